From an optimization exercise on the open Yosys and OpenROAD flow, aimed at a short achievable clock period and few clock cycles; shortcuts taken in it are not production practice.
Where RTL was checked, it was by simulation tests only, not by an equivalence proof against the original.
Runs are listed by start time; runs that overlapped did not see each other's results, and the first one shown may already differ from the original design.
Some runs may be left out. An edit can pass the tests and still lose a function that they never use.
For runs 1 and 2, only the layout was checked, not whether the RTL still works.
Power is estimated from default activity; no workload was simulated.

`run.sh`:
```
#!/bin/bash
# synth_recipe.tcl (not shown) runs the flow's synth.tcl, then flattens the netlist and writes it again
# the make line also repeats each setting of config.mk as NAME=value (left out here)
make -C /OpenROAD-flow-scripts/flow DESIGN_CONFIG=/design/flow/config.mk WORK_HOME=/design/flow/orfs CLKGATE_MAP_FILE= SYNTH_SCRIPT=/design/flow/synth_recipe.tcl finish
```
`config.mk`:
```
export PLATFORM = sky130hd
export DESIGN_NAME = RV32nexpo
export DESIGN_NICKNAME = RV32nexpo
export VERILOG_FILES = /design/flow/design.v
export SDC_FILE = /design/flow/constraint.sdc
export NUM_CORES = 4
export LEC_CHECK = 0
export ABC_CLOCK_PERIOD_IN_PS = 2500
export CAP_MARGIN = 20
export CORE_MARGIN = 2
export CORE_UTILIZATION = 40
export SETUP_SLACK_MARGIN = 5
export SLEW_MARGIN = 20
```
`constraint.sdc`:
```
create_clock -name core_clock -period 10.0 [get_ports {clk}]
set_input_delay 2.0000 -clock core_clock [delete_from_list [all_inputs] [get_ports {clk}]]
set_output_delay 2.0000 -clock core_clock [all_outputs]
set_load 0.01 [all_outputs]
```
`design.v`:
```
module ALU (
  input  [10:0] op,     
  input         sra,    
  input  [31:0] in1,
  input  [31:0] in2,
  input  [2:0]  funct3,  
  output [31:0] sum,     
  output [31:0] ALUout,
  output        branch
);
  assign sum = in1 + in2;
  wire [32:0] minus = {1'b0, in1} - {1'b0, in2};
  wire LTU = minus[32];
  wire LT  = (in1[31] ^ in2[31]) ? in1[31] : minus[32];
  wire EQ  = (in1 == in2);
  wire [31:0] sll = in1 << in2[4:0];
  wire [31:0] sr  = $signed({sra & in1[31], in1}) >>> in2[4:0];
  assign ALUout = ({32{op[0]}} & sum)
                | ({32{op[1]}} & minus[31:0])
                | ({32{op[2]}} & sll)
                | ({32{op[3]}} & {31'b0, LT})
                | ({32{op[4]}} & {31'b0, LTU})
                | ({32{op[5]}} & (in1 ^ in2))
                | ({32{op[6]}} & sr)
                | ({32{op[7]}} & (in1 | in2))
                | ({32{op[8]}} & (in1 & in2));
  reg br;
  always @(*) case (funct3)
    3'b000:  br = EQ;
    3'b001:  br = !EQ;
    3'b100:  br = LT;
    3'b101:  br = !LT;
    3'b110:  br = LTU;
    3'b111:  br = !LTU;
    default: br = 1'b0;
  endcase
  assign branch = br;
endmodule
module registros (
  input         clk,
  input  [4:0]  readReg1,
  input  [4:0]  readReg2,
  output [31:0] reg1,
  output [31:0] reg2,
  input  [4:0]  wr_reg,    
  input  [31:0] wr_data
);
  reg [31:0] WORKREG [1:31];
  assign reg1 = (readReg1 == 5'd0) ? 32'b0 : WORKREG[readReg1];
  assign reg2 = (readReg2 == 5'd0) ? 32'b0 : WORKREG[readReg2];
  always @(posedge clk)
    if (wr_reg != 5'd0)
      WORKREG[wr_reg] <= wr_data;
endmodule
module LoadfromMEM (
  input  [1:0]  addr_LSB,
  input  [31:0] data_mem,
  input  [1:0]  data_width,  
  input         sin_signo,   
  output [31:0] data_readed
);
  wire [15:0] data_half = addr_LSB[1] ? data_mem[31:16] : data_mem[15:0];
  wire  [7:0] data_byte = addr_LSB[0] ? data_half[15:8] : data_half[7:0];
  wire signo_byte = !sin_signo & data_byte[7];
  wire signo_half = !sin_signo & data_half[15];
  assign data_readed = data_width[1] ? data_mem
                     : data_width[0] ? {{16{signo_half}}, data_half}
                     :                 {{24{signo_byte}}, data_byte};
endmodule
module RV32nexpo (
  input rst,
  input clk,
  output error,
  output end_prog,
  input  [31:0] InstrData,
  output [31:0] InstrAddr,
  input  [31:0] mem_in,
  output [31:0] mem_out,
  output [31:0] mem_address,
  output [3:0]  mem_mask,
  output mem_read,
  output mem_write
);
  reg [31:2] f_pc;       
  reg        i_v;        
  reg [31:2] i_pc;       
  reg        d_v;
  reg [31:0] d_ir;
  reg [31:2] d_pc;
  reg        halt_end, halt_err;
  assign InstrAddr = {f_pc, 2'b00};
  assign end_prog  = halt_end;
  assign error     = halt_err;
  wire halted = halt_end | halt_err;
  wire [6:0] D_opcode = d_ir[6:0];
  wire [4:0] D_rd     = d_ir[11:7];
  wire [2:0] D_funct3 = d_ir[14:12];
  wire [4:0] D_rs1    = d_ir[19:15];
  wire [4:0] D_rs2    = d_ir[24:20];
  wire D_isLOAD   = (D_opcode == 7'b0000011);
  wire D_isFENCE  = (D_opcode == 7'b0001111);
  wire D_isALUimm = (D_opcode == 7'b0010011);
  wire D_isAUIPC  = (D_opcode == 7'b0010111);
  wire D_isSTORE  = (D_opcode == 7'b0100011);
  wire D_isALUreg = (D_opcode == 7'b0110011);
  wire D_isLUI    = (D_opcode == 7'b0110111);
  wire D_isBRANCH = (D_opcode == 7'b1100011);
  wire D_isJALR   = (D_opcode == 7'b1100111);
  wire D_isJAL    = (D_opcode == 7'b1101111);
  wire D_isSYSTEM = (D_opcode == 7'b1110011);
  wire D_f3zero   = (D_funct3 == 3'b000);
  wire D_isEBREAK = D_isSYSTEM & D_f3zero & d_ir[20];
  wire D_isCSR    = D_isSYSTEM & !D_f3zero;
  wire D_isILL    = !(D_isLOAD | D_isFENCE | D_isALUimm | D_isAUIPC | D_isSTORE |
                      D_isALUreg | D_isLUI | D_isBRANCH | D_isJALR | D_isJAL |
                      D_isSYSTEM) | (D_isSYSTEM & D_f3zero & !d_ir[20]);
  wire D_use1 = D_isLOAD | D_isALUimm | D_isSTORE | D_isALUreg | D_isBRANCH |
                D_isJALR | (D_isCSR & !D_funct3[2]);
  wire D_use2 = D_isSTORE | D_isALUreg | D_isBRANCH;
  wire D_wr   = D_isLOAD | D_isALUimm | D_isAUIPC | D_isALUreg | D_isLUI |
                D_isJAL | D_isJALR | D_isCSR;
  wire [4:0] D_rdw = D_wr ? D_rd : 5'd0;
  wire [4:0] D_rs1u = D_use1 ? D_rs1 : 5'd0;
  wire [4:0] D_rs2u = D_use2 ? D_rs2 : 5'd0;
  wire [31:0] D_Iimm = {{21{d_ir[31]}}, d_ir[30:20]};
  wire [31:0] D_Simm = {{21{d_ir[31]}}, d_ir[30:25], d_ir[11:7]};
  wire [31:0] D_Bimm = {{20{d_ir[31]}}, d_ir[7], d_ir[30:25], d_ir[11:8], 1'b0};
  wire [31:0] D_Jimm = {{12{d_ir[31]}}, d_ir[19:12], d_ir[20], d_ir[30:21], 1'b0};
  wire [31:0] D_Uimm = {d_ir[31:12], 12'b0};
  wire [31:0] D_aimm = D_isSTORE ? D_Simm : D_Iimm;      
  wire [31:0] D_pimm = D_isJAL ? D_Jimm : D_isBRANCH ? D_Bimm : D_Uimm;
  wire [31:2] D_tgt  = d_pc + D_pimm[31:2];   
  wire [31:2] D_link = d_pc + 30'd1;          
  wire D_predT = D_isJAL | (D_isBRANCH & d_ir[31]);
  wire [31:0] rf1, rf2;
  reg  [31:0] r_res;
  reg  [4:0]  r_rdw;
  registros reg32 (
    .clk(clk),
    .readReg1(D_rs1), .readReg2(D_rs2),
    .reg1(rf1), .reg2(rf2),
    .wr_reg(r_rdw), .wr_data(r_res));
  reg [4:0] e_rdw, m_rdw, w_rdw;
  reg       e_ld, m_ld;
  wire h1E = (D_rs1u != 5'd0) & (D_rs1u == e_rdw);
  wire h1M = (D_rs1u != 5'd0) & (D_rs1u == m_rdw);
  wire h1W = (D_rs1u != 5'd0) & (D_rs1u == w_rdw);
  wire h1R = (D_rs1  != 5'd0) & (D_rs1  == r_rdw);
  wire h2E = (D_rs2u != 5'd0) & (D_rs2u == e_rdw);
  wire h2M = (D_rs2u != 5'd0) & (D_rs2u == m_rdw);
  wire h2W = (D_rs2u != 5'd0) & (D_rs2u == w_rdw);
  wire h2R = (D_rs2  != 5'd0) & (D_rs2  == r_rdw);
  wire D_stall = d_v & (((h1E | h2E) & e_ld) | ((h1M | h2M) & m_ld));
  wire [31:0] D_rs1v = h1R ? r_res : rf1;
  wire [31:0] D_rs2v = h2R ? r_res : rf2;
  wire        D_bimm = !(D_isALUreg | D_isBRANCH);   
  wire D_aluop = D_isALUreg | D_isALUimm;
  wire D_alt   = D_isALUreg ? d_ir[30] : (d_ir[30] & D_funct3 == 3'b101);
  wire [8:0] D_op;
  assign D_op[0] = (D_aluop & D_funct3 == 3'b000 & !(D_isALUreg & d_ir[30])) | D_isLOAD | D_isSTORE;
  assign D_op[1] = D_aluop & D_funct3 == 3'b000 & D_isALUreg & d_ir[30];
  assign D_op[2] = D_aluop & D_funct3 == 3'b001;
  assign D_op[3] = D_aluop & D_funct3 == 3'b010;
  assign D_op[4] = D_aluop & D_funct3 == 3'b011;
  assign D_op[5] = D_aluop & D_funct3 == 3'b100;
  assign D_op[6] = D_aluop & D_funct3 == 3'b101;
  assign D_op[7] = D_aluop & D_funct3 == 3'b110;
  assign D_op[8] = D_aluop & D_funct3 == 3'b111;
  wire D_usePres = D_isLUI | D_isAUIPC | D_isJAL | D_isJALR;
  wire [31:0] D_pres = D_isLUI ? D_Uimm : D_isAUIPC ? {D_tgt, 2'b00} : {D_link, 2'b00};
  wire [11:0] D_csr = d_ir[31:20];
  wire [4:0] D_csrsel;
  assign D_csrsel[0] = D_csr == 12'h800;
  assign D_csrsel[1] = D_csr == 12'hC00 || D_csr == 12'hC01;
  assign D_csrsel[2] = D_csr == 12'hC80 || D_csr == 12'hC81;
  assign D_csrsel[3] = D_csr == 12'hC02;
  assign D_csrsel[4] = D_csr == 12'hC82;
  reg        e_v, e_isBr, e_isJALR, e_isStore, e_pred, e_isCSR, e_usePres, e_sra;
  reg [8:0]  e_op;
  reg [4:0]  e_csrsel;
  reg [2:0]  e_f3;
  reg [4:0]  e_zimm;
  reg [31:0] e_a, e_b, e_s, e_pres;
  reg [31:2] e_alt;
  reg [2:0]  e_fa, e_fb, e_fs;    
  reg [31:0] m_res, w_res;
  wire [31:0] E_a = e_fa[0] ? m_res : e_fa[1] ? w_res : e_fa[2] ? r_res : e_a;
  wire [31:0] E_b = e_fb[0] ? m_res : e_fb[1] ? w_res : e_fb[2] ? r_res : e_b;
  wire [31:0] E_s = e_fs[0] ? m_res : e_fs[1] ? w_res : e_fs[2] ? r_res : e_s;
  wire [31:0] E_sum, E_alu;
  wire        E_take;
  ALU alu (
    .op({2'b00, e_op}), .sra(e_sra), .in1(E_a), .in2(E_b), .funct3(e_f3),
    .sum(E_sum), .ALUout(E_alu), .branch(E_take));
  wire E_redirect = (e_isBr & (E_take ^ e_pred)) | e_isJALR;
  wire [31:2] E_target = e_isJALR ? E_sum[31:2] : e_alt;
  reg [63:0] cycle, instret;
  reg [31:0] PWM_;
  wire [31:0] E_csrv = ({32{e_csrsel[0]}} & PWM_)
                     | ({32{e_csrsel[1]}} & cycle[31:0])
                     | ({32{e_csrsel[2]}} & cycle[63:32])
                     | ({32{e_csrsel[3]}} & instret[31:0])
                     | ({32{e_csrsel[4]}} & instret[63:32]);
  wire [31:0] E_csrsrc = e_f3[2] ? {27'b0, e_zimm} : E_a;
  wire [31:0] E_csrnew = (e_f3[1:0] == 2'b01) ? E_csrsrc
                       : (e_f3[1:0] == 2'b10) ? (PWM_ | E_csrsrc)
                       :                        (PWM_ & ~E_csrsrc);
  wire [31:0] E_res = E_alu
                    | ({32{e_usePres}} & e_pres)
                    | ({32{e_isCSR}} & E_csrv);
  wire [31:0] E_sdata = e_f3[1] ? E_s : e_f3[0] ? {2{E_s[15:0]}} : {4{E_s[7:0]}};
  wire [3:0]  E_smask = e_f3[1] ? 4'b1111
                      : e_f3[0] ? (E_sum[1] ? 4'b1100 : 4'b0011)
                      : (4'b0001 << E_sum[1:0]);
  reg [31:2] m_addr;
  reg [31:0] m_sdata;
  reg [3:0]  m_mask;
  reg        m_rd, m_wr;
  reg [2:0]  m_f3;
  reg [1:0]  m_lo;
  assign mem_address = {m_addr, 2'b00};
  assign mem_out     = m_sdata;
  assign mem_mask    = m_mask;
  assign mem_read    = m_rd;
  assign mem_write   = m_wr;
  reg        w_ld;
  reg [2:0]  w_f3;
  reg [1:0]  w_lo;
  wire [31:0] W_ldata;
  LoadfromMEM load (
    .addr_LSB(w_lo), .data_mem(mem_in), .data_width(w_f3[1:0]),
    .sin_signo(w_f3[2]), .data_readed(W_ldata));
  wire D_go   = d_v & !D_stall & !E_redirect & !halted;   
  wire D_halt = D_go & (D_isEBREAK | D_isILL);
  wire D_pass = D_go & !(D_isEBREAK | D_isILL);
  always @(posedge clk) begin
    if (rst) begin
      f_pc <= 30'd0;
      i_v  <= 1'b0;
      d_v  <= 1'b0;
    end else if (E_redirect) begin
      f_pc <= E_target;
      i_v  <= 1'b0;
      d_v  <= 1'b0;
    end else if (D_stall) begin
      if (i_v) begin            
        f_pc <= i_pc;
        i_v  <= 1'b0;
      end else begin
        f_pc <= f_pc + 30'd1;
        i_v  <= 1'b1;
      end
    end else if (d_v & D_predT) begin
      f_pc <= D_tgt;
      i_v  <= 1'b0;
      d_v  <= 1'b0;
    end else begin
      f_pc <= f_pc + 30'd1;
      i_v  <= 1'b1;
      d_v  <= i_v & !halted;
    end
    i_pc <= f_pc;
    if (!D_stall) begin
      d_ir <= InstrData;
      d_pc <= i_pc;
    end
    e_a     <= D_rs1v;
    e_b     <= D_bimm ? D_aimm : D_rs2v;
    e_s     <= D_rs2v;
    e_pres  <= D_pres;
    e_alt   <= D_predT ? D_link : D_tgt;
    e_pred  <= D_predT;
    e_op    <= D_op;
    e_sra   <= D_alt;
    e_f3    <= D_funct3;
    e_zimm  <= D_rs1;
    e_csrsel <= D_csrsel;
    e_usePres <= D_usePres;
    e_isCSR <= D_isCSR;
    e_fa    <= {h1W & !h1M & !h1E, h1M & !h1E, h1E};
    e_fb    <= D_bimm ? 3'b000 : {h2W & !h2M & !h2E, h2M & !h2E, h2E};
    e_fs    <= {h2W & !h2M & !h2E, h2M & !h2E, h2E};
    if (rst | !D_pass) begin
      e_v       <= 1'b0;
      e_isBr    <= 1'b0;
      e_isJALR  <= 1'b0;
      e_isStore <= 1'b0;
      e_ld      <= 1'b0;
      e_rdw     <= 5'd0;
    end else begin
      e_v       <= 1'b1;
      e_isBr    <= D_isBRANCH;
      e_isJALR  <= D_isJALR;
      e_isStore <= D_isSTORE;
      e_ld      <= D_isLOAD;
      e_rdw     <= D_rdw;
    end
    if (rst) begin
      halt_end <= 1'b0;
      halt_err <= 1'b0;
    end else if (D_halt) begin
      halt_end <= D_isEBREAK;
      halt_err <= D_isILL;
    end
    m_res   <= E_res;
    m_addr  <= E_sum[31:2];
    m_lo    <= E_sum[1:0];
    m_sdata <= E_sdata;
    m_mask  <= E_smask;
    m_f3    <= e_f3;
    if (rst) begin
      m_rd  <= 1'b0;
      m_wr  <= 1'b0;
      m_ld  <= 1'b0;
      m_rdw <= 5'd0;
    end else begin
      m_rd  <= e_ld;
      m_wr  <= e_isStore;
      m_ld  <= e_ld;
      m_rdw <= e_rdw;
    end
    w_res <= m_res;
    w_f3  <= m_f3;
    w_lo  <= m_lo;
    w_ld  <= m_ld;
    w_rdw <= rst ? 5'd0 : m_rdw;
    r_res <= w_ld ? W_ldata : w_res;
    r_rdw <= rst ? 5'd0 : w_rdw;
    if (rst) begin
      PWM_    <= 32'b0;
      cycle   <= 64'b0;
      instret <= 64'b0;
    end else begin
      cycle <= cycle + 64'd1;
      if (e_v) instret <= instret + 64'd1;
      if (e_v & e_isCSR & e_csrsel[0] & (e_f3[1] | (e_zimm != 5'd0))) PWM_ <= E_csrnew;
    end
  end
endmodule
```
==> summary.txt, run 1 <==
pwr/cell area -> 177 nW/µm²
global-route wire length before repair -> 455000 µm
H-tree levels -> 4
drt wl/cell -> 32.4 µm
Synth top area share -> 37.1%
crit-path leading delay family -> simple AND/OR/NAND/NOR gates
via count of the first global-routing pass -> 60900
pre-CTS WS -> 2940 ps
EDFF count, synth -> 1054
clk root buf -> clkbuf_16
post-route cell area -> 98200 µm²
Worst Path Buf+Inv -> 3
critical path type -> reg2reg
Final Slew Violations -> 0
crit path DAT -> 5710 ps
launching element type of the critical path -> flip-flop
die width -> 466 µm
YS warnings -> 3
Sum Neg Setup Slack -> 0 ps
CTS clk-pin slew, worst paths -> 60 ps
clock tree buffer depth -> 3
largest net degree at the start of global routing -> 120
Total GRT Usage -> 29.2%
gpl congestion -> 1.04
final setup fails -> 0
Tcrit/Tclk final -> 49.4%
number of top-level pins -> 170
Fmax -> 202 MHz
Clock Latency Late Sink -> 870 ps
Worst setup EP type -> flip-flop
die area -> 217000 µm²
crit-path cells -> buf_12 > nor2b_2 > buf_12 > a221o_1 > ha_4 > or3_4 > or3_4 > or4b_4 > or2_4 > a2111oi_4 > buf_4 > o221a_4 > nand2_8 > or4_4 > a31oi_1
Slowest cell on crit path -> or4b_4
hold path cells -> 0
total routed wirelength -> 326000 µm
hpwl dp -> 213000 µm
vias -> 63500
Inserted Clock Buffers -> 181
row cnt -> 169
DR pass1 iterations -> 7
Avg Cell Area, Syn -> 12.2 µm²
Initial Util -> 40.2%
Remaining DRCs -> 0
Most used DFF post-synth -> edfxtp_1
endpoints failing hold -> 0
layout cell share with drive strength beyond 1 -> 18.3%
worst path required time -> 10770 ps
IR drop worst, VDD -> 0.175 mV
post-synthesis instance total -> 7005
outcome -> complete, no violations
Yosys cell types -> 89
Post-DRT Antenna Nets -> 0
asr flop ratio synth -> 0%
commonest cells after routing, fill and taps aside -> edfxtp_1, nor2_1, dfxtp_1
Tightest Pin Transition -> 1300 ps
worst hold path class -> reg2reg
slack of the critical path -> 5060 ps
PortBufs -> 165
reg2reg start -> e_fa[0]
DR iter-0 viols -> 8372
antenna violations before repair -> 16
RSZ-0062 raised after global routing -> false
Core Footprint -> 212000 µm²
CTS tree -> built
sequential fraction of the synthesis area -> 51.8%
via/cell ratio -> 6.30
Slew Limit Headroom -> 13.0%
max incr delay on CP -> 570 ps
MaxCap Viol Count -> 0
R2R depth -> 15
Lkg Pwr -> 0.0340 µW
Synth area leader -> edfxtp_1
fillers -> 18900
Syn Std Cell Area -> 85200 µm²
CTS sink count -> 1679
commonest non-fill, non-tap cell in the layout -> edfxtp_1
dpl cell area -> 90200 µm²
final-stage net count -> 7292
gr ovfl total -> 0
Crit Path Max Fanout -> 23
Synth area leaders -> edfxtp_1, mux4_2, dfxtp_1, mux2i_1, nor2_1
#FFs+latches synth -> 1679
Power Total -> 17400 µW
min cycle time layout -> 4940 ps
WHS Endpoint -> w_f3[0]
R2R Setup Slk -> 5060 ps
Die Ht -> 466 µm
RR Endpoint -> f_pc[24]
P&R area growth vs syn -> 15.2%
Final Skew -> 84.9 ps
HP Start -> m_f3[0]
## repair_timing
item / CTS / global route
cloned: 4 / 4
resized for setup: 127 / 69
endpoints found under the setup margin: 170 / 66
pin swaps: 27 / 30
buffers inserted: 35 / 40
hold buffers: 0 / 0
## layer usage
metal	up-vias	track usage, %	part of all wire (%)	routed length (µm)
li1	26900	-	-	-
met1	32000	37.7	38	124000
met4	12	16.2	6.6	21600
met3	822	6.24	9.7	31500
met5	-	0	0.019	63
met2	3721	45.9	46	149000
## per-stage QoR
| stage | hold slack [ps] | utilization (%) | std cells |
|---|---|---|---|
| finish | 337 | 46.3 | 10100 |
| global route | 342 | 46.3 | 10100 |
| global placement | 310 | 42.6 | 9648 |
| CTS | 335 | 46.0 | 10000 |
| floorplan | 310 | - | 7008 |
| detailed placement | 315 | 42.6 | 9648 |
## sequential cells by signal (all words and copies together), names as in the netlist, 9 cells and up, named ones only
| name | count |
|---|---|
| e_pres | 30 |
| i_pc | 30 |
| d_pc | 30 |
| e_b | 32 |
| f_pc | 30 |
| d_ir | 32 |
| w_res | 32 |
| m_addr | 30 |
| r_res | 32 |
| e_op | 9 |
| e_s | 32 |
| cycle | 64 |
| m_res | 32 |
| m_sdata | 32 |
| reg32.WORKREG | 992 |
| instret | 64 |
| e_alt | 30 |
| e_a | 32 |
## cell families after synthesis
group	count (synthesis)	share of synthesized area, %
other cells	1	0.00440
compound gates	1469	11.4
flops	1679	51.8
simple gates	1829	9.83
xor+xnor	258	2.65
mux	938	19.3
fa+ha+maj	133	1.98
buf+inv	698	3.10
## Yosys cell counts, drive strengths merged (40+ instances only)
cell	count
inv	177
a221o	42
clkbuf	414
nor2b	143
nor2	669
nand3	119
mux2i	362
nand2	520
a22oi	64
dfxtp	625
ha	130
nor3	71
o21ai	343
nand2b	40
nand4	46
a21o	55
a211oi	164
a222oi	41
a21oi	389
mux4	559
or3	42
o211ai	59
xor2	140
edfxtp	1054
xnor2	118
and3	46
buf	106
## how the worst max path moves through the flow
stage / from / to / cells past startpoint
finish: e_fa[0] / f_pc[24] / 15
global placement: e_fa[2] / f_pc[24] / 13
global route: d_ir[3] / f_pc[30] / 18
detailed placement: e_fa[2] / e_rdw[4] / 13
CTS: e_fb[0] / m_res[24] / 18
floorplan: e_fa[2] / f_pc[24] / 16
## power breakdown
group	internal [µW]	switching, µW	total, µW
sequential	7610	245	7850
combinational	946	1610	2550
clock	4020	2940	6960
total	12600	4790	17400
## final cells by class
cell class              instances  area [µm²]  share of cell area (%)
diodes                          2        5.00                 0.00510
clock buffers                 239        5050                    5.14
clock inverters                99        1160                    1.18
inverters                     178         677                   0.689
multi-input cells            4633       39500                    40.2
flip-flops and latches       1679       44300                    45.1
well taps                    2821        3530                    3.59
repair buffers                420        4040                    4.11
==> run 2, diff against run 1 <==
--- a/design.v
+++ b/design.v
@@ -88,6 +88,11 @@
   reg [31:0] d_ir;
   reg [31:2] d_pc;
   reg        halt_end, halt_err;
+  reg        i_fp, d_fp;   
+  reg        lb_v;
+  reg [31:2] lb_pc, lb_tgt;
+  wire       F_hit = lb_v & (f_pc == lb_pc);
+  wire [31:2] F_next = F_hit ? lb_tgt : f_pc + 30'd1;
   assign InstrAddr = {f_pc, 2'b00};
   assign end_prog  = halt_end;
   assign error     = halt_err;
@@ -131,7 +136,13 @@
   wire [31:0] D_pimm = D_isJAL ? D_Jimm : D_isBRANCH ? D_Bimm : D_Uimm;
   wire [31:2] D_tgt  = d_pc + D_pimm[31:2];   
   wire [31:2] D_link = d_pc + 30'd1;          
-  wire D_predT = D_isJAL | (D_isBRANCH & d_ir[31]);
+  wire D_brShort  = D_isBRANCH & !d_ir[31] & (d_ir[30:25] == 6'd0) & !d_ir[7] &
+                    !d_ir[8] & (d_ir[11:9] != 3'd0) & (d_ir[11:9] <= 3'd4);
+  wire [1:0] D_brK = d_ir[10:9] - 2'd1;    
+  wire D_jalShort = D_isJAL & !d_ir[31] & (d_ir[30:24] == 7'd0) & (d_ir[19:12] == 8'd0) &
+                    !d_ir[20] & !d_ir[21] & (d_ir[23:22] != 2'd0);
+  wire [1:0] D_jalK = d_ir[23:22] - 2'd1;  
+  wire D_predT = (D_isJAL & !D_jalShort) | (D_isBRANCH & d_ir[31]);
   wire [31:0] rf1, rf2;
   reg  [31:0] r_res;
   reg  [4:0]  r_rdw;
@@ -141,7 +152,8 @@
     .reg1(rf1), .reg2(rf2),
     .wr_reg(r_rdw), .wr_data(r_res));
   reg [4:0] e_rdw, m_rdw, w_rdw;
-  reg       e_ld, m_ld;
+  reg       e_ld, m_ld, w_ld;
+  reg [31:0] m_res, w_res;
   wire h1E = (D_rs1u != 5'd0) & (D_rs1u == e_rdw);
   wire h1M = (D_rs1u != 5'd0) & (D_rs1u == m_rdw);
   wire h1W = (D_rs1u != 5'd0) & (D_rs1u == w_rdw);
@@ -150,9 +162,12 @@
   wire h2M = (D_rs2u != 5'd0) & (D_rs2u == m_rdw);
   wire h2W = (D_rs2u != 5'd0) & (D_rs2u == w_rdw);
   wire h2R = (D_rs2  != 5'd0) & (D_rs2  == r_rdw);
-  wire D_stall = d_v & (((h1E | h2E) & e_ld) | ((h1M | h2M) & m_ld));
-  wire [31:0] D_rs1v = h1R ? r_res : rf1;
-  wire [31:0] D_rs2v = h2R ? r_res : rf2;
+  reg  [1:0] kill_cnt;    
+  wire D_stall = d_v & (kill_cnt == 2'd0) & (((h1E | h2E) & e_ld) | ((h1M | h2M) & m_ld));
+  wire [31:0] D_rs1v = h1M ? m_res : h1W ? w_res : h1R ? r_res : rf1;
+  wire [31:0] D_rs2v = h2M ? m_res : h2W ? w_res : h2R ? r_res : rf2;
+  wire [1:0]  D_f1 = {h1W & w_ld & !h1M & !h1E, h1E};
+  wire [1:0]  D_f2 = {h2W & w_ld & !h2M & !h2E, h2E};
   wire        D_bimm = !(D_isALUreg | D_isBRANCH);   
   wire D_aluop = D_isALUreg | D_isALUimm;
   wire D_alt   = D_isALUreg ? d_ir[30] : (d_ir[30] & D_funct3 == 3'b101);
@@ -175,6 +190,8 @@
   assign D_csrsel[2] = D_csr == 12'hC80 || D_csr == 12'hC81;
   assign D_csrsel[3] = D_csr == 12'hC02;
   assign D_csrsel[4] = D_csr == 12'hC82;
+  reg        e_brShort;
+  reg [1:0]  e_brK;
   reg        e_v, e_isBr, e_isJALR, e_isStore, e_pred, e_isCSR, e_usePres, e_sra;
   reg [8:0]  e_op;
   reg [4:0]  e_csrsel;
@@ -182,17 +199,17 @@
   reg [4:0]  e_zimm;
   reg [31:0] e_a, e_b, e_s, e_pres;
   reg [31:2] e_alt;
-  reg [2:0]  e_fa, e_fb, e_fs;    
-  reg [31:0] m_res, w_res;
-  wire [31:0] E_a = e_fa[0] ? m_res : e_fa[1] ? w_res : e_fa[2] ? r_res : e_a;
-  wire [31:0] E_b = e_fb[0] ? m_res : e_fb[1] ? w_res : e_fb[2] ? r_res : e_b;
-  wire [31:0] E_s = e_fs[0] ? m_res : e_fs[1] ? w_res : e_fs[2] ? r_res : e_s;
+  reg [1:0]  e_fa, e_fb, e_fs;    
+  wire [31:0] E_a = e_fa[0] ? m_res : e_fa[1] ? r_res : e_a;
+  wire [31:0] E_b = e_fb[0] ? m_res : e_fb[1] ? r_res : e_b;
+  wire [31:0] E_s = e_fs[0] ? m_res : e_fs[1] ? r_res : e_s;
   wire [31:0] E_sum, E_alu;
   wire        E_take;
   ALU alu (
     .op({2'b00, e_op}), .sra(e_sra), .in1(E_a), .in2(E_b), .funct3(e_f3),
     .sum(E_sum), .ALUout(E_alu), .branch(E_take));
-  wire E_redirect = (e_isBr & (E_take ^ e_pred)) | e_isJALR;
+  wire E_redirect = (e_isBr & !e_brShort & (E_take ^ e_pred)) | e_isJALR;
+  wire E_skip     = e_isBr & e_brShort & E_take & (e_brK != 2'd0);   
   wire [31:2] E_target = e_isJALR ? E_sum[31:2] : e_alt;
   reg [63:0] cycle, instret;
   reg [31:0] PWM_;
@@ -223,7 +240,6 @@
   assign mem_mask    = m_mask;
   assign mem_read    = m_rd;
   assign mem_write   = m_wr;
-  reg        w_ld;
   reg [2:0]  w_f3;
   reg [1:0]  w_lo;
   wire [31:0] W_ldata;
@@ -231,8 +247,12 @@
     .addr_LSB(w_lo), .data_mem(mem_in), .data_width(w_f3[1:0]),
     .sin_signo(w_f3[2]), .data_readed(W_ldata));
   wire D_go   = d_v & !D_stall & !E_redirect & !halted;   
-  wire D_halt = D_go & (D_isEBREAK | D_isILL);
-  wire D_pass = D_go & !(D_isEBREAK | D_isILL);
+  wire D_kill = (kill_cnt != 2'd0) | E_skip;
+  wire D_halt = D_go & !D_kill & (D_isEBREAK | D_isILL);
+  wire D_pass = D_go & !D_kill & !(D_isEBREAK | D_isILL);
+  wire D_fpbad = d_fp & (D_kill | !(D_isBRANCH & d_ir[31]));
+  wire D_redir = d_v & (D_fpbad | (D_predT & !d_fp & !D_kill));
+  wire [31:2] D_rtgt = d_fp ? D_link : D_tgt;
   always @(posedge clk) begin
     if (rst) begin
       f_pc <= 30'd0;
@@ -247,22 +267,31 @@
         f_pc <= i_pc;
         i_v  <= 1'b0;
       end else begin
-        f_pc <= f_pc + 30'd1;
+        f_pc <= F_next;
         i_v  <= 1'b1;
       end
-    end else if (d_v & D_predT) begin
-      f_pc <= D_tgt;
+    end else if (D_redir) begin
+      f_pc <= D_rtgt;
       i_v  <= 1'b0;
       d_v  <= 1'b0;
     end else begin
-      f_pc <= f_pc + 30'd1;
+      f_pc <= F_next;
       i_v  <= 1'b1;
       d_v  <= i_v & !halted;
     end
     i_pc <= f_pc;
+    i_fp <= F_hit;
     if (!D_stall) begin
       d_ir <= InstrData;
       d_pc <= i_pc;
+      d_fp <= i_fp;
+    end
+    if (rst)
+      lb_v <= 1'b0;
+    else if (!E_redirect & !D_stall & D_redir & D_predT & !d_fp & D_isBRANCH) begin
+      lb_v   <= 1'b1;
+      lb_pc  <= d_pc;
+      lb_tgt <= D_tgt;
     end
     e_a     <= D_rs1v;
     e_b     <= D_bimm ? D_aimm : D_rs2v;
@@ -277,9 +306,9 @@
     e_csrsel <= D_csrsel;
     e_usePres <= D_usePres;
     e_isCSR <= D_isCSR;
-    e_fa    <= {h1W & !h1M & !h1E, h1M & !h1E, h1E};
-    e_fb    <= D_bimm ? 3'b000 : {h2W & !h2M & !h2E, h2M & !h2E, h2E};
-    e_fs    <= {h2W & !h2M & !h2E, h2M & !h2E, h2E};
+    e_fa    <= D_f1;
+    e_fb    <= D_bimm ? 2'b00 : D_f2;
+    e_fs    <= D_f2;
     if (rst | !D_pass) begin
       e_v       <= 1'b0;
       e_isBr    <= 1'b0;
@@ -295,6 +324,16 @@
       e_ld      <= D_isLOAD;
       e_rdw     <= D_rdw;
     end
+    if (rst | E_redirect)
+      kill_cnt <= 2'd0;
+    else if (E_skip)
+      kill_cnt <= e_brK - {1'b0, d_v & !D_stall};
+    else if (kill_cnt != 2'd0)
+      kill_cnt <= kill_cnt - {1'b0, d_v & !halted};
+    else if (D_pass & D_jalShort)
+      kill_cnt <= D_jalK;
+    e_brShort <= D_brShort;
+    e_brK     <= D_brK;
     if (rst) begin
       halt_end <= 1'b0;
       halt_err <= 1'b0;
==> flow/run.sh (new file) <==
#!/bin/bash
# The standard layout (standard.sh: ORFS synthesis to final), with only
# the setup repair target raised: repair_timing works until the worst setup
# slack is SETUP_SLACK_MARGIN ns (or it can do no better). The clock, its
# period and the I/O constraints are the standard flow's, unchanged.
set -euo pipefail
bash standard.sh SETUP_SLACK_MARGIN=6.5 finish > orfs_make.log 2>&1
==> standard.sh (new file) <==
#!/bin/bash
# synth_recipe.tcl (not shown) runs the flow's synth.tcl, then flattens the netlist and writes it again
# the make line also repeats each setting of config.mk as NAME=value (left out here)
make -C /OpenROAD-flow-scripts/flow DESIGN_CONFIG=/design/flow/config.mk WORK_HOME=/design/flow/orfs CLKGATE_MAP_FILE= SYNTH_SCRIPT=/design/flow/synth_recipe.tcl "${@:-finish}"
--- a/config.mk
+++ b/config.mk
@@ -9,5 +9,4 @@
 export CAP_MARGIN = 20
 export CORE_MARGIN = 2
 export CORE_UTILIZATION = 40
-export SETUP_SLACK_MARGIN = 5
 export SLEW_MARGIN = 20
removed: run.sh
==> summary.txt, run 2 <==
critical path type -> reg2reg
post-synthesis instance total -> 7227
WHS -> 330 ps
YS warnings -> 3
Clock Latency Late Sink -> 890 ps
die width -> 474 µm
gr ovfl total -> 0
Inserted Clock Buffers -> 187
max reg flops -> 992
sequential fraction of the synthesis area -> 52.1%
Clock power frac -> 39.8%
MaxCap Viol Count -> 0
Lkg Pwr -> 0.0382 µW
Crit Path Max Fanout -> 15
Tcrit/Tclk final -> 45.9%
row cnt -> 172
R2R depth -> 17
HP Start -> m_f3[0]
Sum Neg Setup Slack -> 0 ps
CTS sink count -> 1744
largest net degree at the start of global routing -> 85
RSZ-0062 raised after global routing -> true
synth cell count leaders -> edfxtp_1, nor2_1, dfxtp_1
Post-DRT Antenna Nets -> 0
Fmax -> 218 MHz
#FFs+latches synth -> 1744
total routed wirelength -> 374000 µm
final-stage net count -> 7858
Remaining DRCs -> 0
P&R area growth vs syn -> 23.3%
hpwl dp -> 232000 µm
Synth top area share -> 37.8%
Most flops, register -> reg32.WORKREG
antenna violations before repair -> 24
IR drop worst, VDD -> 0.180 mV
pwr/cell area -> 168 nW/µm²
min cycle time layout -> 4590 ps
Total GRT Usage -> 32.2%
commonest cells after routing, fill and taps aside -> edfxtp_1, nor2_1, mux4_2
final setup fails -> 0
pre-CTS WS -> 3620 ps
commonest non-fill, non-tap cell in the layout -> edfxtp_1
via/cell ratio -> 6.45
via count of the first global-routing pass -> 66100
Initial Util -> 40.3%
asr flop ratio synth -> 0%
EDFF count, synth -> 1115
Synth area leaders -> edfxtp_1, mux4_2, dfxtp_1, mux2i_1, nor2_1
Crit. Startpoint -> e_fb[1]
DR pass1 iterations -> 8
Final Slew Violations -> 0
top-count cell post-synth -> edfxtp_1
Core Footprint -> 220000 µm²
endpoints failing hold -> 0
switching share of total power -> 28.1%
global-route wire length before repair -> 512000 µm
crit path DAT -> 5370 ps
hold_buf cts -> 0
hold path cells -> 0
launching element type of the critical path -> flip-flop
reg2reg start -> e_fb[1]
Syn Std Cell Area -> 88500 µm²
worst path required time -> 10780 ps
Slew Limit Headroom -> 17.5%
outcome -> complete, no violations
number of top-level pins -> 170
Most used DFF post-synth -> edfxtp_1
DR iter-0 viols -> 9801
clk root buf -> clkbuf_16
Synth area leader -> edfxtp_1
worst hold path class -> reg2reg
CTS clk-pin slew, worst paths -> 60 ps
Final Skew -> 81.7 ps
Avg Cell Area, Syn -> 12.2 µm²
Net Sw Power -> 5150 µW
vias -> 69500
slack of the critical path -> 5410 ps
Sequential Power Share -> 44.1%
gpl congestion -> 1.02
Comb power frac -> 16.1%
Yosys cell types -> 94
Die Ht -> 474 µm
Worst setup EP type -> flip-flop
die area -> 225000 µm²
H-tree levels -> 4
Int Pwr -> 13200 µW
CTS tree -> built
PortBufs -> 165
drt wl/cell -> 34.8 µm
Tightest Pin Transition -> 1230 ps
clock tree buffer depth -> 3
layout cell share with drive strength beyond 1 -> 28.2%
run 2: cell types whose count changed after synthesis, moves of 50 or more:
cell | before | now
nor2b_1 | 143 | 72
nand2_1 | 519 | 573
mux2i_1 | 362 | 412
edfxtp_1 | 1054 | 1115
clkbuf_1 | 413 | 360
a21oi_1 | 389 | 468
run 2: timing repair:
action | 4_1_cts | 5_1_grt
endpoints found under the hold margin | 0 | 0
cloned | 36 | 9
endpoints found under the setup margin | 594 | 369
setup buffers | 282 | 91
resized for setup | 1001 | 301
pin swaps | 148 | 141
run 2: power by group through the flow:
stage                     registers (µW)  clock network, µW  logic (µW)
after floorplan                     8150                  0        1360
after global placement              8270                  0        2350
after detailed placement            8260                  0        2350
after CTS                           8080               7350        2710
after global routing                8090               7630        3040
final                               8090               7310        2960
run 2: path summary, 6_finish.rpt:
path	to	slack [ps]
setup / recovery	f_pc[31]	5410
hold / removal	w_f3[0]	330
setup reg to reg	f_pc[31]	5410
hold reg to reg	w_f3[0]	330
run 2: layout make-up:
class,count,area [µm²]
antenna,5,12.5
clock buffer,267,5500
clock inverter,80,1020
fill,18900,111000
inverter,197,795
multi-input combinational,4772,43700
sequential,1744,46400
tap,2958,3700
timing repair buffer,751,8010
timing repair inverter,2,17.5
run 2: stage by stage:
step | cell area (µm²) | utilization, % | total power [µW] | std cells
2_1_floorplan | 89200 | - | 9510 | 7230
3_3_place_gp | 94000 | 42.8 | 10600 | 10000
3_5_place_dp | 94000 | 42.8 | 10600 | 10000
4_1_cts | 107000 | 48.6 | 18100 | 10700
5_1_grt | 109000 | 49.6 | 18800 | 10800
6_report | 109000 | 49.6 | 18400 | 10800
run 2: per-layer routing:
layer / wire length (µm) / GRT usage (%) / part of all wire (%)
met5: 80 / 0 / 0.021
met3: 40200 / 6.68 / 11
met4: 29700 / 21.2 / 7.9
met1: 141000 / 42.4 / 38
met2: 164000 / 48.1 / 44
run 2: cells by family after synthesis:
kind of cell	share of synthesized area, %
compound gates	11.2
xor+xnor	2.93
fa+ha+maj	1.96
buf+inv	3.14
flops	52.1
mux	19.6
other cells	0.00424
simple gates	9.08
run 2: worst max-delay path, stage by stage (launching register included):
cell      delay (ps)
dfxtp_4          410
buf_8            220
mux2i_1          200
o21a_1           340
ha_2             440
nor4_4           370
nand4_1          300
o21a_1           280
a211o_1          280
buf_4            160
nor4_4           280
buf_6            170
nor4_4            40
buf_4            190
buf_6            110
nand3b_1         220
nor2_1           100
a2111o_1         340
==> run 3, diff against run 2 <==
--- a/design.v
+++ b/design.v
@@ -81,6 +81,8 @@
   output mem_read,
   output mem_write
 );
+  reg rst_r;
+  always @(posedge clk) rst_r <= rst;
   reg [31:2] f_pc;       
   reg        i_v;        
   reg [31:2] i_pc;       
@@ -133,9 +135,11 @@
   wire [31:0] D_Jimm = {{12{d_ir[31]}}, d_ir[19:12], d_ir[20], d_ir[30:21], 1'b0};
   wire [31:0] D_Uimm = {d_ir[31:12], 12'b0};
   wire [31:0] D_aimm = D_isSTORE ? D_Simm : D_Iimm;      
-  wire [31:0] D_pimm = D_isJAL ? D_Jimm : D_isBRANCH ? D_Bimm : D_Uimm;
-  wire [31:2] D_tgt  = d_pc + D_pimm[31:2];   
-  wire [31:2] D_link = d_pc + 30'd1;          
+  wire [31:2]  D_jtgt  = d_pc + D_Jimm[31:2];            
+  wire [31:2]  D_btgt  = d_pc + D_Bimm[31:2];            
+  wire [31:12] D_auhi  = d_pc[31:12] + d_ir[31:12];      
+  wire [31:2]  D_tgt   = D_isJAL ? D_jtgt : D_btgt;
+  wire [31:2]  D_link  = d_pc + 30'd1;                   
   wire D_brShort  = D_isBRANCH & !d_ir[31] & (d_ir[30:25] == 6'd0) & !d_ir[7] &
                     !d_ir[8] & (d_ir[11:9] != 3'd0) & (d_ir[11:9] <= 3'd4);
   wire [1:0] D_brK = d_ir[10:9] - 2'd1;    
@@ -153,22 +157,35 @@
     .wr_reg(r_rdw), .wr_data(r_res));
   reg [4:0] e_rdw, m_rdw, w_rdw;
   reg       e_ld, m_ld, w_ld;
+  reg       e_sq;    
+  wire [4:0] e_rdwv = e_sq ? 5'd0 : e_rdw;
+  wire       e_ldv  = e_ld & !e_sq;
   reg [31:0] m_res, w_res;
-  wire h1E = (D_rs1u != 5'd0) & (D_rs1u == e_rdw);
+  wire h1E = (D_rs1u != 5'd0) & (D_rs1u == e_rdwv);
   wire h1M = (D_rs1u != 5'd0) & (D_rs1u == m_rdw);
   wire h1W = (D_rs1u != 5'd0) & (D_rs1u == w_rdw);
   wire h1R = (D_rs1  != 5'd0) & (D_rs1  == r_rdw);
-  wire h2E = (D_rs2u != 5'd0) & (D_rs2u == e_rdw);
+  wire h2E = (D_rs2u != 5'd0) & (D_rs2u == e_rdwv);
   wire h2M = (D_rs2u != 5'd0) & (D_rs2u == m_rdw);
   wire h2W = (D_rs2u != 5'd0) & (D_rs2u == w_rdw);
   wire h2R = (D_rs2  != 5'd0) & (D_rs2  == r_rdw);
   reg  [1:0] kill_cnt;    
-  wire D_stall = d_v & (kill_cnt == 2'd0) & (((h1E | h2E) & e_ld) | ((h1M | h2M) & m_ld));
-  wire [31:0] D_rs1v = h1M ? m_res : h1W ? w_res : h1R ? r_res : rf1;
-  wire [31:0] D_rs2v = h2M ? m_res : h2W ? w_res : h2R ? r_res : rf2;
-  wire [1:0]  D_f1 = {h1W & w_ld & !h1M & !h1E, h1E};
-  wire [1:0]  D_f2 = {h2W & w_ld & !h2M & !h2E, h2E};
+  wire D_stall = d_v & (kill_cnt == 2'd0) & (((h1E | h2E) & e_ldv) | ((h1M | h2M) & m_ld));
+  reg [2:0]  w_f3;
+  reg [1:0]  w_lo;
+  wire [31:0] W_ldata;
+  LoadfromMEM load (
+    .addr_LSB(w_lo), .data_mem(mem_in), .data_width(w_f3[1:0]),
+    .sin_signo(w_f3[2]), .data_readed(W_ldata));
+  wire [31:0] W_val = w_ld ? W_ldata : w_res;    
+  wire [31:0] E_res;
+  wire [31:0] D_rs1m = h1M ? m_res : h1R ? r_res : rf1;
+  wire [31:0] D_rs2m = h2M ? m_res : h2R ? r_res : rf2;
   wire        D_bimm = !(D_isALUreg | D_isBRANCH);   
+  wire [31:0] D_bm   = D_bimm ? D_aimm : D_rs2m;
+  wire [31:0] D_rs1v = h1E ? E_res : (h1W & !h1M) ? W_val : D_rs1m;
+  wire [31:0] D_rs2v = h2E ? E_res : (h2W & !h2M) ? W_val : D_rs2m;
+  wire [31:0] D_bv   = (h2E & !D_bimm) ? E_res : (h2W & !h2M & !D_bimm) ? W_val : D_bm;
   wire D_aluop = D_isALUreg | D_isALUimm;
   wire D_alt   = D_isALUreg ? d_ir[30] : (d_ir[30] & D_funct3 == 3'b101);
   wire [8:0] D_op;
@@ -182,7 +199,7 @@
   assign D_op[7] = D_aluop & D_funct3 == 3'b110;
   assign D_op[8] = D_aluop & D_funct3 == 3'b111;
   wire D_usePres = D_isLUI | D_isAUIPC | D_isJAL | D_isJALR;
-  wire [31:0] D_pres = D_isLUI ? D_Uimm : D_isAUIPC ? {D_tgt, 2'b00} : {D_link, 2'b00};
+  wire [31:0] D_pres = D_isLUI ? D_Uimm : D_isAUIPC ? {D_auhi, d_pc[11:2], 2'b00} : {D_link, 2'b00};
   wire [11:0] D_csr = d_ir[31:20];
   wire [4:0] D_csrsel;
   assign D_csrsel[0] = D_csr == 12'h800;
@@ -199,17 +216,16 @@
   reg [4:0]  e_zimm;
   reg [31:0] e_a, e_b, e_s, e_pres;
   reg [31:2] e_alt;
-  reg [1:0]  e_fa, e_fb, e_fs;    
-  wire [31:0] E_a = e_fa[0] ? m_res : e_fa[1] ? r_res : e_a;
-  wire [31:0] E_b = e_fb[0] ? m_res : e_fb[1] ? r_res : e_b;
-  wire [31:0] E_s = e_fs[0] ? m_res : e_fs[1] ? r_res : e_s;
+  wire [31:0] E_a = e_a;
+  wire [31:0] E_b = e_b;
+  wire [31:0] E_s = e_s;
   wire [31:0] E_sum, E_alu;
   wire        E_take;
   ALU alu (
     .op({2'b00, e_op}), .sra(e_sra), .in1(E_a), .in2(E_b), .funct3(e_f3),
     .sum(E_sum), .ALUout(E_alu), .branch(E_take));
-  wire E_redirect = (e_isBr & !e_brShort & (E_take ^ e_pred)) | e_isJALR;
-  wire E_skip     = e_isBr & e_brShort & E_take & (e_brK != 2'd0);   
+  wire E_redirect = !e_sq & ((e_isBr & !e_brShort & (E_take ^ e_pred)) | e_isJALR);
+  wire E_skip     = !e_sq & e_isBr & e_brShort & E_take & (e_brK != 2'd0);   
   wire [31:2] E_target = e_isJALR ? E_sum[31:2] : e_alt;
   reg [63:0] cycle, instret;
   reg [31:0] PWM_;
@@ -222,7 +238,7 @@
   wire [31:0] E_csrnew = (e_f3[1:0] == 2'b01) ? E_csrsrc
                        : (e_f3[1:0] == 2'b10) ? (PWM_ | E_csrsrc)
                        :                        (PWM_ & ~E_csrsrc);
-  wire [31:0] E_res = E_alu
+  assign E_res = E_alu
                     | ({32{e_usePres}} & e_pres)
                     | ({32{e_isCSR}} & E_csrv);
   wire [31:0] E_sdata = e_f3[1] ? E_s : e_f3[0] ? {2{E_s[15:0]}} : {4{E_s[7:0]}};
@@ -240,21 +256,15 @@
   assign mem_mask    = m_mask;
   assign mem_read    = m_rd;
   assign mem_write   = m_wr;
-  reg [2:0]  w_f3;
-  reg [1:0]  w_lo;
-  wire [31:0] W_ldata;
-  LoadfromMEM load (
-    .addr_LSB(w_lo), .data_mem(mem_in), .data_width(w_f3[1:0]),
-    .sin_signo(w_f3[2]), .data_readed(W_ldata));
-  wire D_go   = d_v & !D_stall & !E_redirect & !halted;   
+  wire D_go   = d_v & !D_stall & !halted & (kill_cnt == 2'd0);
   wire D_kill = (kill_cnt != 2'd0) | E_skip;
-  wire D_halt = D_go & !D_kill & (D_isEBREAK | D_isILL);
-  wire D_pass = D_go & !D_kill & !(D_isEBREAK | D_isILL);
+  wire D_halt = D_go & !E_redirect & !E_skip & (D_isEBREAK | D_isILL);
+  wire D_pass = D_go & !(D_isEBREAK | D_isILL);
   wire D_fpbad = d_fp & (D_kill | !(D_isBRANCH & d_ir[31]));
   wire D_redir = d_v & (D_fpbad | (D_predT & !d_fp & !D_kill));
   wire [31:2] D_rtgt = d_fp ? D_link : D_tgt;
   always @(posedge clk) begin
-    if (rst) begin
+    if (rst_r) begin
       f_pc <= 30'd0;
       i_v  <= 1'b0;
       d_v  <= 1'b0;
@@ -286,18 +296,18 @@
       d_pc <= i_pc;
       d_fp <= i_fp;
     end
-    if (rst)
+    if (rst_r)
       lb_v <= 1'b0;
-    else if (!E_redirect & !D_stall & D_redir & D_predT & !d_fp & D_isBRANCH) begin
+    else if (d_v & D_isBRANCH & d_ir[31] & !d_fp) begin
       lb_v   <= 1'b1;
       lb_pc  <= d_pc;
-      lb_tgt <= D_tgt;
+      lb_tgt <= D_btgt;
     end
     e_a     <= D_rs1v;
-    e_b     <= D_bimm ? D_aimm : D_rs2v;
+    e_b     <= D_bv;
     e_s     <= D_rs2v;
     e_pres  <= D_pres;
-    e_alt   <= D_predT ? D_link : D_tgt;
+    e_alt   <= D_predT ? D_link : D_btgt;
     e_pred  <= D_predT;
     e_op    <= D_op;
     e_sra   <= D_alt;
@@ -306,10 +316,7 @@
     e_csrsel <= D_csrsel;
     e_usePres <= D_usePres;
     e_isCSR <= D_isCSR;
-    e_fa    <= D_f1;
-    e_fb    <= D_bimm ? 2'b00 : D_f2;
-    e_fs    <= D_f2;
-    if (rst | !D_pass) begin
+    if (rst_r | !D_pass) begin
       e_v       <= 1'b0;
       e_isBr    <= 1'b0;
       e_isJALR  <= 1'b0;
@@ -324,7 +331,8 @@
       e_ld      <= D_isLOAD;
       e_rdw     <= D_rdw;
     end
-    if (rst | E_redirect)
+    e_sq <= !rst_r & (E_redirect | E_skip);
+    if (rst_r | E_redirect)
       kill_cnt <= 2'd0;
     else if (E_skip)
       kill_cnt <= e_brK - {1'b0, d_v & !D_stall};
@@ -334,7 +342,7 @@
       kill_cnt <= D_jalK;
     e_brShort <= D_brShort;
     e_brK     <= D_brK;
-    if (rst) begin
+    if (rst_r) begin
       halt_end <= 1'b0;
       halt_err <= 1'b0;
     end else if (D_halt) begin
@@ -347,32 +355,32 @@
     m_sdata <= E_sdata;
     m_mask  <= E_smask;
     m_f3    <= e_f3;
-    if (rst) begin
+    if (rst_r) begin
       m_rd  <= 1'b0;
       m_wr  <= 1'b0;
       m_ld  <= 1'b0;
       m_rdw <= 5'd0;
     end else begin
-      m_rd  <= e_ld;
-      m_wr  <= e_isStore;
-      m_ld  <= e_ld;
-      m_rdw <= e_rdw;
+      m_rd  <= e_ldv;
+      m_wr  <= e_isStore & !e_sq;
+      m_ld  <= e_ldv;
+      m_rdw <= e_rdwv;
     end
     w_res <= m_res;
     w_f3  <= m_f3;
     w_lo  <= m_lo;
     w_ld  <= m_ld;
-    w_rdw <= rst ? 5'd0 : m_rdw;
-    r_res <= w_ld ? W_ldata : w_res;
-    r_rdw <= rst ? 5'd0 : w_rdw;
-    if (rst) begin
+    w_rdw <= rst_r ? 5'd0 : m_rdw;
+    r_res <= W_val;
+    r_rdw <= rst_r ? 5'd0 : w_rdw;
+    if (rst_r) begin
       PWM_    <= 32'b0;
       cycle   <= 64'b0;
       instret <= 64'b0;
     end else begin
       cycle <= cycle + 64'd1;
-      if (e_v) instret <= instret + 64'd1;
-      if (e_v & e_isCSR & e_csrsel[0] & (e_f3[1] | (e_zimm != 5'd0))) PWM_ <= E_csrnew;
+      if (e_v & !e_sq) instret <= instret + 64'd1;
+      if (e_v & !e_sq & e_isCSR & e_csrsel[0] & (e_f3[1] | (e_zimm != 5'd0))) PWM_ <= E_csrnew;
     end
   end
 endmodule
==> summary.txt, run 3 <==
H-tree levels -> 4
Avg Cell Area, Syn -> 12.4 µm²
global-route wire length before repair -> 488000 µm
PortBufs -> 165
reg2reg start -> e_a[31]
CTS clk-pin slew, worst paths -> 60 ps
die area -> 227000 µm²
Initial Util -> 40.2%
commonest cells after routing, fill and taps aside -> edfxtp_1, nor2_1, mux4_2
Sum Neg Setup Slack -> 0 ps
EDFF count, synth -> 1115
Int Pwr -> 13400 µW
Tightest Pin Transition -> 1220 ps
R2R depth -> 18
via/cell ratio -> 6.31
MaxCap Viol Count -> 0
Worst setup EP type -> flip-flop
Final Slew Violations -> 0
Post-DRT Antenna Nets -> 0
crit path DAT -> 4700 ps
max incr delay on CP -> 380 ps
DP Cell Count -> 9988
Core Footprint -> 222000 µm²
R2R Setup Slk -> 6070 ps
final setup fails -> 0
HP Start -> m_f3[1]
worst hold path class -> reg2reg
Slowest cell on crit path -> a211o_1
final-stage net count -> 7823
P&R area growth vs syn -> 22.2%
RR Endpoint -> f_pc[15]
Final Skew -> 69.7 ps
Slew Limit Headroom -> 18.0%
largest net degree at the start of global routing -> 90
RSZ-0062 raised after global routing -> true
crit-path cells -> buf_8 > clkinvlp_4 > ha_4 > buf_4 > a21oi_1 > a211o_1 > a22o_1 > a211oi_4 > buf_6 > buf_4 > nand3_4 > a311oi_4 > buf_6 > buf_12 > buf_12 > buf_16 > o221ai_4 > o22ai_2
layout cell share with drive strength beyond 1 -> 28.1%
CTS tree -> built
clock tree buffer depth -> 3
Total GRT Usage -> 30.0%
CTS sink count -> 1740
gr ovfl total -> 0
post-synthesis instance total -> 7190
Inserted Clock Buffers -> 187
drt wl/cell -> 32.6 µm
Lkg Pwr -> 0.0385 µW
pwr/cell area -> 170 nW/µm²
WHS Endpoint -> w_f3[1]
max reg flops -> 992
DR iter-0 viols -> 8972
Comb power frac -> 16.6%
Synth area leaders -> edfxtp_1, mux4_2, dfxtp_1, mux2i_1, nor2_1
YS warnings -> 3
asr flop ratio synth -> 0%
Crit Path Max Fanout -> 14
Most flops, register -> reg32.WORKREG
post-route insts no fill -> 10700
Remaining DRCs -> 0
#FFs+latches synth -> 1740
outcome -> complete, no violations
IR drop worst, VDD -> 0.160 mV
commonest non-fill, non-tap cell in the layout -> edfxtp_1
DR pass1 iterations -> 9
sequential fraction of the synthesis area -> 51.6%
synth cell count leaders -> edfxtp_1, nor2_1, dfxtp_1
Die Ht -> 476 µm
endpoints failing hold -> 0
switching share of total power -> 28.0%
via count of the first global-routing pass -> 65500
row cnt -> 173
Yosys cell types -> 103
Sequential Power Share -> 44.3%
antenna violations before repair -> 11
launching element type of the critical path -> flip-flop
number of top-level pins -> 170
clk root buf -> clkbuf_16
Net Sw Power -> 5190 µW
Synth top area share -> 37.6%
Synth area leader -> edfxtp_1
worst path required time -> 10760 ps
Clock Latency Late Sink -> 870 ps
crit-path leading delay family -> compound AO/OA/AOI/OAI gates
min cycle time layout -> 3930 ps
top-count cell post-synth -> edfxtp_1
hold path cells -> 0
die width -> 476 µm
Clock power frac -> 39.1%
total routed wirelength -> 350000 µm
vias -> 67700
Tcrit/Tclk final -> 39.3%
gpl congestion -> 0.982
critical path type -> reg2reg
hpwl dp -> 219000 µm
Most used DFF post-synth -> edfxtp_1
Syn Std Cell Area -> 89100 µm²
Fmax -> 254 MHz
Worst Path Buf+Inv -> 9
==> run 3: cell count changes after synthesis, sizes merged, moves of 27 or more <==
cell | previous run | this run
o21ai | 317 | 284
nor2 | 649 | 752
a221oi | 27 | 54
mux4 | 566 | 614
mux2i | 412 | 293
o21a | 61 | 19
nand2 | 573 | 473
xor2 | 132 | 162
o311ai | 54 | 14
a211oi | 121 | 178
==> run 3: layout make-up <==
class	instances	area (µm²)
Antenna cell	8	20.0
Clock inverter	103	1320
Tap cell	2975	3720
Clock buffer	242	5070
Inverter	193	825
Multi-Input combinational cell	4751	44000
Timing Repair Buffer	722	7740
Fill cell	19000	113000
Sequential cell	1740	46300
==> run 3: cells by family (layout without fill, tap and decap cells) <==
family                   count (synthesis)  in the layout  synth area share (%)
flip-flops                            1740           1740                  51.6
other                                    1             12               0.00421
XOR/XNOR                               319            319                  3.14
AND/OR/NAND/NOR                       1798           1801                  9.14
multiplexers                           954            954                  19.4
adder cells (fa/ha/maj)                162            162                  2.32
AO/OA/AOI/OAI                         1509           1511                  11.2
buffers and inverters                  707           1260                  3.18
==> run 3: how the worst max path moves through the flow <==
| stage | slack, ps | start | end | cells past startpoint |
|---|---|---|---|---|
| after global routing | 6010 | e_a[20] | f_pc[15] | 18 |
| after CTS | 6220 | e_b[0] | f_pc[24] | 20 |
| final | 6070 | e_a[31] | f_pc[15] | 18 |
| after global placement | 4370 | e_b[0] | f_pc[17] | 14 |
| after detailed placement | 4360 | e_b[0] | f_pc[31] | 15 |
| after floorplan | 6310 | mem_in[31] | e_b[9] | 10 |
==> run 3: repair_timing <==
item,4_1_cts,5_1_grt
endpoints found under the setup margin,394,198
gates cloned,31,9
endpoints found under the hold margin,0,0
hold buffers,0,0
gates resized for setup,832,295
pin swaps,110,132
setup buffers,245,108
==> run 3: per-layer routing <==
metal	track usage [%]	part of all wire, %
met1	38.8	38
met3	5.79	9.4
met2	47.1	46
met4	17.6	7.1
met5	0	0.014
==> run 3: power by group through the flow <==
stage	logic [µW]	registers [µW]	clock network, µW
global placement	2360	8380	0
floorplan	1410	8240	0
global route	3180	8240	7610
detailed placement	2370	8400	0
CTS	2780	8200	7330
finish	3070	8220	7260
==> run 3: metrics by stage <==
step	total power (µW)	setup WS, ps	util [%]	hold slack (ps)	instance area [µm²]
2_1_floorplan	9650	6310	-	310	89500
3_3_place_gp	10700	4370	42.5	317	94400
3_5_place_dp	10800	4360	42.5	316	94400
4_1_cts	18300	6220	48.0	331	107000
5_1_grt	19000	6010	49.1	343	109000
6_report	18600	6070	49.1	328	109000
Testbench counts for the RTL of run 3, summed over its fixed seeds: cycles 29,468.
==> run 4, diff against run 3 <==
--- a/design.v
+++ b/design.v
@@ -53,19 +53,31 @@
       WORKREG[wr_reg] <= wr_data;
 endmodule
 module LoadfromMEM (
-  input  [1:0]  addr_LSB,
-  input  [31:0] data_mem,
-  input  [1:0]  data_width,  
-  input         sin_signo,   
+  input  [31:0] data_mem,    
+  input  [31:0] other,       
+  input         use_other,
+  input  [3:0]  b0sel,       
+  input         b1m1,        
+  input         b1m3,        
+  input         b1s,         
+  input         b23m,        
+  input         b23s,        
+  input  [3:0]  sgsel,       
   output [31:0] data_readed
 );
-  wire [15:0] data_half = addr_LSB[1] ? data_mem[31:16] : data_mem[15:0];
-  wire  [7:0] data_byte = addr_LSB[0] ? data_half[15:8] : data_half[7:0];
-  wire signo_byte = !sin_signo & data_byte[7];
-  wire signo_half = !sin_signo & data_half[15];
-  assign data_readed = data_width[1] ? data_mem
-                     : data_width[0] ? {{16{signo_half}}, data_half}
-                     :                 {{24{signo_byte}}, data_byte};
+  wire sign = |(sgsel & {data_mem[31], data_mem[23], data_mem[15], data_mem[7]});
+  assign data_readed[7:0]   = ({8{b0sel[0]}} & data_mem[7:0])
+                            | ({8{b0sel[1]}} & data_mem[15:8])
+                            | ({8{b0sel[2]}} & data_mem[23:16])
+                            | ({8{b0sel[3]}} & data_mem[31:24])
+                            | ({8{use_other}} & other[7:0]);
+  assign data_readed[15:8]  = ({8{b1m1}} & data_mem[15:8])
+                            | ({8{b1m3}} & data_mem[31:24])
+                            | ({8{b1s & sign}})
+                            | ({8{use_other}} & other[15:8]);
+  assign data_readed[31:16] = ({16{b23m}} & data_mem[31:16])
+                            | ({16{b23s & sign}})
+                            | ({16{use_other}} & other[31:16]);
 endmodule
 module RV32nexpo (
   input rst,
@@ -171,13 +183,13 @@
   wire h2R = (D_rs2  != 5'd0) & (D_rs2  == r_rdw);
   reg  [1:0] kill_cnt;    
   wire D_stall = d_v & (kill_cnt == 2'd0) & (((h1E | h2E) & e_ldv) | ((h1M | h2M) & m_ld));
-  reg [2:0]  w_f3;
-  reg [1:0]  w_lo;
-  wire [31:0] W_ldata;
+  reg [3:0]  w_b0sel, w_sgsel;
+  reg        w_b1m1, w_b1m3, w_b1s, w_b23m, w_b23s;
+  wire [31:0] W_val;    
   LoadfromMEM load (
-    .addr_LSB(w_lo), .data_mem(mem_in), .data_width(w_f3[1:0]),
-    .sin_signo(w_f3[2]), .data_readed(W_ldata));
-  wire [31:0] W_val = w_ld ? W_ldata : w_res;    
+    .data_mem(mem_in), .other(w_res), .use_other(!w_ld),
+    .b0sel(w_b0sel), .b1m1(w_b1m1), .b1m3(w_b1m3), .b1s(w_b1s),
+    .b23m(w_b23m), .b23s(w_b23s), .sgsel(w_sgsel), .data_readed(W_val));
   wire [31:0] E_res;
   wire [31:0] D_rs1m = h1M ? m_res : h1R ? r_res : rf1;
   wire [31:0] D_rs2m = h2M ? m_res : h2R ? r_res : rf2;
@@ -256,20 +268,23 @@
   assign mem_mask    = m_mask;
   assign mem_read    = m_rd;
   assign mem_write   = m_wr;
-  wire D_go   = d_v & !D_stall & !halted & (kill_cnt == 2'd0);
-  wire D_kill = (kill_cnt != 2'd0) | E_skip;
+  reg         r_redir;
+  reg  [31:2] r_tgt;
+  wire D_go   = d_v & !D_stall & !halted & !r_redir & (kill_cnt == 2'd0);
+  wire D_kill = kill_cnt != 2'd0;
   wire D_halt = D_go & !E_redirect & !E_skip & (D_isEBREAK | D_isILL);
   wire D_pass = D_go & !(D_isEBREAK | D_isILL);
   wire D_fpbad = d_fp & (D_kill | !(D_isBRANCH & d_ir[31]));
   wire D_redir = d_v & (D_fpbad | (D_predT & !d_fp & !D_kill));
   wire [31:2] D_rtgt = d_fp ? D_link : D_tgt;
+  wire E_recover = E_skip & d_v & !D_stall & (D_redir | d_fp);
   always @(posedge clk) begin
     if (rst_r) begin
       f_pc <= 30'd0;
       i_v  <= 1'b0;
       d_v  <= 1'b0;
-    end else if (E_redirect) begin
-      f_pc <= E_target;
+    end else if (r_redir) begin
+      f_pc <= r_tgt;
       i_v  <= 1'b0;
       d_v  <= 1'b0;
     end else if (D_stall) begin
@@ -291,6 +306,8 @@
     end
     i_pc <= f_pc;
     i_fp <= F_hit;
+    r_redir <= !rst_r & (E_redirect | E_recover);
+    r_tgt   <= E_redirect ? E_target : D_link;
     if (!D_stall) begin
       d_ir <= InstrData;
       d_pc <= i_pc;
@@ -337,7 +354,7 @@
     else if (E_skip)
       kill_cnt <= e_brK - {1'b0, d_v & !D_stall};
     else if (kill_cnt != 2'd0)
-      kill_cnt <= kill_cnt - {1'b0, d_v & !halted};
+      kill_cnt <= kill_cnt - {1'b0, d_v & !halted & !r_redir};
     else if (D_pass & D_jalShort)
       kill_cnt <= D_jalK;
     e_brShort <= D_brShort;
@@ -367,8 +384,16 @@
       m_rdw <= e_rdwv;
     end
     w_res <= m_res;
-    w_f3  <= m_f3;
-    w_lo  <= m_lo;
+    w_b0sel <= !m_ld ? 4'b0000 : m_f3[1] ? 4'b0001 : m_f3[0] ? (m_lo[1] ? 4'b0100 : 4'b0001)
+                                                             : (4'b0001 << m_lo);
+    w_b1m1  <= m_ld & (m_f3[1] | (m_f3[0] & !m_lo[1]));
+    w_b1m3  <= m_ld & !m_f3[1] & m_f3[0] & m_lo[1];
+    w_b1s   <= m_ld & !m_f3[1] & !m_f3[0];
+    w_b23m  <= m_ld & m_f3[1];
+    w_b23s  <= m_ld & !m_f3[1];
+    w_sgsel <= (!m_ld | m_f3[1] | m_f3[2]) ? 4'b0000
+             : m_f3[0] ? (m_lo[1] ? 4'b1000 : 4'b0010)
+             :           (4'b0001 << m_lo);
     w_ld  <= m_ld;
     w_rdw <= rst_r ? 5'd0 : m_rdw;
     r_res <= W_val;
==> summary.txt, run 4 <==
outcome -> complete, no violations
Core Footprint -> 222000 µm²
max incr delay on CP -> 480 ps
drt wl/cell -> 33.5 µm
vias -> 67300
top-count cell post-synth -> edfxtp_1
Worst Path Buf+Inv -> 3
hpwl dp -> 225000 µm
Multi-input gate area -> 42900 µm²
endpoints failing hold -> 0
Crit Path Max Fanout -> 6
Avg Cell Area, Syn -> 12.6 µm²
Remaining DRCs -> 0
die width -> 477 µm
largest net degree at the start of global routing -> 93
GR Util met1 -> 38.9%
sequential fraction of the synthesis area -> 52.2%
Tcrit/Tclk final -> 36.9%
commonest cells after routing, fill and taps aside -> edfxtp_1, mux4_2, nor2_1
number of top-level pins -> 170
EDFF count, synth -> 1115
critical path type -> reg2reg
GRT busiest layer -> met2
layout cell share with drive strength beyond 1 -> 27.3%
row cnt -> 173
Fmax -> 271 MHz
crit path DAT -> 4430 ps
PortBufs -> 165
Total GRT Usage -> 30.3%
IR drop worst, VDD -> 0.130 mV
final setup fails -> 0
MaxCap Viol Count -> 0
clk root buf -> clkbuf_16
Post-DRT Antenna Nets -> 0
Lkg Pwr -> 0.0381 µW
worst hold path class -> reg2reg
commonest non-fill, non-tap cell in the layout -> edfxtp_1
Yosys cell types -> 90
CTS sink count -> 1779
total routed wirelength -> 356000 µm
Synth area leaders -> edfxtp_1, mux4_2, dfxtp_1, mux2i_1, nor2_1
Final Slew Violations -> 0
Tightest Pin Transition -> 1230 ps
gpl congestion -> 0.998
launching element type of the critical path -> flip-flop
clock tree buffer depth -> 3
CTS clk-pin slew, worst paths -> 60 ps
dpl cell area -> 94700 µm²
via count of the first global-routing pass -> 65000
register area -> 47100 µm²
CTS tree -> built
post-route cell area -> 108000 µm²
Most flops, register -> reg32.WORKREG
asr flop ratio synth -> 0%
crit-path leading delay family -> compound AO/OA/AOI/OAI gates
post-synthesis instance total -> 7102
#FFs+latches synth -> 1779
M3 GR Usage -> 5.88%
hold_buf cts -> 0
Slew Limit Headroom -> 17.3%
Sum Neg Setup Slack -> 0 ps
Inserted Clock Buffers -> 192
H-tree levels -> 4
antenna violations before repair -> 27
Synth area leader -> edfxtp_1
P&R area growth vs syn -> 20.6%
min cycle time layout -> 3690 ps
crit-path cells -> buf_12 > clkinv_16 > ha_4 > or4_4 > a211oi_4 > o311ai_4 > nand4_1 > buf_4 > nand2_4 > o211ai_1 > a31oi_2 > a221o_1 > a21o_1 > o21a_1
Clock Latency Late Sink -> 880 ps
via/cell ratio -> 6.33
Synth top area share -> 37.4%
DR iter-0 viols -> 9178
Final Skew -> 44.2 ps
pwr/cell area -> 171 nW/µm²
gr ovfl total -> 0
worst path required time -> 10740 ps
die area -> 228000 µm²
final-stage net count -> 7733
fillers -> 19400
max reg flops -> 992
YS warnings -> 3
Syn Std Cell Area -> 89500 µm²
Slowest cell on crit path -> o211ai_1
synth cell count leaders -> edfxtp_1, dfxtp_1, mux4_2
Most used DFF post-synth -> edfxtp_1
Die Ht -> 477 µm
RSZ-0062 raised after global routing -> true
Initial Util -> 40.3%
global-route wire length before repair -> 495000 µm
GR met2 Demand/Resource -> 47.9%
Worst setup EP type -> flip-flop
DR pass1 iterations -> 8
==> run 4: changes by cell type in the layout (fill, tap and decap cells not counted), sizes merged, moves of 34 or more <==
cell | previous run | this run
a211oi | 178 | 91
o211ai | 62 | 97
a21oi | 463 | 416
nand2 | 473 | 507
dfxtp | 625 | 664
nor2 | 752 | 640
==> run 4: logic make-up (layout without fill, tap and decap cells) <==
kind of cell,Yosys count,in the layout,share of synthesized area (%)
AOI/OAI and AO/OA,1428,1428,10.6
other,1,13,0.00419
DFF,1779,1779,52.2
buffers and inverters,704,1255,3.04
muxes,981,981,20.0
adders and majority gates,162,162,2.31
xor gates and xnor gates,319,319,3.12
and+or+nand+nor,1728,1729,8.68
==> run 4: repair_timing <==
item,4_1_cts,5_1_grt
setup endpoints to repair,440,208
pin swaps,72,104
buffers inserted,232,114
resized for setup,718,237
cloned,24,8
==> run 4: metal layers <==
| metal | vias to the layer above | routed length, µm |
|---|---|---|
| li1 | 28200 | - |
| met3 | 866 | 31900 |
| met2 | 3862 | 165000 |
| met5 | - | 41 |
| met4 | 6 | 23700 |
| met1 | 34400 | 135000 |
==> run 4: final timing paths <==
kind	from	to	slack [ps]	cells after the start
worst max-delay path	e_b[4]	e_s[24]	6310	14
worst min register to register	m_res[24]	w_res[24]	360	0
worst min-delay path	m_res[24]	w_res[24]	360	0
worst max register to register	e_b[4]	e_s[24]	6310	14
==> run 4: per-stage QoR <==
stage | setup WS, ps | std cells | power [µW] | hold WS, ps | utilization [%]
2_1_floorplan | 6450 | 7105 | 9780 | 329 | -
3_3_place_gp | 4320 | 9905 | 10900 | 359 | 42.6
3_5_place_dp | 4660 | 9908 | 10900 | 358 | 42.6
4_1_cts | 6410 | 10500 | 18300 | 348 | 47.6
5_1_grt | 6280 | 10600 | 18900 | 355 | 48.6
6_report | 6310 | 10600 | 18500 | 355 | 48.6
==> run 4: cell type report <==
cell class / count / share of cell area, %
Tap cell: 2975 / 3.45
Clock inverter: 84 / 0.899
Antenna cell: 9 / 0.0209
Timing Repair Buffer: 695 / 6.55
Clock buffer: 262 / 4.89
Timing Repair inverter: 2 / 0.0232
Multi-Input combinational cell: 4623 / 39.7
Sequential cell: 1779 / 43.7
Inverter: 212 / 0.815
==> run 4: report_power, final <==
part           internal, µW  total [µW]  switching (µW)  leakage, µW
combinational          1190        2910            1730       0.0191
clock                  4090        7150            3070      0.00303
sequential             8060        8390             334       0.0159
total                 13300       18500            5130       0.0381
==> run 4: worst register-to-register path, stage by stage (launching register included) <==
cell       delay (ps)
dfxtp_4           360
buf_12            140
clkinv_16          80
ha_4              240
or4_4             450
a211oi_4          300
o311ai_4          180
nand4_1           190
buf_4             150
nand2_4            50
o211ai_1          480
a31oi_2           210
a221o_1           340
a21o_1            220
o21a_1            190
Testbench counts for the RTL of run 4, summed over its fixed seeds: cycles 29,886.
==> run 5, diff against run 4 <==
--- a/design.v
+++ b/design.v
@@ -36,6 +36,18 @@
   endcase
   assign branch = br;
 endmodule
+module SumEq (
+  input  [31:0] a,
+  input  [31:0] b,
+  input  [31:2] c,
+  output        eq
+);
+  wire [1:0]  lo = a[1:0] + b[1:0];
+  wire [31:0] nc = ~{c, lo};
+  wire [31:0] x  = a ^ b ^ nc;
+  wire [31:0] y  = {(a[30:0] & b[30:0]) | (a[30:0] & nc[30:0]) | (b[30:0] & nc[30:0]), 1'b0};
+  assign eq = &(x ^ y);
+endmodule
 module registros (
   input         clk,
   input  [4:0]  readReg1,
@@ -103,10 +115,15 @@
   reg [31:2] d_pc;
   reg        halt_end, halt_err;
   reg        i_fp, d_fp;   
-  reg        lb_v;
-  reg [31:2] lb_pc, lb_tgt;
-  wire       F_hit = lb_v & (f_pc == lb_pc);
-  wire [31:2] F_next = F_hit ? lb_tgt : f_pc + 30'd1;
+  reg [31:2] i_ptgt, d_ptgt, e_ptgt;   
+  reg [15:0] bt_v;
+  reg        be_en, be_val, bd_en;
+  reg [31:2] be_pc, be_tgt, bd_pc, bd_tgt;
+  reg [11:6] bt_tag [0:15];
+  reg [31:2] bt_tgt [0:15];
+  wire [3:0] F_idx = f_pc[5:2];
+  wire       F_hit = bt_v[F_idx] & (bt_tag[F_idx] == f_pc[11:6]);
+  wire [31:2] F_next = F_hit ? bt_tgt[F_idx] : f_pc + 30'd1;
   assign InstrAddr = {f_pc, 2'b00};
   assign end_prog  = halt_end;
   assign error     = halt_err;
@@ -159,6 +176,7 @@
                     !d_ir[20] & !d_ir[21] & (d_ir[23:22] != 2'd0);
   wire [1:0] D_jalK = d_ir[23:22] - 2'd1;  
   wire D_predT = (D_isJAL & !D_jalShort) | (D_isBRANCH & d_ir[31]);
+  wire D_pred  = d_fp | D_predT;    
   wire [31:0] rf1, rf2;
   reg  [31:0] r_res;
   reg  [4:0]  r_rdw;
@@ -227,7 +245,8 @@
   reg [2:0]  e_f3;
   reg [4:0]  e_zimm;
   reg [31:0] e_a, e_b, e_s, e_pres;
-  reg [31:2] e_alt;
+  reg [31:2] e_alt, e_pc, e_tgt;
+  reg        e_fp, e_isJAL;
   wire [31:0] E_a = e_a;
   wire [31:0] E_b = e_b;
   wire [31:0] E_s = e_s;
@@ -236,9 +255,15 @@
   ALU alu (
     .op({2'b00, e_op}), .sra(e_sra), .in1(E_a), .in2(E_b), .funct3(e_f3),
     .sum(E_sum), .ALUout(E_alu), .branch(E_take));
-  wire E_redirect = !e_sq & ((e_isBr & !e_brShort & (E_take ^ e_pred)) | e_isJALR);
+  wire E_jalrEq;
+  SumEq jalrcheck (.a(E_a), .b(E_b), .c(e_ptgt), .eq(E_jalrEq));
+  wire E_jalrOk   = e_pred & E_jalrEq;
+  wire E_fpMis    = !e_sq & e_fp & ((e_isBr & E_take) | e_isJAL) & (e_ptgt != e_tgt);
+  wire E_redirect = (!e_sq & ((e_isBr & !e_brShort & (E_take ^ e_pred)) | (e_isJALR & !E_jalrOk))) | E_fpMis;
   wire E_skip     = !e_sq & e_isBr & e_brShort & E_take & (e_brK != 2'd0);   
   wire [31:2] E_target = e_isJALR ? E_sum[31:2] : e_alt;
+  wire E_btIns = !e_sq & ((e_isBr & !e_pred & E_take) | (e_isJALR & !E_jalrOk));
+  wire E_btDel = (!e_sq & e_isBr & e_pred & !E_take) | E_fpMis;
   reg [63:0] cycle, instret;
   reg [31:0] PWM_;
   wire [31:0] E_csrv = ({32{e_csrsel[0]}} & PWM_)
@@ -268,64 +293,73 @@
   assign mem_mask    = m_mask;
   assign mem_read    = m_rd;
   assign mem_write   = m_wr;
-  reg         r_redir;
-  reg  [31:2] r_tgt;
-  wire D_go   = d_v & !D_stall & !halted & !r_redir & (kill_cnt == 2'd0);
+  reg         r_redir, rd_redir;
+  reg  [31:2] r_tgt, rd_tgt, r_tgtB;
+  reg         r_useB;
+  wire D_go   = d_v & !D_stall & !halted & !r_redir & !rd_redir & (kill_cnt == 2'd0);
   wire D_kill = kill_cnt != 2'd0;
   wire D_halt = D_go & !E_redirect & !E_skip & (D_isEBREAK | D_isILL);
   wire D_pass = D_go & !(D_isEBREAK | D_isILL);
-  wire D_fpbad = d_fp & (D_kill | !(D_isBRANCH & d_ir[31]));
+  wire D_fpbad = d_fp & (D_kill | !(D_isBRANCH | D_isJAL | D_isJALR));
   wire D_redir = d_v & (D_fpbad | (D_predT & !d_fp & !D_kill));
   wire [31:2] D_rtgt = d_fp ? D_link : D_tgt;
   wire E_recover = E_skip & d_v & !D_stall & (D_redir | d_fp);
+  wire        F_alt   = rst_r | r_redir | rd_redir | (D_stall & i_v);
+  wire [31:2] F_altpc = rst_r ? 30'd0 : r_redir ? (r_useB ? r_tgtB : r_tgt) : rd_redir ? rd_tgt : i_pc;
   always @(posedge clk) begin
-    if (rst_r) begin
-      f_pc <= 30'd0;
-      i_v  <= 1'b0;
-      d_v  <= 1'b0;
-    end else if (r_redir) begin
-      f_pc <= r_tgt;
+    f_pc <= F_alt ? F_altpc : F_next;
+    if (rst_r | r_redir | rd_redir) begin
       i_v  <= 1'b0;
       d_v  <= 1'b0;
     end else if (D_stall) begin
-      if (i_v) begin            
-        f_pc <= i_pc;
-        i_v  <= 1'b0;
-      end else begin
-        f_pc <= F_next;
-        i_v  <= 1'b1;
-      end
-    end else if (D_redir) begin
-      f_pc <= D_rtgt;
-      i_v  <= 1'b0;
-      d_v  <= 1'b0;
+      i_v  <= !i_v;             
     end else begin
-      f_pc <= F_next;
       i_v  <= 1'b1;
       d_v  <= i_v & !halted;
     end
     i_pc <= f_pc;
     i_fp <= F_hit;
+    i_ptgt <= bt_tgt[F_idx];
     r_redir <= !rst_r & (E_redirect | E_recover);
-    r_tgt   <= E_redirect ? E_target : D_link;
+    rd_redir <= !rst_r & d_v & !r_redir & !rd_redir & !D_stall & D_redir;
+    rd_tgt   <= D_rtgt;
+    r_tgt   <= (e_isBr & e_brShort) ? D_link : E_target;   
+    r_tgtB  <= e_tgt;
+    r_useB  <= E_fpMis;
     if (!D_stall) begin
       d_ir <= InstrData;
       d_pc <= i_pc;
       d_fp <= i_fp;
+      d_ptgt <= i_ptgt;
     end
+    be_en  <= !rst_r & (E_btIns | E_btDel);
+    be_val <= E_btIns;
+    be_pc  <= e_pc;
+    be_tgt <= E_target;
+    bd_en  <= !rst_r & d_v & !d_fp & (D_isJAL | (D_isBRANCH & d_ir[31]));
+    bd_pc  <= d_pc;
+    bd_tgt <= D_tgt;
     if (rst_r)
-      lb_v <= 1'b0;
-    else if (d_v & D_isBRANCH & d_ir[31] & !d_fp) begin
-      lb_v   <= 1'b1;
-      lb_pc  <= d_pc;
-      lb_tgt <= D_btgt;
+      bt_v <= 16'd0;
+    else if (be_en) begin
+      bt_v[be_pc[5:2]]   <= be_val;
+      bt_tag[be_pc[5:2]] <= be_pc[11:6];
+      bt_tgt[be_pc[5:2]] <= be_tgt;
+    end else if (bd_en) begin
+      bt_v[bd_pc[5:2]]   <= 1'b1;
+      bt_tag[bd_pc[5:2]] <= bd_pc[11:6];
+      bt_tgt[bd_pc[5:2]] <= bd_tgt;
     end
     e_a     <= D_rs1v;
     e_b     <= D_bv;
     e_s     <= D_rs2v;
     e_pres  <= D_pres;
-    e_alt   <= D_predT ? D_link : D_btgt;
-    e_pred  <= D_predT;
+    e_alt   <= D_pred ? D_link : D_btgt;
+    e_pred  <= D_pred;
+    e_pc    <= d_pc;
+    e_tgt   <= D_tgt;
+    e_fp    <= d_fp;
+    e_ptgt  <= d_ptgt;
     e_op    <= D_op;
     e_sra   <= D_alt;
     e_f3    <= D_funct3;
@@ -337,6 +371,7 @@
       e_v       <= 1'b0;
       e_isBr    <= 1'b0;
       e_isJALR  <= 1'b0;
+      e_isJAL   <= 1'b0;
       e_isStore <= 1'b0;
       e_ld      <= 1'b0;
       e_rdw     <= 5'd0;
@@ -344,6 +379,7 @@
       e_v       <= 1'b1;
       e_isBr    <= D_isBRANCH;
       e_isJALR  <= D_isJALR;
+      e_isJAL   <= D_isJAL;
       e_isStore <= D_isSTORE;
       e_ld      <= D_isLOAD;
       e_rdw     <= D_rdw;
@@ -354,10 +390,10 @@
     else if (E_skip)
       kill_cnt <= e_brK - {1'b0, d_v & !D_stall};
     else if (kill_cnt != 2'd0)
-      kill_cnt <= kill_cnt - {1'b0, d_v & !halted & !r_redir};
-    else if (D_pass & D_jalShort)
+      kill_cnt <= kill_cnt - {1'b0, d_v & !halted & !r_redir & !rd_redir};
+    else if (D_pass & D_jalShort & !d_fp)
       kill_cnt <= D_jalK;
-    e_brShort <= D_brShort;
+    e_brShort <= D_brShort & !d_fp;
     e_brK     <= D_brK;
     if (rst_r) begin
       halt_end <= 1'b0;
==> summary.txt, run 5 <==
Die Ht -> 548 µm
global-route wire length before repair -> 635000 µm
MaxCap Viol Count -> 0
Total GRT Usage -> 29.9%
Core Footprint -> 294000 µm²
RSZ-0062 raised after global routing -> true
Inserted Clock Buffers -> 280
die area -> 300000 µm²
Tightest Pin Transition -> 1190 ps
final-stage net count -> 9329
number of top-level pins -> 170
critical path type -> reg2reg
vias -> 84000
launching element type of the critical path -> flip-flop
commonest non-fill, non-tap cell in the layout -> edfxtp_1
DR pass1 iterations -> 9
Post-DRT Antenna Nets -> 0
GR met2 Demand/Resource -> 44.2%
#FFs+latches synth -> 2547
asr flop ratio synth -> 0%
final setup fails -> 0
synth cell count leaders -> edfxtp_1, dfxtp_1, mux4_2
Worst setup EP type -> flip-flop
Clock Latency Late Sink -> 870 ps
commonest cells after routing, fill and taps aside -> edfxtp_1, mux4_2, dfxtp_1
R2R Setup Slk -> 6260 ps
slack of the critical path -> 6260 ps
Final Slew Violations -> 0
clock tree buffer depth -> 4
layout cell share with drive strength beyond 1 -> 29.3%
via/cell ratio -> 6.36
total routed wirelength -> 464000 µm
endpoints failing hold -> 0
EDFF count, synth -> 1661
hold_buf cts -> 0
crit-path cells -> buf_12 > inv_6 > ha_4 > a211o_1 > buf_4 > a221o_1 > xnor2_2 > a221oi_4 > buf_4 > nand2_1 > nor2_1 > a21oi_1 > mux2_2
die width -> 548 µm
largest net degree at the start of global routing -> 72
Remaining DRCs -> 0
Synth area leader -> edfxtp_1
Crit Path Max Fanout -> 6
fillers -> 25000
gr ovfl total -> 0
max reg flops -> 992
CTS tree -> built
CTS sink count -> 2547
drt wl/cell -> 35.1 µm
M3 GR Usage -> 7.06%
GRT busiest layer -> met2
WHS -> 338 ps
Most flops, register -> reg32.WORKREG
Synth area leaders -> edfxtp_1, mux4_2, dfxtp_1, mux2i_1, nor2_1
Synth top area share -> 42.2%
Syn Std Cell Area -> 118000 µm²
hpwl dp -> 291000 µm
Avg Cell Area, Syn -> 13.9 µm²
Initial Util -> 40.2%
worst hold path class -> reg2reg
antenna violations before repair -> 42
row cnt -> 199
DP Cell Count -> 12200
Tcrit/Tclk final -> 37.4%
PortBufs -> 165
sequential fraction of the synthesis area -> 57.2%
clk root buf -> clkbuf_16
outcome -> complete, no violations
gpl congestion -> 1.02
H-tree levels -> 5
pwr/cell area -> 191 nW/µm²
P&R area growth vs syn -> 21.2%
Lkg Pwr -> 0.0496 µW
post-route insts no fill -> 13200
YS warnings -> 3
Final Skew -> 57.0 ps
post-synthesis instance total -> 8508
Slowest cell on crit path -> xnor2_2
R2R depth -> 13
min cycle time layout -> 3740 ps
crit path DAT -> 4530 ps
max incr delay on CP -> 920 ps
CTS clk-pin slew, worst paths -> 60 ps
top-count cell post-synth -> edfxtp_1
worst path required time -> 10790 ps
pre-CTS WS -> 4630 ps
IR drop worst, VDD -> 0.146 mV
Slew Limit Headroom -> 20.4%
DR iter-0 viols -> 12600
via count of the first global-routing pass -> 80400
GR Util met1 -> 41.2%
Finished Core Util -> 48.8%
Fmax -> 267 MHz
Most used DFF post-synth -> edfxtp_1
Yosys cell types -> 104
hold path cells -> 0
Sum Neg Setup Slack -> 0 ps
most used cell, CP -> buf_4
## run 5: cell types whose count changed after synthesis, sizes merged, moves of 24 or more
cell / change
a211oi: +82
xnor2: +24
mux4: +170
mux2: +113
buf: +40
clkbuf: +44
nand4: +24
nand2: +27
fa: +29
edfxtp: +546
dfxtp: +222
mux2i: -32
## run 5: worst paths after layout
path | start | end
setup reg to reg | e_b[1] | e_b[5]
hold / removal | d_ptgt[7] | e_ptgt[7]
setup / recovery | e_b[1] | e_b[5]
hold reg to reg | d_ptgt[7] | e_ptgt[7]
## run 5: worst max-delay path, delay by kind of cell (launching register included)
family | cells | cell delay [ps]
XOR/XNOR | 1 | 920
buffers and inverters | 4 | 580
flip-flops | 1 | 410
AND/OR/NAND/NOR | 2 | 200
AO/OA/AOI/OAI | 4 | 1130
adder cells (fa/ha/maj) | 1 | 270
multiplexers | 1 | 180
## run 5: layout make-up
cell class,count,area (µm²),area share [%]
well taps,3919,4900,3.42
diodes,19,47.5,0.0332
clock inverters,123,1200,0.839
inverters,228,947,0.661
clock buffers,373,7800,5.45
flip-flops and latches,2547,67800,47.4
repair buffers,844,9080,6.34
repair inverters,2,17.5,0.0122
multi-input cells,5161,51400,35.9
## run 5: where the power goes
| group | leakage [µW] | internal, µW | switching [µW] |
|---|---|---|---|
| Clock | 0.00441 | 6020 | 4330 |
| Sequential | 0.0224 | 11700 | 483 |
| Combinational | 0.0228 | 1940 | 2810 |
| Total | 0.0496 | 19700 | 7620 |
## run 5: cell families (layout without fill, tap and decap cells)
group           after synthesis  count (layout)  share of synthesized area [%]
fa+ha+maj                   199             199                           2.32
buf+inv                     804            1570                           2.72
flops                      2547            2547                           57.2
other cells                   1              23                        0.00317
mux                        1232            1232                           19.2
xor+xnor                    359             359                           2.66
simple gates               1821            1822                           7.05
compound gates             1545            1545                           8.82
## run 5: through the flow
| stage | area (µm²) | power (µW) |
|---|---|---|
| 2_1_floorplan | 118000 | 14300 |
| 3_3_place_gp | 125000 | 16100 |
| 3_5_place_dp | 125000 | 16100 |
| 4_1_cts | 140000 | 26900 |
| 5_1_grt | 143000 | 28000 |
| 6_report | 143000 | 27300 |
## run 5: timing repair
| action | in CTS | in global routing |
|---|---|---|
| gates cloned | 28 | 13 |
| pin swaps | 96 | 155 |
| setup buffers | 250 | 183 |
| endpoints found under the setup margin | 560 | 253 |
| resized for setup | 893 | 336 |
## run 5: layer usage
metal | vias up | part of all wire, %
met5 | - | 0.017
met2 | 5338 | 44
li1 | 34300 | -
met3 | 1036 | 11
met4 | 12 | 6.0
met1 | 43400 | 39
Testbench counts for the RTL of run 5, summed over its fixed seeds: cycles 28,893.
==> run 6, diff against run 5 <==
--- a/design.v
+++ b/design.v
@@ -117,6 +117,7 @@
   reg        i_fp, d_fp;   
   reg [31:2] i_ptgt, d_ptgt, e_ptgt;   
   reg [15:0] bt_v;
+  integer    bj;
   reg        be_en, be_val, bd_en;
   reg [31:2] be_pc, be_tgt, bd_pc, bd_tgt;
   reg [11:6] bt_tag [0:15];
@@ -175,8 +176,6 @@
   wire D_jalShort = D_isJAL & !d_ir[31] & (d_ir[30:24] == 7'd0) & (d_ir[19:12] == 8'd0) &
                     !d_ir[20] & !d_ir[21] & (d_ir[23:22] != 2'd0);
   wire [1:0] D_jalK = d_ir[23:22] - 2'd1;  
-  wire D_predT = (D_isJAL & !D_jalShort) | (D_isBRANCH & d_ir[31]);
-  wire D_pred  = d_fp | D_predT;    
   wire [31:0] rf1, rf2;
   reg  [31:0] r_res;
   reg  [4:0]  r_rdw;
@@ -190,6 +189,15 @@
   reg       e_sq;    
   wire [4:0] e_rdwv = e_sq ? 5'd0 : e_rdw;
   wire       e_ldv  = e_ld & !e_sq;
+  reg        e_isAUIPC, e_auz;
+  reg [31:0] e_pres;
+  wire        D_jrKnown = D_isJALR & e_isAUIPC & !e_sq & (D_rs1 != 5'd0) & (D_rs1 == e_rdw);
+  wire [31:2] D_jrTgt   = e_pres[31:2] + D_Iimm[31:2];
+  wire        D_jrShort = D_jrKnown & e_auz & !d_ir[31] & (d_ir[30:25] == 6'd0) &
+                          (d_ir[21:20] == 2'd0) & (d_ir[24:22] >= 3'd2) & (d_ir[24:22] <= 3'd4);
+  wire [1:0]  D_jrK = d_ir[23:22] - 2'd2;    
+  wire D_predT = (D_isJAL & !D_jalShort) | (D_isBRANCH & d_ir[31]) | (D_jrKnown & !D_jrShort);
+  wire D_pred  = d_fp | D_predT | D_jrShort;    
   reg [31:0] m_res, w_res;
   wire h1E = (D_rs1u != 5'd0) & (D_rs1u == e_rdwv);
   wire h1M = (D_rs1u != 5'd0) & (D_rs1u == m_rdw);
@@ -244,7 +252,7 @@
   reg [4:0]  e_csrsel;
   reg [2:0]  e_f3;
   reg [4:0]  e_zimm;
-  reg [31:0] e_a, e_b, e_s, e_pres;
+  reg [31:0] e_a, e_b, e_s;
   reg [31:2] e_alt, e_pc, e_tgt;
   reg        e_fp, e_isJAL;
   wire [31:0] E_a = e_a;
@@ -302,7 +310,7 @@
   wire D_pass = D_go & !(D_isEBREAK | D_isILL);
   wire D_fpbad = d_fp & (D_kill | !(D_isBRANCH | D_isJAL | D_isJALR));
   wire D_redir = d_v & (D_fpbad | (D_predT & !d_fp & !D_kill));
-  wire [31:2] D_rtgt = d_fp ? D_link : D_tgt;
+  wire [31:2] D_rtgt = d_fp ? D_link : D_isJALR ? D_jrTgt : D_tgt;
   wire E_recover = E_skip & d_v & !D_stall & (D_redir | d_fp);
   wire        F_alt   = rst_r | r_redir | rd_redir | (D_stall & i_v);
   wire [31:2] F_altpc = rst_r ? 30'd0 : r_redir ? (r_useB ? r_tgtB : r_tgt) : rd_redir ? rd_tgt : i_pc;
@@ -336,20 +344,21 @@
     be_val <= E_btIns;
     be_pc  <= e_pc;
     be_tgt <= E_target;
-    bd_en  <= !rst_r & d_v & !d_fp & (D_isJAL | (D_isBRANCH & d_ir[31]));
+    bd_en  <= !rst_r & d_v & !d_fp & (D_isJAL | (D_isBRANCH & d_ir[31]) | D_jrKnown);
     bd_pc  <= d_pc;
-    bd_tgt <= D_tgt;
-    if (rst_r)
-      bt_v <= 16'd0;
-    else if (be_en) begin
-      bt_v[be_pc[5:2]]   <= be_val;
+    bd_tgt <= D_isJALR ? D_jrTgt : D_tgt;
+    if (be_en) begin
       bt_tag[be_pc[5:2]] <= be_pc[11:6];
       bt_tgt[be_pc[5:2]] <= be_tgt;
     end else if (bd_en) begin
-      bt_v[bd_pc[5:2]]   <= 1'b1;
       bt_tag[bd_pc[5:2]] <= bd_pc[11:6];
       bt_tgt[bd_pc[5:2]] <= bd_tgt;
     end
+    for (bj = 0; bj < 16; bj = bj + 1)
+      if (rst_r)
+        bt_v[bj] <= 1'b0;
+      else if (be_en ? (be_pc[5:2] == bj) : (bd_en & (bd_pc[5:2] == bj)))
+        bt_v[bj] <= be_en ? be_val : 1'b1;
     e_a     <= D_rs1v;
     e_b     <= D_bv;
     e_s     <= D_rs2v;
@@ -359,7 +368,7 @@
     e_pc    <= d_pc;
     e_tgt   <= D_tgt;
     e_fp    <= d_fp;
-    e_ptgt  <= d_ptgt;
+    e_ptgt  <= d_fp ? d_ptgt : D_jrShort ? d_pc + {28'd0, D_jrK} + 30'd1 : D_jrTgt;
     e_op    <= D_op;
     e_sra   <= D_alt;
     e_f3    <= D_funct3;
@@ -372,6 +381,8 @@
       e_isBr    <= 1'b0;
       e_isJALR  <= 1'b0;
       e_isJAL   <= 1'b0;
+      e_isAUIPC <= 1'b0;
+      e_auz     <= 1'b0;
       e_isStore <= 1'b0;
       e_ld      <= 1'b0;
       e_rdw     <= 5'd0;
@@ -380,6 +391,8 @@
       e_isBr    <= D_isBRANCH;
       e_isJALR  <= D_isJALR;
       e_isJAL   <= D_isJAL;
+      e_isAUIPC <= D_isAUIPC;
+      e_auz     <= D_isAUIPC & (d_ir[31:12] == 20'd0);
       e_isStore <= D_isSTORE;
       e_ld      <= D_isLOAD;
       e_rdw     <= D_rdw;
@@ -391,8 +404,8 @@
       kill_cnt <= e_brK - {1'b0, d_v & !D_stall};
     else if (kill_cnt != 2'd0)
       kill_cnt <= kill_cnt - {1'b0, d_v & !halted & !r_redir & !rd_redir};
-    else if (D_pass & D_jalShort & !d_fp)
-      kill_cnt <= D_jalK;
+    else if (D_pass & !d_fp & (D_jalShort | D_jrShort))
+      kill_cnt <= D_jalShort ? D_jalK : D_jrK;
     e_brShort <= D_brShort & !d_fp;
     e_brK     <= D_brK;
     if (rst_r) begin
==> flow/run.sh (replaced) <==
#!/bin/bash
# The standard layout (standard.sh: ORFS synthesis to final) with two
# layout settings changed; the clock, its period and the I/O constraints are
# the standard flow's, unchanged:
# - SETUP_SLACK_MARGIN: repair_timing works until the worst setup slack is
#   this many ns (or it can do no better);
# - BUFFER_PORTS_ARGS: every input and output port still gets a buffer, a
#   buf_4 instead of the default delay buffer.
# ORFS writes each step's full log under orfs/logs/; make's own output goes
# to orfs_make.log here.
set -euo pipefail
bash standard.sh SETUP_SLACK_MARGIN=6.5 "BUFFER_PORTS_ARGS=-buffer_cell sky130_fd_sc_hd__buf_4" finish > orfs_make.log 2>&1
==> summary.txt, run 6 <==
Syn Std Cell Area -> 121000 µm²
vias -> 85600
crit path DAT -> 4530 ps
Final Slew Violations -> 0
min cycle time layout -> 3740 ps
global-route wire length before repair -> 643000 µm
PortBufs -> 165
commonest cells after routing, fill and taps aside -> edfxtp_1, mux4_2, dfxtp_1
row cnt -> 201
Most used DFF post-synth -> edfxtp_1
reg2reg start -> e_op[7]
Avg Cell Area, Syn -> 13.6 µm²
die width -> 554 µm
P&R area growth vs syn -> 19.3%
IR drop worst, VDD -> 0.143 mV
Final Skew -> 81.1 ps
endpoints failing hold -> 0
Slowest cell on crit path -> a31oi_1
Remaining DRCs -> 0
Most flops, register -> reg32.WORKREG
post-synthesis compound-gate area fraction -> 9.09%
hold path cells -> 0
gpl congestion -> 1.01
synth cell count leaders -> edfxtp_1, dfxtp_1, mux4_2
layout cell share with drive strength beyond 1 -> 29.0%
Synth area leaders -> edfxtp_1, mux4_2, dfxtp_1, nor2_1, a21oi_1
CTS sink count -> 2579
via/cell ratio -> 6.34
WHS Endpoint -> be_pc[9]
Sum Neg Setup Slack -> 0 ps
number of top-level pins -> 170
R2R depth -> 11
Inserted Clock Buffers -> 285
largest family of logic cells by synthesized area -> multiplexers
largest net degree at the start of global routing -> 90
Synth area leader -> edfxtp_1
commonest non-fill, non-tap cell in the layout -> edfxtp_1
RSZ-0062 raised after global routing -> true
clk root buf -> clkbuf_16
Tcrit/Tclk final -> 37.4%
pre-CTS WS -> 4560 ps
Tightest Pin Transition -> 1370 ps
crit-path cells -> inv_1 > buf_4 > o21ai_0 > a31oi_1 > o211ai_1 > a21oi_1 > o211a_1 > a21oi_1 > nand2_1 > o21ai_0 > buf_4
Crit Path Max Fanout -> 32
hpwl dp -> 299000 µm
drt wl/cell -> 34.6 µm
Post-Synth XOR/XNOR Area -> 2.95%
R2R Setup Slk -> 6260 ps
asr flop ratio synth -> 0%
max incr delay on CP -> 690 ps
EDFF count, synth -> 1661
Synth top area share -> 41.2%
Finished Core Util -> 48.0%
critical path type -> reg2reg
CTS tree -> built
total routed wirelength -> 467000 µm
worst path required time -> 10790 ps
max reg flops -> 992
CTS clk-pin slew, worst paths -> 60 ps
pwr/cell area -> 188 nW/µm²
Total GRT Usage -> 29.5%
Power Total -> 27100 µW
via count of the first global-routing pass -> 82700
Synth Area in Adders -> 2.55%
final setup fails -> 0
gr ovfl total -> 0
Worst setup EP type -> flip-flop
DR iter-0 viols -> 12400
die area -> 307000 µm²
Core Footprint -> 301000 µm²
post-synthesis instance total -> 8882
Clock Latency Late Sink -> 920 ps
outcome -> complete, no violations
launching element type of the critical path -> flip-flop
slack of the critical path -> 6260 ps
top-count cell post-synth -> edfxtp_1
proportion of synthesized area in mux cells -> 18.7%
RR Endpoint -> e_b[0]
#FFs+latches synth -> 2579
clock tree buffer depth -> 4
Slew Limit Headroom -> 7.68%
Yosys cell types -> 99
Lkg Pwr -> 0.0503 µW
Die Ht -> 554 µm
HP Start -> bd_pc[9]
DR pass1 iterations -> 9
Initial Util -> 40.3%
worst hold path class -> reg2reg
H-tree levels -> 5
fillers -> 25900
Synth Area in Simple Gates -> 7.52%
Post-DRT Antenna Nets -> 0
antenna violations before repair -> 27
Fmax -> 268 MHz
final-stage net count -> 9590
YS warnings -> 3
sequential fraction of the synthesis area -> 56.4%
MaxCap Viol Count -> 0
## run 6: cells by family after synthesis
kind of cell / count (synthesis)
xor+xnor: 408
fa+ha+maj: 225
flops: 2579
compound gates: 1626
mux: 1210
other cells: 1
simple gates: 1996
buf+inv: 837
## run 6: how the worst max path moves through the flow
stage	start	end	slack, ps
global route	e_a[26]	kill_cnt[0]	6320
detailed placement	e_b[1]	e_b[29]	4560
CTS	e_b[0]	e_b[9]	6360
finish	e_op[7]	e_b[0]	6260
global placement	e_b[0]	e_b[12]	4460
floorplan	d_ir[31]	bd_tgt[27]	6430
## run 6: repair_timing
action	CTS	global route
hold buffers	0	0
pin swaps	78	105
cloned	37	14
setup buffers	194	94
resized for setup	629	248
endpoints found under the setup margin	548	240
## run 6: layout make-up
class / instances / area (µm²) / area share (%)
clock buffer: 384 / 7930 / 5.49
multi-input combinational: 5470 / 53000 / 36.7
timing repair buffer: 715 / 7560 / 5.24
timing repair inverter: 2 / 17.5 / 0.0121
tap: 3958 / 4950 / 3.43
clock inverter: 137 / 1360 / 0.943
antenna: 14 / 35.0 / 0.0243
sequential: 2579 / 68500 / 47.5
inverter: 246 / 983 / 0.681
## run 6: per-layer routing
layer,up-vias,part of all wire [%],track usage (%),wire length (µm)
met5,-,0.039,0.328,181
met4,8,6.2,15.5,28900
met3,983,10,5.58,47800
met2,5349,44,44.1,205000
met1,44000,40,40.7,186000
li1,35200,-,-,-
## run 6: worst max-delay path, delay by kind of cell (launching register included)
kind / cells / cell delay [ps]
AND/OR/NAND/NOR: 1 / 100
AO/OA/AOI/OAI: 7 / 2460
flip-flops: 1 / 290
buffers and inverters: 3 / 690
## run 6: report_power, final
group          internal (µW)  switching, µW  total (µW)
Clock                   5990           4550       10500
Combinational           1740           2530        4270
Sequential             11900            466       12300
Total                  19600           7550       27100
## run 6: metrics by stage
step                hold slack (ps)  instances  area [µm²]
floorplan                       326       8885      121000
global placement                336      12600      127000
detailed placement              341      12600      127000
CTS                             354      13400      142000
global route                    363      13500      144000
finish                          352      13500      144000
Testbench counts for the RTL of run 6, summed over its fixed seeds: cycles 28,519.
==> run 7, diff against run 6 <==
--- a/config.mk
+++ b/config.mk
@@ -8,5 +8,5 @@
 export ABC_CLOCK_PERIOD_IN_PS = 2500
 export CAP_MARGIN = 20
 export CORE_MARGIN = 2
-export CORE_UTILIZATION = 40
+export CORE_UTILIZATION = 55
 export SLEW_MARGIN = 20
==> summary.txt, run 7 <==
P&R area growth vs syn -> 17.2%
top-count cell post-synth -> edfxtp_1
clock tree buffer depth -> 4
layout cell share with drive strength beyond 1 -> 28.2%
largest net degree at the start of global routing -> 88
Crit Path Max Fanout -> 5
Yosys cell types -> 99
Worst setup EP type -> flip-flop
hpwl dp -> 276000 µm
dpl cell area -> 126000 µm²
min cycle time layout -> 3670 ps
synth cell count leaders -> edfxtp_1, dfxtp_1, mux4_2
Initial Util -> 55.2%
EDFF count, synth -> 1661
vias -> 85700
Most used DFF post-synth -> edfxtp_1
total routed wirelength -> 446000 µm
worst path required time -> 10680 ps
YS warnings -> 3
launching element type of the critical path -> flip-flop
clk root buf -> clkbuf_16
PortBufs -> 165
pwr/cell area -> 188 nW/µm²
outcome -> complete, no violations
commonest cells after routing, fill and taps aside -> edfxtp_1, mux4_2, dfxtp_1
crit path DAT -> 4350 ps
Inserted Clock Buffers -> 287
Synth area leaders -> edfxtp_1, mux4_2, dfxtp_1, nor2_1, a21oi_1
global-route wire length before repair -> 615000 µm
crit-path leading delay family -> compound AO/OA/AOI/OAI gates
Most flops, register -> reg32.WORKREG
CTS tree -> built
gpl congestion -> 1.00
post-synthesis instance total -> 8882
Syn Std Cell Area -> 121000 µm²
WHS -> 321 ps
Power Total -> 26600 µW
Final Skew -> 83.3 ps
Slowest cell on crit path -> a221oi_2
antenna violations before repair -> 31
Tcrit/Tclk final -> 36.7%
MaxCap Viol Count -> 0
Fmax -> 272 MHz
Core Footprint -> 219000 µm²
Synth area leader -> edfxtp_1
IR drop worst, VDD -> 0.212 mV
final setup fails -> 0
Sum Neg Setup Slack -> 0 ps
Tightest Pin Transition -> 1330 ps
most used cell, CP -> buf_4
drt wl/cell -> 36.0 µm
max incr delay on CP -> 660 ps
endpoints failing hold -> 0
Avg Cell Area, Syn -> 13.6 µm²
crit-path cells -> buf_4 > ha_4 > fa_2 > a21o_1 > a21oi_4 > o21bai_4 > a31oi_4 > buf_4 > o22ai_1 > o21a_1 > nor2_1 > xnor2_1 > a221oi_2 > a221oi_1
Remaining DRCs -> 0
Lkg Pwr -> 0.0500 µW
asr flop ratio synth -> 0%
worst hold path class -> reg2reg
Total GRT Usage -> 38.8%
#FFs+latches synth -> 2579
final-stage net count -> 9602
CTS clk-pin slew, worst paths -> 70 ps
number of top-level pins -> 170
Die Ht -> 473 µm
slack of the critical path -> 6330 ps
commonest non-fill, non-tap cell in the layout -> edfxtp_1
post-route cell area -> 142000 µm²
Slew Limit Headroom -> 10.5%
Worst Path Buf+Inv -> 2
Final Slew Violations -> 0
via/cell ratio -> 6.92
max reg flops -> 992
gr ovfl total -> 0
CTS sink count -> 2579
Clock Latency Late Sink -> 950 ps
critical path type -> reg2reg
fillers -> 16000
RSZ-0062 raised after global routing -> true
Post-DRT Antenna Nets -> 0
via count of the first global-routing pass -> 81900
DR pass1 iterations -> 8
die area -> 224000 µm²
Synth top area share -> 41.2%
pre-CTS WS -> 4890 ps
die width -> 473 µm
sequential fraction of the synthesis area -> 56.4%
H-tree levels -> 5
row cnt -> 172
DR iter-0 viols -> 12900
==> run 7: cell counts after synthesis <==
Identical to the previous run, type by type.
==> run 7: where the power goes <==
| group | internal [µW] | leakage [µW] | switching (µW) |
|---|---|---|---|
| logic | 1760 | 0.0230 | 2530 |
| clock network | 5800 | 0.00429 | 4280 |
| registers | 11900 | 0.0227 | 402 |
==> run 7: cells by family (layout without fill, tap and decap cells) <==
kind of cell / Yosys count / count (layout) / share of synthesized area (%)
buffers and inverters: 837 / 1459 / 2.76
AO/OA/AOI/OAI: 1626 / 1626 / 9.09
adder cells (fa/ha/maj): 225 / 225 / 2.55
multiplexers: 1210 / 1210 / 18.7
other: 1 / 11 / 0.00310
AND/OR/NAND/NOR: 1996 / 1999 / 7.52
XOR/XNOR: 408 / 408 / 2.95
flip-flops: 2579 / 2579 / 56.4
==> run 7: layout make-up <==
| cell class | instances | area (µm²) | area share (%) |
|---|---|---|---|
| Timing Repair Buffer | 722 | 7570 | 5.33 |
| Sequential cell | 2579 | 68500 | 48.3 |
| Timing Repair inverter | 3 | 27.5 | 0.0194 |
| Multi-Input combinational cell | 5472 | 52400 | 36.9 |
| Clock buffer | 387 | 7950 | 5.60 |
| Clock inverter | 101 | 797 | 0.562 |
| Inverter | 246 | 1010 | 0.710 |
| Antenna cell | 7 | 17.5 | 0.0123 |
| Tap cell | 2871 | 3590 | 2.53 |
==> run 7: worst paths after layout <==
kind / from / to / slack [ps] / depth (start not counted)
worst min-delay path: m_res[11] / w_res[11] / 320 / 0
worst max register to register: e_b[0] / e_b[16] / 6330 / 14
worst min register to register: m_res[11] / w_res[11] / 320 / 0
worst max-delay path: e_b[0] / e_b[16] / 6330 / 14
==> run 7: worst reg2reg max path, cell delays in order (launching register included) <==
cell and delay (ps):
dfxtp_4 380, buf_4 150, ha_4 180, fa_2 410, a21o_1 230, a21oi_4 190
o21bai_4 90, a31oi_4 260, buf_4 170, o22ai_1 90, o21a_1 190, nor2_1 110
xnor2_1 150, a221oi_2 660, a221oi_1 200
==> run 7: repair_timing <==
action / CTS / global route
pin swaps: 58 / 90
hold endpoints to repair: 0 / 0
cloned: 33 / 18
resized for setup: 544 / 273
endpoints found under the setup margin: 505 / 280
hold buffers: 0 / 0
buffers inserted: 179 / 121
==> run 7: per-stage QoR <==
stage                     cells  utilization (%)
after global placement    11500             57.3
after global routing      12400             64.7
after floorplan            8885                -
after detailed placement  11500             57.3
after CTS                 12200             63.5
final                     12400             64.7
==> run 7: routing by layer <==
metal  vias to the layer above  global-route usage [%]  part of all wire, %
li1                      35300                       -                    -
met1                     43700                    54.9                   39
met2                      5578                    56.0                   43
met3                      1136                    10.3                   12
met4                         6                    18.4                  6.0
met5                         -                       0                0.010
==> run 8, diff against run 7 <==
--- a/design.v
+++ b/design.v
@@ -165,8 +165,14 @@
   wire [31:0] D_Jimm = {{12{d_ir[31]}}, d_ir[19:12], d_ir[20], d_ir[30:21], 1'b0};
   wire [31:0] D_Uimm = {d_ir[31:12], 12'b0};
   wire [31:0] D_aimm = D_isSTORE ? D_Simm : D_Iimm;      
-  wire [31:2]  D_jtgt  = d_pc + D_Jimm[31:2];            
-  wire [31:2]  D_btgt  = d_pc + D_Bimm[31:2];            
+  wire [31:0]  I_Bimm = {{20{InstrData[31]}}, InstrData[7], InstrData[30:25], InstrData[11:8], 1'b0};
+  wire [31:0]  I_Jimm = {{12{InstrData[31]}}, InstrData[19:12], InstrData[20], InstrData[30:21], 1'b0};
+  reg  [11:0]  d_blo, d_jlo;                             
+  wire [31:13] D_bhi = d_ir[31] ? (d_blo[11] ? d_pc[31:13] : d_pc[31:13] - 19'd1)
+                                : (d_blo[11] ? d_pc[31:13] + 19'd1 : d_pc[31:13]);
+  wire [31:13] D_jhi = d_pc[31:13] + {{12{d_ir[31]}}, d_ir[19:13]} + {18'd0, d_jlo[11]};
+  wire [31:2]  D_jtgt  = {D_jhi, d_jlo[10:0]};           
+  wire [31:2]  D_btgt  = {D_bhi, d_blo[10:0]};           
   wire [31:12] D_auhi  = d_pc[31:12] + d_ir[31:12];      
   wire [31:2]  D_tgt   = D_isJAL ? D_jtgt : D_btgt;
   wire [31:2]  D_link  = d_pc + 30'd1;                   
@@ -309,14 +315,17 @@
   wire D_halt = D_go & !E_redirect & !E_skip & (D_isEBREAK | D_isILL);
   wire D_pass = D_go & !(D_isEBREAK | D_isILL);
   wire D_fpbad = d_fp & (D_kill | !(D_isBRANCH | D_isJAL | D_isJALR));
-  wire D_redir = d_v & (D_fpbad | (D_predT & !d_fp & !D_kill));
-  wire [31:2] D_rtgt = d_fp ? D_link : D_isJALR ? D_jrTgt : D_tgt;
-  wire E_recover = E_skip & d_v & !D_stall & (D_redir | d_fp);
-  wire        F_alt   = rst_r | r_redir | rd_redir | (D_stall & i_v);
-  wire [31:2] F_altpc = rst_r ? 30'd0 : r_redir ? (r_useB ? r_tgtB : r_tgt) : rd_redir ? rd_tgt : i_pc;
+  wire D_fastC = d_v & !D_kill & !d_fp & ((D_isJAL & !D_jalShort) | (D_isBRANCH & d_ir[31]));
+  wire D_fast  = D_fastC & !r_redir & !rd_redir & !D_stall;
+  wire D_redir = d_v & (D_fpbad | (D_jrKnown & !D_jrShort & !d_fp & !D_kill));
+  wire [31:2] D_rtgt = d_fp ? D_link : D_jrTgt;
+  wire E_recover = E_skip & d_v & !D_stall & (D_redir | D_fastC | d_fp);
+  wire        F_alt   = rst_r | r_redir | rd_redir | (D_stall & i_v) | D_fast;
+  wire [31:2] F_altpc = rst_r ? 30'd0 : r_redir ? (r_useB ? r_tgtB : r_tgt) : rd_redir ? rd_tgt :
+                        D_fast ? D_tgt : i_pc;
   always @(posedge clk) begin
     f_pc <= F_alt ? F_altpc : F_next;
-    if (rst_r | r_redir | rd_redir) begin
+    if (rst_r | r_redir | rd_redir | D_fast) begin
       i_v  <= 1'b0;
       d_v  <= 1'b0;
     end else if (D_stall) begin
@@ -338,6 +347,8 @@
       d_ir <= InstrData;
       d_pc <= i_pc;
       d_fp <= i_fp;
+      d_blo <= {1'b0, i_pc[12:2]} + {1'b0, I_Bimm[12:2]};
+      d_jlo <= {1'b0, i_pc[12:2]} + {1'b0, I_Jimm[12:2]};
       d_ptgt <= i_ptgt;
     end
     be_en  <= !rst_r & (E_btIns | E_btDel);
==> summary.txt, run 8 <==
outcome -> complete, no violations
register area -> 69200 µm²
post-synthesis compound-gate area fraction -> 9.31%
RSZ-0062 raised after global routing -> true
max reg flops -> 992
clock tree buffer depth -> 4
Synth area leaders -> edfxtp_1, dfxtp_1, mux4_2, mux2i_1, nor2_1
Inserted Clock Buffers -> 290
number of top-level pins -> 170
Fmax -> 270 MHz
Lkg Pwr -> 0.0505 µW
DR iter-0 viols -> 14100
MaxCap Viol Count -> 0
Crit Path Max Fanout -> 7
Avg Cell Area, Syn -> 13.5 µm²
YS warnings -> 3
Clock Latency Late Sink -> 960 ps
CTS tree -> built
proportion of synthesized area in mux cells -> 18.4%
post-route insts no fill -> 12700
Core Footprint -> 222000 µm²
critical path type -> reg2reg
Synth area leader -> edfxtp_1
global-route wire length before repair -> 626000 µm
drt wl/cell -> 35.8 µm
Die Ht -> 476 µm
CTS clk-pin slew, worst paths -> 60 ps
H-tree levels -> 5
clk root buf -> clkbuf_16
Syn Std Cell Area -> 122000 µm²
Final Skew -> 97.0 ps
Comb power frac -> 14.1%
endpoints failing hold -> 0
#FFs+latches synth -> 2603
DP Cell Count -> 11800
commonest non-fill, non-tap cell in the layout -> edfxtp_1
Worst setup EP type -> flip-flop
PortBufs -> 165
final-stage net count -> 9767
Sum Neg Setup Slack -> 0 ps
worst hold path class -> reg2reg
Synth top area share -> 41.4%
asr flop ratio synth -> 0%
synth cell count leaders -> edfxtp_1, dfxtp_1, mux4_2
post-synthesis instance total -> 9069
switching share of total power -> 26.2%
top-count cell post-synth -> edfxtp_1
Total GRT Usage -> 39.3%
Remaining DRCs -> 0
CTS sink count -> 2603
total routed wirelength -> 454000 µm
sequential fraction of the synthesis area -> 56.4%
Post-DRT Antenna Nets -> 0
die width -> 476 µm
Synth Area in Simple Gates -> 7.47%
largest family of logic cells by synthesized area -> multiplexers
row cnt -> 173
fillers -> 16500
gr ovfl total -> 0
DR pass1 iterations -> 10
hpwl dp -> 286000 µm
Tcrit/Tclk final -> 37.1%
min cycle time layout -> 3710 ps
commonest cells after routing, fill and taps aside -> edfxtp_1, dfxtp_1, mux4_2
Multi-input gate area -> 52700 µm²
final setup fails -> 0
Most used DFF post-synth -> edfxtp_1
Int Pwr -> 19400 µW
Tightest Pin Transition -> 1200 ps
Post-Synth XOR/XNOR Area -> 3.03%
antenna violations before repair -> 43
EDFF count, synth -> 1685
Clock power frac -> 39.6%
Synth Area in Adders -> 2.51%
Initial Util -> 55.2%
Yosys cell types -> 110
pwr/cell area -> 183 nW/µm²
P&R area growth vs syn -> 17.2%
Final Slew Violations -> 0
vias -> 87400
IR drop worst, VDD -> 0.178 mV
worst path required time -> 10820 ps
via/cell ratio -> 6.89
die area -> 226000 µm²
launching element type of the critical path -> flip-flop
Sequential Power Share -> 46.3%
Net Sw Power -> 6870 µW
crit path DAT -> 4520 ps
via count of the first global-routing pass -> 82600
Most flops, register -> reg32.WORKREG
Slew Limit Headroom -> 19.6%
largest net degree at the start of global routing -> 164
layout cell share with drive strength beyond 1 -> 27.3%
gpl congestion -> 1.02
==> run 8: cell types whose count changed in the layout (fill, tap and decap cells not counted), sizes merged, moves of 29 or more <==
cell    before  now
o21ai      261  327
a221oi     115   69
mux4       824  794
nor2       793  758
mux2i      203  300
clkinv      80  109
a211oi     139  215
a21o        99   63
mux2       183  139
a21oi      479  513
==> run 8: cell families after synthesis <==
family / Yosys count
buffers and inverters: 883
adders and majority gates: 223
AOI/OAI and AO/OA: 1720
xor gates and xnor gates: 423
and+or+nand+nor: 1983
other: 1
DFF: 2603
muxes: 1233
==> run 8: cell type report <==
| type | instances | share of cell area [%] |
|---|---|---|
| antenna | 17 | 0.0297 |
| clock buffer | 365 | 5.50 |
| clock inverter | 140 | 0.848 |
| inverter | 252 | 0.704 |
| multi-input combinational | 5588 | 36.7 |
| sequential | 2603 | 48.3 |
| tap | 2975 | 2.60 |
| timing repair buffer | 740 | 5.29 |
| timing repair inverter | 3 | 0.0157 |
==> run 8: worst max-delay path: stages, from the launching register on <==
cell and delay (ps):
dfxtp_4 390, inv_6 40, buf_12 120, ha_4 310, o211ai_1 190, o21ai_2 300, a32oi_4 200, buf_4 180
a21o_1 220, xnor2_1 820, nor2_1 300, nor2_1 330, nand2_1 110, o21ai_0 120
==> run 8: per-stage QoR <==
stage / area (µm²) / total power [µW] / hold WS, ps / setup slack (ps) / utilization [%]
after floorplan: 123000 / 14000 / 326 / 5990 / -
after CTS: 141000 / 26000 / 332 / 6400 / 63.7
after global placement: 127000 / 15400 / 332 / 5040 / 57.4
final: 143000 / 26200 / 332 / 6290 / 64.7
after global routing: 143000 / 26900 / 342 / 6300 / 64.7
after detailed placement: 127000 / 15400 / 335 / 5030 / 57.4
==> run 8: final timing paths <==
path | from | endpoint | slack, ps | depth (start not counted)
max | e_b[3] | r_tgt[15] | 6290 | 13
min reg2reg | m_res[22] | w_res[22] | 330 | 0
min | m_res[22] | w_res[22] | 330 | 0
max reg2reg | e_b[3] | r_tgt[15] | 6290 | 13
==> run 8: power by group through the flow <==
stage / clock network, µW / logic (µW) / registers (µW)
6_report: 10400 / 3710 / 12100
5_1_grt: 10900 / 3830 / 12200
4_1_cts: 10500 / 3430 / 12100
3_5_place_dp: 0 / 2970 / 12400
3_3_place_gp: 0 / 2950 / 12400
2_1_floorplan: 0 / 1780 / 12300
==> run 8: repair_timing <==
item / 4_1_cts / 5_1_grt
setup buffers: 228 / 102
setup endpoints to repair: 521 / 342
hold buffers: 0 / 0
gates resized for setup: 538 / 206
gates cloned: 22 / 14
pin swaps: 80 / 91
==> run 8: layer usage <==
layer	share of wire [%]	routed length, µm	track usage (%)	vias to the layer above
met3	13	58300	10.7	1182
met2	42	191000	54.9	6031
met1	39	176000	56.1	44300
li1	-	-	-	35900
met4	6.2	28200	20.7	20
met5	0.030	138	0	-
Testbench counts for the RTL of run 8, summed over its fixed seeds: cycles 28,327.
==> run 9, diff against run 8 <==
--- a/design.v
+++ b/design.v
@@ -195,7 +195,8 @@
   reg       e_sq;    
   wire [4:0] e_rdwv = e_sq ? 5'd0 : e_rdw;
   wire       e_ldv  = e_ld & !e_sq;
-  reg        e_isAUIPC, e_auz;
+  reg        e_isAUIPC, e_auz, e_isAdd;
+  reg [31:0] e_a, e_b;
   reg [31:0] e_pres;
   wire        D_jrKnown = D_isJALR & e_isAUIPC & !e_sq & (D_rs1 != 5'd0) & (D_rs1 == e_rdw);
   wire [31:2] D_jrTgt   = e_pres[31:2] + D_Iimm[31:2];
@@ -203,7 +204,11 @@
                           (d_ir[21:20] == 2'd0) & (d_ir[24:22] >= 3'd2) & (d_ir[24:22] <= 3'd4);
   wire [1:0]  D_jrK = d_ir[23:22] - 2'd2;    
   wire D_predT = (D_isJAL & !D_jalShort) | (D_isBRANCH & d_ir[31]) | (D_jrKnown & !D_jrShort);
-  wire D_pred  = d_fp | D_predT | D_jrShort;    
+  wire        D_early = D_isBRANCH & d_ir[31] & (D_funct3[2:1] == 2'b00) & (D_rs2 == 5'd0) &
+                        e_isAdd & !e_sq & (D_rs1 != 5'd0) & (D_rs1 == e_rdw);
+  wire        E_zero  = ((e_a ^ e_b) == {e_a[30:0] | e_b[30:0], 1'b0});
+  wire        D_earlyNT = D_early & !(D_funct3[0] ^ E_zero);   
+  wire D_pred  = D_earlyNT ? 1'b0 : (d_fp | D_predT | D_jrShort);    
   reg [31:0] m_res, w_res;
   wire h1E = (D_rs1u != 5'd0) & (D_rs1u == e_rdwv);
   wire h1M = (D_rs1u != 5'd0) & (D_rs1u == m_rdw);
@@ -258,7 +263,7 @@
   reg [4:0]  e_csrsel;
   reg [2:0]  e_f3;
   reg [4:0]  e_zimm;
-  reg [31:0] e_a, e_b, e_s;
+  reg [31:0] e_s;
   reg [31:2] e_alt, e_pc, e_tgt;
   reg        e_fp, e_isJAL;
   wire [31:0] E_a = e_a;
@@ -315,14 +320,15 @@
   wire D_halt = D_go & !E_redirect & !E_skip & (D_isEBREAK | D_isILL);
   wire D_pass = D_go & !(D_isEBREAK | D_isILL);
   wire D_fpbad = d_fp & (D_kill | !(D_isBRANCH | D_isJAL | D_isJALR));
-  wire D_fastC = d_v & !D_kill & !d_fp & ((D_isJAL & !D_jalShort) | (D_isBRANCH & d_ir[31]));
+  wire D_fastC = d_v & !D_kill & ((!d_fp & ((D_isJAL & !D_jalShort) | (D_isBRANCH & d_ir[31] & !D_earlyNT))) |
+                                  (d_fp & D_earlyNT));
   wire D_fast  = D_fastC & !r_redir & !rd_redir & !D_stall;
   wire D_redir = d_v & (D_fpbad | (D_jrKnown & !D_jrShort & !d_fp & !D_kill));
   wire [31:2] D_rtgt = d_fp ? D_link : D_jrTgt;
   wire E_recover = E_skip & d_v & !D_stall & (D_redir | D_fastC | d_fp);
   wire        F_alt   = rst_r | r_redir | rd_redir | (D_stall & i_v) | D_fast;
   wire [31:2] F_altpc = rst_r ? 30'd0 : r_redir ? (r_useB ? r_tgtB : r_tgt) : rd_redir ? rd_tgt :
-                        D_fast ? D_tgt : i_pc;
+                        D_fast ? (D_earlyNT ? D_link : D_tgt) : i_pc;
   always @(posedge clk) begin
     f_pc <= F_alt ? F_altpc : F_next;
     if (rst_r | r_redir | rd_redir | D_fast) begin
@@ -355,7 +361,7 @@
     be_val <= E_btIns;
     be_pc  <= e_pc;
     be_tgt <= E_target;
-    bd_en  <= !rst_r & d_v & !d_fp & (D_isJAL | (D_isBRANCH & d_ir[31]) | D_jrKnown);
+    bd_en  <= !rst_r & d_v & !d_fp & (D_isJAL | (D_isBRANCH & d_ir[31] & !D_earlyNT) | D_jrKnown);
     bd_pc  <= d_pc;
     bd_tgt <= D_isJALR ? D_jrTgt : D_tgt;
     if (be_en) begin
@@ -394,6 +400,7 @@
       e_isJAL   <= 1'b0;
       e_isAUIPC <= 1'b0;
       e_auz     <= 1'b0;
+      e_isAdd   <= 1'b0;
       e_isStore <= 1'b0;
       e_ld      <= 1'b0;
       e_rdw     <= 5'd0;
@@ -404,6 +411,7 @@
       e_isJAL   <= D_isJAL;
       e_isAUIPC <= D_isAUIPC;
       e_auz     <= D_isAUIPC & (d_ir[31:12] == 20'd0);
+      e_isAdd   <= D_aluop & D_op[0];
       e_isStore <= D_isSTORE;
       e_ld      <= D_isLOAD;
       e_rdw     <= D_rdw;
==> summary.txt, run 9 <==
outcome -> complete, no violations
Crit Path Max Fanout -> 3
Synth area leaders -> edfxtp_1, dfxtp_1, mux4_2, nor2_1, mux2i_1
die area -> 228000 µm²
max incr delay on CP -> 570 ps
hold_buf cts -> 0
Die Ht -> 477 µm
largest net degree at the start of global routing -> 183
final-stage net count -> 9957
sequential fraction of the synthesis area -> 56.1%
YS warnings -> 3
Finished Core Util -> 66.0%
DR pass1 iterations -> 8
Sum Neg Setup Slack -> 0 ps
row cnt -> 173
Tcrit/Tclk final -> 39.7%
R2R Setup Slk -> 6030 ps
Initial Util -> 55.4%
Post-DRT Antenna Nets -> 0
Slew Limit Headroom -> 10.7%
drt wl/cell -> 37.4 µm
MaxCap Viol Count -> 0
min cycle time layout -> 3970 ps
max reg flops -> 992
final setup fails -> 0
crit path DAT -> 4700 ps
clock tree buffer depth -> 4
global-route wire length before repair -> 658000 µm
post-synthesis instance total -> 9185
register area -> 69300 µm²
Synth area leader -> edfxtp_1
layout cell share with drive strength beyond 1 -> 29.5%
Yosys cell types -> 100
commonest cells after routing, fill and taps aside -> edfxtp_1, mux4_2, dfxtp_1
fillers -> 16000
IR drop worst, VDD -> 0.151 mV
Total GRT Usage -> 41.3%
Avg Cell Area, Syn -> 13.4 µm²
Inserted Clock Buffers -> 292
DR iter-0 viols -> 14400
via count of the first global-routing pass -> 84800
CTS tree -> built
R2R depth -> 17
Final Slew Violations -> 0
EDFF count, synth -> 1685
via/cell ratio -> 6.95
Most flops, register -> reg32.WORKREG
endpoints failing hold -> 0
hpwl dp -> 300000 µm
Core Footprint -> 222000 µm²
antenna violations before repair -> 54
worst hold path class -> reg2reg
Fmax -> 252 MHz
total routed wirelength -> 482000 µm
clk root buf -> clkbuf_16
die width -> 477 µm
Final Skew -> 120 ps
Multi-input gate area -> 54900 µm²
slack of the critical path -> 6030 ps
Synth top area share -> 41.1%
commonest non-fill, non-tap cell in the layout -> edfxtp_1
H-tree levels -> 5
critical path type -> reg2reg
Lkg Pwr -> 0.0516 µW
PortBufs -> 165
RSZ-0062 raised after global routing -> true
Most used DFF post-synth -> edfxtp_1
vias -> 89500
CTS sink count -> 2604
#FFs+latches synth -> 2604
top-count cell post-synth -> edfxtp_1
Slowest cell on crit path -> or4_4
hold path cells -> 0
Worst setup EP type -> flip-flop
launching element type of the critical path -> flip-flop
asr flop ratio synth -> 0%
Syn Std Cell Area -> 123000 µm²
Tightest Pin Transition -> 1340 ps
pre-CTS WS -> 3410 ps
pwr/cell area -> 185 nW/µm²
gpl congestion -> 1.05
post-route cell area -> 147000 µm²
P&R area growth vs syn -> 19.1%
CTS clk-pin slew, worst paths -> 60 ps
Power Total -> 27100 µW
dpl cell area -> 128000 µm²
worst path required time -> 10730 ps
synth cell count leaders -> edfxtp_1, dfxtp_1, mux4_2
gr ovfl total -> 0
Remaining DRCs -> 0
number of top-level pins -> 170
crit-path cells -> inv_2 > ha_4 > or4_4 > a211oi_4 > o31ai_4 > a2111oi_4 > buf_4 > buf_6 > buf_12 > o211ai_1 > buf_4 > a21oi_4 > mux2i_1 > o21ai_1 > buf_6 > nor2_4 > o31ai_4
Clock Latency Late Sink -> 960 ps
run 9: changes by cell type after synthesis, sizes merged, moves of 17 or more:
cell / previous run / this run
a211oi: 215 / 112
nand2: 518 / 595
nor2: 758 / 803
xor2: 189 / 232
o211ai: 44 / 73
a21oi: 513 / 485
nor4: 37 / 59
or3: 64 / 43
o31ai: 21 / 41
a21o: 63 / 46
and3: 45 / 62
buf: 218 / 201
mux4: 794 / 811
run 9: power by group:
| part | leakage, µW | switching (µW) | internal (µW) |
|---|---|---|---|
| sequential | 0.0230 | 390 | 11900 |
| combinational | 0.0241 | 2640 | 1680 |
| clock | 0.00447 | 4380 | 6080 |
run 9: routing by layer:
layer,global-route usage (%),vias up,share of wire (%),wire length (µm)
li1,-,36300,-,-
met1,55.9,45300,37,178000
met2,59.4,6403,43,208000
met3,10.2,1498,12,56800
met4,27.0,12,8.0,38500
met5,0,-,0.017,80
run 9: final timing paths:
path	startpoint	end
worst max-delay path	e_b[9]	e_b[30]
worst min-delay path	bd_pc[8]	be_pc[8]
worst max register to register	e_b[9]	e_b[30]
worst min register to register	bd_pc[8]	be_pc[8]
run 9: final cells by class:
cell class | instances | share of cell area [%]
Antenna cell | 32 | 0.0546
Clock buffer | 388 | 5.48
Clock inverter | 119 | 0.733
Inverter | 253 | 0.707
Multi-Input combinational cell | 5707 | 37.4
Sequential cell | 2604 | 47.3
Tap cell | 2975 | 2.54
Timing Repair Buffer | 806 | 5.74
Timing Repair inverter | 4 | 0.0307
run 9: per-stage QoR:
| step | cells | hold slack [ps] |
|---|---|---|
| CTS | 12700 | 298 |
| finish | 12900 | 298 |
| floorplan | 9188 | 326 |
| global placement | 11900 | 334 |
| global route | 12900 | 300 |
| detailed placement | 11900 | 339 |
run 9: repair_timing:
item | 4_1_cts | 5_1_grt
gates resized for setup | 710 | 305
setup buffers | 308 | 99
cloned | 37 | 17
setup endpoints to repair | 549 | 320
pin swaps | 137 | 130
run 9: cells by family after synthesis:
family	Yosys count	share of synthesized area, %
muxes	1262	18.7
xor gates and xnor gates	473	3.37
adders and majority gates	223	2.50
DFF	2604	56.1
buffers and inverters	878	2.79
other	1	0.00305
and+or+nand+nor	2132	7.92
AOI/OAI and AO/OA	1612	8.68
run 9: worst max-delay path: cells and delay by family, from the launching register on:
family                   cells  cell delay [ps]
buffers and inverters        6              790
AO/OA/AOI/OAI                7             1740
AND/OR/NAND/NOR              2              620
multiplexers                 1               80
flip-flops                   1              340
adder cells (fa/ha/maj)      1              240
Testbench counts for the RTL of run 9, summed over its fixed seeds: cycles 27,945.
==> run 10, diff against run 9 <==
--- a/design.v
+++ b/design.v
@@ -8,10 +8,12 @@
   output [31:0] ALUout,
   output        branch
 );
-  assign sum = in1 + in2;
-  wire [32:0] minus = {1'b0, in1} - {1'b0, in2};
-  wire LTU = minus[32];
-  wire LT  = (in1[31] ^ in2[31]) ? in1[31] : minus[32];
+  wire        sum_co, minus_co;
+  wire [31:0] minus;
+  KSAdd #(.W(32)) add_u (.a(in1), .b(in2),  .cin(1'b0), .sum(sum),   .cout(sum_co));
+  KSAdd #(.W(32)) sub_u (.a(in1), .b(~in2), .cin(1'b1), .sum(minus), .cout(minus_co));
+  wire LTU = !minus_co;
+  wire LT  = (in1[31] ^ in2[31]) ? in1[31] : LTU;
   wire EQ  = (in1 == in2);
   wire [31:0] sll = in1 << in2[4:0];
   wire [31:0] sr  = $signed({sra & in1[31], in1}) >>> in2[4:0];
@@ -48,6 +50,37 @@
   wire [31:0] y  = {(a[30:0] & b[30:0]) | (a[30:0] & nc[30:0]) | (b[30:0] & nc[30:0]), 1'b0};
   assign eq = &(x ^ y);
 endmodule
+module KSAdd #(parameter W = 32) (
+  input  [W-1:0] a,
+  input  [W-1:0] b,
+  input          cin,
+  output [W-1:0] sum,
+  output         cout
+);
+  localparam L = (W > 16) ? 5 : (W > 8) ? 4 : (W > 4) ? 3 : (W > 2) ? 2 : 1;   
+  wire [W-1:0] p = a ^ b;
+  wire [W-1:0] g = a & b;
+  wire [W-1:0] G [0:L];
+  wire [W-1:0] P [0:L];
+  assign G[0] = {g[W-1:1], g[0] | (p[0] & cin)};
+  assign P[0] = p;
+  genvar l, i;
+  generate
+    for (l = 0; l < L; l = l + 1) begin : lvl
+      for (i = 0; i < W; i = i + 1) begin : bit_
+        if (i >= (1 << l)) begin : comb
+          assign G[l+1][i] = G[l][i] | (P[l][i] & G[l][i - (1 << l)]);
+          assign P[l+1][i] = P[l][i] & P[l][i - (1 << l)];
+        end else begin : pass
+          assign G[l+1][i] = G[l][i];
+          assign P[l+1][i] = P[l][i];
+        end
+      end
+    end
+  endgenerate
+  assign sum  = p ^ {G[L][W-2:0], cin};
+  assign cout = G[L][W-1];
+endmodule
 module registros (
   input         clk,
   input  [4:0]  readReg1,
@@ -170,7 +203,13 @@
   reg  [11:0]  d_blo, d_jlo;                             
   wire [31:13] D_bhi = d_ir[31] ? (d_blo[11] ? d_pc[31:13] : d_pc[31:13] - 19'd1)
                                 : (d_blo[11] ? d_pc[31:13] + 19'd1 : d_pc[31:13]);
-  wire [31:13] D_jhi = d_pc[31:13] + {{12{d_ir[31]}}, d_ir[19:13]} + {18'd0, d_jlo[11]};
+  wire [31:13] D_jhi;
+  wire        D_jhi_co, I_blo_co, I_jlo_co;
+  KSAdd #(.W(19)) jhi_u (.a(d_pc[31:13]), .b({{12{d_ir[31]}}, d_ir[19:13]}), .cin(d_jlo[11]),
+                         .sum(D_jhi), .cout(D_jhi_co));
+  wire [10:0] I_blo, I_jlo;
+  KSAdd #(.W(11)) blo_u (.a(i_pc[12:2]), .b(I_Bimm[12:2]), .cin(1'b0), .sum(I_blo), .cout(I_blo_co));
+  KSAdd #(.W(11)) jlo_u (.a(i_pc[12:2]), .b(I_Jimm[12:2]), .cin(1'b0), .sum(I_jlo), .cout(I_jlo_co));
   wire [31:2]  D_jtgt  = {D_jhi, d_jlo[10:0]};           
   wire [31:2]  D_btgt  = {D_bhi, d_blo[10:0]};           
   wire [31:12] D_auhi  = d_pc[31:12] + d_ir[31:12];      
@@ -353,8 +392,8 @@
       d_ir <= InstrData;
       d_pc <= i_pc;
       d_fp <= i_fp;
-      d_blo <= {1'b0, i_pc[12:2]} + {1'b0, I_Bimm[12:2]};
-      d_jlo <= {1'b0, i_pc[12:2]} + {1'b0, I_Jimm[12:2]};
+      d_blo <= {I_blo_co, I_blo};
+      d_jlo <= {I_jlo_co, I_jlo};
       d_ptgt <= i_ptgt;
     end
     be_en  <= !rst_r & (E_btIns | E_btDel);
==> summary.txt, run 10 <==
Crit Path Max Fanout -> 5
outcome -> complete, no violations
die width -> 478 µm
post-synthesis instance total -> 9229
Synth area leader -> edfxtp_1
Final Slew Violations -> 0
Remaining DRCs -> 0
critical path type -> reg2reg
layout cell share with drive strength beyond 1 -> 29.9%
endpoints failing hold -> 0
Core Footprint -> 223000 µm²
total routed wirelength -> 470000 µm
synth cell count leaders -> edfxtp_1, dfxtp_1, mux4_2
DR iter-0 viols -> 14000
pwr/cell area -> 186 nW/µm²
final setup fails -> 0
global-route wire length before repair -> 651000 µm
H-tree levels -> 5
Inserted Clock Buffers -> 292
Synth area leaders -> edfxtp_1, mux4_2, dfxtp_1, nor2_1, a21oi_1
CTS clk-pin slew, worst paths -> 70 ps
Net Sw Power -> 7350 µW
P&R area growth vs syn -> 18.8%
Tcrit/Tclk final -> 37.0%
DR pass1 iterations -> 8
Yosys cell types -> 109
RSZ-0062 raised after global routing -> true
asr flop ratio synth -> 0%
worst hold path class -> reg2reg
switching share of total power -> 27.0%
drt wl/cell -> 36.4 µm
Slew Limit Headroom -> 16.1%
clk root buf -> clkbuf_16
Synth top area share -> 41.0%
number of top-level pins -> 170
min cycle time layout -> 3700 ps
clock tree buffer depth -> 4
Lkg Pwr -> 0.0517 µW
largest net degree at the start of global routing -> 115
vias -> 89600
#FFs+latches synth -> 2604
launching element type of the critical path -> flip-flop
MaxCap Viol Count -> 0
sequential fraction of the synthesis area -> 55.9%
Most flops, register -> reg32.WORKREG
post-route cell area -> 147000 µm²
hpwl dp -> 298000 µm
row cnt -> 173
Sequential Power Share -> 45.1%
top-count cell post-synth -> edfxtp_1
PortBufs -> 165
dpl cell area -> 128000 µm²
YS warnings -> 6
die area -> 228000 µm²
commonest cells after routing, fill and taps aside -> edfxtp_1, mux4_2, dfxtp_1
worst path required time -> 10850 ps
Final Skew -> 89.5 ps
Tightest Pin Transition -> 1250 ps
CTS tree -> built
Most used DFF post-synth -> edfxtp_1
hold_buf cts -> 0
Total GRT Usage -> 40.4%
Worst setup EP type -> flip-flop
Int Pwr -> 19900 µW
Die Ht -> 478 µm
Clock power frac -> 39.2%
crit path DAT -> 4550 ps
IR drop worst, VDD -> 0.225 mV
CTS sink count -> 2604
gr ovfl total -> 0
via/cell ratio -> 6.93
Clock Latency Late Sink -> 970 ps
max reg flops -> 992
gpl congestion -> 1.06
WHS -> 345 ps
Avg Cell Area, Syn -> 13.4 µm²
Comb power frac -> 15.7%
EDFF count, synth -> 1685
commonest non-fill, non-tap cell in the layout -> edfxtp_1
antenna violations before repair -> 27
fillers -> 16300
final-stage net count -> 10000
Sum Neg Setup Slack -> 0 ps
Fmax -> 270 MHz
Syn Std Cell Area -> 123000 µm²
via count of the first global-routing pass -> 85200
Initial Util -> 55.4%
Post-DRT Antenna Nets -> 0
## run 10: cell types whose count changed in the layout (fill, tap and decap cells not counted), moves of 20 or more
cell      change
dfxtp_2      -21
a21oi_2      +22
nand2b_1     -22
or3_1        +20
mux2_2       +43
mux2i_1      -49
xor2_1       -22
nor3_1       +33
o21ai_1      +30
## run 10: repair_timing
item                                    CTS  global route
endpoints found under the setup margin  542           310
cloned                                   42            10
buffers inserted                        250           138
pin swaps                               150           186
gates resized for setup                 672           333
## run 10: final timing paths
path / to / slack, ps / from / depth (start not counted)
setup reg to reg: f_pc[30] / 6300 / e_b[19] / 15
setup / recovery: f_pc[30] / 6300 / e_b[19] / 15
hold / removal: be_pc[8] / 350 / bd_pc[8] / 0
hold reg to reg: be_pc[8] / 350 / bd_pc[8] / 0
## run 10: routing by layer
metal,vias to the layer above,track usage (%),wire [µm]
li1,36500,-,-
met1,45400,56.5,180000
met2,6371,57.4,200000
met3,1315,10.6,59100
met4,14,22.6,31900
met5,-,0,106
## run 10: cell type report
cell class	instances	area [µm²]	area share, %
Timing Repair inverter	5	60.1	0.0410
Tap cell	2975	3720	2.54
Sequential cell	2604	69400	47.3
Clock buffer	385	8080	5.51
Antenna cell	13	32.5	0.0222
Inverter	256	1070	0.728
Clock inverter	119	1270	0.870
Multi-Input combinational cell	5757	54700	37.3
Timing Repair Buffer	818	8300	5.66
## run 10: through the flow
stage          std cells  setup WS (ps)  utilization, %  power [µW]
3_3_place_gp       12000           4460            57.6       15900
2_1_floorplan       9232           5920               -       14400
6_report           12900           6300            65.9       27300
3_5_place_dp       12000           4510            57.7       15900
4_1_cts            12800           6250            64.7       26900
5_1_grt            12900           6190            65.9       27900
## run 10: power by group through the flow
stage	clock (µW)	sequential [µW]	combinational, µW
floorplan	0	12400	1980
global placement	0	12600	3330
detailed placement	0	12600	3330
CTS	10700	12300	3910
global route	11200	12300	4400
finish	10700	12300	4290
## run 10: worst max-delay path, stage by stage, from the launching register on
cell and delay, ps:
dfxtp_4 410, inv_4 50, ha_4 320, xor2_4 190
nand4_1 160, nor4_4 330, nand4_1 150, buf_6 170
or4_4 410, a31o_4 280, or2_4 250, buf_12 150
buf_12 120, a31oi_1 330, o211ai_1 170, o22ai_1 150
## run 10: logic make-up (layout without fill, tap and decap cells)
| family | Yosys count | after routing | synth area share (%) |
|---|---|---|---|
| buffers and inverters | 875 | 1583 | 2.83 |
| adder cells (fa/ha/maj) | 222 | 222 | 2.48 |
| XOR/XNOR | 451 | 451 | 3.20 |
| other | 1 | 17 | 0.00304 |
| AO/OA/AOI/OAI | 1671 | 1671 | 8.79 |
| multiplexers | 1241 | 1241 | 18.6 |
| AND/OR/NAND/NOR | 2164 | 2168 | 8.13 |
| flip-flops | 2604 | 2604 | 55.9 |
Testbench counts for the RTL of run 10, summed over its fixed seeds: cycles 27,945.
==> run 11, diff against run 10 <==
--- a/design.v
+++ b/design.v
@@ -365,12 +365,12 @@
   wire D_redir = d_v & (D_fpbad | (D_jrKnown & !D_jrShort & !d_fp & !D_kill));
   wire [31:2] D_rtgt = d_fp ? D_link : D_jrTgt;
   wire E_recover = E_skip & d_v & !D_stall & (D_redir | D_fastC | d_fp);
-  wire        F_alt   = rst_r | r_redir | rd_redir | (D_stall & i_v) | D_fast;
-  wire [31:2] F_altpc = rst_r ? 30'd0 : r_redir ? (r_useB ? r_tgtB : r_tgt) : rd_redir ? rd_tgt :
+  wire        F_alt   = rst | r_redir | rd_redir | (D_stall & i_v) | D_fast;
+  wire [31:2] F_altpc = rst ? 30'd0 : r_redir ? (r_useB ? r_tgtB : r_tgt) : rd_redir ? rd_tgt :
                         D_fast ? (D_earlyNT ? D_link : D_tgt) : i_pc;
   always @(posedge clk) begin
     f_pc <= F_alt ? F_altpc : F_next;
-    if (rst_r | r_redir | rd_redir | D_fast) begin
+    if (rst | r_redir | rd_redir | D_fast) begin
       i_v  <= 1'b0;
       d_v  <= 1'b0;
     end else if (D_stall) begin
==> summary.txt, run 11 <==
H-tree levels -> 5
Remaining DRCs -> 0
Crit Path Max Fanout -> 4
hold_buf cts -> 0
max incr delay on CP -> 500 ps
hold path cells -> 0
clock tree buffer depth -> 4
worst hold path class -> reg2reg
EDFF count, synth -> 1685
IR drop worst, VDD -> 0.210 mV
final-stage net count -> 10100
Sum Neg Setup Slack -> 0 ps
DP Cell Count -> 12000
asr flop ratio synth -> 0%
hpwl dp -> 307000 µm
Most used DFF post-synth -> edfxtp_1
Post-DRT Antenna Nets -> 0
die area -> 229000 µm²
YS warnings -> 6
final setup fails -> 0
DR pass1 iterations -> 10
Final Slew Violations -> 0
R2R depth -> 15
HP Start -> m_res[19]
via/cell ratio -> 6.96
Fmax -> 264 MHz
commonest non-fill, non-tap cell in the layout -> edfxtp_1
Most flops, register -> reg32.WORKREG
top-count cell post-synth -> edfxtp_1
Initial Util -> 55.3%
Core Footprint -> 224000 µm²
Yosys cell types -> 105
largest net degree at the start of global routing -> 138
Slew Limit Headroom -> 15.9%
endpoints failing hold -> 0
synth cell count leaders -> edfxtp_1, dfxtp_1, mux4_2
Slowest cell on crit path -> a221o_2
reg2reg start -> e_b[1]
Die Ht -> 479 µm
global-route wire length before repair -> 669000 µm
max reg flops -> 992
Syn Std Cell Area -> 124000 µm²
CTS clk-pin slew, worst paths -> 70 ps
Avg Cell Area, Syn -> 13.4 µm²
min cycle time layout -> 3790 ps
outcome -> complete, no violations
via count of the first global-routing pass -> 86200
MaxCap Viol Count -> 0
total routed wirelength -> 486000 µm
Worst setup EP type -> flip-flop
RR Endpoint -> e_b[0]
crit-path cells -> buf_12 > clkinvlp_4 > buf_6 > fa_2 > nor2b_4 > o211ai_1 > a211o_2 > o211ai_1 > buf_4 > and3_4 > buf_4 > nor2_2 > a221o_2 > o21a_4 > a21o_1
Clock Latency Late Sink -> 980 ps
RSZ-0062 raised after global routing -> true
commonest cells after routing, fill and taps aside -> edfxtp_1, mux4_2, dfxtp_1
die width -> 479 µm
#FFs+latches synth -> 2604
Final Skew -> 125 ps
PortBufs -> 165
gpl congestion -> 1.04
P&R area growth vs syn -> 19.4%
gr ovfl total -> 0
post-synthesis instance total -> 9257
fillers -> 16000
pwr/cell area -> 189 nW/µm²
Tcrit/Tclk final -> 37.9%
post-route insts no fill -> 13000
number of top-level pins -> 170
Synth area leaders -> edfxtp_1, dfxtp_1, mux4_2, mux2i_1, nor2_1
Synth top area share -> 40.8%
Tightest Pin Transition -> 1260 ps
Inserted Clock Buffers -> 289
dpl cell area -> 129000 µm²
Synth area leader -> edfxtp_1
post-route cell area -> 148000 µm²
clk root buf -> clkbuf_16
critical path type -> reg2reg
layout cell share with drive strength beyond 1 -> 29.8%
CTS tree -> built
Lkg Pwr -> 0.0524 µW
Total GRT Usage -> 41.5%
CTS sink count -> 2604
row cnt -> 174
worst path required time -> 10770 ps
launching element type of the critical path -> flip-flop
DR iter-0 viols -> 14500
vias -> 90500
crit path DAT -> 4560 ps
R2R Setup Slk -> 6210 ps
drt wl/cell -> 37.4 µm
WHS Endpoint -> w_res[19]
sequential fraction of the synthesis area -> 55.6%
antenna violations before repair -> 43
==> run 11: cell count changes in the layout (fill, tap and decap cells not counted), sizes merged, moves of 35 or more <==
cell,previous run,this run
mux2i,227,352
mux2,190,144
a221oi,60,25
nand2,587,546
nand2b,24,62
a21oi,505,443
nor2,795,705
==> run 11: cell type report <==
cell class	instances	area, µm²	share of cell area, %
well taps	2992	3740	2.53
diodes	24	60.1	0.0405
inverters	273	1090	0.735
flip-flops and latches	2604	69300	46.8
repair inverters	1	11.3	0.00760
repair buffers	841	8610	5.81
clock inverters	130	1450	0.981
multi-input cells	5760	56000	37.8
clock buffers	368	7890	5.32
==> run 11: per-stage QoR <==
stage	hold slack [ps]	setup WS, ps	power (µW)	utilization, %
3_5_place_dp	354	4340	16400	57.5
3_3_place_gp	353	4250	16400	57.5
2_1_floorplan	326	5290	14700	-
5_1_grt	322	6200	28500	66.0
6_report	319	6210	27900	66.0
4_1_cts	303	6220	27500	64.6
==> run 11: cell families after synthesis <==
group	Yosys count	share of synthesized area, %
xor gates and xnor gates	458	3.23
DFF	2604	55.6
muxes	1311	18.9
buffers and inverters	897	2.85
AOI/OAI and AO/OA	1711	9.15
adders and majority gates	222	2.47
other	1	0.00302
and+or+nand+nor	2053	7.76
==> run 11: worst max-delay path, delay by kind of cell, from the launching register on <==
family | cells | cell delay (ps)
simple gates | 3 | 440
buf+inv | 5 | 690
flops | 1 | 350
fa+ha+maj | 1 | 220
compound gates | 6 | 1960
==> run 11: where the power goes <==
part | total [µW] | internal [µW] | switching [µW]
logic | 4790 | 1920 | 2870
registers | 12500 | 12000 | 464
clock network | 10700 | 6320 | 4370
==> run 11: metal layers <==
metal  global-route usage (%)  up-vias  wire, µm
met4                     25.2       18     37500
met2                     60.5     6258    210000
met5                        0        -       128
met1                     56.3    46000    182000
li1                         -    36800         -
met3                     10.3     1416     56500
==> run 11: worst max path at each step <==
stage / from / endpoint / slack (ps) / depth (start not counted)
floorplan: d_ir[2] / kill_cnt[0] / 5290 / 12
global route: d_ir[19] / f_pc[18] / 6200 / 17
global placement: e_b[0] / e_b[22] / 4250 / 12
detailed placement: e_a[23] / f_pc[22] / 4340 / 13
finish: e_b[1] / e_b[0] / 6210 / 15
CTS: f_pc[2] / f_pc[21] / 6220 / 11
==> run 11: repair_timing <==
| item | CTS | global route |
|---|---|---|
| pin swaps | 145 | 160 |
| cloned | 35 | 8 |
| endpoints found under the setup margin | 519 | 319 |
| gates resized for setup | 735 | 327 |
| buffers inserted | 243 | 181 |
Testbench counts for the RTL of run 11, summed over its fixed seeds: cycles 27,897.
==> run 12, diff against run 11 <==
--- a/design.v
+++ b/design.v
@@ -167,31 +167,53 @@
   wire [2:0] D_funct3 = d_ir[14:12];
   wire [4:0] D_rs1    = d_ir[19:15];
   wire [4:0] D_rs2    = d_ir[24:20];
-  wire D_isLOAD   = (D_opcode == 7'b0000011);
-  wire D_isFENCE  = (D_opcode == 7'b0001111);
-  wire D_isALUimm = (D_opcode == 7'b0010011);
-  wire D_isAUIPC  = (D_opcode == 7'b0010111);
-  wire D_isSTORE  = (D_opcode == 7'b0100011);
-  wire D_isALUreg = (D_opcode == 7'b0110011);
-  wire D_isLUI    = (D_opcode == 7'b0110111);
-  wire D_isBRANCH = (D_opcode == 7'b1100011);
-  wire D_isJALR   = (D_opcode == 7'b1100111);
-  wire D_isJAL    = (D_opcode == 7'b1101111);
-  wire D_isSYSTEM = (D_opcode == 7'b1110011);
-  wire D_f3zero   = (D_funct3 == 3'b000);
-  wire D_isEBREAK = D_isSYSTEM & D_f3zero & d_ir[20];
-  wire D_isCSR    = D_isSYSTEM & !D_f3zero;
-  wire D_isILL    = !(D_isLOAD | D_isFENCE | D_isALUimm | D_isAUIPC | D_isSTORE |
-                      D_isALUreg | D_isLUI | D_isBRANCH | D_isJALR | D_isJAL |
-                      D_isSYSTEM) | (D_isSYSTEM & D_f3zero & !d_ir[20]);
-  wire D_use1 = D_isLOAD | D_isALUimm | D_isSTORE | D_isALUreg | D_isBRANCH |
-                D_isJALR | (D_isCSR & !D_funct3[2]);
-  wire D_use2 = D_isSTORE | D_isALUreg | D_isBRANCH;
-  wire D_wr   = D_isLOAD | D_isALUimm | D_isAUIPC | D_isALUreg | D_isLUI |
-                D_isJAL | D_isJALR | D_isCSR;
-  wire [4:0] D_rdw = D_wr ? D_rd : 5'd0;
-  wire [4:0] D_rs1u = D_use1 ? D_rs1 : 5'd0;
-  wire [4:0] D_rs2u = D_use2 ? D_rs2 : 5'd0;
+  wire I_isLOAD   = (InstrData[6:0] == 7'b0000011);
+  wire I_isFENCE  = (InstrData[6:0] == 7'b0001111);
+  wire I_isALUimm = (InstrData[6:0] == 7'b0010011);
+  wire I_isAUIPC  = (InstrData[6:0] == 7'b0010111);
+  wire I_isSTORE  = (InstrData[6:0] == 7'b0100011);
+  wire I_isALUreg = (InstrData[6:0] == 7'b0110011);
+  wire I_isLUI    = (InstrData[6:0] == 7'b0110111);
+  wire I_isBRANCH = (InstrData[6:0] == 7'b1100011);
+  wire I_isJALR   = (InstrData[6:0] == 7'b1100111);
+  wire I_isJAL    = (InstrData[6:0] == 7'b1101111);
+  wire I_isSYSTEM = (InstrData[6:0] == 7'b1110011);
+  wire I_f3zero   = (InstrData[14:12] == 3'b000);
+  wire I_isEBREAK = I_isSYSTEM & I_f3zero & InstrData[20];
+  wire I_isCSR    = I_isSYSTEM & !I_f3zero;
+  wire I_isILL    = !(I_isLOAD | I_isFENCE | I_isALUimm | I_isAUIPC | I_isSTORE |
+                      I_isALUreg | I_isLUI | I_isBRANCH | I_isJALR | I_isJAL |
+                      I_isSYSTEM) | (I_isSYSTEM & I_f3zero & !InstrData[20]);
+  wire I_use1 = I_isLOAD | I_isALUimm | I_isSTORE | I_isALUreg | I_isBRANCH |
+                I_isJALR | (I_isCSR & !InstrData[14]);
+  wire I_use2 = I_isSTORE | I_isALUreg | I_isBRANCH;
+  wire I_wr   = I_isLOAD | I_isALUimm | I_isAUIPC | I_isALUreg | I_isLUI |
+                I_isJAL | I_isJALR | I_isCSR;
+  wire [4:0] I_rdw = I_wr ? InstrData[11:7] : 5'd0;
+  wire [4:0] I_rs1u = I_use1 ? InstrData[19:15] : 5'd0;
+  wire [4:0] I_rs2u = I_use2 ? InstrData[24:20] : 5'd0;
+  reg  d_isLOAD, d_isFENCE, d_isALUimm, d_isAUIPC, d_isSTORE, d_isALUreg, d_isLUI, d_isBRANCH, d_isJALR, d_isJAL, d_isSYSTEM, d_isEBREAK, d_isCSR, d_isILL, d_use1, d_use2, d_wr;
+  reg  [4:0] d_rdw, d_rs1u, d_rs2u;
+  wire D_isLOAD = d_isLOAD;
+  wire D_isFENCE = d_isFENCE;
+  wire D_isALUimm = d_isALUimm;
+  wire D_isAUIPC = d_isAUIPC;
+  wire D_isSTORE = d_isSTORE;
+  wire D_isALUreg = d_isALUreg;
+  wire D_isLUI = d_isLUI;
+  wire D_isBRANCH = d_isBRANCH;
+  wire D_isJALR = d_isJALR;
+  wire D_isJAL = d_isJAL;
+  wire D_isSYSTEM = d_isSYSTEM;
+  wire D_isEBREAK = d_isEBREAK;
+  wire D_isCSR = d_isCSR;
+  wire D_isILL = d_isILL;
+  wire D_use1 = d_use1;
+  wire D_use2 = d_use2;
+  wire D_wr = d_wr;
+  wire [4:0] D_rdw = d_rdw;
+  wire [4:0] D_rs1u = d_rs1u;
+  wire [4:0] D_rs2u = d_rs2u;
   wire [31:0] D_Iimm = {{21{d_ir[31]}}, d_ir[30:20]};
   wire [31:0] D_Simm = {{21{d_ir[31]}}, d_ir[30:25], d_ir[11:7]};
   wire [31:0] D_Bimm = {{20{d_ir[31]}}, d_ir[7], d_ir[30:25], d_ir[11:8], 1'b0};
@@ -390,6 +412,26 @@
     r_useB  <= E_fpMis;
     if (!D_stall) begin
       d_ir <= InstrData;
+      d_isLOAD <= I_isLOAD;
+      d_isFENCE <= I_isFENCE;
+      d_isALUimm <= I_isALUimm;
+      d_isAUIPC <= I_isAUIPC;
+      d_isSTORE <= I_isSTORE;
+      d_isALUreg <= I_isALUreg;
+      d_isLUI <= I_isLUI;
+      d_isBRANCH <= I_isBRANCH;
+      d_isJALR <= I_isJALR;
+      d_isJAL <= I_isJAL;
+      d_isSYSTEM <= I_isSYSTEM;
+      d_isEBREAK <= I_isEBREAK;
+      d_isCSR <= I_isCSR;
+      d_isILL <= I_isILL;
+      d_use1 <= I_use1;
+      d_use2 <= I_use2;
+      d_wr <= I_wr;
+      d_rdw <= I_rdw;
+      d_rs1u <= I_rs1u;
+      d_rs2u <= I_rs2u;
       d_pc <= i_pc;
       d_fp <= i_fp;
       d_blo <= {I_blo_co, I_blo};
==> summary.txt, run 12 <==
DR pass1 iterations -> 6
drt wl/cell -> 36.3 µm
Slew Limit Headroom -> 12.1%
layout cell share with drive strength beyond 1 -> 29.4%
worst path required time -> 10710 ps
Initial Util -> 55.3%
critical path type -> reg2reg
Inserted Clock Buffers -> 293
launching element type of the critical path -> flip-flop
Avg Cell Area, Syn -> 13.5 µm²
Synth area leader -> edfxtp_1
Most used DFF post-synth -> edfxtp_1
Synth top area share -> 41.3%
clock tree buffer depth -> 4
Slowest cell on crit path -> buf_4
hold_buf cts -> 0
Final Skew -> 76.5 ps
asr flop ratio synth -> 0%
clk root buf -> clkbuf_16
Clock Latency Late Sink -> 960 ps
Syn Std Cell Area -> 124000 µm²
row cnt -> 174
Tightest Pin Transition -> 1310 ps
global-route wire length before repair -> 647000 µm
H-tree levels -> 5
endpoints failing hold -> 0
sequential fraction of the synthesis area -> 56.1%
P&R area growth vs syn -> 18.6%
outcome -> complete, no violations
top-count cell post-synth -> edfxtp_1
total routed wirelength -> 469000 µm
Fmax -> 272 MHz
fillers -> 16200
largest net degree at the start of global routing -> 86
DR iter-0 viols -> 13700
DP Cell Count -> 11900
die width -> 479 µm
YS warnings -> 6
Yosys cell types -> 90
Post-DRT Antenna Nets -> 0
Final Slew Violations -> 0
Worst setup EP type -> flip-flop
WHS -> 336 ps
number of top-level pins -> 170
synth cell count leaders -> edfxtp_1, dfxtp_1, mux4_2
final setup fails -> 0
EDFF count, synth -> 1705
max incr delay on CP -> 530 ps
Core Footprint -> 224000 µm²
crit path DAT -> 4390 ps
Die Ht -> 479 µm
Sum Neg Setup Slack -> 0 ps
post-route insts no fill -> 12900
CTS sink count -> 2624
final-stage net count -> 9982
Crit. Startpoint -> d_rs2u[2]
post-synthesis instance total -> 9210
Finished Core Util -> 65.5%
HP Start -> m_res[17]
RSZ-0062 raised after global routing -> true
vias -> 89400
commonest non-fill, non-tap cell in the layout -> edfxtp_1
most used cell, CP -> buf_4
Lkg Pwr -> 0.0525 µW
Synth area leaders -> edfxtp_1, dfxtp_1, mux4_2, mux2i_1, nor2_1
Total GRT Usage -> 39.9%
IR drop worst, VDD -> 0.232 mV
Tcrit/Tclk final -> 36.8%
gpl congestion -> 1.01
pwr/cell area -> 193 nW/µm²
MaxCap Viol Count -> 0
crit-path cells -> buf_4 > buf_4 > nor4bb_1 > a31oi_1 > o22ai_1 > and3_1 > buf_4 > nand2_2 > o22ai_1 > a41oi_1
Remaining DRCs -> 0
hpwl dp -> 295000 µm
commonest cells after routing, fill and taps aside -> edfxtp_1, mux4_2, dfxtp_1
CTS clk-pin slew, worst paths -> 60 ps
worst hold path class -> reg2reg
min cycle time layout -> 3680 ps
max reg flops -> 992
reg2reg start -> d_rs2u[2]
via/cell ratio -> 6.92
antenna violations before repair -> 46
die area -> 229000 µm²
Crit Path Max Fanout -> 34
PortBufs -> 165
CTS tree -> built
gr ovfl total -> 0
Most flops, register -> reg32.WORKREG
via count of the first global-routing pass -> 84900
#FFs+latches synth -> 2624
-- run 12: cell types whose count changed after synthesis, sizes merged, moves of 34 or more --
cell | before | now
o211ai | 110 | 35
mux2i | 352 | 281
nand3 | 154 | 94
a221oi | 25 | 83
mux2 | 144 | 184
nand2 | 545 | 584
clkbuf | 415 | 452
a211oi | 126 | 160
-- run 12: layer usage --
| metal | share of wire, % | GRT usage (%) |
|---|---|---|
| met1 | 38 | 55.9 |
| met2 | 44 | 58.5 |
| met5 | 0.016 | 0 |
| met4 | 6.4 | 21.0 |
| met3 | 12 | 9.11 |
-- run 12: layout make-up --
type | instances | area (µm²) | share of cell area (%)
well taps | 2992 | 3740 | 2.54
clock buffers | 386 | 8050 | 5.47
repair inverters | 3 | 26.3 | 0.0179
inverters | 258 | 1050 | 0.711
multi-input cells | 5691 | 54600 | 37.1
repair buffers | 823 | 8440 | 5.74
flip-flops and latches | 2624 | 70000 | 47.6
clock inverters | 117 | 1150 | 0.781
diodes | 19 | 47.5 | 0.0323
-- run 12: kinds of logic (layout without fill, tap and decap cells) --
group | after synthesis | in the layout | synth area share, %
other cells | 1 | 23 | 0.00302
mux | 1264 | 1264 | 18.4
fa+ha+maj | 222 | 222 | 2.47
buf+inv | 903 | 1587 | 2.90
compound gates | 1729 | 1732 | 9.29
xor+xnor | 460 | 460 | 3.25
simple gates | 2007 | 2009 | 7.54
flops | 2624 | 2624 | 56.1
-- run 12: worst paths after layout --
kind	endpoint	slack, ps	depth (start not counted)
setup / recovery	e_b[2]	6320	10
setup reg to reg	e_b[2]	6320	10
hold reg to reg	w_res[17]	340	0
hold / removal	w_res[17]	340	0
-- run 12: metrics by stage --
stage          instance area, µm²  power [µW]  setup slack [ps]
6_report                   147000       28400              6320
3_3_place_gp               129000       16800              4120
2_1_floorplan              124000       15000              6100
5_1_grt                    147000       29000              6290
4_1_cts                    144000       27900              6400
3_5_place_dp               129000       16900              4150
-- run 12: what timing repair did --
| item | 4_1_cts | 5_1_grt |
|---|---|---|
| gates cloned | 35 | 16 |
| gates resized for setup | 647 | 282 |
| pin swaps | 88 | 98 |
| buffers inserted | 263 | 151 |
| setup endpoints to repair | 559 | 243 |
-- run 12: critical path, delay by kind of cell (launching register included) --
family / cells / cell delay [ps]
and+or+nand+nor: 3 / 1210
AOI/OAI and AO/OA: 4 / 950
buffers and inverters: 3 / 830
DFF: 1 / 430
-- run 12: report_power, final --
part	internal [µW]	leakage [µW]	total (µW)	switching, µW
sequential	12100	0.0237	12600	494
clock	6130	0.00452	10500	4400
combinational	2080	0.0242	5250	3170
total	20300	0.0525	28400	8060
Testbench counts for the RTL of run 12, summed over its fixed seeds: cycles 27,897.
==> run 13, diff against run 12 <==
--- a/config.mk
+++ b/config.mk
@@ -9,4 +9,5 @@
 export CAP_MARGIN = 20
 export CORE_MARGIN = 2
 export CORE_UTILIZATION = 55
+export PLACE_DENSITY = 0.7
 export SLEW_MARGIN = 20
==> summary.txt, run 13 <==
outcome -> complete, no violations
endpoints failing hold -> 0
Final Slew Violations -> 0
die area -> 229000 µm²
worst path required time -> 10620 ps
die width -> 479 µm
sequential fraction of the synthesis area -> 56.1%
commonest non-fill, non-tap cell in the layout -> edfxtp_1
Remaining DRCs -> 0
commonest cells after routing, fill and taps aside -> edfxtp_1, dfxtp_1, mux4_2
row cnt -> 174
CTS sink count -> 2624
pre-CTS WS -> 4320 ps
antenna violations before repair -> 34
H-tree levels -> 5
post-synthesis instance total -> 9210
#FFs+latches synth -> 2624
drt wl/cell -> 36.1 µm
max incr delay on CP -> 450 ps
Avg Cell Area, Syn -> 13.5 µm²
Yosys cell types -> 90
RSZ-0062 raised after global routing -> true
Worst setup EP type -> flip-flop
Core Footprint -> 224000 µm²
hold_buf cts -> 0
gpl congestion -> 1.03
Most flops, register -> reg32.WORKREG
number of top-level pins -> 170
Post-DRT Antenna Nets -> 0
Die Ht -> 479 µm
layout cell share with drive strength beyond 1 -> 28.5%
Final Skew -> 113 ps
worst hold path class -> reg2reg
DR pass1 iterations -> 8
WHS -> 337 ps
Worst Path Buf+Inv -> 6
slack of the critical path -> 6290 ps
min cycle time layout -> 3710 ps
IR drop worst, VDD -> 0.198 mV
Synth top area share -> 41.3%
final setup fails -> 0
Tightest Pin Transition -> 1400 ps
via count of the first global-routing pass -> 85800
P&R area growth vs syn -> 17.9%
Tcrit/Tclk final -> 37.1%
clk root buf -> clkbuf_16
global-route wire length before repair -> 641000 µm
YS warnings -> 6
final-stage net count -> 9921
top-count cell post-synth -> edfxtp_1
CTS tree -> built
Synth area leader -> edfxtp_1
asr flop ratio synth -> 0%
vias -> 90000
critical path type -> reg2reg
crit-path cells -> buf_12 > clkinvlp_4 > buf_12 > ha_4 > o211ai_1 > o21a_2 > buf_4 > o221ai_1 > a21oi_2 > buf_4 > a221o_1 > a221o_1 > inv_1 > o221ai_1
Synth area leaders -> edfxtp_1, dfxtp_1, mux4_2, mux2i_1, nor2_1
largest net degree at the start of global routing -> 97
crit path DAT -> 4330 ps
Slowest cell on crit path -> a221o_1
pwr/cell area -> 193 nW/µm²
gr ovfl total -> 0
Inserted Clock Buffers -> 292
Lkg Pwr -> 0.0521 µW
CTS clk-pin slew, worst paths -> 60 ps
Crit. Startpoint -> e_b[4]
launching element type of the critical path -> flip-flop
reg2reg start -> e_b[4]
clock tree buffer depth -> 4
crit-path leading delay family -> compound AO/OA/AOI/OAI gates
PortBufs -> 165
via/cell ratio -> 7.00
DP Cell Count -> 11900
Clock Latency Late Sink -> 990 ps
post-route insts no fill -> 12900
hpwl dp -> 285000 µm
Most used DFF post-synth -> edfxtp_1
EDFF count, synth -> 1705
Initial Util -> 55.3%
max reg flops -> 992
Crit Path Max Fanout -> 6
Syn Std Cell Area -> 124000 µm²
Fmax -> 269 MHz
MaxCap Viol Count -> 0
DR iter-0 viols -> 13500
total routed wirelength -> 464000 µm
HP Start -> e_tgt[15]
Slew Limit Headroom -> 6.51%
Total GRT Usage -> 39.4%
synth cell count leaders -> edfxtp_1, dfxtp_1, mux4_2
Sum Neg Setup Slack -> 0 ps
==> run 13: cell counts after synthesis <==
No cell type changed its count.
==> run 13: per-stage QoR <==
stage	power [µW]	util [%]	area [µm²]
after floorplan	15000	-	124000
after global placement	16800	57.3	129000
after detailed placement	16800	57.3	129000
after CTS	27800	64.0	144000
after global routing	28700	65.1	146000
final	28200	65.1	146000
==> run 13: where the power goes <==
part	total [µW]	internal [µW]	switching, µW
registers	12600	12100	520
clock network	10500	6090	4420
logic	5050	1960	3080
==> run 13: kinds of logic (layout without fill, tap and decap cells) <==
family                   Yosys count  count (layout)  share of synthesized area, %
flip-flops                      2624            2624                          56.1
AND/OR/NAND/NOR                 2007            2009                          7.54
AO/OA/AOI/OAI                   1729            1732                          9.29
multiplexers                    1264            1264                          18.4
buffers and inverters            903            1526                          2.90
XOR/XNOR                         460             460                          3.25
adder cells (fa/ha/maj)          222             222                          2.47
other                              1              27                       0.00302
==> run 13: worst paths after layout <==
path | endpoint | cells past startpoint | slack [ps]
setup / recovery | e_b[13] | 14 | 6290
hold / removal | r_tgtB[15] | 0 | 340
setup reg to reg | e_b[13] | 14 | 6290
hold reg to reg | r_tgtB[15] | 0 | 340
==> run 13: timing repair <==
| item | in CTS | in global routing |
|---|---|---|
| gates cloned | 40 | 13 |
| setup buffers | 252 | 109 |
| pin swaps | 89 | 106 |
| resized for setup | 563 | 277 |
| setup endpoints to repair | 557 | 289 |
==> run 13: cell type report <==
cell class / count / area [µm²]
multi-input cells: 5691 / 54400
flip-flops and latches: 2624 / 69900
well taps: 2992 / 3740
diodes: 23 / 57.6
clock inverters: 123 / 1180
repair inverters: 3 / 28.8
inverters: 258 / 1040
clock buffers: 379 / 7950
fillers: 15900 / 78200
repair buffers: 763 / 7920
==> run 13: metal layers <==
layer	vias to the layer above	global-route usage (%)	routed length, µm
met5	-	0	173
met1	45500	53.0	170000
met4	26	22.9	32700
met2	6714	58.6	205000
met3	1326	9.70	56200
li1	36400	-	-
==> run 14, diff against run 13 <==
--- a/config.mk
+++ b/config.mk
@@ -8,6 +8,5 @@
 export ABC_CLOCK_PERIOD_IN_PS = 2500
 export CAP_MARGIN = 20
 export CORE_MARGIN = 2
-export CORE_UTILIZATION = 55
-export PLACE_DENSITY = 0.7
+export CORE_UTILIZATION = 50
 export SLEW_MARGIN = 20
==> summary.txt, run 14 <==
Inserted Clock Buffers -> 301
total routed wirelength -> 474000 µm
Comb power frac -> 17.6%
gpl congestion -> 1.02
Worst setup EP type -> flip-flop
global-route wire length before repair -> 652000 µm
outcome -> complete, no violations
asr flop ratio synth -> 0%
CTS sink count -> 2624
Int Pwr -> 20600 µW
Lkg Pwr -> 0.0525 µW
Die Ht -> 502 µm
Final Slew Violations -> 0
vias -> 88500
Tcrit/Tclk final -> 36.8%
die width -> 502 µm
Yosys cell types -> 90
Clock Latency Late Sink -> 980 ps
Syn Std Cell Area -> 124000 µm²
number of top-level pins -> 170
EDFF count, synth -> 1705
via/cell ratio -> 6.70
layout cell share with drive strength beyond 1 -> 28.4%
Synth area leader -> edfxtp_1
synth cell count leaders -> edfxtp_1, dfxtp_1, mux4_2
commonest non-fill, non-tap cell in the layout -> edfxtp_1
die area -> 252000 µm²
crit path DAT -> 4500 ps
Avg Cell Area, Syn -> 13.5 µm²
final-stage net count -> 9939
endpoints failing hold -> 0
DP Cell Count -> 12200
clk root buf -> clkbuf_16
Initial Util -> 50.3%
CTS tree -> built
Remaining DRCs -> 0
drt wl/cell -> 35.9 µm
P&R area growth vs syn -> 18.7%
DR pass1 iterations -> 8
max reg flops -> 992
Net Sw Power -> 8120 µW
critical path type -> reg2reg
post-synthesis instance total -> 9210
Sum Neg Setup Slack -> 0 ps
IR drop worst, VDD -> 0.166 mV
Post-DRT Antenna Nets -> 0
Clock power frac -> 38.5%
switching share of total power -> 28.2%
MaxCap Viol Count -> 0
clock tree buffer depth -> 4
H-tree levels -> 5
Total GRT Usage -> 36.8%
Synth area leaders -> edfxtp_1, dfxtp_1, mux4_2, mux2i_1, nor2_1
row cnt -> 182
Crit Path Max Fanout -> 6
worst path required time -> 10820 ps
GR Util met1 -> 50.1%
GR met2 Demand/Resource -> 55.0%
hold_buf cts -> 0
pwr/cell area -> 195 nW/µm²
hpwl dp -> 298000 µm
worst hold path class -> reg2reg
Slew Limit Headroom -> 19.6%
CTS clk-pin slew, worst paths -> 60 ps
DR iter-0 viols -> 12100
launching element type of the critical path -> flip-flop
Most flops, register -> reg32.WORKREG
#FFs+latches synth -> 2624
min cycle time layout -> 3680 ps
largest net degree at the start of global routing -> 100
PortBufs -> 165
Most used DFF post-synth -> edfxtp_1
Fmax -> 271 MHz
Synth top area share -> 41.3%
Tightest Pin Transition -> 1210 ps
top-count cell post-synth -> edfxtp_1
Sequential Power Share -> 43.8%
sequential fraction of the synthesis area -> 56.1%
final setup fails -> 0
Final Skew -> 108 ps
gr ovfl total -> 0
commonest cells after routing, fill and taps aside -> edfxtp_1, dfxtp_1, mux4_2
M3 GR Usage -> 8.00%
post-route insts no fill -> 13200
GRT busiest layer -> met2
Core Footprint -> 246000 µm²
Power Total -> 28800 µW
antenna violations before repair -> 36
YS warnings -> 6
RSZ-0062 raised after global routing -> true
via count of the first global-routing pass -> 84400
-- run 14: changes by cell type in the layout (fill, tap and decap cells not counted), sizes merged --
cell	before	now
bufbuf	24	21
buf	725	736
inv	261	269
diode	23	21
clkbuf	393	414
clkdlybuf4s18	0	1
bufinv	19	27
clkinvlp	15	6
clkinv	89	88
-- run 14: worst paths after layout --
| check | startpoint | cells after the start | slack (ps) | endpoint |
|---|---|---|---|---|
| min | bd_pc[8] | 0 | 310 | be_pc[8] |
| max reg2reg | e_a[27] | 12 | 6320 | f_pc[12] |
| min reg2reg | bd_pc[8] | 0 | 310 | be_pc[8] |
| max | e_a[27] | 12 | 6320 | f_pc[12] |
-- run 14: cells by family (layout without fill, tap and decap cells) --
group	Yosys count	count (layout)	synth area share, %
xor+xnor	460	460	3.25
other cells	1	25	0.00302
flops	2624	2624	56.1
compound gates	1729	1732	9.29
buf+inv	903	1562	2.90
fa+ha+maj	222	222	2.47
simple gates	2007	2009	7.54
mux	1264	1264	18.4
-- run 14: area by class of cell --
class / instances / area, µm²
diodes: 21 / 52.6
clock buffers: 401 / 8360
clock inverters: 128 / 1410
fillers: 19200 / 99100
inverters: 258 / 1030
multi-input cells: 5691 / 54300
flip-flops and latches: 2624 / 69900
well taps: 3312 / 4140
repair buffers: 771 / 8030
repair inverters: 4 / 35.0
-- run 14: power by group through the flow --
stage | clock network [µW] | registers, µW | logic [µW]
after floorplan | 0 | 12600 | 2370
after global placement | 0 | 12900 | 4000
after detailed placement | 0 | 12900 | 4000
after CTS | 11200 | 12600 | 4620
after global routing | 11600 | 12600 | 5200
final | 11100 | 12600 | 5060
-- run 14: metal layers --
layer | vias up | routed length, µm | share of wire, %
li1 | 36500 | - | -
met1 | 45400 | 183000 | 39
met2 | 5394 | 210000 | 44
met3 | 1167 | 49200 | 10
met4 | 16 | 31800 | 6.7
met5 | - | 100 | 0.021
-- run 14: timing repair --
action | CTS | global route
resized for setup | 577 | 258
endpoints found under the setup margin | 608 | 233
buffers inserted | 209 | 149
pin swaps | 72 | 93
gates cloned | 42 | 11
-- run 14: stage by stage --
stage	cell area (µm²)	util (%)	worst slack [ps]	hold WS (ps)
6_report	147000	59.8	6320	310
5_1_grt	147000	59.8	6290	326
4_1_cts	144000	58.6	6310	312
3_5_place_dp	129000	52.4	4510	330
3_3_place_gp	129000	52.4	4460	327
2_1_floorplan	124000	-	6100	323
-- run 14: worst max-delay path, cell delays in order, from the launching register on --
cell and delay (ps):
dfxtp_4 390, inv_4 40, ha_4 280, xnor2_4 160
nor4_4 490, nand4_1 320, o21a_1 300, o31a_1 310
o2111a_2 290, buf_12 160, a211o_4 400, buf_16 190
a31o_2 250

re-timing with driven ports:
How much do the figures lean on ideal ports? The routed layouts below were timed once more, with nothing changed but the port constraints.
Step 1 sets driving cells, clkbuf_16 on the clock port and buf_2 on the other inputs (assumed; they add their load-dependent delay and slew).
Step 2 adds t to the input delays and takes it off the output delays; t is the mean of the earliest and latest rising clock arrival at the registers after step 1. Input paths then give back, and output paths get back, about the clock's delay inside the block.
Three values: ideal ports, drivers, drivers and shift; two values: the first two.
run	t (ns)	slack for setup (ns)	cell pins on the clock port's net
run 1	0.914	5.061 / 5.061 / 5.061	1
run 2	0.954	5.406 / 5.406 / 5.406	1
run 3	0.918	6.067 / 6.067 / 5.620	1
run 4	0.943	6.306 / 6.306 / 5.503	1
run 5	0.934	6.256 / 6.256 / 5.655	1
run 6	0.971	6.263 / 6.263 / 5.799	1
run 7	1.008	6.326 / 6.326 / 5.715	1
run 8	1.006	6.294 / 6.294 / 5.583	1
run 9	0.991	6.026 / 6.026 / 5.376	1
run 10	1.041	6.298 / 6.298 / 5.642	1
run 11	1.010	6.207 / 6.204 / 5.349	1
run 12	1.024	6.324 / 6.324 / 5.494	1
run 13	1.036	6.286 / 6.286 / 5.572	1
run 14	1.035	6.317 / 6.242 / 5.467	1
After both steps setup and hold are still met in every run listed. For run 11, which loses most, drivers alone change the setup slack by -0.003 ns; drivers and shift together by -0.858 ns.
